Source: an optimization exercise on an open RTL-to-GDS flow (aim: small area and a short achievable clock period). Production flows keep margins and buffers that such runs may drop. At most, simulation tests tie the RTL to the original design; equivalence was not proved. The runs stand in the order in which they began. Some may have run side by side, so a run need not build on the results above it, and the first need not be the original design. Not every run is shown, and edits may drop behaviour that the tests do not exercise. The RTL of runs 1 and 2 was laid out without a check of its function. No activity file was given, so power comes from the tool's default toggle rates.

<file path="flow/config.mk">
export PLATFORM = sky130hd
export DESIGN_NAME = systolic_top
export DESIGN_NICKNAME = systolic_top
export VERILOG_FILES = /design/flow/design.v
export SDC_FILE = /design/flow/constraint.sdc
export NUM_CORES = 4
export LEC_CHECK = 0
export CAP_MARGIN = 20
export CORE_MARGIN = 2
export CORE_UTILIZATION = 40
export PLACE_DENSITY = 0.6
export SLEW_MARGIN = 20
</file>
<file path="flow/constraint.sdc">
create_clock -name core_clock -period 10.0 [get_ports {clk}]
set_input_delay 2.0000 -clock core_clock [delete_from_list [all_inputs] [get_ports {clk}]]
set_output_delay 2.0000 -clock core_clock [all_outputs]
set_load 0.01 [all_outputs]
</file>
<file path="flow/design.v">
module VX_shift_register_nr #( 
    parameter DATAW  = 1,
    parameter DEPTH  = 1,
    parameter NTAPS  = 1,
    parameter DEPTHW = $clog2(DEPTH),
    parameter [(DEPTHW*NTAPS)-1:0] TAPS = {NTAPS{DEPTHW'(DEPTH-1)}}
) (
    input wire clk,
    input wire enable,
    input wire [DATAW-1:0]          data_in,
    output wire [(NTAPS*DATAW)-1:0] data_out
);
    reg [DEPTH-1:0][DATAW-1:0] entries;
    always @(posedge clk) begin
        if (enable) begin                    
            for (integer i = DEPTH-1; i > 0; --i)
                entries[i] <= entries[i-1];
            entries[0] <= data_in;
        end
    end
    for (genvar i = 0; i < NTAPS; ++i) begin
        assign data_out [i*DATAW+:DATAW] = entries [TAPS[i*DEPTHW+:DEPTHW]];
    end
endmodule
module VX_shift_register_wr #( 
    parameter DATAW  = 1, 
    parameter DEPTH  = 1,
    parameter NTAPS  = 1,
    parameter DEPTHW = $clog2(DEPTH),
    parameter [(DEPTHW*NTAPS)-1:0] TAPS = {NTAPS{DEPTHW'(DEPTH-1)}}
) (
    input wire clk,
    input wire reset,
    input wire enable,
    input wire [DATAW-1:0]          data_in,
    output wire [(NTAPS*DATAW)-1:0] data_out
);
    reg [DEPTH-1:0][DATAW-1:0] entries;
    always @(posedge clk) begin
        if (reset) begin
            entries <= '0;
        end else if (enable) begin                    
            for (integer i = DEPTH-1; i > 0; --i)
                entries[i] <= entries[i-1];
            entries[0] <= data_in;
        end
    end
    for (genvar i = 0; i < NTAPS; ++i) begin
        assign data_out [i*DATAW+:DATAW] = entries [TAPS[i*DEPTHW+:DEPTHW]];
    end
endmodule
module VX_shift_register #( 
    parameter DATAW  = 1, 
    parameter RESETW = 0,
    parameter DEPTH  = 1,
    parameter NTAPS  = 1,
    parameter DEPTHW = $clog2(DEPTH),
    parameter [(DEPTHW*NTAPS)-1:0] TAPS = {NTAPS{DEPTHW'(DEPTH-1)}}
) (
    input wire clk,
    input wire reset,
    input wire enable,
    input wire [DATAW-1:0]          data_in,
    output wire [(NTAPS*DATAW)-1:0] data_out
);
    if (RESETW != 0) begin
        if (RESETW == DATAW) begin
            VX_shift_register_wr #(
                .DATAW (DATAW),
                .DEPTH (DEPTH),
                .NTAPS (NTAPS),
                .TAPS  (TAPS)
            ) sr (
                .clk      (clk),
                .reset    (reset),
                .enable   (enable),
                .data_in  (data_in),
                .data_out (data_out)
            );
        end else begin
            VX_shift_register_wr #(
                .DATAW (RESETW),
                .DEPTH (DEPTH),
                .NTAPS (NTAPS),
                .TAPS  (TAPS)
            ) sr_wr (
                .clk      (clk),
                .reset    (reset),
                .enable   (enable),
                .data_in  (data_in[DATAW-1:DATAW-RESETW]),
                .data_out (data_out[DATAW-1:DATAW-RESETW])
            );
            VX_shift_register_nr #(
                .DATAW (DATAW-RESETW),
                .DEPTH (DEPTH),
                .NTAPS (NTAPS),
                .TAPS  (TAPS)
            ) sr_nr (
                .clk      (clk),
                .enable   (enable),
                .data_in  (data_in[DATAW-RESETW-1:0]),
                .data_out (data_out[DATAW-RESETW-1:0])
            );
        end
    end else begin        
        VX_shift_register_nr #(
            .DATAW (DATAW),
            .DEPTH (DEPTH),
            .NTAPS (NTAPS),
            .TAPS  (TAPS)
        ) sr (
            .clk      (clk),
            .enable   (enable),
            .data_in  (data_in),
            .data_out (data_out)
        );
    end    
endmodule
module VX_multiplier #(
    parameter WIDTHA  = 1,
    parameter WIDTHB  = 1,
    parameter WIDTHP  = 1,
    parameter SIGNED  = 0,
    parameter LATENCY = 0
) (
    input wire clk,    
    input wire enable,
    input wire reset,
    input wire [WIDTHA-1:0]  dataa,
    input wire [WIDTHB-1:0]  datab,
    output wire [WIDTHP-1:0] result
);
    wire [WIDTHP-1:0] result_unqual;
    if (SIGNED) begin
        assign result_unqual = $signed(dataa) * $signed(datab);
    end else begin
        assign result_unqual = dataa * datab;
    end
    if (LATENCY == 0) begin
        assign result = result_unqual;
    end else begin        
        reg [WIDTHP-1:0] result_pipe [LATENCY-1:0];
        always @(posedge clk) begin
            if (reset) begin
                result_pipe[0] <= '0;
            end else if (enable) begin
                result_pipe[0] <= result_unqual;
            end
        end
        for (genvar i = 1; i < LATENCY; i++) begin
            always @(posedge clk) begin
                if (reset) begin
                    result_pipe[i] <= '0;
                end else if (enable) begin
                    result_pipe[i] <= result_pipe[i-1];
                end
            end
        end
        assign result = result_pipe[LATENCY-1]; 
    end
endmodule
module madd #(
    parameter DATA_SIZE = 32, MULTIPLY_CYCLES = 3
) (
    input wire clk,    
    input wire enable,
    input wire reset,
    input wire [DATA_SIZE-1:0]  dataa,
    input wire [DATA_SIZE-1:0]  datab,
    input wire [DATA_SIZE-1:0]  datac,
    output wire [DATA_SIZE-1:0] result
);
    wire[DATA_SIZE-1:0] mult_out, add_out;
    VX_multiplier #(.WIDTHA(DATA_SIZE), 
                    .WIDTHB(DATA_SIZE), 
                    .WIDTHP(DATA_SIZE), 
                    .SIGNED(1), 
                    .LATENCY(MULTIPLY_CYCLES+1)) 
                    multiplier (.clk(clk), .enable(enable), .reset(reset), .dataa(dataa), .datab(datab), .result(mult_out));
    VX_shift_register #(.DATAW(DATA_SIZE), .RESETW(DATA_SIZE), .DEPTH(MULTIPLY_CYCLES), .NTAPS(1))
                    shift_reg (.clk(clk), .reset(reset), .enable(enable), .data_in(datac), .data_out(add_out));
    assign result = mult_out + add_out;
endmodule
module systolic_pe
#(parameter DATA_SIZE = 32)
(
 input wire [DATA_SIZE-1:0] in_data,
 input wire [DATA_SIZE-1:0] in_sum,  
 input wire clk, reset, enable, ld_weight,
 output reg [DATA_SIZE-1:0] out_data,
 output reg [DATA_SIZE-1:0] out_sum);
reg [DATA_SIZE-1:0] weight;
wire[DATA_SIZE-1:0] madd_out;
wire[DATA_SIZE-1:0] shift_out;
wire [DATA_SIZE-1:0] add;
assign add = ld_weight ? 0 : in_sum;
madd #(.DATA_SIZE(DATA_SIZE), .MULTIPLY_CYCLES(3)) madd_unit (.clk(clk), .enable(enable), .reset(reset), .dataa(in_data), .datab(weight), .datac(add), .result(madd_out));
VX_shift_register #(.DATAW(DATA_SIZE), .RESETW(DATA_SIZE), .DEPTH(3), .NTAPS(1))
				shift_reg (.clk(clk), .reset(reset), .enable(enable), .data_in(in_data), .data_out(shift_out));
always_ff @(posedge clk)
	begin
		if(reset || !enable)
			begin
				out_data <= 0;
				out_sum <= 0;
				if (reset)
					weight <= 0;
			end
		else if(ld_weight) 
			begin 
				weight <= in_sum;
				out_sum <= in_sum;
			end 	
		else
			begin
				out_data <= shift_out;
				out_sum <= madd_out;
			end
	end
endmodule
module systolic_array
#(parameter MATRIX_SIZE = 2, DATA_SIZE = 32)
(
    input logic [MATRIX_SIZE-1:0][DATA_SIZE-1:0] in_data,
    input logic [MATRIX_SIZE-1:0][DATA_SIZE-1:0] in_weights,
    input logic load_weight,             
    input logic enable,                  
    input logic reset, clk,
    output logic [MATRIX_SIZE-1:0][DATA_SIZE-1:0] out_sum
);
logic [MATRIX_SIZE*MATRIX_SIZE-1:0][DATA_SIZE-1:0] row_wire;
logic [MATRIX_SIZE*MATRIX_SIZE-1:0][DATA_SIZE-1:0] col_wire;
logic ld_weight [MATRIX_SIZE-1:0];
logic PE_enable [MATRIX_SIZE-1:0];
genvar i, j;     
generate
    for (i = 1; i < MATRIX_SIZE; i++)        
    begin
        for (j = 1; j < MATRIX_SIZE; j++)        
        begin
            localparam PE_index = MATRIX_SIZE * i + j;
            localparam in_data_wire_index = PE_index - 1;
            localparam out_data_wire_index = PE_index;
            localparam in_sum_wire_index = PE_index - MATRIX_SIZE;
            localparam out_sum_wire_index = PE_index;
            systolic_pe #   (   .DATA_SIZE(DATA_SIZE)) pe_1 
                            (   .in_data(row_wire[in_data_wire_index]), 
                                .in_sum(col_wire[in_sum_wire_index]), 
                                .out_data(row_wire[out_data_wire_index]), 
                                .out_sum(col_wire[out_sum_wire_index]), 
                                .reset(reset), 
                                .clk(clk), 
                                .enable(enable),
                                .ld_weight(load_weight));
        end
    end
    for (j = 1; j < MATRIX_SIZE; j++)        
    begin
        localparam PE_index = j;
        localparam in_data_wire_index = PE_index - 1;
        localparam out_data_wire_index = PE_index;
        localparam out_sum_wire_index = PE_index;
        systolic_pe #   (   .DATA_SIZE(DATA_SIZE)) pe_2 
                        (   .in_data(row_wire[in_data_wire_index]), 
                            .in_sum(in_weights[j]), 
                            .out_data(row_wire[out_data_wire_index]), 
                            .out_sum(col_wire[out_sum_wire_index]), 
                            .reset(reset), 
                            .clk(clk), 
                            .enable(enable),
                            .ld_weight(load_weight));
    end
    for (i = 1; i < MATRIX_SIZE; i++)        
    begin
        localparam PE_index = MATRIX_SIZE * i;
        localparam out_data_wire_index = PE_index;
        localparam in_sum_wire_index = PE_index - MATRIX_SIZE;
        localparam out_sum_wire_index = PE_index;
        systolic_pe #   (   .DATA_SIZE(DATA_SIZE)) pe_3 
                        (   .in_data(in_data[i]), 
                            .in_sum(col_wire[in_sum_wire_index]), 
                            .out_data(row_wire[out_data_wire_index]), 
                            .out_sum(col_wire[out_sum_wire_index]), 
                            .reset(reset), 
                            .clk(clk), 
                            .enable(enable),
                            .ld_weight(load_weight));
    end
    systolic_pe #   (   .DATA_SIZE(DATA_SIZE)) pe_4
                    (   .in_data(in_data[0]), 
                        .in_sum(in_weights[0]), 
                        .out_data(row_wire[0]), 
                        .out_sum(col_wire[0]), 
                        .reset(reset), 
                        .clk(clk), 
                        .enable(enable),
                        .ld_weight(load_weight));
    for (j = 0; j < MATRIX_SIZE; j++)
    begin
        assign out_sum[j] = col_wire[MATRIX_SIZE * (MATRIX_SIZE - 1) + j];
    end
endgenerate
endmodule
module input_skewer
#(parameter MATRIX_SIZE = 2, DATA_SIZE = 32)
(
    input logic [MATRIX_SIZE-1:0][DATA_SIZE-1:0] data,
    input logic reset, clk, enable_in,
    output logic [MATRIX_SIZE-1:0][DATA_SIZE-1:0] data_skewed
);
genvar i;
generate
    for (i = 0; i < MATRIX_SIZE; i++)
    begin
        VX_shift_register   #(.DATAW(DATA_SIZE), .RESETW(DATA_SIZE), .DEPTH(4*i + MATRIX_SIZE), .NTAPS(1))
				            shift_reg (.clk(clk), .reset(reset), .enable(enable_in), .data_in(data[i]), .data_out(data_skewed[i]));
    end
endgenerate
endmodule
module scheduler #(
    parameter MATRIX_SIZE = 2, 
    parameter DATA_SIZE = 32
) (
    input wire clk, reset, general_enable, 
    output wire load_weight,      
    output wire [MATRIX_SIZE-1:0] enable_mult,      
    output wire module_busy_out,
    output wire done
);
    reg[MATRIX_SIZE:0] load_counter;
    reg[MATRIX_SIZE+2 : 0] mult_counter;
    reg[MATRIX_SIZE+2 : 0] cycle_count;
    reg done_load;       
    reg done_next;
    reg [MATRIX_SIZE-1:0] load_weight_next;
    reg [MATRIX_SIZE-1:0] enable_mult_next;
    reg load_weight_reg;
    reg enable_mult_reg;
    reg module_busy;
    reg done_reg;
    always @(posedge clk) begin
        if (reset) begin
            cycle_count <= 0;
            module_busy <= 0;
        end
        else if (general_enable) begin
            cycle_count <= cycle_count + 1;
            if (!done)
                module_busy <= 1;
            else
                module_busy <= 0;
        end
        else
            module_busy <= 0;
    end
    assign module_busy_out = module_busy;
    assign done = (cycle_count < ((2*MATRIX_SIZE) * 4 + MATRIX_SIZE + 4)) ? 0 : 1;
    assign enable_mult = (cycle_count - 3 < ((2*MATRIX_SIZE - 1) * 4 + MATRIX_SIZE) && general_enable) ? {MATRIX_SIZE{1'b1}} : {MATRIX_SIZE{1'b0}};
    assign load_weight = (general_enable && (cycle_count - 3 < MATRIX_SIZE)) ? 1 : 0;
endmodule
module systolic_array_frame
#(parameter MATRIX_SIZE = 2, DATA_SIZE = 32)
(
    input logic [MATRIX_SIZE-1:0][DATA_SIZE-1:0] data_input,
    input logic [MATRIX_SIZE-1:0][DATA_SIZE-1:0] weights_input,
    input logic clk, reset, enable,
    output logic [MATRIX_SIZE-1:0][DATA_SIZE-1:0] result_out,
    output logic finished
);
wire [MATRIX_SIZE-1:0][DATA_SIZE-1:0] data_skewed_out;
wire [MATRIX_SIZE-1:0] load_weight;
wire [MATRIX_SIZE-1:0] enable_mult;
input_skewer #(.MATRIX_SIZE(MATRIX_SIZE), .DATA_SIZE(DATA_SIZE))   
my_input_skewer (
    .reset(reset),
    .clk(clk),
    .enable_in(enable),
    .data(data_input),
    .data_skewed(data_skewed_out)
);
scheduler #(.MATRIX_SIZE(MATRIX_SIZE), .DATA_SIZE(DATA_SIZE))
my_scheduler (
    .reset(reset),
    .clk(clk),
    .general_enable(enable),
    .load_weight(load_weight),
    .enable_mult(enable_mult),
    .done(finished)
);
systolic_array #(.MATRIX_SIZE(MATRIX_SIZE), .DATA_SIZE(DATA_SIZE))
my_systolic_array (
    .reset(reset),
    .clk(clk),
    .in_data(data_skewed_out),
    .in_weights(weights_input),
    .load_weight(load_weight),
    .enable(enable_mult[0]),
    .out_sum(result_out)
);
endmodule
module systolic_top (
    input  wire        clk,
    input  wire        reset,
    input  wire        enable,
    input  wire [63:0] data_input,
    input  wire [63:0] weights_input,
    output wire [63:0] result_out,
    output wire        finished
);
logic [1:0][31:0] data_in_arr;
logic [1:0][31:0] weights_in_arr;
logic [1:0][31:0] result_arr;
assign data_in_arr[0]    = data_input[31:0];
assign data_in_arr[1]    = data_input[63:32];
assign weights_in_arr[0] = weights_input[31:0];
assign weights_in_arr[1] = weights_input[63:32];
assign result_out        = {result_arr[1], result_arr[0]};
systolic_array_frame #(.MATRIX_SIZE(2), .DATA_SIZE(32)) frame (
    .data_input(data_in_arr),
    .weights_input(weights_in_arr),
    .clk(clk),
    .reset(reset),
    .enable(enable),
    .result_out(result_arr),
    .finished(finished)
);
endmodule
</file>
<file path="flow/run.sh">
#!/bin/bash
# synth_recipe.tcl (not shown) runs the flow's synth.tcl, then flattens the netlist and writes it again
# the make line also repeats each setting of config.mk as NAME=value (left out here)
make -C /OpenROAD-flow-scripts/flow DESIGN_CONFIG=/design/flow/config.mk WORK_HOME=/design/flow/orfs CLKGATE_MAP_FILE= SYNTH_SCRIPT=/design/flow/synth_recipe.tcl finish
</file>
==> results of run 1 <==
layout by cell type (no fill, tap or decap), types with 24 or more instances in the layout:
cell / synthesis / routed
inv_1: 1719 / 1719
fa_1: 1636 / 1636
or3_1: 24 / 24
edfxtp_1: 128 / 128
a31oi_1: 27 / 27
nor2_1: 435 / 432
clkbuf_8: 0 / 33
o22a_1: 27 / 27
a21o_1: 75 / 75
nand3_1: 180 / 180
clkbuf_1: 808 / 30
nand2b_1: 36 / 33
nor3_1: 50 / 50
mux2i_1: 264 / 264
xnor2_1: 333 / 333
dfxtp_1: 1541 / 1535
nand2_1: 2991 / 2991
ha_1: 725 / 725
clkbuf_16: 0 / 195
o21a_1: 41 / 41
and2_1: 1471 / 1470
nor2b_1: 32 / 32
a21oi_1: 1306 / 1306
clkdlybuf4s50_1: 0 / 193
a2bb2oi_1: 61 / 61
a211oi_1: 47 / 47
o21ai_0: 114 / 114
clkinv_2: 0 / 28
buf_4: 64 / 142
xor2_1: 110 / 110
cell type report:
type | instances | area, µm²
Fill cell | 31200 | 179000
Sequential cell | 1669 | 34700
Clock inverter | 67 | 757
Antenna cell | 4 | 10.0
Tap cell | 4180 | 5230
Inverter | 1719 | 6450
Timing Repair Buffer | 347 | 3230
Clock buffer | 258 | 5450
Multi-Input combinational cell | 10200 | 83300
power breakdown:
part           switching, mW  leakage, nW  total, mW  internal [mW]
Combinational          0.544         44.1      0.860          0.315
Sequential             0.119         13.7       6.90           6.78
Clock                   2.92         3.06       7.04           4.12
Total                   3.59         60.9       14.8           11.2
worst max-delay path by stage:
stage / startpoint / to / slack [ns] / cells after the start
6_report: register / register / 2.13 / 25
5_1_grt: register / register / 1.72 / 25
4_1_cts: register / register / 2.19 / 24
3_5_place_dp: register / register / 2.21 / 24
3_3_place_gp: register / register / 2.25 / 27
2_1_floorplan: register / register / 3.00 / 26
cell families after synthesis:
| kind of cell | share of synthesized area (%) |
|---|---|
| muxes | 2.06 |
| xor gates and xnor gates | 3.03 |
| and+or+nand+nor | 18.9 |
| adders and majority gates | 32.6 |
| DFF | 27.1 |
| buffers and inverters | 7.99 |
| AOI/OAI and AO/OA | 8.28 |
worst max-delay path, stage by stage, from the launching register on:
cell	delay, ns
edfxtp_1	1.04
nand2_1	0.19
fa_1	0.47
inv_1	0.08
fa_1	0.44
fa_1	0.51
inv_1	0.04
fa_1	0.48
inv_1	0.05
fa_1	0.50
inv_1	0.06
fa_1	0.53
inv_1	0.05
fa_1	0.49
fa_1	0.44
ha_1	0.39
a21o_1	0.19
a21oi_1	0.16
nor2b_1	0.06
o21ai_1	0.17
o2111a_1	0.32
o31ai_2	0.14
a2111o_1	0.43
a31oi_1	0.22
xnor2_1	0.16
a211oi_2	0.09
layer usage:
layer / share of wire [%] / vias to the layer above
li1: - / 44200
met1: 45 / 46600
met2: 47 / 2178
met3: 4.9 / 528
met4: 3.6 / 6
met5: 0.012 / -
stage by stage:
| step | utilization (%) | power (mW) |
|---|---|---|
| floorplan | - | 7.55 |
| global placement | 41.8 | 7.90 |
| detailed placement | 41.8 | 7.89 |
| CTS | 43.7 | 15.0 |
| global route | 43.7 | 15.3 |
| finish | 43.7 | 14.8 |
==> key figures, run 1 <==
Synthesis
  • FFs w/ async S/R, synth: 0%
  • Cells after Synth: 14500
  • Syn nets: 17000
  • Yosys top cell by area: fa_1
  • Distinct cells, synth: 80
  • YS warnings: 9
  • Synth cell count leaders: 2991 x nand2_1, 1719 x inv_1, 1636 x fa_1, 1541 x dfxtp_1, 1471 x and2_1
  • Post-synth EDFFs: 128
  • Top-area cell type share of the netlist area: 25.6%
  • FF+latch count, synth: 1669
  • Top post-synthesis cells by area: fa_1 26%, dfxtp_1 24%, nand2_1 8.8%
  • Mean Syn Cell Area: 8.82 µm²
  • Dominant synthesized flop cell: dfxtp_1
  • Sequential fraction of the synthesis area: 27.1%
  • Synthesized area: 0.128 mm²
  • Top-count cell post-synth: nand2_1

Global routing
  • GRT Resource Usage Total: 22.0%
  • M2 GR Usage: 36.1%
  • Total grt overflow: 0
  • GR Util met3: 2.36%
  • Vias in the first global route: 95600
  • Largest net degree at the start of global routing: 213
  • First-pass GRT wire length: 560000 µm
  • GRT busiest layer: met2
  • Met1 Track Usage GR: 30.0%
  • Initial antenna violation count: 24

Clock tree
  • CTS Hold Bufs: 0
  • Cts repair resizes: 0
  • Clock slew at reported path FFs: 0.06 ns
  • H-Tree Depth: 4
  • Postcts setup bufs: 0
  • CTS tree: done
  • Clock latency (worst-skew pair): 0.89 ns
  • Clock Sinks: 1669
  • Longest Clk Path Bufs: 4
  • Cts bufs inserted: 185
  • CTS Root Buffer Type: clkbuf_16

Route
  • DRC violations left: 0
  • Routed length per instance: 19.2 µm
  • Via Count: 93500
  • Initial DRC Count: 6376
  • Post-route ant nets: 0
  • DR vias/cell: 5.07
  • Final WL: 355000 µm
  • Pre-antenna DRT Iters: 8

Place
  • GP Congestion: 0.900
  • Placed wire-length estimate: 259000 µm
  • PortBufs: 195
  • Pre-CTS WS: 2.21 ns
  • Placed cell count: 18100
  • Placed cell areas: 0.133 mm²

STA
  • Final cycle utilization of the critical path: 78.7%
  • Final Hold Fails: 0
  • Max-slew violation count: 0
  • Fmax: 127 MHz
  • Worst Skew: 0.0894 ns
  • Post-layout min period: 7.87 ns
  • Setup TNS: 0 ns
  • Slew headroom: 26.4%
  • Final setup violation count: 0
  • RSZ-0062 raised after global routing: false
  • Final hold slack: 0.389 ns
  • Worst Tran Pin Value: 1.10 ns
  • Setup slack after layout: 2.13 ns

Die
  • FP Rows: 207
  • Die Ht: 570 µm
  • Initial core utilization: 40.3%
  • DIE AREA: 0.325 mm²
  • Die X: 570 µm
  • Boundary Pins: 196
  • Core outline area: 0.318 mm²

Layout
  • NumNets Final: 16600
  • P&R area growth vs syn: 8.53%
  • Non-filler cells, final: 18500
  • Post-route cell area: 0.139 mm²
  • Share of layout cells above drive strength 1: 3.47%

Power
  • Pwr Density: 106 mW/mm²
  • Leakage: 60.9 nW
  • VDD IR-drop max: 145 µV

Setup path
  • Setup crit end kind: register
  • CP Max Fanout: 24
  • Setup crit start kind: register
  • CP Data Required Time: 10.69 ns
  • Worst EP arrival: 8.56 ns
  • Worst R2R Setup Slack: 2.13 ns
  • WS Path Type: reg -> reg
  • R2R depth: 25

Min path
  • Hold depth: 2
  • Worst hold path type: reg -> reg

Run status
  • Status: finished clean

Run
  • Maxcap violations: 0
--- run 2: outline of the changes from run 1 ---
flow/design.v: 427 -> 9688 lines; modules unchanged: 0
  systolic_top: edited, 27 -> 50 lines
  pe00: new, 2412 lines, shown in part
  pe01: new, 2407 lines, not shown
  pe10: new, 2412 lines, not shown
  pe11: new, 2407 lines, not shown
  removed: VX_shift_register_nr, VX_shift_register_wr, VX_shift_register, VX_multiplier, madd, systolic_pe, systolic_array, input_skewer, scheduler, systolic_array_frame
==> module systolic_top as of run 2 <==
module systolic_top (
    input  wire        clk,
    input  wire        reset,
    input  wire        enable,
    input  wire [63:0] data_input,
    input  wire [63:0] weights_input,
    output wire [63:0] result_out,
    output wire        finished
);
    reg [4:0] cnt;
    reg       fin;    
    reg       win;    
    reg       L;      
    wire [4:0] cnt_n = cnt + 5'd1;
    always @(posedge clk) begin
        if (reset) begin
            cnt <= 5'd0;
            fin <= 1'b0;
            win <= 1'b0;
            L   <= 1'b0;
        end else if (enable) begin
            cnt <= cnt_n;
            fin <= (cnt_n >= 5'd22);
            win <= (cnt_n >= 5'd3) && (cnt_n <= 5'd16);
            L   <= (cnt_n == 5'd3) || (cnt_n == 5'd4);
        end
    end
    assign finished = fin;
    wire S = enable && win;
    reg [31:0] sk0 [0:1];
    reg [31:0] sk1 [0:5];
    integer i;
    always @(posedge clk) begin
        if (reset) begin
            for (i = 0; i < 2; i = i + 1) sk0[i] <= 32'd0;
            for (i = 0; i < 6; i = i + 1) sk1[i] <= 32'd0;
        end else if (enable) begin
            sk0[0] <= data_input[31:0];
            sk0[1] <= sk0[0];
            sk1[0] <= data_input[63:32];
            for (i = 1; i < 6; i = i + 1) sk1[i] <= sk1[i-1];
        end
    end
    wire [31:0] os00, os01, os10, os11, od00, od10;
    pe00 u00 (.clk(clk), .reset(reset), .S(S), .L(L), .din(sk0[1]), .sin(weights_input[31:0]),  .os(os00), .od(od00));
    pe01 u01 (.clk(clk), .reset(reset), .S(S), .L(L), .din(od00),   .sin(weights_input[63:32]), .os(os01));
    pe10 u10 (.clk(clk), .reset(reset), .S(S), .L(L), .din(sk1[5]), .sin(os00), .os(os10), .od(od10));
    pe11 u11 (.clk(clk), .reset(reset), .S(S), .L(L), .din(od10),   .sin(os01), .os(os11));
    assign result_out = {os11, os10};
endmodule
==> module pe00 as of run 2, first 160 of 2412 lines <==
module pe00 (
    input wire clk,
    input wire reset,
    input wire S,
    input wire L,
    input wire [31:0] din,
    input wire [31:0] sin,
    output reg [31:0] os,
    output reg [31:0] od
);
reg [31:0] w;
wire [31:0] add = L ? 32'd0 : sin;
reg [18:0] wd1;
reg [12:0] wd2;
reg [5:0] wd3;
reg [31:0] e0;
reg [31:0] e1;
reg [31:0] e2;
wire s1;
wire c2;
wire s3;
wire c4;
wire s5;
wire c6;
wire s7;
wire c8;
wire s9;
wire c10;
wire s11;
wire c12;
wire s13;
wire c14;
wire s15;
wire c16;
wire s17;
wire c18;
wire s19;
wire c20;
wire s21;
wire c22;
wire s23;
wire c24;
wire s25;
wire c26;
wire s27;
wire c28;
wire s29;
wire c30;
wire s31;
wire c32;
wire s33;
wire c34;
wire s35;
wire c36;
wire s37;
wire c38;
wire s39;
wire c40;
wire s41;
wire c42;
wire s43;
wire c44;
wire s45;
wire c46;
wire s47;
wire c48;
wire s49;
wire c50;
wire s51;
wire c52;
wire s53;
wire c54;
wire s55;
wire c56;
wire s57;
wire c58;
wire s59;
wire c60;
wire s61;
wire c62;
wire s63;
wire c64;
wire s65;
wire c66;
wire s67;
wire c68;
wire s69;
wire c70;
wire s71;
wire c72;
wire s73;
wire c74;
wire s75;
wire c76;
wire s77;
wire c78;
wire s79;
wire c80;
wire s81;
wire c82;
wire s83;
wire c84;
wire s85;
wire c86;
wire s87;
wire c88;
wire s89;
wire c90;
wire s91;
wire c92;
wire s93;
wire c94;
wire s95;
wire c96;
wire s97;
wire c98;
wire s99;
wire c100;
wire s101;
wire c102;
wire s103;
wire c104;
wire s105;
wire c106;
wire s107;
wire c108;
wire s109;
wire c110;
wire s111;
wire c112;
wire s113;
wire c114;
wire s115;
wire c116;
wire s117;
wire c118;
wire s119;
wire c120;
wire s121;
wire c122;
wire s123;
wire c124;
wire s125;
wire c126;
wire s127;
wire c128;
wire s129;
wire c130;
wire s131;
wire c132;
wire s133;
wire c134;
wire s135;
wire c136;
wire s137;
wire c138;
wire s139;
wire c140;
wire s141;
wire c142;
==> run 2 against run 1 <==
Clock skew shrank 0.012 ns. Critical path type unchanged. Clock-buffer cell count grew 30. First-iteration DRC count shrank 7.2%. Flip-flop and latch count grew 135. Worst hold slack gained 0.047 ns. Sequential share of layout area grew 1.7 points. Wire length shrank 11%. Non-clock buffer count shrank 45. Die area shrank 3.3%. Largest cell class unchanged. Largest power group unchanged. Setup slack gained 3.1 ns.
==> key figures, run 2 <==
STA
  • Final Hold Fails: 0
  • Final setup violation count: 0
  • Final hold slack: 0.436 ns
  • Setup TNS: 0 ns
  • Worst Skew: 0.0769 ns
  • Slew headroom: 19.7%
  • Worst Tran Pin Value: 1.20 ns
  • Post-layout min period: 4.76 ns
  • Setup slack after layout: 5.24 ns
  • Max-slew violation count: 0
  • Final cycle utilization of the critical path: 47.6%
  • RSZ-0062 raised after global routing: false
  • Fmax: 210 MHz

Synthesis
  • Post-synth EDFFs: 0
  • Top-count cell post-synth: nand2_1
  • Distinct cells, synth: 55
  • Top-area cell type share of the netlist area: 29.1%
  • Mean Syn Cell Area: 8.72 µm²
  • FF+latch count, synth: 1804
  • Top post-synthesis cells by area: dfxtp_1 29%, fa_1 29%, nand2_1 10%
  • Yosys top cell by area: dfxtp_1
  • Cells after Synth: 14200
  • YS warnings: 9
  • Dominant synthesized flop cell: dfxtp_1
  • Synthesized area: 0.124 mm²
  • Synth cell count leaders: 3431 x nand2_1, 1828 x inv_1, 1804 x dfxtp_1, 1768 x fa_1, 1331 x a21oi_1
  • Syn nets: 16400
  • FFs w/ async S/R, synth: 0%
  • Sequential fraction of the synthesis area: 29.1%

Die
  • Initial core utilization: 40.2%
  • FP Rows: 204
  • Boundary Pins: 196
  • Die X: 561 µm
  • Core outline area: 0.309 mm²
  • DIE AREA: 0.314 mm²
  • Die Ht: 561 µm

Clock tree
  • Postcts setup bufs: 0
  • H-Tree Depth: 4
  • Longest Clk Path Bufs: 4
  • Cts repair resizes: 0
  • CTS Root Buffer Type: clkbuf_16
  • Clock slew at reported path FFs: 0.06 ns
  • Clock latency (worst-skew pair): 0.90 ns
  • CTS Hold Bufs: 0
  • Clock Sinks: 1804
  • Cts bufs inserted: 209
  • CTS tree: done

Layout
  • Share of layout cells above drive strength 1: 3.45%
  • Post-route cell area: 0.136 mm²
  • Biggest register: sk1
  • Max reg flops: 192
  • FILL cells: 30500
  • Largest registers: sk1: 192 flops, sk0: 64 flops
  • Commonest non-fill, non-tap cell in the layout: nand2_1
  • Non-filler cells, final: 18100
  • NumNets Final: 16000
  • Most frequent cells in the layout: 3428 x nand2_1, 1827 x inv_1, 1792 x dfxtp_1, 1768 x fa_1, 1331 x a21oi_1
  • P&R area growth vs syn: 9.61%

Run
  • Maxcap violations: 0

Route
  • Initial DRC Count: 5920
  • Via Count: 88200
  • DRC violations left: 0
  • Pre-antenna DRT Iters: 5
  • Final WL: 317000 µm
  • DR vias/cell: 4.86
  • Post-route ant nets: 0
  • Routed length per instance: 17.5 µm

Global routing
  • First-pass GRT wire length: 514000 µm
  • Initial antenna violation count: 11
  • Vias in the first global route: 90200
  • Largest net degree at the start of global routing: 215
  • GRT Resource Usage Total: 20.3%
  • Total grt overflow: 0

Setup path
  • R2R depth: 11
  • Endpoint of the most critical register-to-register path: u11.x1_29_0$_SDFFE_PP0P_
  • CP Data Required Time: 10.76 ns
  • CP Max Fanout: 99
  • Worst R2R Setup Slack: 5.24 ns
  • Setup crit end kind: register
  • Worst EP arrival: 5.52 ns
  • WS Path Type: reg -> reg
  • Worst reg2reg path startpoint: L$_SDFFE_PP0P_
  • Setup crit start kind: register

Power
  • Pwr Density: 118 mW/mm²
  • VDD IR-drop max: 137 µV
  • Leakage: 51.4 nW

Place
  • Placed wire-length estimate: 221000 µm
  • PortBufs: 195
  • Placed cell areas: 0.129 mm²
  • GP Congestion: 0.834
  • Placed cell count: 17800
  • Pre-CTS WS: 4.71 ns

Min path
  • Hold wc startpoint: u10.w[23]$_SDFFE_PP0P_
  • Hold EP: u10.wd1[10]$_SDFFE_PP0P_
  • Hold depth: 2
  • Worst hold path type: reg -> reg

Run status
  • Status: finished clean
run 2: per-layer routing:
layer	wire length [µm]	global-route usage, %	vias up
met2	146000	33.1	1690
li1	-	-	42100
met1	148000	28.3	43900
met5	9	0	-
met3	14700	2.71	409
met4	8700	5.25	2
run 2: through the flow:
step	power, mW	util (%)
final	16.0	44.0
after global routing	16.6	44.0
after CTS	16.2	44.0
after detailed placement	8.24	41.7
after global placement	8.24	41.7
after floorplan	7.97	-
run 2: area by class of cell:
type	count	area, µm²	share of cell area [%]
Multi-Input combinational cell	9699	77600	57.1
Tap cell	4120	5150	3.80
Clock inverter	94	1150	0.847
Timing Repair Buffer	302	3000	2.21
Inverter	1828	6860	5.05
Antenna cell	3	7.51	0.00553
Sequential cell	1804	36100	26.6
Clock buffer	288	5970	4.39
run 2: logic make-up after synthesis:
group                      after synthesis  share of synthesized area (%)
buffers and inverters                 2715                           8.30
muxes                                  434                           3.51
xor gates and xnor gates               340                           2.40
and+or+nand+nor                       5352                           18.9
DFF                                   1804                           29.1
AOI/OAI and AO/OA                     1571                           6.80
adders and majority gates             2002                           30.9
run 2: critical path: stages, from the launching register on:
cell and delay [ns]:
dfxtp_4 0.71, buf_4 0.67, buf_12 0.40, nor2b_1 0.14
fa_1 0.52, inv_1 0.05, fa_1 0.47, fa_1 0.56
inv_1 0.06, fa_1 0.53, nand2_1 0.06, a21oi_1 0.13
run 2: worst max-delay path by stage:
| stage | from | to | slack [ns] | depth (start not counted) |
|---|---|---|---|---|
| after floorplan | weights_input[2] | u00.cy1$_SDFFE_PP0P_ | 5.50 | 11 |
| after global placement | weights_input[2] | u00.cy1$_SDFFE_PP0P_ | 4.72 | 12 |
| after detailed placement | weights_input[2] | u00.cy1$_SDFFE_PP0P_ | 4.71 | 12 |
| after CTS | L$_SDFFE_PP0P_ | u11.x1_29_0$_SDFFE_PP0P_ | 5.30 | 11 |
| after global routing | L$_SDFFE_PP0P_ | u01.cy1$_SDFFE_PP0P_ | 5.02 | 13 |
| final | L$_SDFFE_PP0P_ | u11.x1_29_0$_SDFFE_PP0P_ | 5.24 | 11 |
run 2: report_power, final:
group	internal (mW)	leakage, nW	switching (mW)
clock	4.76	3.50	3.21
combinational	0.219	33.3	0.531
sequential	7.26	14.6	0.0687
total	12.2	51.4	3.81
==> inputs of run 3 (changes only) <==
--- a/flow/design.v
+++ b/flow/design.v
@@ -5543,5 +5543,5 @@
 wire c593;
 wire s594;
-wire c595;
+wire s595;
 wire s596;
 wire c597;
@@ -5573,73 +5573,73 @@
 wire c623;
 wire s624;
-wire s625;
+wire c625;
 wire s626;
-wire s627;
-wire c628;
-wire s629;
-wire c630;
-wire s631;
-wire c632;
-wire s633;
-wire c634;
-wire s635;
-wire c636;
-wire s637;
-wire c638;
-wire s639;
-wire c640;
-wire s641;
-wire c642;
-wire s643;
-wire c644;
-wire s645;
-wire c646;
-wire s647;
-wire c648;
-wire s649;
-wire c650;
-wire s651;
-wire c652;
-wire s653;
-wire c654;
-wire s655;
-wire c656;
-wire s657;
-wire c658;
+wire c627;
+wire s628;
+wire c629;
+wire s630;
+wire c631;
+wire s632;
+wire c633;
+wire s634;
+wire c635;
+wire s636;
+wire c637;
+wire s638;
+wire c639;
+wire s640;
+wire c641;
+wire s642;
+wire c643;
+wire s644;
+wire c645;
+wire s646;
+wire c647;
+wire s648;
+wire c649;
+wire s650;
+wire c651;
+wire s652;
+wire c653;
+wire s654;
+wire c655;
+wire s656;
+wire c657;
+wire s658;
 wire s659;
-wire c660;
-wire s661;
-wire c662;
-wire s663;
-wire c664;
-wire s665;
-wire c666;
-wire s667;
-wire c668;
-wire s669;
-wire c670;
-wire s671;
-wire c672;
-wire s673;
-wire c674;
-wire s675;
-wire c676;
-wire s677;
-wire c678;
-wire s679;
-wire c680;
-wire s681;
-wire c682;
-wire s683;
-wire c684;
-wire s685;
-wire c686;
-wire s687;
-wire c688;
-wire s689;
-wire c690;
-wire s691;
-wire c692;
-wire s693;
+wire s660;
+wire c661;
+wire s662;
+wire c663;
+wire s664;
+wire c665;
+wire s666;
+wire c667;
+wire s668;
+wire c669;
+wire s670;
+wire c671;
+wire s672;
+wire c673;
+wire s674;
+wire c675;
+wire s676;
+wire c677;
+wire s678;
+wire c679;
+wire s680;
+wire c681;
+wire s682;
+wire c683;
+wire s684;
+wire c685;
+wire s686;
+wire c687;
+wire s688;
+wire c689;
+wire s690;
+wire c691;
+wire s692;
+wire c693;
 wire s694;
 wire s695;
@@ -6536,198 +6536,198 @@
 assign c538 = (c417 & s478) | (c417 & c477) | (s478 & c477);
 assign s539 = c421 ^ s480 ^ c479;
-assign s540 = x0_16_0 ^ x0_16_1;
-assign c541 = x0_16_0 & x0_16_1;
-assign s542 = x0_17_0 ^ x0_17_1 ^ (e0[4] & wd1[0]);
-assign c543 = (x0_17_0 & x0_17_1) | (x0_17_0 & (e0[4] & wd1[0])) | (x0_17_1 & (e0[4] & wd1[0]));
-assign s544 = (e0[3] & wd1[1]) ^ (e0[2] & wd1[2]);
-assign c545 = (e0[3] & wd1[1]) & (e0[2] & wd1[2]);
-assign s546 = x0_18_0 ^ x0_18_1 ^ (e0[5] & wd1[0]);
-assign c547 = (x0_18_0 & x0_18_1) | (x0_18_0 & (e0[5] & wd1[0])) | (x0_18_1 & (e0[5] & wd1[0]));
-assign s548 = (e0[4] & wd1[1]) ^ (e0[3] & wd1[2]) ^ (e0[2] & wd1[3]);
-assign c549 = ((e0[4] & wd1[1]) & (e0[3] & wd1[2])) | ((e0[4] & wd1[1]) & (e0[2] & wd1[3])) | ((e0[3] & wd1[2]) & (e0[2] & wd1[3]));
-assign s550 = (e0[1] & wd1[4]) ^ (e0[0] & wd1[5]);
-assign c551 = (e0[1] & wd1[4]) & (e0[0] & wd1[5]);
-assign s552 = x0_19_0 ^ x0_19_1 ^ (e0[6] & wd1[0]);
-assign c553 = (x0_19_0 & x0_19_1) | (x0_19_0 & (e0[6] & wd1[0])) | (x0_19_1 & (e0[6] & wd1[0]));
-assign s554 = (e0[5] & wd1[1]) ^ (e0[4] & wd1[2]) ^ (e0[3] & wd1[3]);
-assign c555 = ((e0[5] & wd1[1]) & (e0[4] & wd1[2])) | ((e0[5] & wd1[1]) & (e0[3] & wd1[3])) | ((e0[4] & wd1[2]) & (e0[3] & wd1[3]));
-assign s556 = (e0[2] & wd1[4]) ^ (e0[1] & wd1[5]) ^ add[19];
-assign c557 = ((e0[2] & wd1[4]) & (e0[1] & wd1[5])) | ((e0[2] & wd1[4]) & add[19]) | ((e0[1] & wd1[5]) & add[19]);
-assign s558 = x0_20_0 ^ x0_20_1 ^ (e0[7] & wd1[0]);
-assign c559 = (x0_20_0 & x0_20_1) | (x0_20_0 & (e0[7] & wd1[0])) | (x0_20_1 & (e0[7] & wd1[0]));
-assign s560 = (e0[6] & wd1[1]) ^ (e0[5] & wd1[2]) ^ (e0[4] & wd1[3]);
-assign c561 = ((e0[6] & wd1[1]) & (e0[5] & wd1[2])) | ((e0[6] & wd1[1]) & (e0[4] & wd1[3])) | ((e0[5] & wd1[2]) & (e0[4] & wd1[3]));
-assign s562 = (e0[3] & wd1[4]) ^ (e0[2] & wd1[5]) ^ add[20];
-assign c563 = ((e0[3] & wd1[4]) & (e0[2] & wd1[5])) | ((e0[3] & wd1[4]) & add[20]) | ((e0[2] & wd1[5]) & add[20]);
-assign s564 = x0_21_0 ^ x0_21_1 ^ (e0[8] & wd1[0]);
-assign c565 = (x0_21_0 & x0_21_1) | (x0_21_0 & (e0[8] & wd1[0])) | (x0_21_1 & (e0[8] & wd1[0]));
-assign s566 = (e0[7] & wd1[1]) ^ (e0[6] & wd1[2]) ^ (e0[5] & wd1[3]);
-assign c567 = ((e0[7] & wd1[1]) & (e0[6] & wd1[2])) | ((e0[7] & wd1[1]) & (e0[5] & wd1[3])) | ((e0[6] & wd1[2]) & (e0[5] & wd1[3]));
-assign s568 = (e0[4] & wd1[4]) ^ (e0[3] & wd1[5]) ^ add[21];
-assign c569 = ((e0[4] & wd1[4]) & (e0[3] & wd1[5])) | ((e0[4] & wd1[4]) & add[21]) | ((e0[3] & wd1[5]) & add[21]);
-assign s570 = x0_22_0 ^ x0_22_1 ^ (e0[9] & wd1[0]);
-assign c571 = (x0_22_0 & x0_22_1) | (x0_22_0 & (e0[9] & wd1[0])) | (x0_22_1 & (e0[9] & wd1[0]));
-assign s572 = (e0[8] & wd1[1]) ^ (e0[7] & wd1[2]) ^ (e0[6] & wd1[3]);
-assign c573 = ((e0[8] & wd1[1]) & (e0[7] & wd1[2])) | ((e0[8] & wd1[1]) & (e0[6] & wd1[3])) | ((e0[7] & wd1[2]) & (e0[6] & wd1[3]));
-assign s574 = (e0[5] & wd1[4]) ^ (e0[4] & wd1[5]) ^ add[22];
-assign c575 = ((e0[5] & wd1[4]) & (e0[4] & wd1[5])) | ((e0[5] & wd1[4]) & add[22]) | ((e0[4] & wd1[5]) & add[22]);
-assign s576 = x0_23_0 ^ x0_23_1 ^ (e0[10] & wd1[0]);
-assign c577 = (x0_23_0 & x0_23_1) | (x0_23_0 & (e0[10] & wd1[0])) | (x0_23_1 & (e0[10] & wd1[0]));
-assign s578 = (e0[9] & wd1[1]) ^ (e0[8] & wd1[2]) ^ (e0[7] & wd1[3]);
-assign c579 = ((e0[9] & wd1[1]) & (e0[8] & wd1[2])) | ((e0[9] & wd1[1]) & (e0[7] & wd1[3])) | ((e0[8] & wd1[2]) & (e0[7] & wd1[3]));
-assign s580 = (e0[6] & wd1[4]) ^ (e0[5] & wd1[5]) ^ add[23];
-assign c581 = ((e0[6] & wd1[4]) & (e0[5] & wd1[5])) | ((e0[6] & wd1[4]) & add[23]) | ((e0[5] & wd1[5]) & add[23]);
-assign s582 = x0_24_0 ^ x0_24_1 ^ (e0[11] & wd1[0]);
-assign c583 = (x0_24_0 & x0_24_1) | (x0_24_0 & (e0[11] & wd1[0])) | (x0_24_1 & (e0[11] & wd1[0]));
-assign s584 = (e0[10] & wd1[1]) ^ (e0[9] & wd1[2]) ^ (e0[8] & wd1[3]);
-assign c585 = ((e0[10] & wd1[1]) & (e0[9] & wd1[2])) | ((e0[10] & wd1[1]) & (e0[8] & wd1[3])) | ((e0[9] & wd1[2]) & (e0[8] & wd1[3]));
-assign s586 = (e0[7] & wd1[4]) ^ (e0[6] & wd1[5]) ^ add[24];
-assign c587 = ((e0[7] & wd1[4]) & (e0[6] & wd1[5])) | ((e0[7] & wd1[4]) & add[24]) | ((e0[6] & wd1[5]) & add[24]);
-assign s588 = x0_25_0 ^ x0_25_1 ^ (e0[12] & wd1[0]);
-assign c589 = (x0_25_0 & x0_25_1) | (x0_25_0 & (e0[12] & wd1[0])) | (x0_25_1 & (e0[12] & wd1[0]));
-assign s590 = (e0[11] & wd1[1]) ^ (e0[10] & wd1[2]) ^ (e0[9] & wd1[3]);
-assign c591 = ((e0[11] & wd1[1]) & (e0[10] & wd1[2])) | ((e0[11] & wd1[1]) & (e0[9] & wd1[3])) | ((e0[10] & wd1[2]) & (e0[9] & wd1[3]));
-assign s592 = (e0[8] & wd1[4]) ^ (e0[7] & wd1[5]) ^ add[25];
-assign c593 = ((e0[8] & wd1[4]) & (e0[7] & wd1[5])) | ((e0[8] & wd1[4]) & add[25]) | ((e0[7] & wd1[5]) & add[25]);
-assign s594 = x0_26_0 ^ x0_26_1 ^ (e0[13] & wd1[0]);
-assign c595 = (x0_26_0 & x0_26_1) | (x0_26_0 & (e0[13] & wd1[0])) | (x0_26_1 & (e0[13] & wd1[0]));
-assign s596 = (e0[12] & wd1[1]) ^ (e0[11] & wd1[2]) ^ (e0[10] & wd1[3]);
-assign c597 = ((e0[12] & wd1[1]) & (e0[11] & wd1[2])) | ((e0[12] & wd1[1]) & (e0[10] & wd1[3])) | ((e0[11] & wd1[2]) & (e0[10] & wd1[3]));
-assign s598 = (e0[9] & wd1[4]) ^ (e0[8] & wd1[5]) ^ add[26];
-assign c599 = ((e0[9] & wd1[4]) & (e0[8] & wd1[5])) | ((e0[9] & wd1[4]) & add[26]) | ((e0[8] & wd1[5]) & add[26]);
-assign s600 = x0_27_0 ^ x0_27_1 ^ (e0[14] & wd1[0]);
-assign c601 = (x0_27_0 & x0_27_1) | (x0_27_0 & (e0[14] & wd1[0])) | (x0_27_1 & (e0[14] & wd1[0]));
-assign s602 = (e0[13] & wd1[1]) ^ (e0[12] & wd1[2]) ^ (e0[11] & wd1[3]);
-assign c603 = ((e0[13] & wd1[1]) & (e0[12] & wd1[2])) | ((e0[13] & wd1[1]) & (e0[11] & wd1[3])) | ((e0[12] & wd1[2]) & (e0[11] & wd1[3]));
-assign s604 = (e0[10] & wd1[4]) ^ (e0[9] & wd1[5]) ^ add[27];
-assign c605 = ((e0[10] & wd1[4]) & (e0[9] & wd1[5])) | ((e0[10] & wd1[4]) & add[27]) | ((e0[9] & wd1[5]) & add[27]);
-assign s606 = x0_28_0 ^ x0_28_1 ^ (e0[15] & wd1[0]);
-assign c607 = (x0_28_0 & x0_28_1) | (x0_28_0 & (e0[15] & wd1[0])) | (x0_28_1 & (e0[15] & wd1[0]));
-assign s608 = (e0[14] & wd1[1]) ^ (e0[13] & wd1[2]) ^ (e0[12] & wd1[3]);
-assign c609 = ((e0[14] & wd1[1]) & (e0[13] & wd1[2])) | ((e0[14] & wd1[1]) & (e0[12] & wd1[3])) | ((e0[13] & wd1[2]) & (e0[12] & wd1[3]));
-assign s610 = (e0[11] & wd1[4]) ^ (e0[10] & wd1[5]) ^ add[28];
-assign c611 = ((e0[11] & wd1[4]) & (e0[10] & wd1[5])) | ((e0[11] & wd1[4]) & add[28]) | ((e0[10] & wd1[5]) & add[28]);
-assign s612 = x0_29_0 ^ x0_29_1 ^ (e0[16] & wd1[0]);
-assign c613 = (x0_29_0 & x0_29_1) | (x0_29_0 & (e0[16] & wd1[0])) | (x0_29_1 & (e0[16] & wd1[0]));
-assign s614 = (e0[15] & wd1[1]) ^ (e0[14] & wd1[2]) ^ (e0[13] & wd1[3]);
-assign c615 = ((e0[15] & wd1[1]) & (e0[14] & wd1[2])) | ((e0[15] & wd1[1]) & (e0[13] & wd1[3])) | ((e0[14] & wd1[2]) & (e0[13] & wd1[3]));
-assign s616 = (e0[12] & wd1[4]) ^ (e0[11] & wd1[5]) ^ add[29];
-assign c617 = ((e0[12] & wd1[4]) & (e0[11] & wd1[5])) | ((e0[12] & wd1[4]) & add[29]) | ((e0[11] & wd1[5]) & add[29]);
-assign s618 = x0_30_0 ^ x0_30_1 ^ (e0[17] & wd1[0]);
-assign c619 = (x0_30_0 & x0_30_1) | (x0_30_0 & (e0[17] & wd1[0])) | (x0_30_1 & (e0[17] & wd1[0]));
-assign s620 = (e0[16] & wd1[1]) ^ (e0[15] & wd1[2]) ^ (e0[14] & wd1[3]);
-assign c621 = ((e0[16] & wd1[1]) & (e0[15] & wd1[2])) | ((e0[16] & wd1[1]) & (e0[14] & wd1[3])) | ((e0[15] & wd1[2]) & (e0[14] & wd1[3]));
-assign s622 = (e0[13] & wd1[4]) ^ (e0[12] & wd1[5]) ^ add[30];
-assign c623 = ((e0[13] & wd1[4]) & (e0[12] & wd1[5])) | ((e0[13] & wd1[4]) & add[30]) | ((e0[12] & wd1[5]) & add[30]);
-assign s624 = x0_31_0 ^ x0_31_1 ^ (e0[18] & wd1[0]);
-assign s625 = (e0[17] & wd1[1]) ^ (e0[16] & wd1[2]) ^ (e0[15] & wd1[3]);
-assign s626 = (e0[14] & wd1[4]) ^ (e0[13] & wd1[5]) ^ add[31];
-assign s627 = x0_14_0 ^ x0_14_1;
-assign c628 = x0_14_0 & x0_14_1;
-assign s629 = x0_15_0 ^ x0_15_1 ^ (e0[2] & wd1[0]);
-assign c630 = (x0_15_0 & x0_15_1) | (x0_15_0 & (e0[2] & wd1[0])) | (x0_15_1 & (e0[2] & wd1[0]));
-assign s631 = (e0[1] & wd1[1]) ^ (e0[0] & wd1[2]);
-assign c632 = (e0[1] & wd1[1]) & (e0[0] & wd1[2]);
-assign s633 = (e0[3] & wd1[0]) ^ (e0[2] & wd1[1]) ^ (e0[1] & wd1[2]);
-assign c634 = ((e0[3] & wd1[0]) & (e0[2] & wd1[1])) | ((e0[3] & wd1[0]) & (e0[1] & wd1[2])) | ((e0[2] & wd1[1]) & (e0[1] & wd1[2]));
-assign s635 = (e0[0] & wd1[3]) ^ add[16] ^ s540;
-assign c636 = ((e0[0] & wd1[3]) & add[16]) | ((e0[0] & wd1[3]) & s540) | (add[16] & s540);
-assign s637 = (e0[1] & wd1[3]) ^ (e0[0] & wd1[4]) ^ add[17];
-assign c638 = ((e0[1] & wd1[3]) & (e0[0] & wd1[4])) | ((e0[1] & wd1[3]) & add[17]) | ((e0[0] & wd1[4]) & add[17]);
-assign s639 = s542 ^ s544 ^ c541;
-assign c640 = (s542 & s544) | (s542 & c541) | (s544 & c541);
-assign s641 = add[18] ^ s546 ^ s548;
-assign c642 = (add[18] & s546) | (add[18] & s548) | (s546 & s548);
-assign s643 = s550 ^ c543 ^ c545;
-assign c644 = (s550 & c543) | (s550 & c545) | (c543 & c545);
-assign s645 = s552 ^ s554 ^ s556;
-assign c646 = (s552 & s554) | (s552 & s556) | (s554 & s556);
-assign s647 = c547 ^ c549 ^ c551;
-assign c648 = (c547 & c549) | (c547 & c551) | (c549 & c551);
-assign s649 = s558 ^ s560 ^ s562;
-assign c650 = (s558 & s560) | (s558 & s562) | (s560 & s562);
-assign s651 = c553 ^ c555 ^ c557;
-assign c652 = (c553 & c555) | (c553 & c557) | (c555 & c557);
-assign s653 = s564 ^ s566 ^ s568;
-assign c654 = (s564 & s566) | (s564 & s568) | (s566 & s568);
-assign s655 = c559 ^ c561 ^ c563;
-assign c656 = (c559 & c561) | (c559 & c563) | (c561 & c563);
-assign s657 = s570 ^ s572 ^ s574;
-assign c658 = (s570 & s572) | (s570 & s574) | (s572 & s574);
-assign s659 = c565 ^ c567 ^ c569;
-assign c660 = (c565 & c567) | (c565 & c569) | (c567 & c569);
-assign s661 = s576 ^ s578 ^ s580;
-assign c662 = (s576 & s578) | (s576 & s580) | (s578 & s580);
-assign s663 = c571 ^ c573 ^ c575;
-assign c664 = (c571 & c573) | (c571 & c575) | (c573 & c575);
-assign s665 = s582 ^ s584 ^ s586;
-assign c666 = (s582 & s584) | (s582 & s586) | (s584 & s586);
-assign s667 = c577 ^ c579 ^ c581;
-assign c668 = (c577 & c579) | (c577 & c581) | (c579 & c581);
-assign s669 = s588 ^ s590 ^ s592;
-assign c670 = (s588 & s590) | (s588 & s592) | (s590 & s592);
-assign s671 = c583 ^ c585 ^ c587;
-assign c672 = (c583 & c585) | (c583 & c587) | (c585 & c587);
-assign s673 = s594 ^ s596 ^ s598;
-assign c674 = (s594 & s596) | (s594 & s598) | (s596 & s598);
-assign s675 = c589 ^ c591 ^ c593;
-assign c676 = (c589 & c591) | (c589 & c593) | (c591 & c593);
-assign s677 = s600 ^ s602 ^ s604;
-assign c678 = (s600 & s602) | (s600 & s604) | (s602 & s604);
-assign s679 = c595 ^ c597 ^ c599;
-assign c680 = (c595 & c597) | (c595 & c599) | (c597 & c599);
-assign s681 = s606 ^ s608 ^ s610;
-assign c682 = (s606 & s608) | (s606 & s610) | (s608 & s610);
-assign s683 = c601 ^ c603 ^ c605;
-assign c684 = (c601 & c603) | (c601 & c605) | (c603 & c605);
-assign s685 = s612 ^ s614 ^ s616;
-assign c686 = (s612 & s614) | (s612 & s616) | (s614 & s616);
-assign s687 = c607 ^ c609 ^ c611;
-assign c688 = (c607 & c609) | (c607 & c611) | (c609 & c611);
-assign s689 = s618 ^ s620 ^ s622;
-assign c690 = (s618 & s620) | (s618 & s622) | (s620 & s622);
-assign s691 = c613 ^ c615 ^ c617;
-assign c692 = (c613 & c615) | (c613 & c617) | (c615 & c617);
-assign s693 = s624 ^ s625 ^ s626;
-assign s694 = c619 ^ c621 ^ c623;
+assign s540 = x0_17_0 ^ x0_17_1;
+assign c541 = x0_17_0 & x0_17_1;
+assign s542 = x0_18_0 ^ x0_18_1 ^ (e0[5] & wd1[0]);
+assign c543 = (x0_18_0 & x0_18_1) | (x0_18_0 & (e0[5] & wd1[0])) | (x0_18_1 & (e0[5] & wd1[0]));
+assign s544 = (e0[4] & wd1[1]) ^ (e0[3] & wd1[2]);
+assign c545 = (e0[4] & wd1[1]) & (e0[3] & wd1[2]);
+assign s546 = x0_19_0 ^ x0_19_1 ^ (e0[6] & wd1[0]);
+assign c547 = (x0_19_0 & x0_19_1) | (x0_19_0 & (e0[6] & wd1[0])) | (x0_19_1 & (e0[6] & wd1[0]));
+assign s548 = (e0[5] & wd1[1]) ^ (e0[4] & wd1[2]) ^ (e0[3] & wd1[3]);
+assign c549 = ((e0[5] & wd1[1]) & (e0[4] & wd1[2])) | ((e0[5] & wd1[1]) & (e0[3] & wd1[3])) | ((e0[4] & wd1[2]) & (e0[3] & wd1[3]));
+assign s550 = x0_20_0 ^ x0_20_1 ^ (e0[7] & wd1[0]);
+assign c551 = (x0_20_0 & x0_20_1) | (x0_20_0 & (e0[7] & wd1[0])) | (x0_20_1 & (e0[7] & wd1[0]));
+assign s552 = (e0[6] & wd1[1]) ^ (e0[5] & wd1[2]) ^ (e0[4] & wd1[3]);
+assign c553 = ((e0[6] & wd1[1]) & (e0[5] & wd1[2])) | ((e0[6] & wd1[1]) & (e0[4] & wd1[3])) | ((e0[5] & wd1[2]) & (e0[4] & wd1[3]));
+assign s554 = x0_21_0 ^ x0_21_1 ^ (e0[8] & wd1[0]);
+assign c555 = (x0_21_0 & x0_21_1) | (x0_21_0 & (e0[8] & wd1[0])) | (x0_21_1 & (e0[8] & wd1[0]));
+assign s556 = (e0[7] & wd1[1]) ^ (e0[6] & wd1[2]) ^ (e0[5] & wd1[3]);
+assign c557 = ((e0[7] & wd1[1]) & (e0[6] & wd1[2])) | ((e0[7] & wd1[1]) & (e0[5] & wd1[3])) | ((e0[6] & wd1[2]) & (e0[5] & wd1[3]));
+assign s558 = x0_22_0 ^ x0_22_1 ^ (e0[9] & wd1[0]);
+assign c559 = (x0_22_0 & x0_22_1) | (x0_22_0 & (e0[9] & wd1[0])) | (x0_22_1 & (e0[9] & wd1[0]));
+assign s560 = (e0[8] & wd1[1]) ^ (e0[7] & wd1[2]) ^ (e0[6] & wd1[3]);
+assign c561 = ((e0[8] & wd1[1]) & (e0[7] & wd1[2])) | ((e0[8] & wd1[1]) & (e0[6] & wd1[3])) | ((e0[7] & wd1[2]) & (e0[6] & wd1[3]));
+assign s562 = x0_23_0 ^ x0_23_1 ^ (e0[10] & wd1[0]);
+assign c563 = (x0_23_0 & x0_23_1) | (x0_23_0 & (e0[10] & wd1[0])) | (x0_23_1 & (e0[10] & wd1[0]));
+assign s564 = (e0[9] & wd1[1]) ^ (e0[8] & wd1[2]) ^ (e0[7] & wd1[3]);
+assign c565 = ((e0[9] & wd1[1]) & (e0[8] & wd1[2])) | ((e0[9] & wd1[1]) & (e0[7] & wd1[3])) | ((e0[8] & wd1[2]) & (e0[7] & wd1[3]));
+assign s566 = x0_24_0 ^ x0_24_1 ^ (e0[11] & wd1[0]);
+assign c567 = (x0_24_0 & x0_24_1) | (x0_24_0 & (e0[11] & wd1[0])) | (x0_24_1 & (e0[11] & wd1[0]));
+assign s568 = (e0[10] & wd1[1]) ^ (e0[9] & wd1[2]) ^ (e0[8] & wd1[3]);
+assign c569 = ((e0[10] & wd1[1]) & (e0[9] & wd1[2])) | ((e0[10] & wd1[1]) & (e0[8] & wd1[3])) | ((e0[9] & wd1[2]) & (e0[8] & wd1[3]));
+assign s570 = x0_25_0 ^ x0_25_1 ^ (e0[12] & wd1[0]);
+assign c571 = (x0_25_0 & x0_25_1) | (x0_25_0 & (e0[12] & wd1[0])) | (x0_25_1 & (e0[12] & wd1[0]));
+assign s572 = (e0[11] & wd1[1]) ^ (e0[10] & wd1[2]) ^ (e0[9] & wd1[3]);
+assign c573 = ((e0[11] & wd1[1]) & (e0[10] & wd1[2])) | ((e0[11] & wd1[1]) & (e0[9] & wd1[3])) | ((e0[10] & wd1[2]) & (e0[9] & wd1[3]));
+assign s574 = x0_26_0 ^ x0_26_1 ^ (e0[13] & wd1[0]);
+assign c575 = (x0_26_0 & x0_26_1) | (x0_26_0 & (e0[13] & wd1[0])) | (x0_26_1 & (e0[13] & wd1[0]));
+assign s576 = (e0[12] & wd1[1]) ^ (e0[11] & wd1[2]) ^ (e0[10] & wd1[3]);
+assign c577 = ((e0[12] & wd1[1]) & (e0[11] & wd1[2])) | ((e0[12] & wd1[1]) & (e0[10] & wd1[3])) | ((e0[11] & wd1[2]) & (e0[10] & wd1[3]));
+assign s578 = x0_27_0 ^ x0_27_1 ^ (e0[14] & wd1[0]);
+assign c579 = (x0_27_0 & x0_27_1) | (x0_27_0 & (e0[14] & wd1[0])) | (x0_27_1 & (e0[14] & wd1[0]));
+assign s580 = (e0[13] & wd1[1]) ^ (e0[12] & wd1[2]) ^ (e0[11] & wd1[3]);
+assign c581 = ((e0[13] & wd1[1]) & (e0[12] & wd1[2])) | ((e0[13] & wd1[1]) & (e0[11] & wd1[3])) | ((e0[12] & wd1[2]) & (e0[11] & wd1[3]));
+assign s582 = x0_28_0 ^ x0_28_1 ^ (e0[15] & wd1[0]);
+assign c583 = (x0_28_0 & x0_28_1) | (x0_28_0 & (e0[15] & wd1[0])) | (x0_28_1 & (e0[15] & wd1[0]));
+assign s584 = (e0[14] & wd1[1]) ^ (e0[13] & wd1[2]) ^ (e0[12] & wd1[3]);
+assign c585 = ((e0[14] & wd1[1]) & (e0[13] & wd1[2])) | ((e0[14] & wd1[1]) & (e0[12] & wd1[3])) | ((e0[13] & wd1[2]) & (e0[12] & wd1[3]));
+assign s586 = x0_29_0 ^ x0_29_1 ^ (e0[16] & wd1[0]);
+assign c587 = (x0_29_0 & x0_29_1) | (x0_29_0 & (e0[16] & wd1[0])) | (x0_29_1 & (e0[16] & wd1[0]));
+assign s588 = (e0[15] & wd1[1]) ^ (e0[14] & wd1[2]) ^ (e0[13] & wd1[3]);
+assign c589 = ((e0[15] & wd1[1]) & (e0[14] & wd1[2])) | ((e0[15] & wd1[1]) & (e0[13] & wd1[3])) | ((e0[14] & wd1[2]) & (e0[13] & wd1[3]));
+assign s590 = x0_30_0 ^ x0_30_1 ^ (e0[17] & wd1[0]);
+assign c591 = (x0_30_0 & x0_30_1) | (x0_30_0 & (e0[17] & wd1[0])) | (x0_30_1 & (e0[17] & wd1[0]));
+assign s592 = (e0[16] & wd1[1]) ^ (e0[15] & wd1[2]) ^ (e0[14] & wd1[3]);
+assign c593 = ((e0[16] & wd1[1]) & (e0[15] & wd1[2])) | ((e0[16] & wd1[1]) & (e0[14] & wd1[3])) | ((e0[15] & wd1[2]) & (e0[14] & wd1[3]));
+assign s594 = x0_31_0 ^ x0_31_1 ^ (e0[18] & wd1[0]);
+assign s595 = (e0[17] & wd1[1]) ^ (e0[16] & wd1[2]) ^ (e0[15] & wd1[3]);
+assign s596 = x0_15_0 ^ x0_15_1;
+assign c597 = x0_15_0 & x0_15_1;
+assign s598 = x0_16_0 ^ x0_16_1 ^ (e0[3] & wd1[0]);
+assign c599 = (x0_16_0 & x0_16_1) | (x0_16_0 & (e0[3] & wd1[0])) | (x0_16_1 & (e0[3] & wd1[0]));
+assign s600 = (e0[2] & wd1[1]) ^ (e0[1] & wd1[2]);
+assign c601 = (e0[2] & wd1[1]) & (e0[1] & wd1[2]);
+assign s602 = (e0[4] & wd1[0]) ^ (e0[3] & wd1[1]) ^ (e0[2] & wd1[2]);
+assign c603 = ((e0[4] & wd1[0]) & (e0[3] & wd1[1])) | ((e0[4] & wd1[0]) & (e0[2] & wd1[2])) | ((e0[3] & wd1[1]) & (e0[2] & wd1[2]));
+assign s604 = (e0[1] & wd1[3]) ^ (e0[0] & wd1[4]) ^ s540;
+assign c605 = ((e0[1] & wd1[3]) & (e0[0] & wd1[4])) | ((e0[1] & wd1[3]) & s540) | ((e0[0] & wd1[4]) & s540);
+assign s606 = (e0[2] & wd1[3]) ^ (e0[1] & wd1[4]) ^ (e0[0] & wd1[5]);
+assign c607 = ((e0[2] & wd1[3]) & (e0[1] & wd1[4])) | ((e0[2] & wd1[3]) & (e0[0] & wd1[5])) | ((e0[1] & wd1[4]) & (e0[0] & wd1[5]));
+assign s608 = s542 ^ s544 ^ c541;
+assign c609 = (s542 & s544) | (s542 & c541) | (s544 & c541);
+assign s610 = (e0[2] & wd1[4]) ^ (e0[1] & wd1[5]) ^ s546;
+assign c611 = ((e0[2] & wd1[4]) & (e0[1] & wd1[5])) | ((e0[2] & wd1[4]) & s546) | ((e0[1] & wd1[5]) & s546);
+assign s612 = s548 ^ c543 ^ c545;
+assign c613 = (s548 & c543) | (s548 & c545) | (c543 & c545);
+assign s614 = (e0[3] & wd1[4]) ^ (e0[2] & wd1[5]) ^ s550;
+assign c615 = ((e0[3] & wd1[4]) & (e0[2] & wd1[5])) | ((e0[3] & wd1[4]) & s550) | ((e0[2] & wd1[5]) & s550);
+assign s616 = s552 ^ c547 ^ c549;
+assign c617 = (s552 & c547) | (s552 & c549) | (c547 & c549);
+assign s618 = (e0[4] & wd1[4]) ^ (e0[3] & wd1[5]) ^ s554;
+assign c619 = ((e0[4] & wd1[4]) & (e0[3] & wd1[5])) | ((e0[4] & wd1[4]) & s554) | ((e0[3] & wd1[5]) & s554);
+assign s620 = s556 ^ c551 ^ c553;
+assign c621 = (s556 & c551) | (s556 & c553) | (c551 & c553);
+assign s622 = (e0[5] & wd1[4]) ^ (e0[4] & wd1[5]) ^ s558;
+assign c623 = ((e0[5] & wd1[4]) & (e0[4] & wd1[5])) | ((e0[5] & wd1[4]) & s558) | ((e0[4] & wd1[5]) & s558);
+assign s624 = s560 ^ c555 ^ c557;
+assign c625 = (s560 & c555) | (s560 & c557) | (c555 & c557);
+assign s626 = (e0[6] & wd1[4]) ^ (e0[5] & wd1[5]) ^ s562;
+assign c627 = ((e0[6] & wd1[4]) & (e0[5] & wd1[5])) | ((e0[6] & wd1[4]) & s562) | ((e0[5] & wd1[5]) & s562);
+assign s628 = s564 ^ c559 ^ c561;
+assign c629 = (s564 & c559) | (s564 & c561) | (c559 & c561);
+assign s630 = (e0[7] & wd1[4]) ^ (e0[6] & wd1[5]) ^ s566;
+assign c631 = ((e0[7] & wd1[4]) & (e0[6] & wd1[5])) | ((e0[7] & wd1[4]) & s566) | ((e0[6] & wd1[5]) & s566);
+assign s632 = s568 ^ c563 ^ c565;
+assign c633 = (s568 & c563) | (s568 & c565) | (c563 & c565);
+assign s634 = (e0[8] & wd1[4]) ^ (e0[7] & wd1[5]) ^ s570;
+assign c635 = ((e0[8] & wd1[4]) & (e0[7] & wd1[5])) | ((e0[8] & wd1[4]) & s570) | ((e0[7] & wd1[5]) & s570);
+assign s636 = s572 ^ c567 ^ c569;
+assign c637 = (s572 & c567) | (s572 & c569) | (c567 & c569);
+assign s638 = (e0[9] & wd1[4]) ^ (e0[8] & wd1[5]) ^ s574;
+assign c639 = ((e0[9] & wd1[4]) & (e0[8] & wd1[5])) | ((e0[9] & wd1[4]) & s574) | ((e0[8] & wd1[5]) & s574);
+assign s640 = s576 ^ c571 ^ c573;
+assign c641 = (s576 & c571) | (s576 & c573) | (c571 & c573);
+assign s642 = (e0[10] & wd1[4]) ^ (e0[9] & wd1[5]) ^ s578;
+assign c643 = ((e0[10] & wd1[4]) & (e0[9] & wd1[5])) | ((e0[10] & wd1[4]) & s578) | ((e0[9] & wd1[5]) & s578);
+assign s644 = s580 ^ c575 ^ c577;
+assign c645 = (s580 & c575) | (s580 & c577) | (c575 & c577);
+assign s646 = (e0[11] & wd1[4]) ^ (e0[10] & wd1[5]) ^ s582;
+assign c647 = ((e0[11] & wd1[4]) & (e0[10] & wd1[5])) | ((e0[11] & wd1[4]) & s582) | ((e0[10] & wd1[5]) & s582);
+assign s648 = s584 ^ c579 ^ c581;
+assign c649 = (s584 & c579) | (s584 & c581) | (c579 & c581);
+assign s650 = (e0[12] & wd1[4]) ^ (e0[11] & wd1[5]) ^ s586;
+assign c651 = ((e0[12] & wd1[4]) & (e0[11] & wd1[5])) | ((e0[12] & wd1[4]) & s586) | ((e0[11] & wd1[5]) & s586);
+assign s652 = s588 ^ c583 ^ c585;
+assign c653 = (s588 & c583) | (s588 & c585) | (c583 & c585);
+assign s654 = (e0[13] & wd1[4]) ^ (e0[12] & wd1[5]) ^ s590;
+assign c655 = ((e0[13] & wd1[4]) & (e0[12] & wd1[5])) | ((e0[13] & wd1[4]) & s590) | ((e0[12] & wd1[5]) & s590);
+assign s656 = s592 ^ c587 ^ c589;
+assign c657 = (s592 & c587) | (s592 & c589) | (c587 & c589);
+assign s658 = (e0[14] & wd1[4]) ^ (e0[13] & wd1[5]) ^ s594;
+assign s659 = s595 ^ c591 ^ c593;
+assign s660 = x0_14_0 ^ x0_14_1;
+assign c661 = x0_14_0 & x0_14_1;
+assign s662 = (e0[2] & wd1[0]) ^ (e0[1] & wd1[1]) ^ (e0[0] & wd1[2]);
+assign c663 = ((e0[2] & wd1[0]) & (e0[1] & wd1[1])) | ((e0[2] & wd1[0]) & (e0[0] & wd1[2])) | ((e0[1] & wd1[1]) & (e0[0] & wd1[2]));
+assign s664 = (e0[0] & wd1[3]) ^ s598 ^ s600;
+assign c665 = ((e0[0] & wd1[3]) & s598) | ((e0[0] & wd1[3]) & s600) | (s598 & s600);
+assign s666 = s602 ^ s604 ^ c599;
+assign c667 = (s602 & s604) | (s602 & c599) | (s604 & c599);
+assign s668 = s606 ^ s608 ^ c603;
+assign c669 = (s606 & s608) | (s606 & c603) | (s608 & c603);
+assign s670 = s610 ^ s612 ^ c607;
+assign c671 = (s610 & s612) | (s610 & c607) | (s612 & c607);
+assign s672 = s614 ^ s616 ^ c611;
+assign c673 = (s614 & s616) | (s614 & c611) | (s616 & c611);
+assign s674 = s618 ^ s620 ^ c615;
+assign c675 = (s618 & s620) | (s618 & c615) | (s620 & c615);
+assign s676 = s622 ^ s624 ^ c619;
+assign c677 = (s622 & s624) | (s622 & c619) | (s624 & c619);
+assign s678 = s626 ^ s628 ^ c623;
+assign c679 = (s626 & s628) | (s626 & c623) | (s628 & c623);
+assign s680 = s630 ^ s632 ^ c627;
+assign c681 = (s630 & s632) | (s630 & c627) | (s632 & c627);
+assign s682 = s634 ^ s636 ^ c631;
+assign c683 = (s634 & s636) | (s634 & c631) | (s636 & c631);
+assign s684 = s638 ^ s640 ^ c635;
+assign c685 = (s638 & s640) | (s638 & c635) | (s640 & c635);
+assign s686 = s642 ^ s644 ^ c639;
+assign c687 = (s642 & s644) | (s642 & c639) | (s644 & c639);
+assign s688 = s646 ^ s648 ^ c643;
+assign c689 = (s646 & s648) | (s646 & c643) | (s648 & c643);
+assign s690 = s650 ^ s652 ^ c647;
+assign c691 = (s650 & s652) | (s650 & c647) | (s652 & c647);
+assign s692 = s654 ^ s656 ^ c651;
+assign c693 = (s654 & s656) | (s654 & c651) | (s656 & c651);
+assign s694 = s658 ^ s659 ^ c655;
 assign s695 = x0_13_0 ^ x0_13_1;
 assign c696 = x0_13_0 & x0_13_1;
-assign s697 = (e0[1] & wd1[0]) ^ (e0[0] & wd1[1]) ^ add[14];
-assign c698 = ((e0[1] & wd1[0]) & (e0[0] & wd1[1])) | ((e0[1] & wd1[0]) & add[14]) | ((e0[0] & wd1[1]) & add[14]);
-assign s699 = add[15] ^ s629 ^ s631;
-assign c700 = (add[15] & s629) | (add[15] & s631) | (s629 & s631);
-assign s701 = s633 ^ s635 ^ c630;
-assign c702 = (s633 & s635) | (s633 & c630) | (s635 & c630);
-assign s703 = s637 ^ s639 ^ c634;
-assign c704 = (s637 & s639) | (s637 & c634) | (s639 & c634);
-assign s705 = s641 ^ s643 ^ c638;
-assign c706 = (s641 & s643) | (s641 & c638) | (s643 & c638);
-assign s707 = s645 ^ s647 ^ c642;
-assign c708 = (s645 & s647) | (s645 & c642) | (s647 & c642);
-assign s709 = s649 ^ s651 ^ c646;
-assign c710 = (s649 & s651) | (s649 & c646) | (s651 & c646);
-assign s711 = s653 ^ s655 ^ c650;
-assign c712 = (s653 & s655) | (s653 & c650) | (s655 & c650);
-assign s713 = s657 ^ s659 ^ c654;
-assign c714 = (s657 & s659) | (s657 & c654) | (s659 & c654);
-assign s715 = s661 ^ s663 ^ c658;
-assign c716 = (s661 & s663) | (s661 & c658) | (s663 & c658);
-assign s717 = s665 ^ s667 ^ c662;
-assign c718 = (s665 & s667) | (s665 & c662) | (s667 & c662);
-assign s719 = s669 ^ s671 ^ c666;
-assign c720 = (s669 & s671) | (s669 & c666) | (s671 & c666);
-assign s721 = s673 ^ s675 ^ c670;
-assign c722 = (s673 & s675) | (s673 & c670) | (s675 & c670);
-assign s723 = s677 ^ s679 ^ c674;
-assign c724 = (s677 & s679) | (s677 & c674) | (s679 & c674);
-assign s725 = s681 ^ s683 ^ c678;
-assign c726 = (s681 & s683) | (s681 & c678) | (s683 & c678);
-assign s727 = s685 ^ s687 ^ c682;
-assign c728 = (s685 & s687) | (s685 & c682) | (s687 & c682);
-assign s729 = s689 ^ s691 ^ c686;
-assign c730 = (s689 & s691) | (s689 & c686) | (s691 & c686);
-assign s731 = s693 ^ s694 ^ c690;
-assign s732 = x0_1_0 ^ x0_1_1;
-assign c733 = x0_1_0 & x0_1_1;
+assign s697 = (e0[1] & wd1[0]) ^ (e0[0] & wd1[1]) ^ s660;
+assign c698 = ((e0[1] & wd1[0]) & (e0[0] & wd1[1])) | ((e0[1] & wd1[0]) & s660) | ((e0[0] & wd1[1]) & s660);
+assign s699 = s596 ^ s662 ^ c661;
+assign c700 = (s596 & s662) | (s596 & c661) | (s662 & c661);
+assign s701 = c597 ^ s664 ^ c663;
+assign c702 = (c597 & s664) | (c597 & c663) | (s664 & c663);
+assign s703 = c601 ^ s666 ^ c665;
+assign c704 = (c601 & s666) | (c601 & c665) | (s666 & c665);
+assign s705 = c605 ^ s668 ^ c667;
+assign c706 = (c605 & s668) | (c605 & c667) | (s668 & c667);
+assign s707 = c609 ^ s670 ^ c669;
+assign c708 = (c609 & s670) | (c609 & c669) | (s670 & c669);
+assign s709 = c613 ^ s672 ^ c671;
+assign c710 = (c613 & s672) | (c613 & c671) | (s672 & c671);
+assign s711 = c617 ^ s674 ^ c673;
+assign c712 = (c617 & s674) | (c617 & c673) | (s674 & c673);
+assign s713 = c621 ^ s676 ^ c675;
+assign c714 = (c621 & s676) | (c621 & c675) | (s676 & c675);
+assign s715 = c625 ^ s678 ^ c677;
+assign c716 = (c625 & s678) | (c625 & c677) | (s678 & c677);
+assign s717 = c629 ^ s680 ^ c679;
+assign c718 = (c629 & s680) | (c629 & c679) | (s680 & c679);
+assign s719 = c633 ^ s682 ^ c681;
+assign c720 = (c633 & s682) | (c633 & c681) | (s682 & c681);
+assign s721 = c637 ^ s684 ^ c683;
+assign c722 = (c637 & s684) | (c637 & c683) | (s684 & c683);
+assign s723 = c641 ^ s686 ^ c685;
+assign c724 = (c641 & s686) | (c641 & c685) | (s686 & c685);
+assign s725 = c645 ^ s688 ^ c687;
+assign c726 = (c645 & s688) | (c645 & c687) | (s688 & c687);
+assign s727 = c649 ^ s690 ^ c689;
+assign c728 = (c649 & s690) | (c649 & c689) | (s690 & c689);
+assign s729 = c653 ^ s692 ^ c691;
+assign c730 = (c653 & s692) | (c653 & c691) | (s692 & c691);
+assign s731 = c657 ^ s694 ^ c693;
+assign s732 = x0_1_0 ^ x0_1_1 ^ add[1];
+assign c733 = (x0_1_0 & x0_1_1) | (x0_1_0 & add[1]) | (x0_1_1 & add[1]);
 assign s734 = x0_2_0 ^ x0_2_1 ^ add[2];
 assign c735 = (x0_2_0 & x0_2_1) | (x0_2_0 & add[2]) | (x0_2_1 & add[2]);
@@ -6752,42 +6752,42 @@
 assign s754 = x0_12_0 ^ x0_12_1 ^ add[12];
 assign c755 = (x0_12_0 & x0_12_1) | (x0_12_0 & add[12]) | (x0_12_1 & add[12]);
-assign s756 = (e0[0] & wd1[0]) ^ add[13] ^ s695;
-assign c757 = ((e0[0] & wd1[0]) & add[13]) | ((e0[0] & wd1[0]) & s695) | (add[13] & s695);
-assign s758 = s627 ^ s697 ^ c696;
-assign c759 = (s627 & s697) | (s627 & c696) | (s697 & c696);
-assign s760 = c628 ^ s699 ^ c698;
-assign c761 = (c628 & s699) | (c628 & c698) | (s699 & c698);
-assign s762 = c632 ^ s701 ^ c700;
-assign c763 = (c632 & s701) | (c632 & c700) | (s701 & c700);
-assign s764 = c636 ^ s703 ^ c702;
-assign c765 = (c636 & s703) | (c636 & c702) | (s703 & c702);
-assign s766 = c640 ^ s705 ^ c704;
-assign c767 = (c640 & s705) | (c640 & c704) | (s705 & c704);
-assign s768 = c644 ^ s707 ^ c706;
-assign c769 = (c644 & s707) | (c644 & c706) | (s707 & c706);
-assign s770 = c648 ^ s709 ^ c708;
-assign c771 = (c648 & s709) | (c648 & c708) | (s709 & c708);
-assign s772 = c652 ^ s711 ^ c710;
-assign c773 = (c652 & s711) | (c652 & c710) | (s711 & c710);
-assign s774 = c656 ^ s713 ^ c712;
-assign c775 = (c656 & s713) | (c656 & c712) | (s713 & c712);
-assign s776 = c660 ^ s715 ^ c714;
-assign c777 = (c660 & s715) | (c660 & c714) | (s715 & c714);
-assign s778 = c664 ^ s717 ^ c716;
-assign c779 = (c664 & s717) | (c664 & c716) | (s717 & c716);
-assign s780 = c668 ^ s719 ^ c718;
-assign c781 = (c668 & s719) | (c668 & c718) | (s719 & c718);
-assign s782 = c672 ^ s721 ^ c720;
-assign c783 = (c672 & s721) | (c672 & c720) | (s721 & c720);
-assign s784 = c676 ^ s723 ^ c722;
-assign c785 = (c676 & s723) | (c676 & c722) | (s723 & c722);
-assign s786 = c680 ^ s725 ^ c724;
-assign c787 = (c680 & s725) | (c680 & c724) | (s725 & c724);
-assign s788 = c684 ^ s727 ^ c726;
-assign c789 = (c684 & s727) | (c684 & c726) | (s727 & c726);
-assign s790 = c688 ^ s729 ^ c728;
-assign c791 = (c688 & s729) | (c688 & c728) | (s729 & c728);
-assign s792 = c692 ^ s731 ^ c730;
-assign r1 = {1'b0, s754, s752, s750, s748, s746, s744, s742, s740, s738, s736, s734, add[1], x0_0_0} + {1'b0, c753, c751, c749, c747, c745, c743, c741, c739, c737, c735, c733, s732, add[0]} + 1'b0;
+assign s756 = (e0[0] & wd1[0]) ^ s695 ^ add[13];
+assign c757 = ((e0[0] & wd1[0]) & s695) | ((e0[0] & wd1[0]) & add[13]) | (s695 & add[13]);
+assign s758 = s697 ^ c696 ^ add[14];
+assign c759 = (s697 & c696) | (s697 & add[14]) | (c696 & add[14]);
+assign s760 = s699 ^ c698 ^ add[15];
+assign c761 = (s699 & c698) | (s699 & add[15]) | (c698 & add[15]);
+assign s762 = s701 ^ c700 ^ add[16];
+assign c763 = (s701 & c700) | (s701 & add[16]) | (c700 & add[16]);
+assign s764 = s703 ^ c702 ^ add[17];
+assign c765 = (s703 & c702) | (s703 & add[17]) | (c702 & add[17]);
+assign s766 = s705 ^ c704 ^ add[18];
+assign c767 = (s705 & c704) | (s705 & add[18]) | (c704 & add[18]);
+assign s768 = s707 ^ c706 ^ add[19];
+assign c769 = (s707 & c706) | (s707 & add[19]) | (c706 & add[19]);
+assign s770 = s709 ^ c708 ^ add[20];
+assign c771 = (s709 & c708) | (s709 & add[20]) | (c708 & add[20]);
+assign s772 = s711 ^ c710 ^ add[21];
+assign c773 = (s711 & c710) | (s711 & add[21]) | (c710 & add[21]);
+assign s774 = s713 ^ c712 ^ add[22];
+assign c775 = (s713 & c712) | (s713 & add[22]) | (c712 & add[22]);
+assign s776 = s715 ^ c714 ^ add[23];
+assign c777 = (s715 & c714) | (s715 & add[23]) | (c714 & add[23]);
+assign s778 = s717 ^ c716 ^ add[24];
+assign c779 = (s717 & c716) | (s717 & add[24]) | (c716 & add[24]);
+assign s780 = s719 ^ c718 ^ add[25];
+assign c781 = (s719 & c718) | (s719 & add[25]) | (c718 & add[25]);
+assign s782 = s721 ^ c720 ^ add[26];
+assign c783 = (s721 & c720) | (s721 & add[26]) | (c720 & add[26]);
+assign s784 = s723 ^ c722 ^ add[27];
+assign c785 = (s723 & c722) | (s723 & add[27]) | (c722 & add[27]);
+assign s786 = s725 ^ c724 ^ add[28];
+assign c787 = (s725 & c724) | (s725 & add[28]) | (c724 & add[28]);
+assign s788 = s727 ^ c726 ^ add[29];
+assign c789 = (s727 & c726) | (s727 & add[29]) | (c726 & add[29]);
+assign s790 = s729 ^ c728 ^ add[30];
+assign c791 = (s729 & c728) | (s729 & add[30]) | (c728 & add[30]);
+assign s792 = s731 ^ c730 ^ add[31];
+assign r1 = {1'b0, s754, s752, s750, s748, s746, s744, s742, s740, s738, s736, s734, s732, x0_0_0} + {1'b0, c753, c751, c749, c747, c745, c743, c741, c739, c737, c735, c733, 1'b0, add[0]} + 1'b0;
 assign s793 = x1_23_0 ^ x1_23_1;
 assign c794 = x1_23_0 & x1_23_1;
@@ -7954,5 +7954,5 @@
 wire c593;
 wire s594;
-wire c595;
+wire s595;
 wire s596;
 wire c597;
@@ -7984,73 +7984,73 @@
 wire c623;
 wire s624;
-wire s625;
+wire c625;
 wire s626;
-wire s627;
-wire c628;
-wire s629;
-wire c630;
-wire s631;
-wire c632;
-wire s633;
-wire c634;
-wire s635;
-wire c636;
-wire s637;
-wire c638;
-wire s639;
-wire c640;
-wire s641;
-wire c642;
-wire s643;
-wire c644;
-wire s645;
-wire c646;
-wire s647;
-wire c648;
-wire s649;
-wire c650;
-wire s651;
-wire c652;
-wire s653;
-wire c654;
-wire s655;
-wire c656;
-wire s657;
-wire c658;
+wire c627;
+wire s628;
+wire c629;
+wire s630;
+wire c631;
+wire s632;
+wire c633;
+wire s634;
+wire c635;
+wire s636;
+wire c637;
+wire s638;
+wire c639;
+wire s640;
+wire c641;
+wire s642;
+wire c643;
+wire s644;
+wire c645;
+wire s646;
+wire c647;
+wire s648;
+wire c649;
+wire s650;
+wire c651;
+wire s652;
+wire c653;
+wire s654;
+wire c655;
+wire s656;
+wire c657;
+wire s658;
 wire s659;
-wire c660;
-wire s661;
-wire c662;
-wire s663;
-wire c664;
-wire s665;
-wire c666;
-wire s667;
-wire c668;
-wire s669;
-wire c670;
-wire s671;
-wire c672;
-wire s673;
-wire c674;
-wire s675;
-wire c676;
-wire s677;
-wire c678;
-wire s679;
-wire c680;
-wire s681;
-wire c682;
-wire s683;
-wire c684;
-wire s685;
-wire c686;
-wire s687;
-wire c688;
-wire s689;
-wire c690;
-wire s691;
-wire c692;
-wire s693;
+wire s660;
+wire c661;
+wire s662;
+wire c663;
+wire s664;
+wire c665;
+wire s666;
+wire c667;
+wire s668;
+wire c669;
+wire s670;
+wire c671;
+wire s672;
+wire c673;
+wire s674;
+wire c675;
+wire s676;
+wire c677;
+wire s678;
+wire c679;
+wire s680;
+wire c681;
+wire s682;
+wire c683;
+wire s684;
+wire c685;
+wire s686;
+wire c687;
+wire s688;
+wire c689;
+wire s690;
+wire c691;
+wire s692;
+wire c693;
 wire s694;
 wire s695;
@@ -8947,198 +8947,198 @@
 assign c538 = (c417 & s478) | (c417 & c477) | (s478 & c477);
 assign s539 = c421 ^ s480 ^ c479;
-assign s540 = x0_16_0 ^ x0_16_1;
-assign c541 = x0_16_0 & x0_16_1;
-assign s542 = x0_17_0 ^ x0_17_1 ^ (e0[4] & wd1[0]);
-assign c543 = (x0_17_0 & x0_17_1) | (x0_17_0 & (e0[4] & wd1[0])) | (x0_17_1 & (e0[4] & wd1[0]));
-assign s544 = (e0[3] & wd1[1]) ^ (e0[2] & wd1[2]);
-assign c545 = (e0[3] & wd1[1]) & (e0[2] & wd1[2]);
-assign s546 = x0_18_0 ^ x0_18_1 ^ (e0[5] & wd1[0]);
-assign c547 = (x0_18_0 & x0_18_1) | (x0_18_0 & (e0[5] & wd1[0])) | (x0_18_1 & (e0[5] & wd1[0]));
-assign s548 = (e0[4] & wd1[1]) ^ (e0[3] & wd1[2]) ^ (e0[2] & wd1[3]);
-assign c549 = ((e0[4] & wd1[1]) & (e0[3] & wd1[2])) | ((e0[4] & wd1[1]) & (e0[2] & wd1[3])) | ((e0[3] & wd1[2]) & (e0[2] & wd1[3]));
-assign s550 = (e0[1] & wd1[4]) ^ (e0[0] & wd1[5]);
-assign c551 = (e0[1] & wd1[4]) & (e0[0] & wd1[5]);
-assign s552 = x0_19_0 ^ x0_19_1 ^ (e0[6] & wd1[0]);
-assign c553 = (x0_19_0 & x0_19_1) | (x0_19_0 & (e0[6] & wd1[0])) | (x0_19_1 & (e0[6] & wd1[0]));
-assign s554 = (e0[5] & wd1[1]) ^ (e0[4] & wd1[2]) ^ (e0[3] & wd1[3]);
-assign c555 = ((e0[5] & wd1[1]) & (e0[4] & wd1[2])) | ((e0[5] & wd1[1]) & (e0[3] & wd1[3])) | ((e0[4] & wd1[2]) & (e0[3] & wd1[3]));
-assign s556 = (e0[2] & wd1[4]) ^ (e0[1] & wd1[5]) ^ add[19];
-assign c557 = ((e0[2] & wd1[4]) & (e0[1] & wd1[5])) | ((e0[2] & wd1[4]) & add[19]) | ((e0[1] & wd1[5]) & add[19]);
-assign s558 = x0_20_0 ^ x0_20_1 ^ (e0[7] & wd1[0]);
-assign c559 = (x0_20_0 & x0_20_1) | (x0_20_0 & (e0[7] & wd1[0])) | (x0_20_1 & (e0[7] & wd1[0]));
-assign s560 = (e0[6] & wd1[1]) ^ (e0[5] & wd1[2]) ^ (e0[4] & wd1[3]);
-assign c561 = ((e0[6] & wd1[1]) & (e0[5] & wd1[2])) | ((e0[6] & wd1[1]) & (e0[4] & wd1[3])) | ((e0[5] & wd1[2]) & (e0[4] & wd1[3]));
-assign s562 = (e0[3] & wd1[4]) ^ (e0[2] & wd1[5]) ^ add[20];
-assign c563 = ((e0[3] & wd1[4]) & (e0[2] & wd1[5])) | ((e0[3] & wd1[4]) & add[20]) | ((e0[2] & wd1[5]) & add[20]);
-assign s564 = x0_21_0 ^ x0_21_1 ^ (e0[8] & wd1[0]);
-assign c565 = (x0_21_0 & x0_21_1) | (x0_21_0 & (e0[8] & wd1[0])) | (x0_21_1 & (e0[8] & wd1[0]));
-assign s566 = (e0[7] & wd1[1]) ^ (e0[6] & wd1[2]) ^ (e0[5] & wd1[3]);
-assign c567 = ((e0[7] & wd1[1]) & (e0[6] & wd1[2])) | ((e0[7] & wd1[1]) & (e0[5] & wd1[3])) | ((e0[6] & wd1[2]) & (e0[5] & wd1[3]));
-assign s568 = (e0[4] & wd1[4]) ^ (e0[3] & wd1[5]) ^ add[21];
-assign c569 = ((e0[4] & wd1[4]) & (e0[3] & wd1[5])) | ((e0[4] & wd1[4]) & add[21]) | ((e0[3] & wd1[5]) & add[21]);
-assign s570 = x0_22_0 ^ x0_22_1 ^ (e0[9] & wd1[0]);
-assign c571 = (x0_22_0 & x0_22_1) | (x0_22_0 & (e0[9] & wd1[0])) | (x0_22_1 & (e0[9] & wd1[0]));
-assign s572 = (e0[8] & wd1[1]) ^ (e0[7] & wd1[2]) ^ (e0[6] & wd1[3]);
-assign c573 = ((e0[8] & wd1[1]) & (e0[7] & wd1[2])) | ((e0[8] & wd1[1]) & (e0[6] & wd1[3])) | ((e0[7] & wd1[2]) & (e0[6] & wd1[3]));
-assign s574 = (e0[5] & wd1[4]) ^ (e0[4] & wd1[5]) ^ add[22];
-assign c575 = ((e0[5] & wd1[4]) & (e0[4] & wd1[5])) | ((e0[5] & wd1[4]) & add[22]) | ((e0[4] & wd1[5]) & add[22]);
-assign s576 = x0_23_0 ^ x0_23_1 ^ (e0[10] & wd1[0]);
-assign c577 = (x0_23_0 & x0_23_1) | (x0_23_0 & (e0[10] & wd1[0])) | (x0_23_1 & (e0[10] & wd1[0]));
-assign s578 = (e0[9] & wd1[1]) ^ (e0[8] & wd1[2]) ^ (e0[7] & wd1[3]);
-assign c579 = ((e0[9] & wd1[1]) & (e0[8] & wd1[2])) | ((e0[9] & wd1[1]) & (e0[7] & wd1[3])) | ((e0[8] & wd1[2]) & (e0[7] & wd1[3]));
-assign s580 = (e0[6] & wd1[4]) ^ (e0[5] & wd1[5]) ^ add[23];
-assign c581 = ((e0[6] & wd1[4]) & (e0[5] & wd1[5])) | ((e0[6] & wd1[4]) & add[23]) | ((e0[5] & wd1[5]) & add[23]);
-assign s582 = x0_24_0 ^ x0_24_1 ^ (e0[11] & wd1[0]);
-assign c583 = (x0_24_0 & x0_24_1) | (x0_24_0 & (e0[11] & wd1[0])) | (x0_24_1 & (e0[11] & wd1[0]));
-assign s584 = (e0[10] & wd1[1]) ^ (e0[9] & wd1[2]) ^ (e0[8] & wd1[3]);
-assign c585 = ((e0[10] & wd1[1]) & (e0[9] & wd1[2])) | ((e0[10] & wd1[1]) & (e0[8] & wd1[3])) | ((e0[9] & wd1[2]) & (e0[8] & wd1[3]));
-assign s586 = (e0[7] & wd1[4]) ^ (e0[6] & wd1[5]) ^ add[24];
-assign c587 = ((e0[7] & wd1[4]) & (e0[6] & wd1[5])) | ((e0[7] & wd1[4]) & add[24]) | ((e0[6] & wd1[5]) & add[24]);
-assign s588 = x0_25_0 ^ x0_25_1 ^ (e0[12] & wd1[0]);
-assign c589 = (x0_25_0 & x0_25_1) | (x0_25_0 & (e0[12] & wd1[0])) | (x0_25_1 & (e0[12] & wd1[0]));
-assign s590 = (e0[11] & wd1[1]) ^ (e0[10] & wd1[2]) ^ (e0[9] & wd1[3]);
-assign c591 = ((e0[11] & wd1[1]) & (e0[10] & wd1[2])) | ((e0[11] & wd1[1]) & (e0[9] & wd1[3])) | ((e0[10] & wd1[2]) & (e0[9] & wd1[3]));
-assign s592 = (e0[8] & wd1[4]) ^ (e0[7] & wd1[5]) ^ add[25];
-assign c593 = ((e0[8] & wd1[4]) & (e0[7] & wd1[5])) | ((e0[8] & wd1[4]) & add[25]) | ((e0[7] & wd1[5]) & add[25]);
-assign s594 = x0_26_0 ^ x0_26_1 ^ (e0[13] & wd1[0]);
-assign c595 = (x0_26_0 & x0_26_1) | (x0_26_0 & (e0[13] & wd1[0])) | (x0_26_1 & (e0[13] & wd1[0]));
-assign s596 = (e0[12] & wd1[1]) ^ (e0[11] & wd1[2]) ^ (e0[10] & wd1[3]);
-assign c597 = ((e0[12] & wd1[1]) & (e0[11] & wd1[2])) | ((e0[12] & wd1[1]) & (e0[10] & wd1[3])) | ((e0[11] & wd1[2]) & (e0[10] & wd1[3]));
-assign s598 = (e0[9] & wd1[4]) ^ (e0[8] & wd1[5]) ^ add[26];
-assign c599 = ((e0[9] & wd1[4]) & (e0[8] & wd1[5])) | ((e0[9] & wd1[4]) & add[26]) | ((e0[8] & wd1[5]) & add[26]);
-assign s600 = x0_27_0 ^ x0_27_1 ^ (e0[14] & wd1[0]);
-assign c601 = (x0_27_0 & x0_27_1) | (x0_27_0 & (e0[14] & wd1[0])) | (x0_27_1 & (e0[14] & wd1[0]));
-assign s602 = (e0[13] & wd1[1]) ^ (e0[12] & wd1[2]) ^ (e0[11] & wd1[3]);
-assign c603 = ((e0[13] & wd1[1]) & (e0[12] & wd1[2])) | ((e0[13] & wd1[1]) & (e0[11] & wd1[3])) | ((e0[12] & wd1[2]) & (e0[11] & wd1[3]));
-assign s604 = (e0[10] & wd1[4]) ^ (e0[9] & wd1[5]) ^ add[27];
-assign c605 = ((e0[10] & wd1[4]) & (e0[9] & wd1[5])) | ((e0[10] & wd1[4]) & add[27]) | ((e0[9] & wd1[5]) & add[27]);
-assign s606 = x0_28_0 ^ x0_28_1 ^ (e0[15] & wd1[0]);
-assign c607 = (x0_28_0 & x0_28_1) | (x0_28_0 & (e0[15] & wd1[0])) | (x0_28_1 & (e0[15] & wd1[0]));
-assign s608 = (e0[14] & wd1[1]) ^ (e0[13] & wd1[2]) ^ (e0[12] & wd1[3]);
-assign c609 = ((e0[14] & wd1[1]) & (e0[13] & wd1[2])) | ((e0[14] & wd1[1]) & (e0[12] & wd1[3])) | ((e0[13] & wd1[2]) & (e0[12] & wd1[3]));
-assign s610 = (e0[11] & wd1[4]) ^ (e0[10] & wd1[5]) ^ add[28];
-assign c611 = ((e0[11] & wd1[4]) & (e0[10] & wd1[5])) | ((e0[11] & wd1[4]) & add[28]) | ((e0[10] & wd1[5]) & add[28]);
-assign s612 = x0_29_0 ^ x0_29_1 ^ (e0[16] & wd1[0]);
-assign c613 = (x0_29_0 & x0_29_1) | (x0_29_0 & (e0[16] & wd1[0])) | (x0_29_1 & (e0[16] & wd1[0]));
-assign s614 = (e0[15] & wd1[1]) ^ (e0[14] & wd1[2]) ^ (e0[13] & wd1[3]);
-assign c615 = ((e0[15] & wd1[1]) & (e0[14] & wd1[2])) | ((e0[15] & wd1[1]) & (e0[13] & wd1[3])) | ((e0[14] & wd1[2]) & (e0[13] & wd1[3]));
-assign s616 = (e0[12] & wd1[4]) ^ (e0[11] & wd1[5]) ^ add[29];
-assign c617 = ((e0[12] & wd1[4]) & (e0[11] & wd1[5])) | ((e0[12] & wd1[4]) & add[29]) | ((e0[11] & wd1[5]) & add[29]);
-assign s618 = x0_30_0 ^ x0_30_1 ^ (e0[17] & wd1[0]);
-assign c619 = (x0_30_0 & x0_30_1) | (x0_30_0 & (e0[17] & wd1[0])) | (x0_30_1 & (e0[17] & wd1[0]));
-assign s620 = (e0[16] & wd1[1]) ^ (e0[15] & wd1[2]) ^ (e0[14] & wd1[3]);
-assign c621 = ((e0[16] & wd1[1]) & (e0[15] & wd1[2])) | ((e0[16] & wd1[1]) & (e0[14] & wd1[3])) | ((e0[15] & wd1[2]) & (e0[14] & wd1[3]));
-assign s622 = (e0[13] & wd1[4]) ^ (e0[12] & wd1[5]) ^ add[30];
-assign c623 = ((e0[13] & wd1[4]) & (e0[12] & wd1[5])) | ((e0[13] & wd1[4]) & add[30]) | ((e0[12] & wd1[5]) & add[30]);
-assign s624 = x0_31_0 ^ x0_31_1 ^ (e0[18] & wd1[0]);
-assign s625 = (e0[17] & wd1[1]) ^ (e0[16] & wd1[2]) ^ (e0[15] & wd1[3]);
-assign s626 = (e0[14] & wd1[4]) ^ (e0[13] & wd1[5]) ^ add[31];
-assign s627 = x0_14_0 ^ x0_14_1;
-assign c628 = x0_14_0 & x0_14_1;
-assign s629 = x0_15_0 ^ x0_15_1 ^ (e0[2] & wd1[0]);
-assign c630 = (x0_15_0 & x0_15_1) | (x0_15_0 & (e0[2] & wd1[0])) | (x0_15_1 & (e0[2] & wd1[0]));
-assign s631 = (e0[1] & wd1[1]) ^ (e0[0] & wd1[2]);
-assign c632 = (e0[1] & wd1[1]) & (e0[0] & wd1[2]);
-assign s633 = (e0[3] & wd1[0]) ^ (e0[2] & wd1[1]) ^ (e0[1] & wd1[2]);
-assign c634 = ((e0[3] & wd1[0]) & (e0[2] & wd1[1])) | ((e0[3] & wd1[0]) & (e0[1] & wd1[2])) | ((e0[2] & wd1[1]) & (e0[1] & wd1[2]));
-assign s635 = (e0[0] & wd1[3]) ^ add[16] ^ s540;
-assign c636 = ((e0[0] & wd1[3]) & add[16]) | ((e0[0] & wd1[3]) & s540) | (add[16] & s540);
-assign s637 = (e0[1] & wd1[3]) ^ (e0[0] & wd1[4]) ^ add[17];
-assign c638 = ((e0[1] & wd1[3]) & (e0[0] & wd1[4])) | ((e0[1] & wd1[3]) & add[17]) | ((e0[0] & wd1[4]) & add[17]);
-assign s639 = s542 ^ s544 ^ c541;
-assign c640 = (s542 & s544) | (s542 & c541) | (s544 & c541);
-assign s641 = add[18] ^ s546 ^ s548;
-assign c642 = (add[18] & s546) | (add[18] & s548) | (s546 & s548);
-assign s643 = s550 ^ c543 ^ c545;
-assign c644 = (s550 & c543) | (s550 & c545) | (c543 & c545);
-assign s645 = s552 ^ s554 ^ s556;
-assign c646 = (s552 & s554) | (s552 & s556) | (s554 & s556);
-assign s647 = c547 ^ c549 ^ c551;
-assign c648 = (c547 & c549) | (c547 & c551) | (c549 & c551);
-assign s649 = s558 ^ s560 ^ s562;
-assign c650 = (s558 & s560) | (s558 & s562) | (s560 & s562);
-assign s651 = c553 ^ c555 ^ c557;
-assign c652 = (c553 & c555) | (c553 & c557) | (c555 & c557);
-assign s653 = s564 ^ s566 ^ s568;
-assign c654 = (s564 & s566) | (s564 & s568) | (s566 & s568);
-assign s655 = c559 ^ c561 ^ c563;
-assign c656 = (c559 & c561) | (c559 & c563) | (c561 & c563);
-assign s657 = s570 ^ s572 ^ s574;
-assign c658 = (s570 & s572) | (s570 & s574) | (s572 & s574);
-assign s659 = c565 ^ c567 ^ c569;
-assign c660 = (c565 & c567) | (c565 & c569) | (c567 & c569);
-assign s661 = s576 ^ s578 ^ s580;
-assign c662 = (s576 & s578) | (s576 & s580) | (s578 & s580);
-assign s663 = c571 ^ c573 ^ c575;
-assign c664 = (c571 & c573) | (c571 & c575) | (c573 & c575);
-assign s665 = s582 ^ s584 ^ s586;
-assign c666 = (s582 & s584) | (s582 & s586) | (s584 & s586);
-assign s667 = c577 ^ c579 ^ c581;
-assign c668 = (c577 & c579) | (c577 & c581) | (c579 & c581);
-assign s669 = s588 ^ s590 ^ s592;
-assign c670 = (s588 & s590) | (s588 & s592) | (s590 & s592);
-assign s671 = c583 ^ c585 ^ c587;
-assign c672 = (c583 & c585) | (c583 & c587) | (c585 & c587);
-assign s673 = s594 ^ s596 ^ s598;
-assign c674 = (s594 & s596) | (s594 & s598) | (s596 & s598);
-assign s675 = c589 ^ c591 ^ c593;
-assign c676 = (c589 & c591) | (c589 & c593) | (c591 & c593);
-assign s677 = s600 ^ s602 ^ s604;
-assign c678 = (s600 & s602) | (s600 & s604) | (s602 & s604);
-assign s679 = c595 ^ c597 ^ c599;
-assign c680 = (c595 & c597) | (c595 & c599) | (c597 & c599);
-assign s681 = s606 ^ s608 ^ s610;
-assign c682 = (s606 & s608) | (s606 & s610) | (s608 & s610);
-assign s683 = c601 ^ c603 ^ c605;
-assign c684 = (c601 & c603) | (c601 & c605) | (c603 & c605);
-assign s685 = s612 ^ s614 ^ s616;
-assign c686 = (s612 & s614) | (s612 & s616) | (s614 & s616);
-assign s687 = c607 ^ c609 ^ c611;
-assign c688 = (c607 & c609) | (c607 & c611) | (c609 & c611);
-assign s689 = s618 ^ s620 ^ s622;
-assign c690 = (s618 & s620) | (s618 & s622) | (s620 & s622);
-assign s691 = c613 ^ c615 ^ c617;
-assign c692 = (c613 & c615) | (c613 & c617) | (c615 & c617);
-assign s693 = s624 ^ s625 ^ s626;
-assign s694 = c619 ^ c621 ^ c623;
+assign s540 = x0_17_0 ^ x0_17_1;
+assign c541 = x0_17_0 & x0_17_1;
+assign s542 = x0_18_0 ^ x0_18_1 ^ (e0[5] & wd1[0]);
+assign c543 = (x0_18_0 & x0_18_1) | (x0_18_0 & (e0[5] & wd1[0])) | (x0_18_1 & (e0[5] & wd1[0]));
+assign s544 = (e0[4] & wd1[1]) ^ (e0[3] & wd1[2]);
+assign c545 = (e0[4] & wd1[1]) & (e0[3] & wd1[2]);
+assign s546 = x0_19_0 ^ x0_19_1 ^ (e0[6] & wd1[0]);
+assign c547 = (x0_19_0 & x0_19_1) | (x0_19_0 & (e0[6] & wd1[0])) | (x0_19_1 & (e0[6] & wd1[0]));
+assign s548 = (e0[5] & wd1[1]) ^ (e0[4] & wd1[2]) ^ (e0[3] & wd1[3]);
+assign c549 = ((e0[5] & wd1[1]) & (e0[4] & wd1[2])) | ((e0[5] & wd1[1]) & (e0[3] & wd1[3])) | ((e0[4] & wd1[2]) & (e0[3] & wd1[3]));
+assign s550 = x0_20_0 ^ x0_20_1 ^ (e0[7] & wd1[0]);
+assign c551 = (x0_20_0 & x0_20_1) | (x0_20_0 & (e0[7] & wd1[0])) | (x0_20_1 & (e0[7] & wd1[0]));
+assign s552 = (e0[6] & wd1[1]) ^ (e0[5] & wd1[2]) ^ (e0[4] & wd1[3]);
+assign c553 = ((e0[6] & wd1[1]) & (e0[5] & wd1[2])) | ((e0[6] & wd1[1]) & (e0[4] & wd1[3])) | ((e0[5] & wd1[2]) & (e0[4] & wd1[3]));
+assign s554 = x0_21_0 ^ x0_21_1 ^ (e0[8] & wd1[0]);
+assign c555 = (x0_21_0 & x0_21_1) | (x0_21_0 & (e0[8] & wd1[0])) | (x0_21_1 & (e0[8] & wd1[0]));
+assign s556 = (e0[7] & wd1[1]) ^ (e0[6] & wd1[2]) ^ (e0[5] & wd1[3]);
+assign c557 = ((e0[7] & wd1[1]) & (e0[6] & wd1[2])) | ((e0[7] & wd1[1]) & (e0[5] & wd1[3])) | ((e0[6] & wd1[2]) & (e0[5] & wd1[3]));
+assign s558 = x0_22_0 ^ x0_22_1 ^ (e0[9] & wd1[0]);
+assign c559 = (x0_22_0 & x0_22_1) | (x0_22_0 & (e0[9] & wd1[0])) | (x0_22_1 & (e0[9] & wd1[0]));
+assign s560 = (e0[8] & wd1[1]) ^ (e0[7] & wd1[2]) ^ (e0[6] & wd1[3]);
+assign c561 = ((e0[8] & wd1[1]) & (e0[7] & wd1[2])) | ((e0[8] & wd1[1]) & (e0[6] & wd1[3])) | ((e0[7] & wd1[2]) & (e0[6] & wd1[3]));
+assign s562 = x0_23_0 ^ x0_23_1 ^ (e0[10] & wd1[0]);
+assign c563 = (x0_23_0 & x0_23_1) | (x0_23_0 & (e0[10] & wd1[0])) | (x0_23_1 & (e0[10] & wd1[0]));
+assign s564 = (e0[9] & wd1[1]) ^ (e0[8] & wd1[2]) ^ (e0[7] & wd1[3]);
+assign c565 = ((e0[9] & wd1[1]) & (e0[8] & wd1[2])) | ((e0[9] & wd1[1]) & (e0[7] & wd1[3])) | ((e0[8] & wd1[2]) & (e0[7] & wd1[3]));
+assign s566 = x0_24_0 ^ x0_24_1 ^ (e0[11] & wd1[0]);
+assign c567 = (x0_24_0 & x0_24_1) | (x0_24_0 & (e0[11] & wd1[0])) | (x0_24_1 & (e0[11] & wd1[0]));
+assign s568 = (e0[10] & wd1[1]) ^ (e0[9] & wd1[2]) ^ (e0[8] & wd1[3]);
+assign c569 = ((e0[10] & wd1[1]) & (e0[9] & wd1[2])) | ((e0[10] & wd1[1]) & (e0[8] & wd1[3])) | ((e0[9] & wd1[2]) & (e0[8] & wd1[3]));
+assign s570 = x0_25_0 ^ x0_25_1 ^ (e0[12] & wd1[0]);
+assign c571 = (x0_25_0 & x0_25_1) | (x0_25_0 & (e0[12] & wd1[0])) | (x0_25_1 & (e0[12] & wd1[0]));
+assign s572 = (e0[11] & wd1[1]) ^ (e0[10] & wd1[2]) ^ (e0[9] & wd1[3]);
+assign c573 = ((e0[11] & wd1[1]) & (e0[10] & wd1[2])) | ((e0[11] & wd1[1]) & (e0[9] & wd1[3])) | ((e0[10] & wd1[2]) & (e0[9] & wd1[3]));
+assign s574 = x0_26_0 ^ x0_26_1 ^ (e0[13] & wd1[0]);
+assign c575 = (x0_26_0 & x0_26_1) | (x0_26_0 & (e0[13] & wd1[0])) | (x0_26_1 & (e0[13] & wd1[0]));
+assign s576 = (e0[12] & wd1[1]) ^ (e0[11] & wd1[2]) ^ (e0[10] & wd1[3]);
+assign c577 = ((e0[12] & wd1[1]) & (e0[11] & wd1[2])) | ((e0[12] & wd1[1]) & (e0[10] & wd1[3])) | ((e0[11] & wd1[2]) & (e0[10] & wd1[3]));
+assign s578 = x0_27_0 ^ x0_27_1 ^ (e0[14] & wd1[0]);
+assign c579 = (x0_27_0 & x0_27_1) | (x0_27_0 & (e0[14] & wd1[0])) | (x0_27_1 & (e0[14] & wd1[0]));
+assign s580 = (e0[13] & wd1[1]) ^ (e0[12] & wd1[2]) ^ (e0[11] & wd1[3]);
+assign c581 = ((e0[13] & wd1[1]) & (e0[12] & wd1[2])) | ((e0[13] & wd1[1]) & (e0[11] & wd1[3])) | ((e0[12] & wd1[2]) & (e0[11] & wd1[3]));
+assign s582 = x0_28_0 ^ x0_28_1 ^ (e0[15] & wd1[0]);
+assign c583 = (x0_28_0 & x0_28_1) | (x0_28_0 & (e0[15] & wd1[0])) | (x0_28_1 & (e0[15] & wd1[0]));
+assign s584 = (e0[14] & wd1[1]) ^ (e0[13] & wd1[2]) ^ (e0[12] & wd1[3]);
+assign c585 = ((e0[14] & wd1[1]) & (e0[13] & wd1[2])) | ((e0[14] & wd1[1]) & (e0[12] & wd1[3])) | ((e0[13] & wd1[2]) & (e0[12] & wd1[3]));
+assign s586 = x0_29_0 ^ x0_29_1 ^ (e0[16] & wd1[0]);
+assign c587 = (x0_29_0 & x0_29_1) | (x0_29_0 & (e0[16] & wd1[0])) | (x0_29_1 & (e0[16] & wd1[0]));
+assign s588 = (e0[15] & wd1[1]) ^ (e0[14] & wd1[2]) ^ (e0[13] & wd1[3]);
+assign c589 = ((e0[15] & wd1[1]) & (e0[14] & wd1[2])) | ((e0[15] & wd1[1]) & (e0[13] & wd1[3])) | ((e0[14] & wd1[2]) & (e0[13] & wd1[3]));
+assign s590 = x0_30_0 ^ x0_30_1 ^ (e0[17] & wd1[0]);
+assign c591 = (x0_30_0 & x0_30_1) | (x0_30_0 & (e0[17] & wd1[0])) | (x0_30_1 & (e0[17] & wd1[0]));
+assign s592 = (e0[16] & wd1[1]) ^ (e0[15] & wd1[2]) ^ (e0[14] & wd1[3]);
+assign c593 = ((e0[16] & wd1[1]) & (e0[15] & wd1[2])) | ((e0[16] & wd1[1]) & (e0[14] & wd1[3])) | ((e0[15] & wd1[2]) & (e0[14] & wd1[3]));
+assign s594 = x0_31_0 ^ x0_31_1 ^ (e0[18] & wd1[0]);
+assign s595 = (e0[17] & wd1[1]) ^ (e0[16] & wd1[2]) ^ (e0[15] & wd1[3]);
+assign s596 = x0_15_0 ^ x0_15_1;
+assign c597 = x0_15_0 & x0_15_1;
+assign s598 = x0_16_0 ^ x0_16_1 ^ (e0[3] & wd1[0]);
+assign c599 = (x0_16_0 & x0_16_1) | (x0_16_0 & (e0[3] & wd1[0])) | (x0_16_1 & (e0[3] & wd1[0]));
+assign s600 = (e0[2] & wd1[1]) ^ (e0[1] & wd1[2]);
+assign c601 = (e0[2] & wd1[1]) & (e0[1] & wd1[2]);
+assign s602 = (e0[4] & wd1[0]) ^ (e0[3] & wd1[1]) ^ (e0[2] & wd1[2]);
+assign c603 = ((e0[4] & wd1[0]) & (e0[3] & wd1[1])) | ((e0[4] & wd1[0]) & (e0[2] & wd1[2])) | ((e0[3] & wd1[1]) & (e0[2] & wd1[2]));
+assign s604 = (e0[1] & wd1[3]) ^ (e0[0] & wd1[4]) ^ s540;
+assign c605 = ((e0[1] & wd1[3]) & (e0[0] & wd1[4])) | ((e0[1] & wd1[3]) & s540) | ((e0[0] & wd1[4]) & s540);
+assign s606 = (e0[2] & wd1[3]) ^ (e0[1] & wd1[4]) ^ (e0[0] & wd1[5]);
+assign c607 = ((e0[2] & wd1[3]) & (e0[1] & wd1[4])) | ((e0[2] & wd1[3]) & (e0[0] & wd1[5])) | ((e0[1] & wd1[4]) & (e0[0] & wd1[5]));
+assign s608 = s542 ^ s544 ^ c541;
+assign c609 = (s542 & s544) | (s542 & c541) | (s544 & c541);
+assign s610 = (e0[2] & wd1[4]) ^ (e0[1] & wd1[5]) ^ s546;
+assign c611 = ((e0[2] & wd1[4]) & (e0[1] & wd1[5])) | ((e0[2] & wd1[4]) & s546) | ((e0[1] & wd1[5]) & s546);
+assign s612 = s548 ^ c543 ^ c545;
+assign c613 = (s548 & c543) | (s548 & c545) | (c543 & c545);
+assign s614 = (e0[3] & wd1[4]) ^ (e0[2] & wd1[5]) ^ s550;
+assign c615 = ((e0[3] & wd1[4]) & (e0[2] & wd1[5])) | ((e0[3] & wd1[4]) & s550) | ((e0[2] & wd1[5]) & s550);
+assign s616 = s552 ^ c547 ^ c549;
+assign c617 = (s552 & c547) | (s552 & c549) | (c547 & c549);
+assign s618 = (e0[4] & wd1[4]) ^ (e0[3] & wd1[5]) ^ s554;
+assign c619 = ((e0[4] & wd1[4]) & (e0[3] & wd1[5])) | ((e0[4] & wd1[4]) & s554) | ((e0[3] & wd1[5]) & s554);
+assign s620 = s556 ^ c551 ^ c553;
+assign c621 = (s556 & c551) | (s556 & c553) | (c551 & c553);
+assign s622 = (e0[5] & wd1[4]) ^ (e0[4] & wd1[5]) ^ s558;
+assign c623 = ((e0[5] & wd1[4]) & (e0[4] & wd1[5])) | ((e0[5] & wd1[4]) & s558) | ((e0[4] & wd1[5]) & s558);
+assign s624 = s560 ^ c555 ^ c557;
+assign c625 = (s560 & c555) | (s560 & c557) | (c555 & c557);
+assign s626 = (e0[6] & wd1[4]) ^ (e0[5] & wd1[5]) ^ s562;
+assign c627 = ((e0[6] & wd1[4]) & (e0[5] & wd1[5])) | ((e0[6] & wd1[4]) & s562) | ((e0[5] & wd1[5]) & s562);
+assign s628 = s564 ^ c559 ^ c561;
+assign c629 = (s564 & c559) | (s564 & c561) | (c559 & c561);
+assign s630 = (e0[7] & wd1[4]) ^ (e0[6] & wd1[5]) ^ s566;
+assign c631 = ((e0[7] & wd1[4]) & (e0[6] & wd1[5])) | ((e0[7] & wd1[4]) & s566) | ((e0[6] & wd1[5]) & s566);
+assign s632 = s568 ^ c563 ^ c565;
+assign c633 = (s568 & c563) | (s568 & c565) | (c563 & c565);
+assign s634 = (e0[8] & wd1[4]) ^ (e0[7] & wd1[5]) ^ s570;
+assign c635 = ((e0[8] & wd1[4]) & (e0[7] & wd1[5])) | ((e0[8] & wd1[4]) & s570) | ((e0[7] & wd1[5]) & s570);
+assign s636 = s572 ^ c567 ^ c569;
+assign c637 = (s572 & c567) | (s572 & c569) | (c567 & c569);
+assign s638 = (e0[9] & wd1[4]) ^ (e0[8] & wd1[5]) ^ s574;
+assign c639 = ((e0[9] & wd1[4]) & (e0[8] & wd1[5])) | ((e0[9] & wd1[4]) & s574) | ((e0[8] & wd1[5]) & s574);
+assign s640 = s576 ^ c571 ^ c573;
+assign c641 = (s576 & c571) | (s576 & c573) | (c571 & c573);
+assign s642 = (e0[10] & wd1[4]) ^ (e0[9] & wd1[5]) ^ s578;
+assign c643 = ((e0[10] & wd1[4]) & (e0[9] & wd1[5])) | ((e0[10] & wd1[4]) & s578) | ((e0[9] & wd1[5]) & s578);
+assign s644 = s580 ^ c575 ^ c577;
+assign c645 = (s580 & c575) | (s580 & c577) | (c575 & c577);
+assign s646 = (e0[11] & wd1[4]) ^ (e0[10] & wd1[5]) ^ s582;
+assign c647 = ((e0[11] & wd1[4]) & (e0[10] & wd1[5])) | ((e0[11] & wd1[4]) & s582) | ((e0[10] & wd1[5]) & s582);
+assign s648 = s584 ^ c579 ^ c581;
+assign c649 = (s584 & c579) | (s584 & c581) | (c579 & c581);
+assign s650 = (e0[12] & wd1[4]) ^ (e0[11] & wd1[5]) ^ s586;
+assign c651 = ((e0[12] & wd1[4]) & (e0[11] & wd1[5])) | ((e0[12] & wd1[4]) & s586) | ((e0[11] & wd1[5]) & s586);
+assign s652 = s588 ^ c583 ^ c585;
+assign c653 = (s588 & c583) | (s588 & c585) | (c583 & c585);
+assign s654 = (e0[13] & wd1[4]) ^ (e0[12] & wd1[5]) ^ s590;
+assign c655 = ((e0[13] & wd1[4]) & (e0[12] & wd1[5])) | ((e0[13] & wd1[4]) & s590) | ((e0[12] & wd1[5]) & s590);
+assign s656 = s592 ^ c587 ^ c589;
+assign c657 = (s592 & c587) | (s592 & c589) | (c587 & c589);
+assign s658 = (e0[14] & wd1[4]) ^ (e0[13] & wd1[5]) ^ s594;
+assign s659 = s595 ^ c591 ^ c593;
+assign s660 = x0_14_0 ^ x0_14_1;
+assign c661 = x0_14_0 & x0_14_1;
+assign s662 = (e0[2] & wd1[0]) ^ (e0[1] & wd1[1]) ^ (e0[0] & wd1[2]);
+assign c663 = ((e0[2] & wd1[0]) & (e0[1] & wd1[1])) | ((e0[2] & wd1[0]) & (e0[0] & wd1[2])) | ((e0[1] & wd1[1]) & (e0[0] & wd1[2]));
+assign s664 = (e0[0] & wd1[3]) ^ s598 ^ s600;
+assign c665 = ((e0[0] & wd1[3]) & s598) | ((e0[0] & wd1[3]) & s600) | (s598 & s600);
+assign s666 = s602 ^ s604 ^ c599;
+assign c667 = (s602 & s604) | (s602 & c599) | (s604 & c599);
+assign s668 = s606 ^ s608 ^ c603;
+assign c669 = (s606 & s608) | (s606 & c603) | (s608 & c603);
+assign s670 = s610 ^ s612 ^ c607;
+assign c671 = (s610 & s612) | (s610 & c607) | (s612 & c607);
+assign s672 = s614 ^ s616 ^ c611;
+assign c673 = (s614 & s616) | (s614 & c611) | (s616 & c611);
+assign s674 = s618 ^ s620 ^ c615;
+assign c675 = (s618 & s620) | (s618 & c615) | (s620 & c615);
+assign s676 = s622 ^ s624 ^ c619;
+assign c677 = (s622 & s624) | (s622 & c619) | (s624 & c619);
+assign s678 = s626 ^ s628 ^ c623;
+assign c679 = (s626 & s628) | (s626 & c623) | (s628 & c623);
+assign s680 = s630 ^ s632 ^ c627;
+assign c681 = (s630 & s632) | (s630 & c627) | (s632 & c627);
+assign s682 = s634 ^ s636 ^ c631;
+assign c683 = (s634 & s636) | (s634 & c631) | (s636 & c631);
+assign s684 = s638 ^ s640 ^ c635;
+assign c685 = (s638 & s640) | (s638 & c635) | (s640 & c635);
+assign s686 = s642 ^ s644 ^ c639;
+assign c687 = (s642 & s644) | (s642 & c639) | (s644 & c639);
+assign s688 = s646 ^ s648 ^ c643;
+assign c689 = (s646 & s648) | (s646 & c643) | (s648 & c643);
+assign s690 = s650 ^ s652 ^ c647;
+assign c691 = (s650 & s652) | (s650 & c647) | (s652 & c647);
+assign s692 = s654 ^ s656 ^ c651;
+assign c693 = (s654 & s656) | (s654 & c651) | (s656 & c651);
+assign s694 = s658 ^ s659 ^ c655;
 assign s695 = x0_13_0 ^ x0_13_1;
 assign c696 = x0_13_0 & x0_13_1;
-assign s697 = (e0[1] & wd1[0]) ^ (e0[0] & wd1[1]) ^ add[14];
-assign c698 = ((e0[1] & wd1[0]) & (e0[0] & wd1[1])) | ((e0[1] & wd1[0]) & add[14]) | ((e0[0] & wd1[1]) & add[14]);
-assign s699 = add[15] ^ s629 ^ s631;
-assign c700 = (add[15] & s629) | (add[15] & s631) | (s629 & s631);
-assign s701 = s633 ^ s635 ^ c630;
-assign c702 = (s633 & s635) | (s633 & c630) | (s635 & c630);
-assign s703 = s637 ^ s639 ^ c634;
-assign c704 = (s637 & s639) | (s637 & c634) | (s639 & c634);
-assign s705 = s641 ^ s643 ^ c638;
-assign c706 = (s641 & s643) | (s641 & c638) | (s643 & c638);
-assign s707 = s645 ^ s647 ^ c642;
-assign c708 = (s645 & s647) | (s645 & c642) | (s647 & c642);
-assign s709 = s649 ^ s651 ^ c646;
-assign c710 = (s649 & s651) | (s649 & c646) | (s651 & c646);
-assign s711 = s653 ^ s655 ^ c650;
-assign c712 = (s653 & s655) | (s653 & c650) | (s655 & c650);
-assign s713 = s657 ^ s659 ^ c654;
-assign c714 = (s657 & s659) | (s657 & c654) | (s659 & c654);
-assign s715 = s661 ^ s663 ^ c658;
-assign c716 = (s661 & s663) | (s661 & c658) | (s663 & c658);
-assign s717 = s665 ^ s667 ^ c662;
-assign c718 = (s665 & s667) | (s665 & c662) | (s667 & c662);
-assign s719 = s669 ^ s671 ^ c666;
-assign c720 = (s669 & s671) | (s669 & c666) | (s671 & c666);
-assign s721 = s673 ^ s675 ^ c670;
-assign c722 = (s673 & s675) | (s673 & c670) | (s675 & c670);
-assign s723 = s677 ^ s679 ^ c674;
-assign c724 = (s677 & s679) | (s677 & c674) | (s679 & c674);
-assign s725 = s681 ^ s683 ^ c678;
-assign c726 = (s681 & s683) | (s681 & c678) | (s683 & c678);
-assign s727 = s685 ^ s687 ^ c682;
-assign c728 = (s685 & s687) | (s685 & c682) | (s687 & c682);
-assign s729 = s689 ^ s691 ^ c686;
-assign c730 = (s689 & s691) | (s689 & c686) | (s691 & c686);
-assign s731 = s693 ^ s694 ^ c690;
-assign s732 = x0_1_0 ^ x0_1_1;
-assign c733 = x0_1_0 & x0_1_1;
+assign s697 = (e0[1] & wd1[0]) ^ (e0[0] & wd1[1]) ^ s660;
+assign c698 = ((e0[1] & wd1[0]) & (e0[0] & wd1[1])) | ((e0[1] & wd1[0]) & s660) | ((e0[0] & wd1[1]) & s660);
+assign s699 = s596 ^ s662 ^ c661;
+assign c700 = (s596 & s662) | (s596 & c661) | (s662 & c661);
+assign s701 = c597 ^ s664 ^ c663;
+assign c702 = (c597 & s664) | (c597 & c663) | (s664 & c663);
+assign s703 = c601 ^ s666 ^ c665;
+assign c704 = (c601 & s666) | (c601 & c665) | (s666 & c665);
+assign s705 = c605 ^ s668 ^ c667;
+assign c706 = (c605 & s668) | (c605 & c667) | (s668 & c667);
+assign s707 = c609 ^ s670 ^ c669;
+assign c708 = (c609 & s670) | (c609 & c669) | (s670 & c669);
+assign s709 = c613 ^ s672 ^ c671;
+assign c710 = (c613 & s672) | (c613 & c671) | (s672 & c671);
+assign s711 = c617 ^ s674 ^ c673;
+assign c712 = (c617 & s674) | (c617 & c673) | (s674 & c673);
+assign s713 = c621 ^ s676 ^ c675;
+assign c714 = (c621 & s676) | (c621 & c675) | (s676 & c675);
+assign s715 = c625 ^ s678 ^ c677;
+assign c716 = (c625 & s678) | (c625 & c677) | (s678 & c677);
+assign s717 = c629 ^ s680 ^ c679;
+assign c718 = (c629 & s680) | (c629 & c679) | (s680 & c679);
+assign s719 = c633 ^ s682 ^ c681;
+assign c720 = (c633 & s682) | (c633 & c681) | (s682 & c681);
+assign s721 = c637 ^ s684 ^ c683;
+assign c722 = (c637 & s684) | (c637 & c683) | (s684 & c683);
+assign s723 = c641 ^ s686 ^ c685;
+assign c724 = (c641 & s686) | (c641 & c685) | (s686 & c685);
+assign s725 = c645 ^ s688 ^ c687;
+assign c726 = (c645 & s688) | (c645 & c687) | (s688 & c687);
+assign s727 = c649 ^ s690 ^ c689;
+assign c728 = (c649 & s690) | (c649 & c689) | (s690 & c689);
+assign s729 = c653 ^ s692 ^ c691;
+assign c730 = (c653 & s692) | (c653 & c691) | (s692 & c691);
+assign s731 = c657 ^ s694 ^ c693;
+assign s732 = x0_1_0 ^ x0_1_1 ^ add[1];
+assign c733 = (x0_1_0 & x0_1_1) | (x0_1_0 & add[1]) | (x0_1_1 & add[1]);
 assign s734 = x0_2_0 ^ x0_2_1 ^ add[2];
 assign c735 = (x0_2_0 & x0_2_1) | (x0_2_0 & add[2]) | (x0_2_1 & add[2]);
@@ -9163,42 +9163,42 @@
 assign s754 = x0_12_0 ^ x0_12_1 ^ add[12];
 assign c755 = (x0_12_0 & x0_12_1) | (x0_12_0 & add[12]) | (x0_12_1 & add[12]);
-assign s756 = (e0[0] & wd1[0]) ^ add[13] ^ s695;
-assign c757 = ((e0[0] & wd1[0]) & add[13]) | ((e0[0] & wd1[0]) & s695) | (add[13] & s695);
-assign s758 = s627 ^ s697 ^ c696;
-assign c759 = (s627 & s697) | (s627 & c696) | (s697 & c696);
-assign s760 = c628 ^ s699 ^ c698;
-assign c761 = (c628 & s699) | (c628 & c698) | (s699 & c698);
-assign s762 = c632 ^ s701 ^ c700;
-assign c763 = (c632 & s701) | (c632 & c700) | (s701 & c700);
-assign s764 = c636 ^ s703 ^ c702;
-assign c765 = (c636 & s703) | (c636 & c702) | (s703 & c702);
-assign s766 = c640 ^ s705 ^ c704;
-assign c767 = (c640 & s705) | (c640 & c704) | (s705 & c704);
-assign s768 = c644 ^ s707 ^ c706;
-assign c769 = (c644 & s707) | (c644 & c706) | (s707 & c706);
-assign s770 = c648 ^ s709 ^ c708;
-assign c771 = (c648 & s709) | (c648 & c708) | (s709 & c708);
-assign s772 = c652 ^ s711 ^ c710;
-assign c773 = (c652 & s711) | (c652 & c710) | (s711 & c710);
-assign s774 = c656 ^ s713 ^ c712;
-assign c775 = (c656 & s713) | (c656 & c712) | (s713 & c712);
-assign s776 = c660 ^ s715 ^ c714;
-assign c777 = (c660 & s715) | (c660 & c714) | (s715 & c714);
-assign s778 = c664 ^ s717 ^ c716;
-assign c779 = (c664 & s717) | (c664 & c716) | (s717 & c716);
-assign s780 = c668 ^ s719 ^ c718;
-assign c781 = (c668 & s719) | (c668 & c718) | (s719 & c718);
-assign s782 = c672 ^ s721 ^ c720;
-assign c783 = (c672 & s721) | (c672 & c720) | (s721 & c720);
-assign s784 = c676 ^ s723 ^ c722;
-assign c785 = (c676 & s723) | (c676 & c722) | (s723 & c722);
-assign s786 = c680 ^ s725 ^ c724;
-assign c787 = (c680 & s725) | (c680 & c724) | (s725 & c724);
-assign s788 = c684 ^ s727 ^ c726;
-assign c789 = (c684 & s727) | (c684 & c726) | (s727 & c726);
-assign s790 = c688 ^ s729 ^ c728;
-assign c791 = (c688 & s729) | (c688 & c728) | (s729 & c728);
-assign s792 = c692 ^ s731 ^ c730;
-assign r1 = {1'b0, s754, s752, s750, s748, s746, s744, s742, s740, s738, s736, s734, add[1], x0_0_0} + {1'b0, c753, c751, c749, c747, c745, c743, c741, c739, c737, c735, c733, s732, add[0]} + 1'b0;
+assign s756 = (e0[0] & wd1[0]) ^ s695 ^ add[13];
+assign c757 = ((e0[0] & wd1[0]) & s695) | ((e0[0] & wd1[0]) & add[13]) | (s695 & add[13]);
+assign s758 = s697 ^ c696 ^ add[14];
+assign c759 = (s697 & c696) | (s697 & add[14]) | (c696 & add[14]);
+assign s760 = s699 ^ c698 ^ add[15];
+assign c761 = (s699 & c698) | (s699 & add[15]) | (c698 & add[15]);
+assign s762 = s701 ^ c700 ^ add[16];
+assign c763 = (s701 & c700) | (s701 & add[16]) | (c700 & add[16]);
+assign s764 = s703 ^ c702 ^ add[17];
+assign c765 = (s703 & c702) | (s703 & add[17]) | (c702 & add[17]);
+assign s766 = s705 ^ c704 ^ add[18];
+assign c767 = (s705 & c704) | (s705 & add[18]) | (c704 & add[18]);
+assign s768 = s707 ^ c706 ^ add[19];
+assign c769 = (s707 & c706) | (s707 & add[19]) | (c706 & add[19]);
+assign s770 = s709 ^ c708 ^ add[20];
+assign c771 = (s709 & c708) | (s709 & add[20]) | (c708 & add[20]);
+assign s772 = s711 ^ c710 ^ add[21];
+assign c773 = (s711 & c710) | (s711 & add[21]) | (c710 & add[21]);
+assign s774 = s713 ^ c712 ^ add[22];
+assign c775 = (s713 & c712) | (s713 & add[22]) | (c712 & add[22]);
+assign s776 = s715 ^ c714 ^ add[23];
+assign c777 = (s715 & c714) | (s715 & add[23]) | (c714 & add[23]);
+assign s778 = s717 ^ c716 ^ add[24];
+assign c779 = (s717 & c716) | (s717 & add[24]) | (c716 & add[24]);
+assign s780 = s719 ^ c718 ^ add[25];
+assign c781 = (s719 & c718) | (s719 & add[25]) | (c718 & add[25]);
+assign s782 = s721 ^ c720 ^ add[26];
+assign c783 = (s721 & c720) | (s721 & add[26]) | (c720 & add[26]);
+assign s784 = s723 ^ c722 ^ add[27];
+assign c785 = (s723 & c722) | (s723 & add[27]) | (c722 & add[27]);
+assign s786 = s725 ^ c724 ^ add[28];
+assign c787 = (s725 & c724) | (s725 & add[28]) | (c724 & add[28]);
+assign s788 = s727 ^ c726 ^ add[29];
+assign c789 = (s727 & c726) | (s727 & add[29]) | (c726 & add[29]);
+assign s790 = s729 ^ c728 ^ add[30];
+assign c791 = (s729 & c728) | (s729 & add[30]) | (c728 & add[30]);
+assign s792 = s731 ^ c730 ^ add[31];
+assign r1 = {1'b0, s754, s752, s750, s748, s746, s744, s742, s740, s738, s736, s734, s732, x0_0_0} + {1'b0, c753, c751, c749, c747, c745, c743, c741, c739, c737, c735, c733, 1'b0, add[0]} + 1'b0;
 assign s793 = x1_23_0 ^ x1_23_1;
 assign c794 = x1_23_0 & x1_23_1;
==> run 3 against run 2 <==
Synthesized area is essentially flat. Highest routed layer unchanged. Synthesized cell count hardly changed. Cell count shrank 0.23%. Core utilization shrank 0.17 points. Cell area shrank 0.37%. Power is 1.0% lower. Largest power group unchanged. Via count rose by 0.84%. Worst hold slack lost 0.013 ns. Clock power decreased by 2%. Critical path type unchanged. Global-route usage up 0.32 points. Register-to-register slack worse by 0.08 ns. Critical endpoint is now u00.x0_16_0$_SDFFE_PP0P_. Combinational power down 0.7%.
==> key figures, run 3 <==
Run status
  • Status: finished clean

STA
  • Final setup violation count: 0
  • Slew headroom: 23.3%
  • Worst Skew: 0.0906 ns
  • Setup TNS: 0 ns
  • Post-layout min period: 4.85 ns
  • Worst Tran Pin Value: 1.15 ns
  • Final cycle utilization of the critical path: 48.4%
  • Final Hold Fails: 0
  • Max-slew violation count: 0
  • Final hold slack: 0.423 ns
  • Fmax: 206 MHz
  • RSZ-0062 raised after global routing: false

Setup path
  • CP Max Fanout: 19
  • Crit path cell chain: buf_4 -> nand2_1 -> fa_1 -> inv_1 -> fa_1 -> inv_1 -> fa_1 -> fa_1 -> inv_1 -> fa_1 -> nand2_1 -> a21oi_1
  • Worst reg2reg path startpoint: u00.w[0]$_SDFFE_PP0P_
  • Setup crit start kind: register
  • Worst R2R Setup Slack: 5.16 ns
  • CP Data Required Time: 10.77 ns
  • WS Path Type: reg -> reg
  • Crit path launch: u00.w[0]$_SDFFE_PP0P_
  • Slowest cell delay on critical path: 1.08 ns
  • Most common cell on crit path: fa_1
  • R2R depth: 12
  • Worst EP arrival: 5.61 ns
  • Setup crit end kind: register
  • Endpoint of the most critical register-to-register path: u00.x0_16_0$_SDFFE_PP0P_
  • Max stage delay cell, worst path: dfxtp_1

Place
  • PortBufs: 195
  • GP Congestion: 0.843
  • Placed wire-length estimate: 225000 µm
  • Placed cell areas: 0.128 mm²

Synthesis
  • Distinct cells, synth: 57
  • Largest family of logic cells by synthesized area: adder cells
  • Yosys top cell by area: dfxtp_1
  • Dominant synthesized flop cell: dfxtp_1
  • Syn nets: 16300
  • FFs w/ async S/R, synth: 0%
  • Adder-cell share of the synthesized area: 30.9%
  • Post-synthesis mux area share: 3.51%
  • Post-synth EDFFs: 0
  • Xor/xnor share of the synthesized area: 2.43%
  • Synth cell count leaders: 3531 x nand2_1, 1804 x dfxtp_1, 1790 x inv_1, 1768 x fa_1, 1318 x a21oi_1
  • Top-area cell type share of the netlist area: 29.2%
  • YS warnings: 9
  • Synthesized area: 0.124 mm²
  • Top post-synthesis cells by area: dfxtp_1 29%, fa_1 29%, nand2_1 11%
  • Mean Syn Cell Area: 8.72 µm²
  • Top-count cell post-synth: nand2_1
  • Cells after Synth: 14200
  • Synth Area in Compound Gates: 6.78%
  • Sequential fraction of the synthesis area: 29.2%
  • Simple-gate share of the synthesized area: 18.8%
  • FF+latch count, synth: 1804

Layout
  • Max reg flops: 192
  • Register area: 0.0361 mm²
  • Most frequent cells in the layout: 3529 x nand2_1, 1795 x dfxtp_1, 1790 x inv_1, 1768 x fa_1, 1318 x a21oi_1
  • Post-route cell area: 0.135 mm²
  • Commonest non-fill, non-tap cell in the layout: nand2_1
  • Share of layout cells above drive strength 1: 3.39%
  • P&R area growth vs syn: 9.25%
  • Utilization after layout: 43.9%
  • Biggest register: sk1
  • Largest registers: sk1: 192 flops, sk0: 64 flops
  • NumNets Final: 15900
  • FILL cells: 30500
  • Multi-input gate area: 0.0774 mm²

Power
  • Pwr Total: 15.9 mW
  • VDD IR-drop max: 161 µV
  • Pwr Density: 117 mW/mm²
  • Leakage: 50.5 nW

Die
  • Die Ht: 560 µm
  • Die X: 560 µm
  • DIE AREA: 0.314 mm²
  • Initial core utilization: 40.1%
  • Core outline area: 0.309 mm²
  • Boundary Pins: 196
  • FP Rows: 204

Clock tree
  • CTS Root Buffer Type: clkbuf_16
  • Longest Clk Path Bufs: 4
  • H-Tree Depth: 4
  • CTS Hold Bufs: 0
  • Clock Sinks: 1804
  • CTS tree: done
  • Clock slew at reported path FFs: 0.07 ns
  • Cts repair resizes: 0
  • Cts bufs inserted: 204
  • Postcts setup bufs: 0
  • Clock latency (worst-skew pair): 0.91 ns

Route
  • Initial DRC Count: 5504
  • Post-route ant nets: 0
  • DR vias/cell: 4.91
  • Routed length per instance: 17.9 µm
  • Via Count: 88900
  • Pre-antenna DRT Iters: 5
  • DRC violations left: 0
  • Final WL: 324000 µm

Min path
  • Hold EP: u10.wd2[7]$_SDFFE_PP0P_
  • Hold depth: 2
  • Hold wc startpoint: u10.wd1[13]$_SDFFE_PP0P_
  • Worst hold path type: reg -> reg

Global routing
  • GRT Resource Usage Total: 20.6%
  • Largest net degree at the start of global routing: 216
  • First-pass GRT wire length: 521000 µm
  • Initial antenna violation count: 12
  • Vias in the first global route: 90800
  • Total grt overflow: 0

Run
  • Maxcap violations: 0
run 3: routing by layer:
metal / part of all wire (%) / routed length [µm] / GRT usage, %
met1: 46 / 149000 / 28.7
met2: 47 / 151000 / 33.8
met3: 4.5 / 14500 / 2.39
met4: 2.8 / 9010 / 5.62
met5: 0.0059 / 19 / 0
run 3: power breakdown:
group	total, mW	internal (mW)	leakage [nW]	switching [mW]
Combinational	0.745	0.218	32.5	0.527
Sequential	7.33	7.26	14.6	0.0740
Clock	7.81	4.57	3.42	3.23
Total	15.9	12.0	50.5	3.84
run 3: final cells by class:
cell class / count / share of cell area, %
diodes: 5 / 0.00925
repair buffers: 307 / 2.21
flip-flops and latches: 1804 / 26.7
clock inverters: 79 / 0.748
well taps: 4120 / 3.81
clock buffers: 293 / 4.38
multi-input cells: 9699 / 57.2
inverters: 1790 / 4.97
run 3: through the flow:
stage                     std cells  setup slack, ns
after floorplan               14200             5.64
after global routing          18100             5.08
after global placement        17700             4.75
after detailed placement      17700             4.75
final                         18100             5.16
after CTS                     18100             5.29
run 3: kinds of logic (layout without fill, tap and decap cells):
logic type               Yosys count  after routing
buffers and inverters           2703           2469
flip-flops                      1804           1804
other                              0              5
AND/OR/NAND/NOR                 5361           5361
AO/OA/AOI/OAI                   1561           1561
multiplexers                     434            434
XOR/XNOR                         343            343
adder cells (fa/ha/maj)         2000           2000
run 3: worst max path at each step:
| stage | to | slack, ns | cells past startpoint |
|---|---|---|---|
| after global placement | u11.q3[24]$_SDFFE_PP0P_ | 4.75 | 6 |
| after floorplan | u01.q1[12]$_SDFFE_PP0P_ | 5.64 | 11 |
| after global routing | u00.x0_15_0$_SDFFE_PP0P_ | 5.08 | 12 |
| after CTS | u00.x0_16_0$_SDFFE_PP0P_ | 5.29 | 12 |
| after detailed placement | u11.q3[24]$_SDFFE_PP0P_ | 4.75 | 6 |
| final | u00.x0_16_0$_SDFFE_PP0P_ | 5.16 | 12 |
run 3: worst max-delay path: cells and delay by family (launching register included):
| kind | cells | cell delay, ns |
|---|---|---|
| flip-flops | 1 | 1.08 |
| AO/OA/AOI/OAI | 1 | 0.15 |
| buffers and inverters | 4 | 0.57 |
| AND/OR/NAND/NOR | 2 | 0.20 |
| adder cells (fa/ha/maj) | 5 | 2.70 |
==> inputs of run 4 (changes only) <==
==> flow/flow/run.sh (new file) <==
#!/bin/bash
# Standard synthesis and layout (standard.sh), with timing repair
# aimed at a setup slack margin well beyond the 10 ns clock period's needs,
# so that the resizer works the critical paths down instead of stopping
# once 10 ns is met. The SDC is not touched.
set -euo pipefail
bash standard.sh SETUP_SLACK_MARGIN=6.6 TNS_END_PERCENT=100 finish > standard_flow.log 2>&1
==> flow/standard.sh (new file) <==
#!/bin/bash
# synth_recipe.tcl (not shown) runs the flow's synth.tcl, then flattens the netlist and writes it again
# the make line also repeats each setting of config.mk as NAME=value (left out here)
make -C /OpenROAD-flow-scripts/flow DESIGN_CONFIG=/design/flow/config.mk WORK_HOME=/design/flow/orfs CLKGATE_MAP_FILE= SYNTH_SCRIPT=/design/flow/synth_recipe.tcl "${@:-finish}"
removed: flow/run.sh
==> run 4 against run 3 <==
Still clean on timing, DRC and antenna. Worst hold slack improved by 0.0087 ns. Clock skew decreased by 0.026 ns. Maximum frequency increased by 26%. Largest power group unchanged. Register-to-register slack improved by 1.0 ns. Power increased by 2.1%. Clock power increased by 2.9%. Wire length increased by 13%. Clock-buffer cell count increased by 11. Critical endpoint is now u10.x0_28_0$_SDFFE_PP0P_.
==> key figures, run 4 <==
Run status
  • Status: finished clean

Global routing
  • M2 GR Usage: 37.2%
  • Initial antenna violation count: 23
  • First-pass GRT wire length: 564000 µm
  • GR Util met3: 3.26%
  • GRT Resource Usage Total: 22.7%
  • GRT busiest layer: met2
  • Largest net degree at the start of global routing: 197
  • Total grt overflow: 0
  • Vias in the first global route: 95400
  • Met1 Track Usage GR: 31.1%

STA
  • Final setup violation count: 0
  • Final Hold Fails: 0
  • Setup TNS: 0 ns
  • Post-layout min period: 3.83 ns
  • Fmax: 261 MHz
  • Final hold slack: 0.432 ns
  • Slew headroom: 24.2%
  • RSZ-0062 raised after global routing: true
  • Max-slew violation count: 0
  • Worst Tran Pin Value: 1.14 ns
  • Worst Skew: 0.0650 ns
  • Final cycle utilization of the critical path: 38.3%

Synthesis
  • Cells after Synth: 14200
  • Synth cell count leaders: 3531 x nand2_1, 1804 x dfxtp_1, 1790 x inv_1, 1768 x fa_1, 1318 x a21oi_1
  • Mean Syn Cell Area: 8.72 µm²
  • Post-synth EDFFs: 0
  • FFs w/ async S/R, synth: 0%
  • Synthesized area: 0.124 mm²
  • Syn nets: 16300
  • Top-area cell type share of the netlist area: 29.2%
  • Xor/xnor share of the synthesized area: 2.43%
  • Adder-cell share of the synthesized area: 30.9%
  • Dominant synthesized flop cell: dfxtp_1
  • Largest family of logic cells by synthesized area: adder cells
  • Top-count cell post-synth: nand2_1
  • Synth Area in Compound Gates: 6.78%
  • Simple-gate share of the synthesized area: 18.8%
  • Post-synthesis mux area share: 3.51%
  • Distinct cells, synth: 57
  • Yosys top cell by area: dfxtp_1
  • YS warnings: 9
  • FF+latch count, synth: 1804
  • Top post-synthesis cells by area: dfxtp_1 29%, fa_1 29%, nand2_1 11%
  • Sequential fraction of the synthesis area: 29.2%

Place
  • Placed wire-length estimate: 225000 µm
  • Placed cell count: 17700
  • PortBufs: 195
  • GP Congestion: 0.847
  • Placed cell areas: 0.129 mm²

Clock tree
  • Clock Sinks: 1804
  • CTS Hold Bufs: 0
  • CTS tree: done
  • Clock slew at reported path FFs: 0.06 ns
  • Cts bufs inserted: 211
  • Clock latency (worst-skew pair): 0.90 ns
  • CTS Root Buffer Type: clkbuf_16
  • Longest Clk Path Bufs: 4
  • H-Tree Depth: 4

Setup path
  • Setup crit start kind: register
  • Worst EP arrival: 4.66 ns
  • Worst R2R Setup Slack: 6.17 ns
  • R2R depth: 15
  • Setup crit end kind: register
  • CP Data Required Time: 10.82 ns
  • CP Max Fanout: 5
  • WS Path Type: reg -> reg

Layout
  • Non-filler cells, final: 18600
  • Most frequent cells in the layout: 3166 x nand2_1, 1563 x inv_1, 1548 x dfxtp_1, 1431 x fa_1, 1182 x a21oi_1
  • Share of layout cells above drive strength 1: 18.1%
  • NumNets Final: 16500
  • Max reg flops: 192
  • Biggest register: sk1
  • Commonest non-fill, non-tap cell in the layout: nand2_1
  • P&R area growth vs syn: 19.4%
  • Largest registers: sk1: 192 flops, sk0: 64 flops
  • Post-route cell area: 0.148 mm²

Route
  • Initial DRC Count: 6570
  • Final WL: 366000 µm
  • Routed length per instance: 19.6 µm
  • DRC violations left: 0
  • DR vias/cell: 5.04
  • Pre-antenna DRT Iters: 5
  • Via Count: 93800
  • Post-route ant nets: 0

Die
  • Die Ht: 560 µm
  • DIE AREA: 0.314 mm²
  • Core outline area: 0.309 mm²
  • FP Rows: 204
  • Die X: 560 µm
  • Initial core utilization: 40.1%
  • Boundary Pins: 196

Power
  • Pwr Density: 110 mW/mm²
  • Leakage: 57.0 nW
  • VDD IR-drop max: 129 µV

Min path
  • Worst hold path type: reg -> reg
  • Hold depth: 2

Run
  • Maxcap violations: 0
## run 4: metrics by stage
| step | util [%] | setup WS [ns] | power (mW) |
|---|---|---|---|
| 2_1_floorplan | - | 5.83 | 7.99 |
| 3_3_place_gp | 41.8 | 4.36 | 8.25 |
| 3_5_place_dp | 41.8 | 4.34 | 8.25 |
| 4_1_cts | 46.7 | 6.20 | 16.3 |
| 5_1_grt | 47.9 | 6.08 | 16.7 |
| 6_report | 47.9 | 6.17 | 16.2 |
## run 4: final cells by class
class	instances	area [µm²]
Inverter	1790	6720
Clock inverter	81	1090
Multi-Input combinational cell	9702	81400
Clock buffer	304	6080
Timing Repair Buffer	813	10500
Sequential cell	1804	36800
Tap cell	4120	5150
Antenna cell	19	47.5
Fill cell	29200	161000
## run 4: cells by family (layout without fill, tap and decap cells)
| logic type | Yosys count | after routing |
|---|---|---|
| other | 0 | 19 |
| buffers and inverters | 2703 | 2988 |
| DFF | 1804 | 1804 |
| and+or+nand+nor | 5361 | 5364 |
| xor gates and xnor gates | 343 | 343 |
| AOI/OAI and AO/OA | 1561 | 1561 |
| adders and majority gates | 2000 | 2000 |
| muxes | 434 | 434 |
## run 4: what timing repair did
item / CTS / global route
cloned: 38 / 19
endpoints found under the setup margin: 1628 / 1104
resized for setup: 1658 / 769
pin swaps: 704 / 526
setup buffers: 371 / 104
## run 4: path summary, 6_finish.rpt
check / startpoint / endpoint
hold / removal: u00.w[15]$_SDFFE_PP0P_ / u00.wd1[2]$_SDFFE_PP0P_
setup reg to reg: u10.w[2]$_SDFFE_PP0P_ / u10.x0_28_0$_SDFFE_PP0P_
hold reg to reg: u00.w[15]$_SDFFE_PP0P_ / u00.wd1[2]$_SDFFE_PP0P_
setup / recovery: u10.w[2]$_SDFFE_PP0P_ / u10.x0_28_0$_SDFFE_PP0P_
## run 4: per-layer routing
metal / vias up / share of wire (%)
met5: - / 0.0022
met4: 2 / 3.1
met3: 619 / 6.3
met2: 2722 / 47
met1: 47200 / 44
li1: 43300 / -
## run 4: power breakdown
part	internal, mW	switching (mW)	leakage (nW)
Combinational	0.284	0.606	38.7
Sequential	7.22	0.0727	14.7
Clock	4.75	3.29	3.51
Total	12.3	3.97	57.0
## run 4: critical path, stage by stage, from the launching register on
cell and delay, ns:
dfxtp_4 0.36, buf_12 0.13, buf_12 0.11, buf_12 0.11
buf_12 0.13, nand2_4 0.05, fa_1 0.50, inv_2 0.05
fa_1 0.51, inv_1 0.05, fa_2 0.42, fa_1 0.55
inv_1 0.07, fa_2 0.53, nand2_1 0.05, a21oi_1 0.14
==> inputs of run 5 (changes only) <==
==> flow/flow/run.sh (replaced) <==
#!/bin/bash
# Standard synthesis and layout (standard.sh). Timing repair aims at a
# setup margin well beyond what the 10 ns period needs, so the resizer keeps
# working the worst path down; TNS_END_PERCENT 0 limits it to the worst path.
# The SDC is not touched.
set -euo pipefail
bash standard.sh SETUP_SLACK_MARGIN=6.6 TNS_END_PERCENT=0 finish > standard_flow.log 2>&1
==> run 5 against run 4 <==
Power fell by 0.46%. Clock-buffer cell count fell by 23. First-iteration DRC count fell by 8.4%. Largest cell class unchanged. Largest power group unchanged. Clock power barely moved. Still clean. Via count fell by 4.6%. Register-to-register slack got worse by 0.08 ns. Cell count fell by 2.6%. Core utilization fell by 3.5 points. Wire length fell by 9.4%. Highest routed layer unchanged.
==> key figures, run 5 <==
Die
  • Boundary Pins: 196
  • DIE AREA: 0.314 mm²
  • Initial core utilization: 40.1%
  • Core outline area: 0.309 mm²
  • FP Rows: 204
  • Die Ht: 560 µm
  • Die X: 560 µm

Route
  • Initial DRC Count: 6019
  • DR vias/cell: 4.93
  • Routed length per instance: 18.2 µm
  • Via Count: 89600
  • DRC violations left: 0
  • Final WL: 331000 µm
  • Post-route ant nets: 0
  • Pre-antenna DRT Iters: 6

Power
  • Internal Power: 12.2 mW
  • Sw Share: 24.2%
  • Seq pwr share: 45.3%
  • P_sw: 3.91 mW
  • Clk pwr share: 49.9%
  • Pwr Density: 118 mW/mm²
  • Pwr Total: 16.1 mW
  • Gate power share: 4.8%
  • VDD IR-drop max: 163 µV
  • Leakage: 51.3 nW

Clock tree
  • Clock Sinks: 1804
  • Cts bufs inserted: 208
  • CTS Root Buffer Type: clkbuf_16
  • Longest Clk Path Bufs: 4
  • H-Tree Depth: 4
  • CTS tree: done
  • CTS Hold Bufs: 0
  • Clock latency (worst-skew pair): 0.92 ns
  • Clock slew at reported path FFs: 0.06 ns

Setup path
  • Instance count on the critical path: 9
  • Slowest cell delay on critical path: 0.64 ns
  • R2R depth: 14
  • Worst EP arrival: 4.69 ns
  • Max stage delay cell, worst path: clkdlybuf4s50_1
  • Setup crit start kind: input pin
  • Crit path max-delay family: compound AO/OA/AOI/OAI gates
  • Setup crit end kind: register
  • CP Data Required Time: 10.76 ns
  • Crit path cell chain: clkdlybuf4s50_1 -> nand2b_1 -> fa_1 -> inv_1 -> ha_1 -> a2111o_1 -> o311ai_2 -> xnor2_1 -> a211oi_1
  • WS Path Type: in -> reg
  • CP Max Fanout: 3
  • Worst Path Buf+Inv: 2

Min path
  • Worst hold path type: reg -> reg
  • Hold depth: 2

Synthesis
  • Distinct cells, synth: 57
  • Top-area cell type share of the netlist area: 29.2%
  • Post-synth EDFFs: 0
  • Mean Syn Cell Area: 8.72 µm²
  • Simple-gate share of the synthesized area: 18.8%
  • Post-synthesis mux area share: 3.51%
  • Synthesized area: 0.124 mm²
  • Synth cell count leaders: 3531 x nand2_1, 1804 x dfxtp_1, 1790 x inv_1, 1768 x fa_1, 1318 x a21oi_1
  • Synth Area in Compound Gates: 6.78%
  • Largest family of logic cells by synthesized area: adder cells
  • YS warnings: 9
  • FFs w/ async S/R, synth: 0%
  • Yosys top cell by area: dfxtp_1
  • Adder-cell share of the synthesized area: 30.9%
  • Sequential fraction of the synthesis area: 29.2%
  • FF+latch count, synth: 1804
  • Xor/xnor share of the synthesized area: 2.43%
  • Cells after Synth: 14200
  • Top post-synthesis cells by area: dfxtp_1 29%, fa_1 29%, nand2_1 11%
  • Top-count cell post-synth: nand2_1
  • Dominant synthesized flop cell: dfxtp_1
  • Syn nets: 16300

STA
  • Final hold slack: 0.413 ns
  • Final cycle utilization of the critical path: 39.3%
  • Worst Skew: 0.0855 ns
  • Setup TNS: 0 ns
  • RSZ-0062 raised after global routing: true
  • Slew headroom: 14.4%
  • Final setup violation count: 0
  • Max-slew violation count: 0
  • Fmax: 254 MHz
  • Final Hold Fails: 0
  • Post-layout min period: 3.93 ns
  • Worst Tran Pin Value: 1.27 ns

Run
  • Maxcap violations: 0

Global routing
  • Largest net degree at the start of global routing: 209
  • GRT Resource Usage Total: 21.1%
  • Initial antenna violation count: 14
  • Vias in the first global route: 90800
  • Total grt overflow: 0
  • First-pass GRT wire length: 529000 µm

Layout
  • Biggest register: sk1
  • P&R area growth vs syn: 10.7%
  • Share of layout cells above drive strength 1: 4.95%
  • Most frequent cells in the layout: 3527 x nand2_1, 1788 x inv_1, 1762 x fa_1, 1661 x dfxtp_1, 1314 x a21oi_1
  • Post-route cell area: 0.137 mm²
  • Largest registers: sk1: 192 flops, sk0: 64 flops
  • Commonest non-fill, non-tap cell in the layout: nand2_1
  • NumNets Final: 16000
  • Max reg flops: 192
  • FILL cells: 30300

Place
  • GP Congestion: 0.845
  • Placed cell areas: 0.128 mm²
  • Placed wire-length estimate: 228000 µm
  • PortBufs: 195

Run status
  • Status: finished clean
-- run 5: cell types whose count changed in the layout (fill, tap and decap cells not counted), sizes merged, moves of 2 or more --
| cell | change |
|---|---|
| buf | -521 |
| clkdlybuf4s50 | +59 |
| clkbuf | -44 |
| dlygate4sd2 | +27 |
| diode | -13 |
| bufinv | +5 |
| clkinv | +4 |
| inv | +4 |
| clkinvlp | +3 |
| and2 | +2 |
| bufbuf | -2 |
| nand2b | -2 |
-- run 5: tightest hold or removal path: cells and delay by family (launching register included) --
kind	cells	cell delay, ns
AO/OA/AOI/OAI	1	0.05
flip-flops	1	0.31
AND/OR/NAND/NOR	1	0.06
-- run 5: timing repair --
| action | 4_1_cts | 5_1_grt |
|---|---|---|
| gates resized for setup | 295 | 18 |
| cloned | 9 | 1 |
| setup endpoints to repair | 1583 | 1415 |
| pin swaps | 40 | 6 |
| hold endpoints to repair | 0 | 0 |
| buffers inserted | 40 | 7 |
-- run 5: cells by family after synthesis --
| logic type | Yosys count |
|---|---|
| AOI/OAI and AO/OA | 1561 |
| xor gates and xnor gates | 343 |
| adders and majority gates | 2000 |
| buffers and inverters | 2703 |
| DFF | 1804 |
| muxes | 434 |
| and+or+nand+nor | 5361 |
-- run 5: final cells by class --
cell class	instances	area (µm²)	share of cell area, %
Timing Repair Buffer	355	4080	2.98
Multi-Input combinational cell	9701	77600	56.6
Antenna cell	6	15.0	0.0110
Clock buffer	281	5820	4.24
Inverter	1790	6720	4.90
Tap cell	4120	5150	3.76
Clock inverter	97	1390	1.01
Sequential cell	1804	36400	26.5
-- run 5: per-stage QoR --
stage | util, % | setup WS [ns] | instances
floorplan | - | 5.83 | 14200
global placement | 41.6 | 4.15 | 17700
detailed placement | 41.6 | 4.10 | 17700
CTS | 44.4 | 6.12 | 18100
global route | 44.4 | 5.95 | 18200
finish | 44.4 | 6.07 | 18200
-- run 5: worst paths after layout --
| kind | startpoint | endpoint | slack, ns |
|---|---|---|---|
| max | weights_input[39] | u01.q1[11]$_SDFFE_PP0P_ | 6.07 |
| max reg2reg | u10.w[0]$_SDFFE_PP0P_ | u10.x0_31_0$_SDFFE_PP0P_ | 6.09 |
| min | u10.q1[7]$_SDFFE_PP0P_ | u10.q2[7]$_SDFFE_PP0P_ | 0.41 |
| min reg2reg | u10.q1[7]$_SDFFE_PP0P_ | u10.q2[7]$_SDFFE_PP0P_ | 0.41 |
-- run 5: per-layer routing --
| layer | GRT usage [%] | routed length, µm | vias to the layer above | share of wire [%] |
|---|---|---|---|---|
| li1 | - | - | 42200 | - |
| met1 | 29.3 | 150000 | 44800 | 45 |
| met2 | 34.2 | 153000 | 2131 | 46 |
| met3 | 2.86 | 18400 | 453 | 5.6 |
| met4 | 6.07 | 9960 | 4 | 3.0 |
| met5 | 0 | 23 | - | 0.0069 |
-- run 5: power by group through the flow --
stage | clock network [mW] | registers [mW] | logic, mW
6_report | 8.06 | 7.32 | 0.767
5_1_grt | 8.53 | 7.32 | 0.842
4_1_cts | 8.24 | 7.32 | 0.772
3_5_place_dp | 0 | 7.49 | 0.752
3_3_place_gp | 0 | 7.49 | 0.749
2_1_floorplan | 0 | 7.44 | 0.532
==> inputs of run 6 (changes only) <==
==> flow/flow/run.sh (replaced) <==
#!/bin/bash
# Standard synthesis and layout (standard.sh). Timing repair aims at a
# setup margin well beyond what the 10 ns period needs, so the resizer keeps
# working the worst path down; TNS_END_PERCENT 0 limits it to the worst path.
# Denser core. The SDC is not touched.
set -euo pipefail
bash standard.sh SETUP_SLACK_MARGIN=6.6 TNS_END_PERCENT=0 CORE_UTILIZATION=60 PLACE_DENSITY=0.7 finish > standard_flow.log 2>&1
==> run 6 against run 5 <==
Still clean. Die area is 33% lower. Core utilization is 22 points higher. Clock skew is 0.047 ns lower. Sequential share of layout area is 0.28 points higher. Cell count is 7.8% lower. Flip-flop and latch count stayed put. Critical path type unchanged. Critical endpoint is now u00.cy1$_SDFFE_PP0P_. Largest cell class unchanged.
==> key figures, run 6 <==
Place
  • GP Congestion: 0.901
  • Pre-CTS WS: 4.34 ns
  • PortBufs: 195
  • Placed wire-length estimate: 223000 µm

Route
  • Post-route ant nets: 0
  • Final WL: 334000 µm
  • Pre-antenna DRT Iters: 7
  • Via Count: 92800
  • DR vias/cell: 5.55
  • Routed length per instance: 20.0 µm
  • Initial DRC Count: 7027
  • DRC violations left: 0

STA
  • Final cycle utilization of the critical path: 38.9%
  • Final Hold Fails: 0
  • Post-layout min period: 3.89 ns
  • Max-slew violation count: 0
  • RSZ-0062 raised after global routing: true
  • Setup slack after layout: 6.11 ns
  • Worst Skew: 0.0390 ns
  • Worst Tran Pin Value: 1.19 ns
  • Final setup violation count: 0
  • Setup TNS: 0 ns
  • Fmax: 257 MHz
  • Slew headroom: 20.4%

Layout
  • Max reg flops: 192
  • P&R area growth vs syn: 9.90%
  • FILL cells: 16600
  • Largest registers: sk1: 192 flops, sk0: 64 flops
  • Most frequent cells in the layout: 3524 x nand2_1, 1788 x inv_1, 1756 x fa_1, 1633 x dfxtp_1, 1315 x a21oi_1
  • Share of layout cells above drive strength 1: 5.48%
  • Commonest non-fill, non-tap cell in the layout: nand2_1
  • Utilization after layout: 66.4%
  • Biggest register: sk1
  • NumNets Final: 16000

Synthesis
  • Sequential fraction of the synthesis area: 29.2%
  • YS warnings: 9
  • Syn nets: 16300
  • Top post-synthesis cells by area: dfxtp_1 29%, fa_1 29%, nand2_1 11%
  • Distinct cells, synth: 57
  • Top-area cell type share of the netlist area: 29.2%
  • Cells after Synth: 14200
  • FFs w/ async S/R, synth: 0%
  • Post-synth EDFFs: 0
  • Top-count cell post-synth: nand2_1
  • Yosys top cell by area: dfxtp_1
  • Synthesized area: 0.124 mm²
  • Synth cell count leaders: 3531 x nand2_1, 1804 x dfxtp_1, 1790 x inv_1, 1768 x fa_1, 1318 x a21oi_1
  • Dominant synthesized flop cell: dfxtp_1
  • Mean Syn Cell Area: 8.72 µm²
  • FF+latch count, synth: 1804

Setup path
  • CP Max Fanout: 3
  • Worst EP arrival: 4.61 ns
  • Setup crit start kind: input pin
  • Setup crit end kind: register
  • CP Data Required Time: 10.71 ns
  • Worst Path Buf+Inv: 2
  • Crit path max-delay family: compound AO/OA/AOI/OAI gates
  • WS Path Type: in -> reg
  • Max stage delay cell, worst path: fa_1
  • Slowest cell delay on critical path: 0.56 ns
  • Crit path cell chain: clkdlybuf4s15_1 -> nand2b_1 -> fa_1 -> inv_1 -> ha_1 -> a2111o_1 -> o311a_1 -> a2111oi_2 -> nor4_1

Power
  • Leakage: 51.6 nW
  • Pwr Total: 15.7 mW
  • VDD IR-drop max: 184 µV
  • Pwr Density: 115 mW/mm²

Global routing
  • Vias in the first global route: 97500
  • GRT Resource Usage Total: 32.1%
  • Total grt overflow: 0
  • Initial antenna violation count: 14
  • Largest net degree at the start of global routing: 206
  • First-pass GRT wire length: 535000 µm

Clock tree
  • Clock slew at reported path FFs: 0.08 ns
  • Clock latency (worst-skew pair): 0.86 ns
  • H-Tree Depth: 4
  • CTS Root Buffer Type: clkbuf_16
  • CTS tree: done
  • Clock Sinks: 1804
  • Cts bufs inserted: 193
  • Longest Clk Path Bufs: 3

Die
  • Die X: 458 µm
  • Boundary Pins: 196
  • DIE AREA: 0.210 mm²
  • Die Ht: 458 µm
  • Core outline area: 0.205 mm²
  • Initial core utilization: 60.4%
  • FP Rows: 166

Min path
  • Worst hold path type: reg -> reg

Run status
  • Status: finished clean

Run
  • Maxcap violations: 0
[run 6: cell counts after synthesis]
No cell type changed its count.
[run 6: logic make-up after synthesis]
family,synth area share [%]
compound gates,6.78
buf+inv,8.40
simple gates,18.8
fa+ha+maj,30.9
flops,29.2
xor+xnor,2.43
mux,3.51
[run 6: cell type report]
type                            count  area [µm²]  share of cell area (%)
Sequential cell                  1804       36500                    26.8
Tap cell                         2688        3360                    2.47
Timing Repair Buffer              390        5170                    3.80
Inverter                         1790        6720                    4.94
Clock inverter                     97        1290                   0.950
Clock buffer                      261        5460                    4.01
Multi-Input combinational cell   9703       77600                    57.0
Antenna cell                        4        10.0                 0.00735
[run 6: report_power, final]
group          switching, mW  internal (mW)
sequential            0.0749           7.24
combinational          0.544          0.235
clock                   3.16           4.42
[run 6: worst paths after layout]
path	cells past startpoint	start	end	slack, ns
worst max-delay path	9	weights_input[10]	u00.cy1$_SDFFE_PP0P_	6.11
worst min register to register	2	u10.w[14]$_SDFFE_PP0P_	u10.wd1[1]$_SDFFE_PP0P_	0.42
worst min-delay path	2	u10.w[14]$_SDFFE_PP0P_	u10.wd1[1]$_SDFFE_PP0P_	0.42
worst max register to register	11	u10.od[15]$_SDFFE_PP0N_	u11.x0_16_0$_SDFFE_PP0P_	6.12
[run 6: per-stage QoR]
stage / cells / cell area, µm² / hold slack (ns)
global placement: 16300 / 126000 / 0.436
floorplan: 14200 / 124000 / 0.425
global route: 16700 / 136000 / 0.456
finish: 16700 / 136000 / 0.424
detailed placement: 16300 / 126000 / 0.442
CTS: 16700 / 136000 / 0.432
[run 6: worst reg2reg max path, cell delays in order, from the launching register on]
cell	delay, ns
dfxtp_2	0.60
nand2_1	0.15
fa_1	0.54
inv_1	0.06
fa_1	0.50
inv_1	0.06
fa_1	0.50
fa_1	0.56
inv_1	0.07
fa_1	0.55
nand2_1	0.06
a21oi_1	0.14
[run 6: timing repair]
| item | CTS | global route |
|---|---|---|
| cloned | 37 | 1 |
| setup endpoints to repair | 1808 | 1534 |
| hold buffers | 0 | 0 |
| buffers inserted | 57 | 11 |
| gates resized for setup | 453 | 28 |
| pin swaps | 135 | 14 |
[run 6: routing by layer]
metal | vias to the layer above | part of all wire (%) | track usage [%]
met2 | 3374 | 48 | 53.2
met1 | 46300 | 40 | 40.9
li1 | 42300 | - | -
met4 | 10 | 5.7 | 16.3
met5 | - | 0.029 | 0
met3 | 895 | 6.7 | 4.93
==> run 7: too many edits to list; what changed since run 6 <==
flow/design.v: 9688 -> 10024 lines; modules unchanged: 1
  pe00: edited, 2412 -> 2495 lines, not shown
  pe01: edited, 2407 -> 2490 lines, not shown
  pe10: edited, 2412 -> 2497 lines, shown in part
  pe11: edited, 2407 -> 2492 lines, not shown
==> module pe10, changes in run 7, first 142 of 3695 lines <==
@@ -11,10 +11,12 @@
 reg [31:0] w;
 wire [31:0] add = L ? 32'd0 : sin;
-reg [18:0] wd1;
-reg [12:0] wd2;
-reg [5:0] wd3;
+reg [22:0] wd1;
+reg [16:0] wd2;
+reg [10:0] wd3;
+reg [3:0] wd4;
 reg [31:0] e0;
 reg [31:0] e1;
 reg [31:0] e2;
+reg [3:0] e3;
 wire s1;
 wire c2;
@@ -162,230 +164,293 @@
 wire c144;
 wire s145;
-wire c146;
+wire s146;
 wire s147;
-wire c148;
-wire s149;
-wire c150;
-wire s151;
-wire c152;
-wire s153;
-wire c154;
-wire s155;
-wire c156;
-wire s157;
-wire c158;
-wire s159;
-wire c160;
-wire s161;
-wire c162;
-wire s163;
-wire c164;
-wire s165;
+wire s148;
+wire c149;
+wire s150;
+wire c151;
+wire s152;
+wire c153;
+wire s154;
+wire c155;
+wire s156;
+wire c157;
+wire s158;
+wire c159;
+wire s160;
+wire c161;
+wire s162;
+wire c163;
+wire s164;
+wire c165;
 wire s166;
-wire s167;
+wire c167;
 wire s168;
-wire s169;
-wire c170;
-wire s171;
-wire c172;
-wire s173;
-wire c174;
-wire s175;
-wire c176;
-wire s177;
-wire c178;
-wire s179;
-wire c180;
-wire s181;
-wire c182;
-wire s183;
-wire c184;
-wire s185;
-wire c186;
-wire s187;
-wire c188;
-wire s189;
-wire c190;
-wire s191;
-wire c192;
-wire s193;
-wire c194;
-wire s195;
-wire c196;
-wire s197;
-wire c198;
-wire s199;
-wire c200;
-wire s201;
-wire c202;
-wire s203;
-wire c204;
-wire s205;
-wire c206;
-wire s207;
-wire c208;
-wire s209;
-wire c210;
-wire s211;
-wire c212;
-wire s213;
-wire c214;
-wire s215;
-wire c216;
-wire s217;
-wire c218;
-wire s219;
-wire c220;
-wire s221;
-wire c222;
-wire s223;
-wire c224;
-wire s225;
-wire c226;
-wire s227;
-wire c228;
-wire s229;
-wire c230;
-wire s231;
-wire c232;
-wire s233;
-wire c234;
-wire s235;
-wire c236;
-wire s237;
-wire c238;
-wire s239;
-wire c240;
-wire s241;
-wire c242;
-wire s243;
-wire c244;
-wire s245;
-wire c246;
-wire s247;
-wire c248;
==> flow/flow/run.sh (replaced) <==
#!/bin/bash
# Standard synthesis and layout (standard.sh). Timing repair aims at a
# setup margin well beyond what the 10 ns period needs, so the resizer keeps
# working the worst path down; TNS_END_PERCENT 0 limits it to the worst path.
# The SDC is not touched.
set -euo pipefail
bash standard.sh SETUP_SLACK_MARGIN=6.6 TNS_END_PERCENT=0 finish > standard_flow.log 2>&1
==> run 7 against run 6 <==
Setup slack improved by 0.30 ns. Global-route usage fell by 12 points. First-iteration DRC count down 12%. Clock-buffer cell count up 50. Via count grew 0.99%. Combinational power rose by 5.8%. Sequential share of layout area increased by 1.3 points. Maximum frequency increased by 8.2%. Synthesized cell count grew 5.4%. Worst hold slack worse by 0.0050 ns. Critical endpoint is now u11.os[26]$_SDFF_PP0_. Cell count grew 14%. Register-to-register slack improved by 0.35 ns.
==> key figures, run 7 <==
STA
  • Post-layout min period: 3.60 ns
  • Final setup violation count: 0
  • Max-slew violation count: 0
  • Setup slack after layout: 6.40 ns
  • RSZ-0062 raised after global routing: true
  • Fmax: 278 MHz
  • Final Hold Fails: 0
  • Worst Skew: 0.0699 ns
  • Worst Tran Pin Value: 1.27 ns
  • Setup TNS: 0 ns
  • Final cycle utilization of the critical path: 36.0%
  • Slew headroom: 15.5%

Global routing
  • Initial antenna violation count: 14
  • GRT Resource Usage Total: 20.3%
  • Largest net degree at the start of global routing: 196
  • Total grt overflow: 0
  • Vias in the first global route: 93500
  • First-pass GRT wire length: 542000 µm

Synthesis
  • Post-synth EDFFs: 0
  • FF+latch count, synth: 2014
  • Top post-synthesis cells by area: dfxtp_1 31%, fa_1 27%, nand2_1 12%
  • Syn nets: 17100
  • FFs w/ async S/R, synth: 0%
  • Sequential fraction of the synthesis area: 30.9%
  • Yosys top cell by area: dfxtp_1
  • Mean Syn Cell Area: 8.72 µm²
  • Distinct cells, synth: 61
  • Synthesized area: 0.131 mm²
  • Dominant synthesized flop cell: dfxtp_1
  • Synth cell count leaders: 4018 x nand2_1, 2014 x dfxtp_1, 1756 x fa_1, 1662 x inv_1, 1498 x a21oi_1
  • YS warnings: 9
  • Top-count cell post-synth: nand2_1
  • Top-area cell type share of the netlist area: 30.9%
  • Cells after Synth: 15000

Place
  • GP Congestion: 0.844
  • Placed cell areas: 0.135 mm²
  • Pre-CTS WS: 4.94 ns
  • PortBufs: 195
  • Placed wire-length estimate: 234000 µm

Clock tree
  • CTS tree: done
  • Clock Sinks: 2014
  • Longest Clk Path Bufs: 4
  • Clock latency (worst-skew pair): 0.92 ns
  • CTS Hold Bufs: 0
  • Clock slew at reported path FFs: 0.06 ns
  • CTS Root Buffer Type: clkbuf_16
  • Cts bufs inserted: 226
  • H-Tree Depth: 4

Setup path
  • CP endpoint: u11.os[26]$_SDFF_PP0_
  • Worst EP arrival: 4.42 ns
  • Worst R2R Setup Slack: 6.47 ns
  • R2R depth: 11
  • Most common cell on crit path: buf_12
  • Slowest cell delay on critical path: 0.61 ns
  • Setup crit end kind: register
  • Setup crit start kind: input pin
  • Worst reg2reg path startpoint: L$_SDFFE_PP0P_
  • WS Path Type: in -> reg
  • Endpoint of the most critical register-to-register path: u11.x1_30_0$_SDFFE_PP0P_
  • CP Max Fanout: 110
  • CP Data Required Time: 10.82 ns
  • Max stage delay cell, worst path: or4_1
  • Crit path launch: enable
  • Crit path cell chain: buf_12 -> and2_4 -> nand2b_4 -> buf_6 -> buf_12 -> or4_1 -> nand3_1

Route
  • Pre-antenna DRT Iters: 6
  • DR vias/cell: 4.92
  • Final WL: 339000 µm
  • Routed length per instance: 17.8 µm
  • Via Count: 93800
  • Post-route ant nets: 0
  • DRC violations left: 0
  • Initial DRC Count: 6183

Die
  • Initial core utilization: 40.2%
  • Core outline area: 0.325 mm²
  • FP Rows: 209
  • Boundary Pins: 196
  • Die X: 575 µm
  • Die Ht: 575 µm
  • DIE AREA: 0.331 mm²

Layout
  • Biggest register: sk1
  • Commonest non-fill, non-tap cell in the layout: nand2_1
  • Max reg flops: 192
  • P&R area growth vs syn: 9.98%
  • Post-route cell area: 0.144 mm²
  • Share of layout cells above drive strength 1: 4.08%
  • NumNets Final: 16700
  • Most frequent cells in the layout: 4014 x nand2_1, 1958 x dfxtp_1, 1753 x fa_1, 1660 x inv_1, 1494 x a21oi_1
  • Largest registers: sk1: 192 flops, sk0: 64 flops

Run
  • Maxcap violations: 0

Min path
  • Worst hold path type: reg -> reg
  • Hold depth: 2

Power
  • Leakage: 53.8 nW
  • VDD IR-drop max: 156 µV
  • Pwr Density: 124 mW/mm²

Run status
  • Status: finished clean
==> run 7: repair_timing <==
action	CTS	global route
pin swaps	2	10
endpoints found under the hold margin	0	0
endpoints found under the setup margin	1698	1641
cloned	7	8
resized for setup	113	120
setup buffers	7	14
==> run 7: worst min-delay path by stage <==
stage,from,endpoint,slack [ns]
after floorplan,u00.q1[6]$_SDFFE_PP0P_,u00.q1[6]$_SDFFE_PP0P_,0.42
after global placement,u10.q1[7]$_SDFFE_PP0P_,u10.q1[7]$_SDFFE_PP0P_,0.44
after detailed placement,u10.w[11]$_SDFFE_PP0P_,u10.wd1[2]$_SDFFE_PP0P_,0.44
after CTS,u00.wd2[16]$_SDFFE_PP0P_,u00.wd3[10]$_SDFFE_PP0P_,0.41
after global routing,u11.w[23]$_SDFFE_PP0P_,u11.wd1[14]$_SDFFE_PP0P_,0.44
final,u10.wd1[19]$_SDFFE_PP0P_,u10.wd2[13]$_SDFFE_PP0P_,0.42
==> run 7: per-stage QoR <==
stage | instances | hold slack [ns] | power, mW | util, %
after floorplan | 15000 | 0.425 | 8.84 | -
after detailed placement | 18600 | 0.441 | 9.12 | 41.6
final | 19100 | 0.419 | 17.7 | 44.2
after global placement | 18600 | 0.436 | 9.12 | 41.5
after CTS | 19000 | 0.411 | 17.9 | 44.0
after global routing | 19100 | 0.442 | 18.3 | 44.2
==> run 7: report_power, final <==
group	total (mW)	internal, mW	switching [mW]
clock network	8.76	5.17	3.59
registers	8.15	8.09	0.0668
logic	0.824	0.236	0.589
total	17.7	13.5	4.25
==> run 7: per-layer routing <==
layer	part of all wire, %	GRT usage, %	up-vias
met5	0.0068	0	-
met4	2.5	5.21	4
met3	4.4	2.16	433
met2	46	32.8	1871
met1	47	29.1	46600
li1	-	-	44900
==> run 7: kinds of logic (layout without fill, tap and decap cells) <==
| logic type | count (synthesis) | after routing | synth area share (%) |
|---|---|---|---|
| other | 0 | 6 | 0 |
| XOR/XNOR | 333 | 333 | 2.26 |
| AO/OA/AOI/OAI | 1809 | 1809 | 7.49 |
| AND/OR/NAND/NOR | 5748 | 5752 | 18.8 |
| adder cells (fa/ha/maj) | 2018 | 2018 | 29.4 |
| buffers and inverters | 2632 | 2395 | 7.90 |
| flip-flops | 2014 | 2014 | 30.9 |
| multiplexers | 416 | 416 | 3.19 |
==> run 7: area by class of cell <==
class	instances	area [µm²]
Antenna cell	6	15.0
Clock inverter	100	1350
Timing Repair Buffer	320	3550
Inverter	1662	6260
Multi-Input combinational cell	10300	80000
Tap cell	4325	5410
Clock buffer	311	6500
Fill cell	32000	181000
Sequential cell	2014	40400
Timing Repair inverter	2	20.0
==> run 7: worst max-delay path, delay by kind of cell <==
family	cells	cell delay (ns)
AND/OR/NAND/NOR	4	1.37
buffers and inverters	3	0.81
==> inputs of run 8 (changes only) <==
==> flow/flow/run.sh (replaced) <==
#!/bin/bash
# Standard synthesis and layout (standard.sh) with these changes:
# - timing repair aims at a setup margin well beyond what the 10 ns period
#   needs, so the resizer keeps working the worst path down (TNS_END_PERCENT 0
#   keeps it on the worst path), and may resize across cell footprints;
# - a denser core;
# - larger clock-tree sink clusters (fewer clock buffers);
# - port buffers are buf_4 cells.
# The SDC is not touched.
set -euo pipefail
bash standard.sh SETUP_SLACK_MARGIN=6.8 TNS_END_PERCENT=0 MATCH_CELL_FOOTPRINT=0 \
  CORE_UTILIZATION=60 PLACE_DENSITY=0.7 \
  CTS_CLUSTER_SIZE=24 CTS_CLUSTER_DIAMETER=80 \
  "BUFFER_PORTS_ARGS=-buffer_cell sky130_fd_sc_hd__buf_4" \
  finish > standard_flow.log 2>&1
==> run 8 against run 7 <==
Still clean. Non-clock buffer count is 11 higher. Worst hold slack better by 0.021 ns. Die area is 33% lower. Power is 16% lower. Clock skew is 0.033 ns lower. Synthesized area stayed put. Cell count is 8.6% lower. Setup slack better by 0.16 ns. Critical path type unchanged. Largest cell class unchanged. Highest routed layer unchanged.
==> key figures, run 8 <==
STA
  • Fmax: 290 MHz
  • Slew headroom: 35.0%
  • Final setup violation count: 0
  • Setup TNS: 0 ns
  • Final Hold Fails: 0
  • Setup slack after layout: 6.56 ns
  • Worst Tran Pin Value: 0.974 ns
  • Worst Skew: 0.0372 ns
  • Post-layout min period: 3.44 ns
  • RSZ-0062 raised after global routing: true
  • Max-slew violation count: 0
  • Final cycle utilization of the critical path: 34.4%

Power
  • Leakage: 52.4 nW
  • Pwr Density: 108 mW/mm²
  • VDD IR-drop max: 152 µV

Die
  • FP Rows: 171
  • Initial core utilization: 60.2%
  • Die X: 470 µm
  • Die Ht: 470 µm
  • Boundary Pins: 196
  • Core outline area: 0.217 mm²
  • DIE AREA: 0.221 mm²

Setup path
  • Setup crit start kind: input pin
  • WS Path Type: in -> reg
  • CP Max Fanout: 47
  • CP Data Required Time: 10.75 ns
  • Worst EP arrival: 4.20 ns
  • Setup crit end kind: register

Run status
  • Status: finished clean

Layout
  • Share of layout cells above drive strength 1: 5.10%
  • Most frequent cells in the layout: 4009 x nand2_1, 1871 x dfxtp_1, 1752 x fa_1, 1660 x inv_1, 1493 x a21oi_1
  • Max reg flops: 192
  • P&R area growth vs syn: 6.23%
  • Largest registers: sk1: 192 flops, sk0: 64 flops
  • NumNets Final: 16600
  • Biggest register: sk1
  • Non-filler cells, final: 17400
  • Commonest non-fill, non-tap cell in the layout: nand2_1

Synthesis
  • Syn nets: 17100
  • FFs w/ async S/R, synth: 0%
  • Distinct cells, synth: 61
  • Top post-synthesis cells by area: dfxtp_1 31%, fa_1 27%, nand2_1 12%
  • Dominant synthesized flop cell: dfxtp_1
  • Top-area cell type share of the netlist area: 30.9%
  • FF+latch count, synth: 2014
  • Synth cell count leaders: 4018 x nand2_1, 2014 x dfxtp_1, 1756 x fa_1, 1662 x inv_1, 1498 x a21oi_1
  • Top-count cell post-synth: nand2_1
  • YS warnings: 9
  • Cells after Synth: 15000
  • Synthesized area: 0.131 mm²
  • Sequential fraction of the synthesis area: 30.9%
  • Post-synth EDFFs: 0
  • Yosys top cell by area: dfxtp_1
  • Mean Syn Cell Area: 8.72 µm²

Route
  • Routed length per instance: 19.9 µm
  • DRC violations left: 0
  • Pre-antenna DRT Iters: 6
  • Post-route ant nets: 0
  • Initial DRC Count: 7297
  • Final WL: 347000 µm
  • DR vias/cell: 5.55
  • Via Count: 96700

Min path
  • Worst hold path type: reg -> reg

Place
  • Placed cell count: 17100
  • GP Congestion: 0.896
  • Placed wire-length estimate: 238000 µm
  • PortBufs: 195
  • Pre-CTS WS: 4.48 ns

Global routing
  • Vias in the first global route: 99200
  • Total grt overflow: 0
  • First-pass GRT wire length: 550000 µm
  • Initial antenna violation count: 17
  • Largest net degree at the start of global routing: 197
  • GRT Resource Usage Total: 31.2%

Clock tree
  • Cts bufs inserted: 130
  • H-Tree Depth: 4
  • CTS Root Buffer Type: clkbuf_16
  • Clock latency (worst-skew pair): 0.83 ns
  • Clock slew at reported path FFs: 0.10 ns
  • CTS tree: done
  • Longest Clk Path Bufs: 3
  • CTS Hold Bufs: 0
  • Clock Sinks: 2014

Run
  • Maxcap violations: 0
==> run 8: cell counts after synthesis <==
No cell type changed its count.
==> run 8: path summary, 6_finish.rpt <==
path | from | to | slack, ns | cells past startpoint
worst max-delay path | enable | u11.os[30]$_SDFF_PP0_ | 6.56 | 7
worst min-delay path | u00.q1[5]$_SDFFE_PP0P_ | u00.q2[5]$_SDFFE_PP0P_ | 0.44 | 2
worst max register to register | u00.os[28]$_SDFF_PP0_ | u10.x1_28_0$_SDFFE_PP0P_ | 6.57 | 8
worst min register to register | u00.q1[5]$_SDFFE_PP0P_ | u00.q2[5]$_SDFFE_PP0P_ | 0.44 | 2
==> run 8: critical path, stage by stage <==
cell and delay, ns:
buf_16 0.24, and2_4 0.43, nand2b_4 0.22, nor2_4 0.11, buf_4 0.68, o31a_1 0.26, a32o_1 0.15
==> run 8: cell type report <==
cell class / count / area [µm²]
antenna: 12 / 30.0
tap: 2854 / 3570
timing repair buffer: 331 / 3580
clock inverter: 74 / 937
multi-input combinational: 10300 / 80100
fill: 18300 / 78100
inverter: 1662 / 6260
sequential: 2014 / 40600
clock buffer: 149 / 3540
==> run 8: where the power goes <==
group          total (mW)  internal (mW)  switching (mW)
combinational       0.838          0.236           0.602
clock                5.98           2.82            3.16
sequential           8.13           8.07          0.0685
==> run 8: timing repair <==
item / CTS / global route
pin swaps: 3 / 14
setup buffers: 11 / 26
setup endpoints to repair: 2015 / 1683
gates resized for setup: 173 / 185
gates cloned: 16 / 8
==> run 8: cells by family (layout without fill, tap and decap cells) <==
family	after synthesis	count (layout)	share of synthesized area, %
xor gates and xnor gates	333	333	2.26
AOI/OAI and AO/OA	1809	1809	7.49
adders and majority gates	2018	2018	29.4
DFF	2014	2014	30.9
other	0	12	0
buffers and inverters	2632	2216	7.90
muxes	416	416	3.19
and+or+nand+nor	5748	5752	18.8
==> run 8: per-stage QoR <==
step                      total power, mW  hold WS, ns  area (µm²)  utilization [%]
final                                15.0        0.440      139000             64.0
after global routing                 15.4        0.461      139000             64.0
after CTS                            15.1        0.449      138000             63.6
after detailed placement             9.08        0.442      132000             61.1
after global placement               9.07        0.433      132000             61.1
after floorplan                      8.84        0.425      131000                -
==> run 8: metal layers <==
metal	wire length (µm)	up-vias	track usage, %
li1	-	44600	-
met1	146000	48500	41.7
met2	163000	2973	51.3
met3	23200	610	4.84
met4	14300	6	11.9
met5	35	-	0
==> inputs of run 9 (changes only) <==
==> flow/flow/run.sh (replaced) <==
#!/bin/bash
# Standard synthesis and layout (standard.sh) with these changes:
# - timing repair aims at a setup margin well beyond what the 10 ns period
#   needs, so the resizer keeps working the worst paths down (TNS_END_PERCENT
#   10 limits it to the worst tenth of the endpoints), and may resize across
#   cell footprints;
# - a denser core;
# - larger clock-tree sink clusters (fewer clock buffers);
# - port buffers are buf_4 cells.
# The SDC is not touched.
set -euo pipefail
bash standard.sh SETUP_SLACK_MARGIN=6.8 TNS_END_PERCENT=10 MATCH_CELL_FOOTPRINT=0 \
  CORE_UTILIZATION=65 PLACE_DENSITY=0.75 \
  CTS_CLUSTER_SIZE=24 CTS_CLUSTER_DIAMETER=80 \
  "BUFFER_PORTS_ARGS=-buffer_cell sky130_fd_sc_hd__buf_4" \
  finish > standard_flow.log 2>&1
==> run 9 against run 8 <==
Largest power group unchanged. Largest cell class unchanged. Combinational power rose by 13%. Register-to-register slack better by 0.04 ns. Wire length rose by 7.2%.
==> key figures, run 9 <==
Layout
  • Most frequent cells in the layout: 3954 x nand2_1, 1806 x dfxtp_1, 1679 x fa_1, 1623 x inv_1, 1447 x a21oi_1
  • Register area: 0.0408 mm²
  • Share of layout cells above drive strength 1: 8.81%
  • Multi-input gate area: 0.0810 mm²
  • Biggest register: sk1
  • NumNets Final: 16900
  • Post-route cell area: 0.143 mm²
  • Non-filler cells, final: 17500
  • Largest registers: sk1: 192 flops, sk0: 64 flops
  • P&R area growth vs syn: 9.70%
  • FILL cells: 14700
  • Max reg flops: 192
  • Commonest non-fill, non-tap cell in the layout: nand2_1

Synthesis
  • Yosys top cell by area: dfxtp_1
  • Cells after Synth: 15000
  • Synthesized area: 0.131 mm²
  • Top-count cell post-synth: nand2_1
  • Sequential fraction of the synthesis area: 30.9%
  • Dominant synthesized flop cell: dfxtp_1
  • Top-area cell type share of the netlist area: 30.9%
  • Synth cell count leaders: 4018 x nand2_1, 2014 x dfxtp_1, 1756 x fa_1, 1662 x inv_1, 1498 x a21oi_1
  • Syn nets: 17100
  • Top post-synthesis cells by area: dfxtp_1 31%, fa_1 27%, nand2_1 12%
  • FF+latch count, synth: 2014
  • Post-synth EDFFs: 0
  • Distinct cells, synth: 61
  • YS warnings: 9
  • FFs w/ async S/R, synth: 0%
  • Mean Syn Cell Area: 8.72 µm²

STA
  • Setup TNS: 0 ns
  • Max-slew violation count: 0
  • Fmax: 295 MHz
  • Slew headroom: 32.9%
  • Final Hold Fails: 0
  • Worst Tran Pin Value: 1.01 ns
  • Final setup violation count: 0
  • Final cycle utilization of the critical path: 33.9%
  • Worst Skew: 0.0631 ns
  • RSZ-0062 raised after global routing: true
  • Post-layout min period: 3.39 ns

Setup path
  • CP Data Required Time: 10.75 ns
  • WS Path Type: in -> reg
  • Setup crit end kind: register
  • CP Max Fanout: 57
  • Worst reg2reg path startpoint: L$_SDFFE_PP0P_
  • R2R depth: 12
  • Crit path launch: enable
  • Worst EP arrival: 4.15 ns
  • Setup crit start kind: input pin

Clock tree
  • Clock Sinks: 2014
  • CTS tree: done
  • CTS Root Buffer Type: clkbuf_16
  • Clock slew at reported path FFs: 0.10 ns
  • Longest Clk Path Bufs: 3
  • H-Tree Depth: 3
  • Cts bufs inserted: 118
  • CTS Hold Bufs: 0
  • Clock latency (worst-skew pair): 0.84 ns

Power
  • VDD IR-drop max: 168 µV
  • Leakage: 54.5 nW
  • Pwr Density: 103 mW/mm²
  • Pwr Total: 14.7 mW

Run
  • Maxcap violations: 0

Route
  • DR vias/cell: 5.81
  • Pre-antenna DRT Iters: 6
  • Via Count: 101000
  • Final WL: 372000 µm
  • Initial DRC Count: 10100
  • DRC violations left: 0
  • Post-route ant nets: 0
  • Routed length per instance: 21.3 µm

Global routing
  • GRT Resource Usage Total: 33.8%
  • Total grt overflow: 0
  • Largest net degree at the start of global routing: 191
  • First-pass GRT wire length: 554000 µm
  • Initial antenna violation count: 31
  • Vias in the first global route: 102000

Place
  • Placed cell count: 16900
  • GP Congestion: 0.910
  • Placed wire-length estimate: 232000 µm
  • Placed cell areas: 0.132 mm²
  • PortBufs: 195

Run status
  • Status: finished clean

Die
  • Core outline area: 0.200 mm²
  • Die Ht: 452 µm
  • Die X: 452 µm
  • FP Rows: 164
  • DIE AREA: 0.204 mm²
  • Initial core utilization: 65.4%
  • Boundary Pins: 196

Min path
  • Hold wc startpoint: u10.e1[27]$_SDFFE_PP0P_
  • Hold depth: 2
  • Worst hold path type: reg -> reg
-- run 9: cell count changes in the layout (fill, tap and decap cells not counted), moves of 46 or more --
cell / previous run / this run
a21oi_1: 1493 / 1447
a21oi_2: 7 / 53
and2_1: 979 / 932
and2_4: 1 / 48
buf_12: 15 / 76
buf_4: 235 / 325
dfxtp_1: 1871 / 1806
dfxtp_4: 49 / 102
fa_1: 1752 / 1679
fa_2: 4 / 77
nand2_1: 4009 / 3954
-- run 9: layout make-up --
class | count | area share (%)
inverter | 1662 | 4.37
clock buffer | 127 | 2.14
tap | 2656 | 2.32
multi-input combinational | 10300 | 56.6
timing repair buffer | 579 | 5.31
clock inverter | 67 | 0.699
antenna | 23 | 0.0402
timing repair inverter | 1 | 0.0114
sequential | 2014 | 28.5
-- run 9: metal layers --
| metal | global-route usage (%) | up-vias | wire (µm) |
|---|---|---|---|
| met1 | 45.0 | 50400 | 146000 |
| li1 | - | 45100 | - |
| met5 | 0 | - | 7 |
| met4 | 15.6 | 2 | 20100 |
| met3 | 5.10 | 1022 | 35100 |
| met2 | 54.9 | 4875 | 170000 |
-- run 9: worst paths after layout --
kind                                    to  slack, ns
setup / recovery   u01.q2[14]$_SDFFE_PP0P_       6.61
hold / removal     u10.e2[27]$_SDFFE_PP0P_       0.43
setup reg to reg  u11.x1_16_0$_SDFFE_PP0P_       6.61
hold reg to reg    u10.e2[27]$_SDFFE_PP0P_       0.43
-- run 9: through the flow --
step / hold slack [ns] / util [%] / worst slack, ns
floorplan: 0.425 / - / 6.48
detailed placement: 0.441 / 66.2 / 3.64
CTS: 0.420 / 69.2 / 6.56
global placement: 0.435 / 66.2 / 3.70
finish: 0.435 / 71.7 / 6.61
global route: 0.420 / 71.7 / 6.47
-- run 9: cell families (layout without fill, tap and decap cells) --
| logic type | count (synthesis) | in the layout | synth area share, % |
|---|---|---|---|
| AO/OA/AOI/OAI | 1809 | 1809 | 7.49 |
| XOR/XNOR | 333 | 333 | 2.26 |
| adder cells (fa/ha/maj) | 2018 | 2018 | 29.4 |
| buffers and inverters | 2632 | 2436 | 7.90 |
| flip-flops | 2014 | 2014 | 30.9 |
| multiplexers | 416 | 416 | 3.19 |
| other | 0 | 23 | 0 |
| AND/OR/NAND/NOR | 5748 | 5755 | 18.8 |
-- run 9: where the power goes --
part / internal [mW] / leakage, nW / switching (mW)
Clock: 2.50 / 1.97 / 3.14
Sequential: 8.05 / 16.4 / 0.0696
Combinational: 0.290 / 36.1 / 0.653
Total: 10.8 / 54.5 / 3.86
-- run 9: timing repair --
action	CTS	global route
gates cloned	41	52
pin swaps	60	376
buffers inserted	26	191
endpoints found under the setup margin	2079	1545
gates resized for setup	279	651
-- run 9: critical path: stages --
cell,delay (ns)
buf_16,0.21
buf_16,0.18
nand2_8,0.16
buf_16,0.29
buf_16,0.22
buf_16,0.32
or4_1,0.49
nand3_1,0.07
## Run 10: large edit since run 9, in outline
flow/design.v: 10024 -> 8168 lines; modules unchanged: 1
  pe00: edited, 2495 -> 2032 lines, not shown
  pe01: edited, 2490 -> 2027 lines, not shown
  pe10: edited, 2497 -> 2032 lines, shown in part
  pe11: edited, 2492 -> 2027 lines, not shown
==> module pe10 as of run 10, first 159 of 2032 lines <==
module pe10 (
    input wire clk,
    input wire reset,
    input wire S,
    input wire L,
    input wire [31:0] din,
    input wire [31:0] sin,
    output reg [31:0] os,
    output reg [31:0] od
);
reg [31:0] w;
wire [31:0] add = L ? 32'd0 : sin;
reg [22:0] wd1;
reg [16:0] wd2;
reg [10:0] wd3;
reg [3:0] wd4;
reg [31:0] e0;
reg [31:0] e1;
reg [31:0] e2;
reg [3:0] e3;
wire s1;
wire c2;
wire s3;
wire c4;
wire s5;
wire c6;
wire s7;
wire c8;
wire s9;
wire c10;
wire s11;
wire c12;
wire s13;
wire c14;
wire s15;
wire c16;
wire s17;
wire c18;
wire s19;
wire c20;
wire s21;
wire c22;
wire s23;
wire c24;
wire s25;
wire c26;
wire s27;
wire c28;
wire s29;
wire c30;
wire s31;
wire c32;
wire s33;
wire c34;
wire s35;
wire c36;
wire s37;
wire c38;
wire s39;
wire c40;
wire s41;
wire c42;
wire s43;
wire c44;
wire s45;
wire c46;
wire s47;
wire c48;
wire s49;
wire c50;
wire s51;
wire c52;
wire s53;
wire c54;
wire s55;
wire c56;
wire s57;
wire c58;
wire s59;
wire c60;
wire s61;
wire c62;
wire s63;
wire c64;
wire s65;
wire c66;
wire s67;
wire c68;
wire s69;
wire c70;
wire s71;
wire c72;
wire s73;
wire c74;
wire s75;
wire c76;
wire s77;
wire c78;
wire s79;
wire c80;
wire s81;
wire c82;
wire s83;
wire c84;
wire s85;
wire c86;
wire s87;
wire c88;
wire s89;
wire c90;
wire s91;
wire c92;
wire s93;
wire c94;
wire s95;
wire c96;
wire s97;
wire c98;
wire s99;
wire c100;
wire s101;
wire c102;
wire s103;
wire c104;
wire s105;
wire c106;
wire s107;
wire c108;
wire s109;
wire c110;
wire s111;
wire c112;
wire s113;
wire c114;
wire s115;
wire c116;
wire s117;
wire c118;
wire s119;
wire c120;
wire s121;
wire c122;
wire s123;
wire c124;
wire s125;
wire c126;
wire s127;
wire c128;
wire s129;
wire c130;
wire s131;
wire c132;
wire s133;
wire c134;
wire s135;
wire c136;
wire s137;
wire c138;
wire s139;
==> flow/flow/run.sh (replaced) <==
#!/bin/bash
# Standard synthesis and layout (standard.sh) with these changes:
# - timing repair aims at a setup margin well beyond what the 10 ns period
#   needs, so the resizer keeps working the worst path down (TNS_END_PERCENT 0
#   keeps it on the worst path), and may resize across cell footprints;
# - a denser core;
# - larger clock-tree sink clusters (fewer clock buffers);
# - port buffers are buf_4 cells.
# The SDC is not touched.
set -euo pipefail
bash standard.sh SETUP_SLACK_MARGIN=6.8 TNS_END_PERCENT=0 MATCH_CELL_FOOTPRINT=0 \
  CORE_UTILIZATION=60 PLACE_DENSITY=0.7 \
  CTS_CLUSTER_SIZE=24 CTS_CLUSTER_DIAMETER=80 \
  "BUFFER_PORTS_ARGS=-buffer_cell sky130_fd_sc_hd__buf_4" \
  finish > standard_flow.log 2>&1
==> run 10 against run 9 <==
Maximum frequency is 0.25% lower. Synthesized cell count fell by 1.6%. Via count decreased by 5.7%. Sequential share of layout area grew 1.1 points. Flip-flop and latch count did not move. Non-clock buffer count down 248. Die area up 6.9%. Synthesized area decreased by 1.3%. Combinational power down 6.4%. Still clean on timing, DRC and antenna. Cell count fell by 1.8%. Register-to-register slack barely moved. Worst hold slack improved by 0.0065 ns.
==> key figures, run 10 <==
Synthesis
  • Mean Syn Cell Area: 8.75 µm²
  • Top-area cell type share of the netlist area: 31.3%
  • Top post-synthesis cells by area: dfxtp_1 31%, fa_1 27%, nand2_1 12%
  • Top-count cell post-synth: nand2_1
  • Synth cell count leaders: 4176 x nand2_1, 2014 x dfxtp_1, 1756 x fa_1, 1450 x a21oi_1, 1450 x inv_1
  • FFs w/ async S/R, synth: 0%
  • Synthesized area: 0.129 mm²
  • Dominant synthesized flop cell: dfxtp_1
  • Yosys top cell by area: dfxtp_1
  • Syn nets: 16900
  • Cells after Synth: 14700
  • YS warnings: 9
  • Sequential fraction of the synthesis area: 31.3%
  • FF+latch count, synth: 2014
  • Post-synth EDFFs: 0
  • Distinct cells, synth: 62

Layout
  • P&R area growth vs syn: 6.14%
  • Max reg flops: 192
  • Commonest non-fill, non-tap cell in the layout: nand2_1
  • Biggest register: sk1
  • Share of layout cells above drive strength 1: 5.05%
  • Most frequent cells in the layout: 4155 x nand2_1, 1905 x dfxtp_1, 1749 x fa_1, 1450 x inv_1, 1447 x a21oi_1
  • Largest registers: sk1: 192 flops, sk0: 64 flops
  • NumNets Final: 16400
  • Utilization after layout: 63.9%
  • Non-filler cells, final: 17100
  • Post-route cell area: 0.137 mm²

Power
  • Pwr Total: 14.9 mW
  • Pwr Density: 109 mW/mm²
  • Clk pwr share: 39.1%
  • Internal Power: 11.0 mW
  • Gate power share: 5.9%
  • VDD IR-drop max: 209 µV
  • Sw Share: 25.8%
  • Seq pwr share: 54.9%
  • Leakage: 53.6 nW
  • P_sw: 3.84 mW

Place
  • Placed cell areas: 0.131 mm²
  • GP Congestion: 0.882
  • Placed cell count: 16900
  • Pre-CTS WS: 4.26 ns
  • Placed wire-length estimate: 233000 µm
  • PortBufs: 195

Setup path
  • CP Data Required Time: 8.00 ns
  • Worst R2R Setup Slack: 6.61 ns
  • R2R depth: 8
  • Crit path cell chain: buf_6
  • Setup crit end kind: output port
  • Endpoint of the most critical register-to-register path: u00.x0_18_0$_SDFFE_PP0P_
  • Setup crit start kind: register
  • Crit path max-delay family: flip-flops
  • Worst Path Buf+Inv: 1
  • Worst EP arrival: 1.40 ns
  • Slowest cell delay on critical path: 0.44 ns
  • CP Max Fanout: 1
  • Max stage delay cell, worst path: dfxtp_4
  • WS Path Type: reg -> out
  • Worst reg2reg path startpoint: sk0[1][9]$_SDFFE_PP0P_

Run status
  • Status: finished clean

STA
  • RSZ-0062 raised after global routing: true
  • Final hold slack: 0.441 ns
  • Worst Skew: 0.0490 ns
  • Setup TNS: 0 ns
  • Max-slew violation count: 0
  • Final cycle utilization of the critical path: 34.0%
  • Post-layout min period: 3.40 ns
  • Slew headroom: 22.6%
  • Final setup violation count: 0
  • Fmax: 294 MHz
  • Setup slack after layout: 6.60 ns
  • Final Hold Fails: 0
  • Worst Tran Pin Value: 1.16 ns

Die
  • DIE AREA: 0.218 mm²
  • Die Ht: 467 µm
  • Die X: 467 µm
  • Initial core utilization: 60.2%
  • Boundary Pins: 196
  • FP Rows: 170
  • Core outline area: 0.214 mm²

Clock tree
  • CTS Root Buffer Type: clkbuf_16
  • Longest Clk Path Bufs: 3
  • Clock latency (worst-skew pair): 0.85 ns
  • H-Tree Depth: 4
  • Clock Sinks: 2014
  • CTS tree: done
  • Cts bufs inserted: 130
  • Clock slew at reported path FFs: 0.09 ns
  • CTS Hold Bufs: 0

Min path
  • Hold wc startpoint: u11.q2[10]$_SDFFE_PP0P_
  • Hold EP: u11.q3[10]$_SDFFE_PP0P_
  • Hold depth: 2
  • Worst hold path type: reg -> reg

Global routing
  • Initial antenna violation count: 8
  • Vias in the first global route: 99300
  • Largest net degree at the start of global routing: 196
  • Total grt overflow: 0
  • GRT Resource Usage Total: 30.8%
  • First-pass GRT wire length: 537000 µm

Route
  • Post-route ant nets: 0
  • Routed length per instance: 19.7 µm
  • Initial DRC Count: 7276
  • DR vias/cell: 5.58
  • Final WL: 337000 µm
  • Via Count: 95600
  • DRC violations left: 0
  • Pre-antenna DRT Iters: 7

Run
  • Maxcap violations: 0
==> run 10: power groups by stage <==
stage               Combinational, mW  Clock [mW]  Sequential [mW]
finish                          0.884        5.82             8.17
global route                    0.957        6.22             8.18
CTS                             0.845        5.93             8.17
detailed placement              0.788           0             8.36
global placement                0.773           0             8.36
floorplan                       0.590           0             8.32
==> run 10: timing repair <==
action / 4_1_cts / 5_1_grt
pin swaps: 4 / 27
cloned: 21 / 10
endpoints found under the setup margin: 2028 / 1520
setup buffers: 10 / 21
gates resized for setup: 133 / 173
hold endpoints to repair: 0 / 0
==> run 10: cell families after synthesis <==
family                   share of synthesized area, %
buffers and inverters                            7.39
XOR/XNOR                                         2.22
adder cells (fa/ha/maj)                          29.8
AO/OA/AOI/OAI                                    7.61
AND/OR/NAND/NOR                                  18.4
multiplexers                                     3.22
flip-flops                                       31.3
==> run 10: final cells by class <==
cell class | instances | area, µm²
Fill cell | 18100 | 77200
Clock buffer | 148 | 3460
Inverter | 1451 | 5460
Clock inverter | 67 | 872
Tap cell | 2838 | 3550
Sequential cell | 2014 | 40500
Antenna cell | 5 | 12.5
Timing Repair Buffer | 331 | 3560
Multi-Input combinational cell | 10300 | 79300
==> run 10: tightest hold or removal path, delay by kind of cell, from the launching register on <==
kind | cells | cell delay (ns)
AO/OA/AOI/OAI | 1 | 0.05
AND/OR/NAND/NOR | 1 | 0.05
flip-flops | 1 | 0.32
==> run 10: routing by layer <==
layer,vias to the layer above,share of wire [%],GRT usage [%]
met5,-,0.0062,0
met4,4,5.0,14.5
met3,747,6.3,4.19
met2,3134,48,52.1
met1,47700,41,39.3
li1,44100,-,-
==> run 10: how the worst max path moves through the flow <==
stage	from	slack, ns	to	depth (start not counted)
after floorplan	weights_input[32]	6.14	u01.cy1_1$_SDFFE_PP0P_	10
after global placement	enable	4.30	u01.wd2[10]$_SDFFE_PP0P_	7
after detailed placement	enable	4.26	u01.e1[2]$_SDFFE_PP0P_	7
after CTS	u10.os[23]$_SDFF_PP0_	6.56	result_out[23]	1
after global routing	L$_SDFFE_PP0P_	6.56	u11.x1_16_0$_SDFFE_PP0P_	10
final	u10.os[23]$_SDFF_PP0_	6.60	result_out[23]	1
==> inputs of run 11 (changes only) <==
--- a/flow/flow/run.sh
+++ b/flow/flow/run.sh
@@ -1,4 +1,7 @@
 #!/bin/bash
 # Standard synthesis and layout (standard.sh) with these changes:
+# - after the standard Yosys synthesis, flow/fa_polarity.tcl flips the logical
+#   polarity of full adders where that removes inverters between them
+#   (FA(~a,~b,~c) = (~sum,~cout)); registers are untouched;
 # - timing repair aims at a setup margin well beyond what the 10 ns period
 #   needs, so the resizer keeps working the worst path down (TNS_END_PERCENT 0
@@ -13,3 +16,4 @@
   CTS_CLUSTER_SIZE=24 CTS_CLUSTER_DIAMETER=80 \
   "BUFFER_PORTS_ARGS=-buffer_cell sky130_fd_sc_hd__buf_4" \
+  "POST_SYNTH_TCL=$PWD/flow/fa_polarity.tcl" \
   finish > standard_flow.log 2>&1
==> flow/flow/fa_polarity.tcl (new file) <==
# Full adders are self-dual: FA(~a,~b,~c) = (~sum, ~cout). Synthesis leaves
# many inverters between full adders; this flips the logical polarity of full
# adders where that removes inverters, and rewires each full-adder input (and
# each load of a full-adder output) straight to its source net or to one shared
# inverter of it. Registers and all other cells are left as they are.
proc fap_master {inst} { return [[$inst getMaster] getName] }
proc fap_is_fa {inst} { return [string match "sky130_fd_sc_hd__fa_*" [fap_master $inst]] }
proc fap_is_inv {inst} { return [string match "sky130_fd_sc_hd__inv_*" [fap_master $inst]] }
proc fap_driver {net} {
  foreach it [$net getITerms] {
    if {[$it getIoType] == "OUTPUT"} { return $it }
  }
  return ""
}
proc fa_polarity {} {
  set block [ord::get_db_block]
  set db [ord::get_db]
  set invm [$db findMaster sky130_fd_sc_hd__inv_1]
  # full adders
  set fas {}
  foreach inst [$block getInsts] {
    if {[fap_is_fa $inst]} { lappend fas $inst }
  }
  set idx [dict create]
  set i 0
  foreach f $fas { dict set idx [$f getName] $i; incr i }
  set nfa [llength $fas]
  # edges: list of {srcnet srcfa sinkiterm sinkfa c}
  set edges {}
  proc_src_of $block
  foreach f $fas {
    set fi [dict get $idx [$f getName]]
    foreach pin {A B CIN} {
      set it [$f findITerm $pin]
      set net [$it getNet]
      if {$net == "NULL"} { continue }
      set c 0
      set src $net
      set d [fap_driver $net]
      if {$d != "" && [fap_is_inv [$d getInst]]} {
        set n2 [[[$d getInst] findITerm A] getNet]
        if {$n2 != "NULL"} { set c 1; set src $n2 }
      }
      set sd [fap_driver $src]
      set sf -1
      if {$sd != "" && [fap_is_fa [$sd getInst]]} { set sf [dict get $idx [[$sd getInst] getName]] }
      lappend edges [list $src $sf $it $fi $c]
    }
  }
  # loads of full-adder outputs that are not full adders
  foreach f $fas {
    set fi [dict get $idx [$f getName]]
    foreach pin {SUM COUT} {
      set net [[$f findITerm $pin] getNet]
      if {$net == "NULL"} { continue }
      if {[llength [$net getBTerms]] > 0} { return "skip: full adder drives a port" }
      foreach it [$net getITerms] {
        if {[$it getIoType] == "OUTPUT"} { continue }
        set li [$it getInst]
        if {[fap_is_fa $li]} { continue }
        if {[fap_is_inv $li]} {
          set on [[$li findITerm Y] getNet]
          if {$on == "NULL"} { continue }
          if {[llength [$on getBTerms]] > 0} { return "skip: inverter drives a port" }
          foreach it2 [$on getITerms] {
            if {[$it2 getIoType] == "OUTPUT"} { continue }
            if {[fap_is_fa [$it2 getInst]]} { continue }
            lappend edges [list $net $fi $it2 -1 1]
          }
        } else {
          lappend edges [list $net $fi $it -1 0]
        }
      }
    }
  }
  # greedy polarity assignment
  set p [lrepeat $nfa 0]
  set adj [lrepeat $nfa {}]
  set e 0
  foreach ed $edges {
    lassign $ed src sf it tf c
    if {$sf >= 0} { lset adj $sf [concat [lindex $adj $sf] $e] }
    if {$tf >= 0 && $tf != $sf} { lset adj $tf [concat [lindex $adj $tf] $e] }
    incr e
  }
  set cost 0
  foreach ed $edges { incr cost [lindex $ed 4] }
  
  for {set pass 0} {$pass < 20} {incr pass} {
    set flips 0
    for {set f 0} {$f < $nfa} {incr f} {
      set gain 0
      foreach e [lindex $adj $f] {
        lassign [lindex $edges $e] src sf it tf c
        set ps [expr {$sf >= 0 ? [lindex $p $sf] : 0}]
        set pt [expr {$tf >= 0 ? [lindex $p $tf] : 0}]
        set now [expr {$c ^ $ps ^ $pt}]
        incr gain [expr {$now ? 1 : -1}]
      }
      if {$gain > 0} { lset p $f [expr {1 - [lindex $p $f]}]; incr flips }
    }
    if {$flips == 0} { break }
  }
  set ncost 0
  foreach ed $edges {
    lassign $ed src sf it tf c
    set ps [expr {$sf >= 0 ? [lindex $p $sf] : 0}]
    set pt [expr {$tf >= 0 ? [lindex $p $tf] : 0}]
    incr ncost [expr {$c ^ $ps ^ $pt}]
  }
  puts "fa_polarity: inverted edges after: $ncost"
  # rewire
  set invof [dict create]
  set k 0
  foreach ed $edges {
    lassign $ed src sf it tf c
    set ps [expr {$sf >= 0 ? [lindex $p $sf] : 0}]
    set pt [expr {$tf >= 0 ? [lindex $p $tf] : 0}]
    set need [expr {$c ^ $ps ^ $pt}]
    if {$need} {
      set sname [$src getName]
      if {![dict exists $invof $sname]} {
        incr k
        set ni [odb::dbInst_create $block $invm "fap_inv_$k"]
        set nn [odb::dbNet_create $block "fap_n_$k"]
        [$ni findITerm A] connect $src
        [$ni findITerm Y] connect $nn
        dict set invof $sname $nn
      }
      set target [dict get $invof $sname]
    } else {
      set target $src
    }
    $it disconnect
    $it connect $target
  }
  # remove inverters left without loads
  set removed 0
  foreach inst [$block getInsts] {
    if {![fap_is_inv $inst]} { continue }
    set on [[$inst findITerm Y] getNet]
    if {$on == "NULL"} { continue }
    if {[llength [$on getBTerms]] > 0} { continue }
    set used 0
    foreach it [$on getITerms] { if {[$it getIoType] != "OUTPUT"} { set used 1; break } }
    if {!$used} {
      odb::dbInst_destroy $inst
      odb::dbNet_destroy $on
      incr removed
    }
  }
  puts "fa_polarity: added $k inverters, removed $removed"
  return ok
}
proc proc_src_of {block} {}
puts [fa_polarity]
==> run 11 against run 10 <==
Synthesized cell count is 4.7% lower. Sequential power about the same. Critical endpoint is now result_out[29]. Combinational power is 3.8% lower. Worst hold slack worse by 0.015 ns. Highest routed layer is now met4. Power is 0.87% lower. First-iteration DRC count decreased by 0.34%. Largest cell class unchanged. Largest power group unchanged.
==> key figures, run 11 <==
Setup path
  • Slowest cell delay on critical path: 0.42 ns
  • Crit path launch: u10.os[29]$_SDFF_PP0_
  • Setup crit end kind: output port
  • Instance count on the critical path: 1
  • Crit path max-delay family: flip-flops
  • CP Data Required Time: 8.00 ns
  • Setup crit start kind: register
  • Worst EP arrival: 1.40 ns
  • Worst reg2reg path startpoint: u00.os[22]$_SDFF_PP0_
  • WS Path Type: reg -> out
  • CP Max Fanout: 1
  • Worst Path Buf+Inv: 1
  • Max stage delay cell, worst path: dfxtp_4
  • R2R depth: 8
  • Crit path cell chain: buf_6

Layout
  • Utilization after layout: 63.7%
  • Share of layout cells above drive strength 1: 4.86%
  • Biggest register: sk1
  • Post-route cell area: 0.133 mm²
  • NumNets Final: 15600
  • Commonest non-fill, non-tap cell in the layout: nand2_1
  • Register area: 0.0405 mm²
  • FILL cells: 17700
  • Largest registers: sk1: 192 flops, sk0: 64 flops
  • Multi-input gate area: 0.0792 mm²
  • Most frequent cells in the layout: 4169 x nand2_1, 1908 x dfxtp_1, 1749 x fa_1, 1447 x a21oi_1, 754 x inv_1
  • P&R area growth vs syn: 5.69%
  • Max reg flops: 192

STA
  • Setup TNS: 0 ns
  • Fmax: 294 MHz
  • Worst Tran Pin Value: 1.14 ns
  • Worst Skew: 0.0535 ns
  • Post-layout min period: 3.40 ns
  • Final setup violation count: 0
  • Final cycle utilization of the critical path: 34.0%
  • Final Hold Fails: 0
  • Max-slew violation count: 0
  • RSZ-0062 raised after global routing: true
  • Slew headroom: 23.9%

Clock tree
  • H-Tree Depth: 3
  • CTS Root Buffer Type: clkbuf_16
  • Longest Clk Path Bufs: 3
  • Clock Sinks: 2014
  • CTS Hold Bufs: 0
  • Clock latency (worst-skew pair): 0.85 ns
  • Cts bufs inserted: 120
  • Clock slew at reported path FFs: 0.09 ns
  • CTS tree: done

Min path
  • Hold depth: 2
  • Hold wc startpoint: u10.q2[12]$_SDFFE_PP0P_
  • Worst hold path type: reg -> reg

Place
  • GP Congestion: 0.886
  • Placed wire-length estimate: 233000 µm
  • PortBufs: 195
  • Placed cell areas: 0.128 mm²

Die
  • Core outline area: 0.209 mm²
  • Die Ht: 463 µm
  • Initial core utilization: 60.3%
  • FP Rows: 168
  • DIE AREA: 0.214 mm²
  • Die X: 463 µm
  • Boundary Pins: 196

Power
  • Internal Power: 10.9 mW
  • Pwr Total: 14.7 mW
  • Leakage: 51.1 nW
  • VDD IR-drop max: 181 µV
  • Gate power share: 5.8%
  • Clk pwr share: 38.8%
  • Pwr Density: 110 mW/mm²
  • Sw Share: 26.0%
  • Seq pwr share: 55.4%
  • P_sw: 3.84 mW

Global routing
  • GRT Resource Usage Total: 30.9%
  • Initial antenna violation count: 1
  • Vias in the first global route: 96000
  • Total grt overflow: 0
  • Largest net degree at the start of global routing: 192
  • First-pass GRT wire length: 531000 µm

Run
  • Maxcap violations: 0

Synthesis
  • Syn nets: 16200
  • Synthesized area: 0.126 mm²
  • Mean Syn Cell Area: 9.00 µm²
  • Cells after Synth: 14000
  • YS warnings: 9

Route
  • Via Count: 92800
  • Post-route ant nets: 0
  • Final WL: 333000 µm
  • DR vias/cell: 5.67
  • Pre-antenna DRT Iters: 8
  • DRC violations left: 0
  • Initial DRC Count: 7251
  • Routed length per instance: 20.4 µm

Run status
  • Status: finished clean
run 11: repair_timing:
| item | 4_1_cts | 5_1_grt |
|---|---|---|
| setup endpoints to repair | 2000 | 1660 |
| pin swaps | 3 | 21 |
| buffers inserted | 7 | 10 |
| resized for setup | 109 | 130 |
| cloned | 15 | 5 |
run 11: path summary, 6_finish.rpt:
check                                                 to  slack (ns)
worst min-delay path             u10.q3[12]$_SDFFE_PP0P_        0.43
worst max-delay path                      result_out[29]        6.60
worst max register to register  u10.x1_22_0$_SDFFE_PP0P_        6.60
worst min register to register   u10.q3[12]$_SDFFE_PP0P_        0.43
run 11: final cells by class:
cell class              instances  share of cell area [%]
multi-input cells           10300                    59.3
inverters                     756                    2.14
repair buffers                306                    2.35
well taps                    2805                    2.63
clock buffers                 130                    2.34
flip-flops and latches       2014                    30.4
diodes                          2                 0.00375
clock inverters                69                   0.818
run 11: per-stage QoR:
step / hold WS [ns] / cells / setup slack, ns
floorplan: 0.425 / 14000 / 6.14
global placement: 0.436 / 16100 / 4.36
detailed placement: 0.441 / 16100 / 4.29
CTS: 0.437 / 16400 / 6.54
global route: 0.453 / 16400 / 6.55
finish: 0.426 / 16400 / 6.60
run 11: metal layers:
| layer | vias to the layer above | track usage, % | part of all wire, % |
|---|---|---|---|
| li1 | 42500 | - | - |
| met5 | - | 0 | 0 |
| met1 | 46300 | 40.6 | 41 |
| met4 | 0 | 13.9 | 5.1 |
| met2 | 3165 | 51.3 | 47 |
| met3 | 731 | 4.00 | 6.1 |
run 11: power by group through the flow:
stage               combinational (mW)  clock, mW  sequential, mW
floorplan                        0.586          0            8.32
global placement                 0.770          0            8.36
CTS                              0.831       5.82            8.17
detailed placement               0.785          0            8.36
global route                     0.922       6.10            8.18
finish                           0.850       5.72            8.17
run 11: worst reg2reg max path: cells and delay by family, from the launching register on:
family          cells  cell delay [ns]
compound gates      1             0.12
fa+ha+maj           4             2.10
buf+inv             1             0.06
flops               1             0.76
simple gates        2             0.32
==> inputs of run 12 (changes only) <==
--- a/flow/flow/run.sh
+++ b/flow/flow/run.sh
@@ -14,5 +14,5 @@
 bash standard.sh SETUP_SLACK_MARGIN=6.8 TNS_END_PERCENT=0 MATCH_CELL_FOOTPRINT=0 \
   CORE_UTILIZATION=60 PLACE_DENSITY=0.7 \
-  CTS_CLUSTER_SIZE=24 CTS_CLUSTER_DIAMETER=80 \
+  CTS_CLUSTER_SIZE=28 CTS_CLUSTER_DIAMETER=85 \
   "BUFFER_PORTS_ARGS=-buffer_cell sky130_fd_sc_hd__buf_4" \
   "POST_SYNTH_TCL=$PWD/flow/fa_polarity.tcl" \
==> run 12 against run 11 <==
Sequential share of layout area about the same. Largest cell class unchanged. Highest routed layer is now met5. Cell area about the same. First-iteration DRC count increased by 1.9%.
==> key figures, run 12 <==
Global routing
  • M2 GR Usage: 51.3%
  • GRT busiest layer: met2
  • Largest net degree at the start of global routing: 192
  • Initial antenna violation count: 3
  • Met1 Track Usage GR: 40.9%
  • First-pass GRT wire length: 532000 µm
  • Vias in the first global route: 96000
  • Total grt overflow: 0
  • GR Util met3: 3.69%
  • GRT Resource Usage Total: 30.9%

Layout
  • NumNets Final: 15600
  • Commonest non-fill, non-tap cell in the layout: nand2_1
  • Biggest register: sk1
  • Utilization after layout: 63.7%
  • Max reg flops: 192
  • Most frequent cells in the layout: 4170 x nand2_1, 1915 x dfxtp_1, 1750 x fa_1, 1448 x a21oi_1, 754 x inv_1
  • FILL cells: 17700
  • P&R area growth vs syn: 5.63%
  • Largest registers: sk1: 192 flops, sk0: 64 flops
  • Share of layout cells above drive strength 1: 4.81%

STA
  • Final setup violation count: 0
  • Final cycle utilization of the critical path: 34.3%
  • Worst Tran Pin Value: 1.14 ns
  • Fmax: 291 MHz
  • Max-slew violation count: 0
  • Setup TNS: 0 ns
  • Worst Skew: 0.0496 ns
  • Post-layout min period: 3.43 ns
  • Final Hold Fails: 0
  • Final hold slack: 0.440 ns
  • RSZ-0062 raised after global routing: true
  • Slew headroom: 24.1%

Setup path
  • WS Path Type: reg -> reg
  • CP Data Required Time: 10.78 ns
  • Setup crit start kind: register
  • Worst EP arrival: 4.21 ns
  • Setup crit end kind: register
  • CP Max Fanout: 4

Route
  • Final WL: 332000 µm
  • Initial DRC Count: 7388
  • Post-route ant nets: 0
  • Via Count: 92700
  • DRC violations left: 0
  • Pre-antenna DRT Iters: 6
  • DR vias/cell: 5.66
  • Routed length per instance: 20.3 µm

Die
  • Die X: 463 µm
  • Core outline area: 0.209 mm²
  • Boundary Pins: 196
  • FP Rows: 168
  • Die Ht: 463 µm
  • Initial core utilization: 60.3%
  • DIE AREA: 0.214 mm²

Clock tree
  • Clock latency (worst-skew pair): 0.85 ns
  • Cts bufs inserted: 115
  • Clock slew at reported path FFs: 0.11 ns
  • Longest Clk Path Bufs: 3
  • CTS tree: done
  • CTS Root Buffer Type: clkbuf_16
  • Clock Sinks: 2014
  • H-Tree Depth: 3

Run
  • Maxcap violations: 0

Power
  • VDD IR-drop max: 180 µV
  • Pwr Total: 14.7 mW
  • Pwr Density: 110 mW/mm²
  • Leakage: 51.1 nW

Place
  • GP Congestion: 0.886
  • PortBufs: 195
  • Placed wire-length estimate: 233000 µm

Synthesis
  • Mean Syn Cell Area: 9.00 µm²
  • Cells after Synth: 14000
  • Syn nets: 16200
  • Synthesized area: 0.126 mm²
  • YS warnings: 9

Run status
  • Status: finished clean

Min path
  • Worst hold path type: reg -> reg
==> run 12: worst paths after layout <==
kind | start | end | slack (ns) | cells after the start
hold / removal | u11.w[13]$_SDFFE_PP0P_ | u11.wd1[4]$_SDFFE_PP0P_ | 0.44 | 2
setup reg to reg | u00.os[22]$_SDFF_PP0_ | u10.x1_22_0$_SDFFE_PP0P_ | 6.57 | 8
setup / recovery | u00.os[22]$_SDFF_PP0_ | u10.x1_22_0$_SDFFE_PP0P_ | 6.57 | 8
hold reg to reg | u11.w[13]$_SDFFE_PP0P_ | u11.wd1[4]$_SDFFE_PP0P_ | 0.44 | 2
==> run 12: per-layer routing <==
metal  up-vias  share of wire, %
met5         -            0.0033
met4         2               5.1
met3       707               6.1
met2      3119                47
met1     46300                41
li1      42500                 -
==> run 12: through the flow <==
stage / cells / setup WS [ns] / cell area [µm²]
finish: 16400 / 6.57 / 133000
global placement: 16100 / 4.36 / 128000
floorplan: 14000 / 6.14 / 126000
detailed placement: 16100 / 4.29 / 128000
CTS: 16400 / 6.52 / 133000
global route: 16400 / 6.54 / 133000
==> run 12: where the power goes <==
| part | switching (mW) | total, mW | leakage, nW | internal, mW |
|---|---|---|---|---|
| clock | 3.31 | 5.68 | 2.02 | 2.37 |
| sequential | 0.0843 | 8.17 | 16.3 | 8.09 |
| combinational | 0.598 | 0.847 | 32.8 | 0.249 |
| total | 4.00 | 14.7 | 51.1 | 10.7 |
==> run 12: cell type report <==
cell class | instances | area, µm² | share of cell area, %
multi-input combinational | 10300 | 79200 | 59.4
sequential | 2014 | 40500 | 30.4
tap | 2805 | 3510 | 2.63
timing repair buffer | 306 | 3100 | 2.33
clock buffer | 118 | 2910 | 2.18
inverter | 756 | 2850 | 2.14
clock inverter | 84 | 1290 | 0.970
antenna | 3 | 7.51 | 0.00563
==> run 12: worst max-delay path, stage by stage (launching register included) <==
cell	delay (ns)
dfxtp_1	0.75
nand2_1	0.26
fa_1	0.54
inv_1	0.06
fa_1	0.51
fa_1	0.53
fa_1	0.51
nand2_1	0.06
a21oi_1	0.13
==> run 12: what timing repair did <==
action / in CTS / in global routing
hold buffers: 0 / 0
endpoints found under the setup margin: 2001 / 1659
setup buffers: 7 / 10
pin swaps: 3 / 13
cloned: 16 / 4
resized for setup: 103 / 114
==> inputs of run 13 (changes only) <==
==> flow/flow/run.sh (replaced) <==
#!/bin/bash
# Standard synthesis and layout (standard.sh) with these changes:
# - after the standard Yosys synthesis, flow/fa_polarity.tcl flips the logical
#   polarity of full adders where that removes inverters between them
#   (FA(~a,~b,~c) = (~sum,~cout)); registers are untouched;
# - timing repair aims at a setup margin well beyond what the 10 ns period
#   needs, so the resizer keeps working the worst path down (TNS_END_PERCENT 3
#   keeps it on the worst 3% of endpoints), and may resize across cell footprints;
# - a denser core;
# - larger clock-tree sink clusters (fewer clock buffers);
# - port buffers are buf_4 cells.
# The SDC is not touched.
set -euo pipefail
bash standard.sh SETUP_SLACK_MARGIN=6.8 TNS_END_PERCENT=3 MATCH_CELL_FOOTPRINT=0 \
  CORE_UTILIZATION=60 PLACE_DENSITY=0.7 \
  CTS_CLUSTER_SIZE=24 CTS_CLUSTER_DIAMETER=80 \
  "BUFFER_PORTS_ARGS=-buffer_cell sky130_fd_sc_hd__buf_4" \
  "POST_SYNTH_TCL=$PWD/flow/fa_polarity.tcl" \
  finish > standard_flow.log 2>&1
==> run 13 against run 12 <==
Highest routed layer unchanged. Flip-flop and latch count stayed put. First-iteration DRC count is 13% higher. Combinational power is 6.4% higher. Largest cell class unchanged. Worst hold slack worse by 0.013 ns. Critical path depth is 2 lower.
==> key figures, run 13 <==
Run status
  • Status: finished clean

Setup path
  • Most common cell on crit path: buf_16
  • Crit path max-delay family: buffers and inverters
  • Crit path cell chain: buf_16 -> buf_8 -> nand2b_4 -> buf_16 -> o41ai_1 -> a211o_1
  • R2R depth: 10
  • Instance count on the critical path: 6
  • Setup crit end kind: register
  • Worst EP arrival: 4.14 ns
  • Setup crit start kind: input pin
  • WS Path Type: in -> reg
  • Max stage delay cell, worst path: buf_8
  • CP Data Required Time: 10.70 ns
  • Worst Path Buf+Inv: 3
  • CP Max Fanout: 62
  • Slowest cell delay on critical path: 0.42 ns

STA
  • Fmax: 291 MHz
  • Final setup violation count: 0
  • Max-slew violation count: 0
  • Worst Tran Pin Value: 1.00 ns
  • Worst Skew: 0.0484 ns
  • Final Hold Fails: 0
  • Slew headroom: 33.1%
  • RSZ-0062 raised after global routing: true
  • Post-layout min period: 3.43 ns
  • Setup TNS: 0 ns
  • Final cycle utilization of the critical path: 34.3%

Route
  • Pre-antenna DRT Iters: 7
  • Post-route ant nets: 0
  • Final WL: 343000 µm
  • Via Count: 93600
  • DRC violations left: 0
  • DR vias/cell: 5.69
  • Routed length per instance: 20.9 µm
  • Initial DRC Count: 8313

Layout
  • Most frequent cells in the layout: 4162 x nand2_1, 1857 x dfxtp_1, 1740 x fa_1, 1447 x a21oi_1, 753 x inv_1
  • Max reg flops: 192
  • Share of layout cells above drive strength 1: 6.04%
  • Post-route cell area: 0.135 mm²
  • Commonest non-fill, non-tap cell in the layout: nand2_1
  • Biggest register: sk1
  • Largest registers: sk1: 192 flops, sk0: 64 flops
  • P&R area growth vs syn: 7.10%
  • Non-filler cells, final: 16500
  • FILL cells: 17400
  • NumNets Final: 15700

Place
  • Placed wire-length estimate: 230000 µm
  • PortBufs: 195
  • Placed cell count: 16100
  • GP Congestion: 0.879
  • Placed cell areas: 0.128 mm²

Clock tree
  • Longest Clk Path Bufs: 3
  • CTS Hold Bufs: 0
  • H-Tree Depth: 3
  • CTS tree: done
  • Clock latency (worst-skew pair): 0.83 ns
  • Clock slew at reported path FFs: 0.09 ns
  • Clock Sinks: 2014
  • CTS Root Buffer Type: clkbuf_16
  • Cts bufs inserted: 118

Power
  • Gate power share: 6.2%
  • Pwr Density: 108 mW/mm²
  • P_sw: 3.79 mW
  • VDD IR-drop max: 172 µV
  • Pwr Total: 14.6 mW
  • Leakage: 51.9 nW
  • Sw Share: 25.9%
  • Seq pwr share: 55.8%
  • Internal Power: 10.8 mW
  • Clk pwr share: 38.1%

Synthesis
  • Cells after Synth: 14000
  • YS warnings: 9
  • Mean Syn Cell Area: 9.00 µm²
  • Synthesized area: 0.126 mm²
  • Syn nets: 16200

Die
  • Initial core utilization: 60.3%
  • Die Ht: 463 µm
  • FP Rows: 168
  • DIE AREA: 0.214 mm²
  • Die X: 463 µm
  • Boundary Pins: 196
  • Core outline area: 0.209 mm²

Global routing
  • Vias in the first global route: 95700
  • Largest net degree at the start of global routing: 207
  • First-pass GRT wire length: 532000 µm
  • Initial antenna violation count: 8
  • Total grt overflow: 0
  • GRT Resource Usage Total: 31.0%

Min path
  • Hold depth: 2
  • Worst hold path type: reg -> reg

Run
  • Maxcap violations: 0
==> run 13: cell count changes in the layout (fill, tap and decap cells not counted), moves of 13 or more <==
cell	delta
dfxtp_4	+55
clkbuf_16	+25
dfxtp_1	-58
buf_4	+17
buf_8	+13
buf_12	+27
==> run 13: worst register-to-register path, cell delays in order, from the launching register on <==
cell and delay, ns:
dfxtp_4 0.50, clkinv_8 0.20, buf_16 0.22, nand2_2 0.13, fa_1 0.45, fa_2 0.60
inv_2 0.06, fa_2 0.56, fa_1 0.41, nand2_1 0.09, a21oi_1 0.06
==> run 13: through the flow <==
stage | utilization [%] | setup slack [ns] | hold WS [ns]
final | 64.6 | 6.57 | 0.426
after global routing | 64.6 | 6.54 | 0.458
after CTS | 63.6 | 6.56 | 0.431
after detailed placement | 61.2 | 4.22 | 0.439
after global placement | 61.1 | 4.38 | 0.434
after floorplan | - | 6.15 | 0.425
==> run 13: cell type report <==
cell class / instances / area, µm² / share of cell area [%]
multi-input combinational: 10300 / 79300 / 58.7
sequential: 2014 / 40700 / 30.1
timing repair buffer: 396 / 4740 / 3.50
tap: 2805 / 3510 / 2.60
clock buffer: 129 / 3090 / 2.29
inverter: 756 / 2850 / 2.11
clock inverter: 66 / 945 / 0.699
antenna: 5 / 12.5 / 0.00925
timing repair inverter: 1 / 8.76 / 0.00648
==> run 13: final timing paths <==
| check | from | slack [ns] | endpoint |
|---|---|---|---|
| setup / recovery | reset | 6.57 | u01.os[30]$_SDFF_PP0_ |
| hold / removal | u00.q1[5]$_SDFFE_PP0P_ | 0.43 | u00.q2[5]$_SDFFE_PP0P_ |
| setup reg to reg | L$_SDFFE_PP0P_ | 6.60 | u10.x1_18_0$_SDFFE_PP0P_ |
| hold reg to reg | u00.q1[5]$_SDFFE_PP0P_ | 0.43 | u00.q2[5]$_SDFFE_PP0P_ |
==> run 13: power groups by stage <==
stage                     logic, mW  clock network (mW)  registers, mW
after floorplan               0.587                   0           8.32
after global placement        0.774                   0           8.36
after detailed placement      0.788                   0           8.36
after CTS                     0.865                5.66           8.17
after global routing          0.969                5.95           8.17
final                         0.901                5.57           8.16
==> run 13: per-layer routing <==
metal / share of wire [%] / vias up / track usage [%]
met5: 0.0047 / - / 0
met4: 5.1 / 4 / 13.0
met3: 6.4 / 755 / 3.70
met2: 48 / 3438 / 51.8
met1: 41 / 46700 / 41.1
li1: - / 42700 / -
==> run 13: repair_timing <==
item                                    4_1_cts  5_1_grt
endpoints found under the setup margin     1974     1419
endpoints found under the hold margin         0        0
pin swaps                                     3       53
setup buffers                                 6       74
cloned                                       21       23
gates resized for setup                     144      305
==> inputs of run 14 (changes only) <==
==> flow/flow/run.sh (replaced) <==
#!/bin/bash
# Standard synthesis and layout (standard.sh) with these changes:
# - after the standard Yosys synthesis, flow/fa_polarity.tcl flips the logical
#   polarity of full adders where that removes inverters between them
#   (FA(~a,~b,~c) = (~sum,~cout)); registers are untouched;
# - timing repair aims at a setup margin well beyond what the 10 ns period
#   needs, so the resizer keeps working the worst path down (TNS_END_PERCENT 0
#   keeps it on the worst path), and may resize across cell footprints;
# - a denser core;
# - larger clock-tree sink clusters (fewer clock buffers);
# - port buffers are buf_4 cells.
# The SDC is not touched.
set -euo pipefail
bash standard.sh SETUP_SLACK_MARGIN=6.8 TNS_END_PERCENT=0 MATCH_CELL_FOOTPRINT=0 \
  CORE_UTILIZATION=66 PLACE_DENSITY=0.74 \
  CTS_CLUSTER_SIZE=24 CTS_CLUSTER_DIAMETER=80 \
  "BUFFER_PORTS_ARGS=-buffer_cell sky130_fd_sc_hd__buf_4" \
  "POST_SYNTH_TCL=$PWD/flow/fa_polarity.tcl" \
  finish > standard_flow.log 2>&1
==> run 14 against run 13 <==
Register-to-register slack is essentially flat. Critical endpoint is now u01.os[12]$_SDFF_PP0_. Largest cell class unchanged. Still clean on timing, DRC and antenna. Flip-flop and latch count is the same. Sequential power is essentially flat.
==> key figures, run 14 <==
Die
  • Die X: 441 µm
  • DIE AREA: 0.195 mm²
  • Initial core utilization: 66.4%
  • Boundary Pins: 196
  • Die Ht: 441 µm
  • FP Rows: 160
  • Core outline area: 0.190 mm²

Clock tree
  • CTS tree: done
  • H-Tree Depth: 3
  • Cts bufs inserted: 120
  • CTS Hold Bufs: 0
  • Clock latency (worst-skew pair): 0.86 ns
  • CTS Root Buffer Type: clkbuf_16
  • Clock Sinks: 2014
  • Longest Clk Path Bufs: 3
  • Clock slew at reported path FFs: 0.09 ns

STA
  • Setup slack after layout: 6.61 ns
  • Worst Skew: 0.0580 ns
  • Final Hold Fails: 0
  • Slew headroom: 27.0%
  • Max-slew violation count: 0
  • Post-layout min period: 3.39 ns
  • Final setup violation count: 0
  • Setup TNS: 0 ns
  • Worst Tran Pin Value: 1.09 ns
  • Fmax: 295 MHz
  • Final cycle utilization of the critical path: 33.9%
  • RSZ-0062 raised after global routing: true

Power
  • Seq pwr share: 55.7%
  • Clk pwr share: 38.3%
  • Internal Power: 10.8 mW
  • Sw Share: 26.1%
  • Leakage: 51.3 nW
  • Gate power share: 6.0%
  • VDD IR-drop max: 202 µV
  • P_sw: 3.84 mW
  • Pwr Density: 110 mW/mm²

Setup path
  • CP Max Fanout: 36
  • Setup crit start kind: register
  • R2R depth: 6
  • Endpoint of the most critical register-to-register path: u01.os[12]$_SDFF_PP0_
  • WS Path Type: reg -> reg
  • Worst reg2reg path startpoint: L$_SDFFE_PP0P_
  • CP Data Required Time: 10.68 ns
  • Max stage delay cell, worst path: mux2i_1
  • Worst R2R Setup Slack: 6.61 ns
  • Setup crit end kind: register
  • Worst Path Buf+Inv: 4
  • Slowest cell delay on critical path: 0.85 ns
  • Crit path max-delay family: buffers and inverters
  • Worst EP arrival: 4.07 ns
  • Crit path cell chain: buf_16 -> buf_8 -> buf_6 -> buf_4 -> mux2i_1 -> nor2_1

Global routing
  • Total grt overflow: 0
  • Largest net degree at the start of global routing: 191
  • Vias in the first global route: 96700
  • GRT Resource Usage Total: 34.7%
  • Initial antenna violation count: 9
  • First-pass GRT wire length: 533000 µm

Layout
  • Post-route cell area: 0.133 mm²
  • Biggest register: sk1
  • NumNets Final: 15700
  • Most frequent cells in the layout: 4169 x nand2_1, 1912 x dfxtp_1, 1753 x fa_1, 1448 x a21oi_1, 755 x inv_1
  • Max reg flops: 192
  • Largest registers: sk1: 192 flops, sk0: 64 flops
  • P&R area growth vs syn: 5.59%
  • Commonest non-fill, non-tap cell in the layout: nand2_1
  • Share of layout cells above drive strength 1: 4.94%

Run
  • Maxcap violations: 0

Synthesis
  • Syn nets: 16200
  • Synthesized area: 0.126 mm²
  • YS warnings: 9
  • Cells after Synth: 14000
  • Mean Syn Cell Area: 9.00 µm²

Place
  • Placed cell areas: 0.128 mm²
  • PortBufs: 195
  • Placed wire-length estimate: 231000 µm
  • Pre-CTS WS: 4.40 ns
  • GP Congestion: 0.899

Route
  • Via Count: 93600
  • Routed length per instance: 21.0 µm
  • DRC violations left: 0
  • Pre-antenna DRT Iters: 8
  • Post-route ant nets: 0
  • DR vias/cell: 5.82
  • Initial DRC Count: 7729
  • Final WL: 338000 µm

Min path
  • Hold EP: u11.wd3[9]$_SDFFE_PP0P_
  • Hold depth: 2
  • Hold wc startpoint: u11.wd2[15]$_SDFFE_PP0P_
  • Worst hold path type: reg -> reg

Run status
  • Status: finished clean
-- run 14: timing repair --
action | in CTS | in global routing
pin swaps | 3 | 9
gates resized for setup | 132 | 138
gates cloned | 21 | 8
buffers inserted | 12 | 5
setup endpoints to repair | 2053 | 1659
-- run 14: worst max path at each step --
| stage | startpoint | cells past startpoint | end | slack (ns) |
|---|---|---|---|---|
| after global routing | L$_SDFFE_PP0P_ | 10 | u10.x1_26_0$_SDFFE_PP0P_ | 6.56 |
| after CTS | u10.os[24]$_SDFF_PP0_ | 1 | result_out[24] | 6.56 |
| after floorplan | weights_input[32] | 10 | u01.cy1_1$_SDFFE_PP0P_ | 6.14 |
| after global placement | enable | 7 | u01.wd3[9]$_SDFFE_PP0P_ | 4.49 |
| final | L$_SDFFE_PP0P_ | 6 | u01.os[12]$_SDFF_PP0_ | 6.61 |
| after detailed placement | enable | 7 | u01.x2_26_0$_SDFFE_PP0P_ | 4.40 |
-- run 14: metrics by stage --
step / power (mW) / cells / util [%] / hold slack [ns]
global placement: 9.13 / 15800 / 67.1 / 0.434
global route: 15.1 / 16100 / 70.1 / 0.462
finish: 14.7 / 16100 / 70.1 / 0.438
floorplan: 8.91 / 14000 / - / 0.425
detailed placement: 9.15 / 15800 / 67.1 / 0.442
CTS: 14.7 / 16100 / 69.8 / 0.431
-- run 14: power groups by stage --
stage	Sequential (mW)	Clock [mW]	Combinational (mW)
floorplan	8.32	0	0.586
global route	8.19	5.97	0.950
detailed placement	8.36	0	0.788
global placement	8.36	0	0.771
finish	8.17	5.63	0.884
CTS	8.17	5.71	0.855
-- run 14: layer usage --
metal / global-route usage [%] / part of all wire, % / up-vias / wire, µm
met5: 0 / 0.0041 / - / 14
met4: 19.5 / 6.5 / 2 / 22000
met3: 5.01 / 6.9 / 863 / 23200
met2: 57.0 / 47 / 3488 / 159000
met1: 44.4 / 39 / 46700 / 133000
li1: - / - / 42600 / -
-- run 14: worst min-delay path: cells and delay by family, from the launching register on --
family	cells	cell delay, ns
flip-flops	1	0.32
AND/OR/NAND/NOR	1	0.05
AO/OA/AOI/OAI	1	0.05
-- run 14: cell type report --
type,instances,area [µm²]
repair inverters,1,11.3
fillers,14900,56900
well taps,2511,3140
multi-input cells,10300,79200
clock buffers,132,3110
diodes,5,12.5
clock inverters,73,1020
inverters,756,2860
repair buffers,317,3430
flip-flops and latches,2014,40500
==> inputs of run 15 (changes only) <==
--- a/flow/flow/run.sh
+++ b/flow/flow/run.sh
@@ -13,5 +13,5 @@
 set -euo pipefail
 bash standard.sh SETUP_SLACK_MARGIN=6.8 TNS_END_PERCENT=0 MATCH_CELL_FOOTPRINT=0 \
-  CORE_UTILIZATION=66 PLACE_DENSITY=0.74 \
+  CORE_UTILIZATION=72 PLACE_DENSITY=0.8 \
   CTS_CLUSTER_SIZE=24 CTS_CLUSTER_DIAMETER=80 \
   "BUFFER_PORTS_ARGS=-buffer_cell sky130_fd_sc_hd__buf_4" \
==> run 15 against run 14 <==
Still clean on timing, DRC and antenna. Global-route usage rose by 2.6 points. Highest routed layer is now met4. Cell area decreased by 0.15%. Maximum frequency is 2.1% lower. Via count grew 1.4%. Flip-flop and latch count unchanged. Core utilization rose by 6.4 points. Critical endpoint is now u11.x0_31_0$_SDFFE_PP0P_. Synthesized area stayed put. Clock-buffer cell count decreased by 4. Combinational power shrank 1%. Power is 1.4% lower.
==> key figures, run 15 <==
Synthesis
  • YS warnings: 9
  • Syn nets: 16200
  • Synthesized area: 0.126 mm²
  • Mean Syn Cell Area: 9.00 µm²
  • Cells after Synth: 14000

Layout
  • Multi-input gate area: 0.0793 mm²
  • Max reg flops: 192
  • FILL cells: 12300
  • Register area: 0.0406 mm²
  • NumNets Final: 15600
  • Share of layout cells above drive strength 1: 4.97%
  • P&R area growth vs syn: 5.43%
  • Commonest non-fill, non-tap cell in the layout: nand2_1
  • Largest registers: sk1: 192 flops, sk0: 64 flops
  • Utilization after layout: 76.5%
  • Biggest register: sk1
  • Most frequent cells in the layout: 4167 x nand2_1, 1896 x dfxtp_1, 1753 x fa_1, 1449 x a21oi_1, 755 x inv_1
  • Post-route cell area: 0.133 mm²
  • Non-filler cells, final: 15900

Clock tree
  • Clock slew at reported path FFs: 0.09 ns
  • Cts bufs inserted: 116
  • H-Tree Depth: 3
  • CTS Hold Bufs: 0
  • CTS tree: done
  • Clock Sinks: 2014
  • Longest Clk Path Bufs: 3
  • Clock latency (worst-skew pair): 0.82 ns
  • CTS Root Buffer Type: clkbuf_16

STA
  • Max-slew violation count: 0
  • Setup TNS: 0 ns
  • Final Hold Fails: 0
  • Final cycle utilization of the critical path: 34.6%
  • Final hold slack: 0.445 ns
  • Worst Skew: 0.0272 ns
  • Post-layout min period: 3.46 ns
  • Slew headroom: 24.7%
  • Fmax: 289 MHz
  • Final setup violation count: 0
  • Setup slack after layout: 6.54 ns
  • Worst Tran Pin Value: 1.13 ns
  • RSZ-0062 raised after global routing: true

Setup path
  • Crit path max-delay family: buffers and inverters
  • Setup crit start kind: input pin
  • Max stage delay cell, worst path: nor2_4
  • Slowest cell delay on critical path: 0.59 ns
  • Setup crit end kind: register
  • CP Data Required Time: 10.73 ns
  • Worst EP arrival: 4.19 ns
  • WS Path Type: in -> reg
  • Crit path cell chain: buf_16 -> buf_16 -> nor2_4 -> buf_8 -> nand2_1 -> o21ai_0
  • Most common cell on crit path: buf_16
  • CP Max Fanout: 179
  • Worst Path Buf+Inv: 3

Global routing
  • Vias in the first global route: 97600
  • First-pass GRT wire length: 530000 µm
  • Initial antenna violation count: 2
  • Total grt overflow: 0
  • GRT Resource Usage Total: 37.3%
  • Largest net degree at the start of global routing: 224

Die
  • Die Ht: 423 µm
  • Core outline area: 0.174 mm²
  • Boundary Pins: 196
  • FP Rows: 153
  • DIE AREA: 0.179 mm²
  • Initial core utilization: 72.6%
  • Die X: 423 µm

Place
  • Placed cell count: 15600
  • Placed wire-length estimate: 227000 µm
  • PortBufs: 195
  • GP Congestion: 0.929
  • Placed cell areas: 0.127 mm²
  • Pre-CTS WS: 4.55 ns

Run status
  • Status: finished clean

Power
  • Pwr Density: 109 mW/mm²
  • Pwr Total: 14.5 mW
  • Leakage: 51.2 nW
  • VDD IR-drop max: 161 µV

Route
  • DR vias/cell: 5.97
  • Routed length per instance: 21.1 µm
  • DRC violations left: 0
  • Pre-antenna DRT Iters: 7
  • Final WL: 335000 µm
  • Via Count: 95000
  • Post-route ant nets: 0
  • Initial DRC Count: 8991

Min path
  • Worst hold path type: reg -> reg

Run
  • Maxcap violations: 0
==> run 15: area by class of cell <==
type                            count  share of cell area, %
Multi-Input combinational cell  10300                   59.5
Sequential cell                  2014                   30.5
Timing Repair Buffer              319                   2.72
Clock buffer                      128                   2.27
Tap cell                         2325                   2.19
Inverter                          756                   2.15
Clock inverter                     63                  0.654
Timing Repair inverter              1                0.00846
Antenna cell                        1                0.00188
==> run 15: layer usage <==
metal	global-route usage, %	routed length, µm	part of all wire [%]
met1	47.6	127000	38
met2	60.7	158000	47
met3	5.23	24800	7.4
met4	23.0	25500	7.6
met5	0	0	0
==> run 15: what timing repair did <==
item / 4_1_cts / 5_1_grt
setup buffers: 9 / 16
setup endpoints to repair: 2073 / 1750
pin swaps: 6 / 19
cloned: 20 / 10
resized for setup: 197 / 133
==> run 15: power breakdown <==
group | total [mW] | leakage, nW | switching [mW] | internal, mW
logic | 0.875 | 33.0 | 0.618 | 0.257
registers | 8.17 | 16.3 | 0.0872 | 8.08
clock network | 5.43 | 1.89 | 3.05 | 2.38
total | 14.5 | 51.2 | 3.75 | 10.7
==> run 15: final timing paths <==
check | startpoint | endpoint | slack [ns] | cells after the start
max reg2reg | sk1[5][11]$_SDFFE_PP0P_ | u10.x0_11_0$_SDFFE_PP0P_ | 6.56 | 8
min reg2reg | u00.q1[5]$_SDFFE_PP0P_ | u00.q2[5]$_SDFFE_PP0P_ | 0.44 | 2
max | reset | u11.x0_31_0$_SDFFE_PP0P_ | 6.54 | 6
min | u00.q1[5]$_SDFFE_PP0P_ | u00.q2[5]$_SDFFE_PP0P_ | 0.44 | 2
==> run 15: worst min-delay path, delay by kind of cell, from the launching register on <==
kind | cells | cell delay, ns
AO/OA/AOI/OAI | 1 | 0.05
flip-flops | 1 | 0.32
AND/OR/NAND/NOR | 1 | 0.05

-- port drivers added, routing unchanged --
In the flow no input, the clock included, has a driving cell. The finished layouts below were timed again as built, in two steps.
Step 1 assumes that a clkbuf_16 drives the clock port and a buf_2 every other input.
Step 2 adds t to the input delays and takes it off the output delays; t is the mean of the earliest and latest rising clock arrival at the registers after step 1. Input paths then give back, and output paths get back, about the clock's delay inside the block.
Three values: ideal, step 1, step 2; two values: the first two.
| run | t, ns | setup WS [ns] | worst hold slack (ns) | worst setup path after step 2 | clock arrival spread, ns |
|---|---|---|---|---|---|
| run 1 | 0.937 | 2.133 / 2.133 / 2.133 | 0.389 / 0.389 / 0.389 | register to register | 0.092 / 0.092 |
| run 2 | 0.963 | 5.240 / 5.240 / 4.694 | 0.436 / 0.436 / 0.436 | input to register | 0.082 / 0.083 |
| run 3 | 0.962 | 5.155 / 5.155 / 4.610 | 0.423 / 0.423 / 0.423 | input to register | 0.090 / 0.091 |
| run 4 | 0.969 | 6.165 / 6.165 / 5.471 | 0.432 / 0.432 / 0.432 | input to register | 0.072 / 0.072 |
| run 5 | 0.982 | 6.069 / 6.089 / 5.106 | 0.413 / 0.413 / 0.413 | input to register | 0.086 / 0.087 |
| run 6 | 0.938 | 6.105 / 6.124 / 5.204 | 0.424 / 0.424 / 0.424 | input to register | 0.049 / 0.049 |
| run 7 | 0.979 | 6.401 / 6.365 / 5.458 | 0.419 / 0.419 / 0.419 | input to register | 0.081 / 0.080 |
| run 8 | 0.903 | 6.557 / 6.489 / 5.586 | 0.440 / 0.440 / 0.440 | input to register | 0.039 / 0.039 |
| run 9 | 0.899 | 6.606 / 6.495 / 5.595 | 0.435 / 0.435 / 0.435 | input to register | 0.069 / 0.069 |
| run 10 | 0.917 | 6.598 / 6.506 / 5.639 | 0.441 / 0.441 / 0.441 | input to register | 0.053 / 0.053 |
| run 11 | 0.918 | 6.597 / 6.509 / 5.633 | 0.426 / 0.426 / 0.426 | input to register | 0.072 / 0.072 |
| run 12 | 0.916 | 6.568 / 6.493 / 5.637 | 0.440 / 0.440 / 0.440 | input to register | 0.061 / 0.061 |
| run 13 | 0.899 | 6.566 / 6.461 / 5.562 | 0.426 / 0.426 / 0.426 | input to register | 0.062 / 0.061 |
| run 14 | 0.926 | 6.609 / 6.518 / 5.650 | 0.438 / 0.438 / 0.438 | input to register | 0.062 / 0.062 |
| run 15 | 0.901 | 6.536 / 6.499 / 5.670 | 0.445 / 0.445 / 0.445 | input to register | 0.030 / 0.030 |
After both steps every run listed still meets setup and hold. For run 9, which loses most, drivers alone change the setup slack by -0.111 ns; drivers and shift together by -1.011 ns.
